This design comes from an exercise in tuning for small area on the open sky130 flow, not from production work. Where RTL was checked, it was by simulation tests only, not by an equivalence proof against the original. Order is by start time. A run may have started before the one above it ended, and the first run may already hold edits. Not every run is shown, and edits may drop behaviour that the tests do not exercise. Function not checked in runs 3 to 6: the RTL went through the layout flow alone. Power and IR drop assume default switching activity.

==> design.v <==
module alu(
    input logic [31:0] operand_a,
    input logic [31:0] operand_b,
    input logic [11:0] immediate,  
    input logic [4:0] op_code,     
    output logic [31:0] result,
    output logic zero
);
    localparam ADD  = 5'b00000;  
    localparam SUB  = 5'b00001;  
    localparam SLL  = 5'b00010;  
    localparam SLT  = 5'b00011;  
    localparam SLTU = 5'b00100;  
    localparam XOR  = 5'b00101;  
    localparam SRL  = 5'b00110;  
    localparam SRA  = 5'b00111;  
    localparam OR   = 5'b01000;  
    localparam AND  = 5'b01001;  
    localparam ADDI  = 5'b01010;  
    localparam SLLI  = 5'b01011;  
    localparam SLTI  = 5'b01100;  
    localparam SLTUI = 5'b01101;  
    localparam XORI  = 5'b01110;  
    localparam SRLI  = 5'b01111;  
    localparam SRAI  = 5'b10000;  
    localparam ORI   = 5'b10001;  
    localparam ANDI  = 5'b10010;  
    logic [31:0] immediate_extended;
    assign immediate_extended = {{20{immediate[11]}}, immediate};   
     always_comb begin
        case (op_code)
            ADD:  result = operand_a + operand_b;
            SUB:  result = operand_a - operand_b;
            SLL:  result = operand_a << operand_b[4:0];
            SLT:  result = ($signed(operand_a) < $signed(operand_b)) ? 32'd1 : 32'd0;
            SLTU: result = (operand_a < operand_b) ? 32'd1 : 32'd0;  
            XOR:  result = operand_a ^ operand_b;
            SRL:  result = operand_a >> operand_b[4:0];
            SRA:  result = $signed(operand_a) >>> operand_b[4:0];  
            OR:   result = operand_a | operand_b;
            AND:  result = operand_a & operand_b;
            ADDI: result = operand_a + immediate_extended;
            SLLI: result = operand_a << immediate_extended[4:0];
            SLTI: result = ($signed(operand_a) < $signed(immediate_extended)) ? 32'd1 : 32'd0;
            SLTUI:result = (operand_a < immediate_extended) ? 32'd1 : 32'd0;
            XORI: result = operand_a ^ immediate_extended;
            SRLI: result = operand_a >> immediate_extended[4:0];
            SRAI: result = $signed(operand_a) >>> immediate_extended[4:0];  
            ORI:  result = operand_a | immediate_extended;
            ANDI: result = operand_a & immediate_extended;
            default: result = 32'd0;
        endcase
    end
    assign zero = (result == 32'd0);
endmodule
module control_unit(
    input logic [31:0] instruction,
    output logic [4:0] alu_op,
    output logic mem_read_enable,
    output logic mem_write_enable,
    output logic reg_read_enable,
    output logic reg_write_enable,
    output logic [4:0] reg_write_addr,
    output logic [4:0] reg_read_addr1,
    output logic [4:0] reg_read_addr2,
    output logic [11:0] immediate,
    output logic [2:0] load_operation,
    output logic [2:0] store_operation,
    output logic jump
);
    localparam R_TYPE = 7'b0110011;
    localparam I_TYPE = 7'b0010011;
    localparam LOAD   = 7'b0000011;
    localparam STORE  = 7'b0100011;
    localparam ADD_SUB  = 3'b000;  
    localparam SLL  = 3'b001;  
    localparam SLT  = 3'b010;  
    localparam SLTU = 3'b011;  
    localparam XOR  = 3'b100;  
    localparam SR   = 3'b101;  
    localparam OR   = 3'b110;  
    localparam AND  = 3'b111;  
    localparam ADDI  = 3'b000;  
    localparam SLLI  = 3'b001;  
    localparam SLTI  = 3'b010;  
    localparam SLTUI = 3'b011;  
    localparam XORI  = 3'b100;  
    localparam SRI  = 3'b101;  
    localparam ORI   = 3'b110;  
    localparam ANDI  = 3'b111;  
    always_comb begin
        immediate = 12'b000000000000;
        alu_op = 5'b11111;
        load_operation = 3'b011;
        store_operation = 3'b011;
        mem_read_enable = 0;
        mem_write_enable = 0;
        reg_read_enable = 0;
        reg_write_enable = 0;
        jump = 0;
        reg_write_addr = instruction[11:7];  
        reg_read_addr1 = instruction[19:15];  
        reg_read_addr2 = 5'b00000;  
        if (instruction != 32'b0) begin
            case (instruction[6:0])
                R_TYPE: begin
                    reg_read_addr2 = instruction[24:20];  
                    reg_read_enable = 1;
                    reg_write_enable = 1;
                    case (instruction[14:12]) 
                        ADD_SUB: alu_op = (instruction[30] ? 5'b00001 : 5'b00000);  
                        SLL  : alu_op = 5'b00010;
                        SLT  : alu_op = 5'b00011;
                        SLTU : alu_op = 5'b00100;
                        XOR  : alu_op = 5'b00101;
                        SR   : alu_op = (instruction[30] ? 5'b00111 : 5'b00110);  
                        OR   : alu_op = 5'b01000;
                        AND  : alu_op = 5'b01001;
                    endcase
                end
                I_TYPE: begin 
                    immediate = instruction[31:20];
                    reg_read_enable = 1;
                    reg_write_enable = 1;
                    case (instruction[14:12])
                        ADDI : alu_op = 5'b01010;
                        SLLI : alu_op = 5'b01011;
                        SLTI : alu_op = 5'b01100;
                        SLTUI: alu_op = 5'b01101;
                        XORI : alu_op = 5'b01110;
                        SRI : begin
                            immediate = instruction[24:20];  
                            alu_op = (instruction[30] ? 5'b10000 : 5'b01111);  
                        end
                        ORI  : alu_op = 5'b10001;
                        ANDI : alu_op = 5'b10010;
                    endcase
                end
                LOAD: begin  
                    mem_read_enable = 1;
                    immediate = instruction[31:20];
                    load_operation = instruction[14:12];
                    alu_op = 5'b01010;  
                    reg_write_enable = 1;
                end
                STORE: begin  
                    immediate = {instruction[31:25], instruction[11:7]};
                    store_operation = instruction[14:12];
                    reg_read_addr2 = instruction[24:20];  
                    reg_read_enable = 1;
                    mem_write_enable = 1;
                    alu_op = 5'b01010;  
                end
                7'b1101111: begin  
                    jump = 1;
                    reg_write_enable = 1;
                end
            endcase
        end
    end
endmodule
module register_file(
    input logic clk,
    input logic reset,
    input logic [4:0] reg_read_addr1,  
    input logic [4:0] reg_read_addr2,  
    input logic [4:0] reg_write_addr,  
    input logic [31:0] reg_write_data,  
    input logic [2:0] load_operation,  
    input logic reg_write_enable,  
    input logic reg_read_enable,  
    input logic read_from_mem,  
    input logic [31:0] data_from_mem,  
    output logic [31:0] reg_read_data1,
    output logic [31:0] reg_read_data2
);
    logic [31:0] registers [0:31];
    localparam LB  = 3'b000;  
    localparam LH  = 3'b001;  
    localparam LW  = 3'b010;  
    localparam LBU = 3'b100;  
    localparam LHU = 3'b101;  
    assign reg_read_data1 = reg_read_addr1 ? registers[reg_read_addr1] : 32'b0;
    assign reg_read_data2 = reg_read_addr2 ? registers[reg_read_addr2] : 32'b0;
    always @(posedge clk or posedge reset) begin
        if (reset) begin
            integer i;
            for (i = 0; i < 32; i = i + 1) begin
                registers[i] = 32'h00000000;
            end
            registers[1] = 32'h00000002;   
            registers[2] = 32'h00000007;   
            registers[4] = 32'h00000010;   
            registers[5] = 32'hFFFFFFF0;   
            registers[7] = 32'h00000014;   
        end else if (reg_write_enable && (reg_write_addr != 0)) begin
            if (read_from_mem) begin
                case(load_operation)
                    LB  : registers[reg_write_addr] = {{24{data_from_mem[7]}}, data_from_mem[7:0]};
                    LH  : registers[reg_write_addr] = {{16{data_from_mem[15]}}, data_from_mem[15:0]};
                    LW  : registers[reg_write_addr] = data_from_mem;
                    LBU : registers[reg_write_addr] = {24'b0, data_from_mem[7:0]};
                    LHU : registers[reg_write_addr] = {16'b0, data_from_mem[15:0]};
                endcase
            end else begin
                registers[reg_write_addr] = reg_write_data;
            end
        end
    end
endmodule
`timescale 1ns / 1ps
module program_counter(
    input wire clk,
    input wire reset,
    input wire [31:0] jump_addr,
    input wire jump,
    output reg [31:0] pc
);
    always @(posedge clk or posedge reset)
    begin
        if (reset) begin
            pc <= 4'h0;
        end else if (jump) begin
            pc <= jump_addr; 
        end else begin
            pc <= pc + 4; 
        end
    end
endmodule
module riscv_core(
    input  logic        clk,
    input  logic        reset,           
    output logic [31:0] imem_addr,
    input  logic [31:0] imem_rdata,
    output logic [31:0] dmem_addr,
    output logic        dmem_re,
    input  logic [31:0] dmem_rdata,
    output logic        dmem_we,
    output logic [31:0] dmem_wdata,
    output logic        wb_en,
    output logic [4:0]  wb_addr,
    output logic [31:0] wb_data
);
logic [31:0] alu_result;
logic [31:0] reg_read_data1;
logic [31:0] reg_read_data2;
logic [31:0] program_counter;
logic [4:0] alu_op;
logic [11:0] immediate;
logic [2:0] load_operation;
logic [2:0] store_operation;
logic jump;
logic mem_read_enable, mem_write_enable;
logic reg_write_enable;
logic reg_read_enable;
logic [4:0] reg_read_addr1, reg_read_addr2, reg_write_addr;
logic [31:0] instruction;
logic [31:0] jump_target;
logic [31:0] link_addr;
logic [31:0] reg_write_data;
assign instruction = imem_rdata;
assign imem_addr   = program_counter;
control_unit control_unit_inst (
    .instruction(instruction),
    .alu_op(alu_op),
    .mem_read_enable(mem_read_enable),
    .mem_write_enable(mem_write_enable),
    .reg_read_enable(reg_read_enable),
    .reg_write_enable(reg_write_enable),
    .reg_write_addr(reg_write_addr),
    .reg_read_addr1(reg_read_addr1),
    .reg_read_addr2(reg_read_addr2),
    .immediate(immediate),
    .load_operation(load_operation),
    .store_operation(store_operation),
    .jump(jump)
);
alu alu_inst (
    .operand_a(reg_read_data1),
    .operand_b(reg_read_data2),
    .immediate(immediate),
    .op_code(alu_op),
    .result(alu_result),
    .zero()
);
assign jump_target = program_counter + {{12{instruction[31]}}, instruction[19:12],
                                        instruction[20], instruction[30:21], 1'b0};
assign link_addr = program_counter + 32'd4;
assign reg_write_data = jump ? link_addr : alu_result;
register_file register_file_inst (
    .clk(clk),
    .reset(reset),
    .reg_read_addr1(reg_read_addr1),
    .reg_read_addr2(reg_read_addr2),
    .reg_write_addr(reg_write_addr),
    .reg_write_data(reg_write_data),
    .load_operation(load_operation),
    .reg_write_enable(reg_write_enable),
    .reg_read_enable(reg_read_enable),
    .read_from_mem(mem_read_enable),
    .data_from_mem(dmem_rdata),
    .reg_read_data1(reg_read_data1),
    .reg_read_data2(reg_read_data2)
);
program_counter pc_inst (
    .clk(clk),
    .reset(reset),
    .jump_addr(jump_target),
    .jump(jump),
    .pc(program_counter)
);
assign dmem_addr = alu_result;
assign dmem_re   = mem_read_enable;
assign dmem_we   = mem_write_enable && reg_read_enable && (alu_result != 32'd0) &&
                   (store_operation == 3'b000 || store_operation == 3'b001 ||
                    store_operation == 3'b010);
always_comb begin
    case (store_operation)
        3'b000:  dmem_wdata = {24'b0, reg_read_data2[7:0]};    
        3'b001:  dmem_wdata = {16'b0, reg_read_data2[15:0]};   
        default: dmem_wdata = reg_read_data2;                  
    endcase
end
assign wb_addr = reg_write_addr;
assign wb_en   = reg_write_enable && (reg_write_addr != 5'd0) &&
                 (!mem_read_enable || load_operation == 3'b000 || load_operation == 3'b001 ||
                  load_operation == 3'b010 || load_operation == 3'b100 ||
                  load_operation == 3'b101);
always_comb begin
    if (mem_read_enable) begin
        case (load_operation)
            3'b000:  wb_data = {{24{dmem_rdata[7]}}, dmem_rdata[7:0]};     
            3'b001:  wb_data = {{16{dmem_rdata[15]}}, dmem_rdata[15:0]};   
            3'b100:  wb_data = {24'b0, dmem_rdata[7:0]};                   
            3'b101:  wb_data = {16'b0, dmem_rdata[15:0]};                  
            default: wb_data = dmem_rdata;                                 
        endcase
    end else begin
        wb_data = reg_write_data;
    end
end
endmodule
==> run.sh <==
#!/bin/bash
# synth_recipe.tcl (not shown) runs the flow's synth.tcl, then flattens the netlist and writes it again
# the make line also repeats each setting of config.mk as NAME=value (left out here)
make -C /OpenROAD-flow-scripts/flow DESIGN_CONFIG=/design/flow/config.mk WORK_HOME=/design/flow/orfs CLKGATE_MAP_FILE= SYNTH_SCRIPT=/design/flow/synth_recipe.tcl finish
==> config.mk <==
export PLATFORM = sky130hd
export DESIGN_NAME = riscv_core
export DESIGN_NICKNAME = riscv_core
export VERILOG_FILES = /design/flow/design.v
export SDC_FILE = /design/flow/constraint.sdc
export NUM_CORES = 8
export LEC_CHECK = 0
export CAP_MARGIN = 20
export CORE_MARGIN = 2
export CORE_UTILIZATION = 28
export PLACE_DENSITY = 0.4
export SETUP_SLACK_MARGIN = 2.0
export SLEW_MARGIN = 20
==> constraint.sdc <==
create_clock -name core_clock -period 16.0 [get_ports {clk}]
set_input_delay 3.2000 -clock core_clock [delete_from_list [all_inputs] [get_ports {clk}]]
set_output_delay 3.2000 -clock core_clock [all_outputs]
set_load 0.01 [all_outputs]
==> summary.txt, run 1 <==
Route
  – TritonRoute pass-1 iters: 30
  – Vias per cell: around 6.5
  – Wire length per cell: approximately 43 µm
  – 1st-iter DRT viols: 10.99k
  – Routed vias: around 76k
  – Detailed Route WL: just over 500,000 µm
  – Final ANT Viol Nets: 0
  – DR DRC count: 0

GRT
  – Overflow after GRT: 0
  – Largest net degree at the start of global routing: 142
  – Vias in the first global route: 71.09k
  – First-pass GRT wire length: 668,300 µm
  – GRT Total Usage: 0.4023
  – Initial antenna violation count: 39

Timing
  – RSZ-0062 raised after global routing: true
  – Worst-Margin Slew: ~1.2 ns
  – Final setup vio count: 0
  – Ratio of final minimum period to clock period: 0.8812
  – Layout Skew: 0.05530 ns
  – Slew Limit Fails: 0
  – Hold slack final: 0.4972 ns
  – Setup_tns: 0 ns
  – Rel. slew slack: 0.1875
  – Hold Fails Final Rpt: 0
  – Fmax: slightly above 0.07 GHz
  – Setup ws final: roughly 1.9 ns
  – Minimum clock period: 14.10 ns

Clock tree
  – H-tree depth: 4
  – Worst-Skew Late Latency: 0.86 ns
  – CTS Buf Count: 130
  – CTS tree: built
  – Clk slew on worst S/H paths: around 0.06 ns
  – Root buf cell: clkbuf_16
  – Clock Sinks: 1,023
  – Clock buffer depth: 3

Logic synthesis
  – Most used DFF post-synth: dfrtp_1
  – Seq/Total Area, Yosys: 0.3830
  – Ys Warns: 6
  – Top cells by area, synth: dfrtp_1 37%, o21ai_0 8.2%, nand2_1 7.4%
  – Post-synthesis cell count: between 8k and 9k
  – Synthesized area: 0.06695 mm²
  – Async set-or-reset flop fraction in the synthesized netlist: 1.000
  – Synth top area share: 0.3693
  – Cell variety after synth: around 120
  – EDFF count, synth: 0
  – Average cell area after synthesis: 8.245 µm²
  – #FFs+latches synth: slightly above 1k
  – Post-synth top cells: 1,321 x nand2_1, 1,097 x o21ai_0, 988 x dfrtp_1
  – Most frequent cell after synthesis: nand2_1
  – Cell taking the most area after synthesis: dfrtp_1

Power and ir drop
  – VDD IR max: 0.09281 mV
  – Cell Pwr Density: 80.38 mW/mm²
  – Lkg Pwr: 34.77 nW

Floorplanning
  – Site Rows: 179
  – IO Pins: just over 200
  – Initial Utilization: 0.2815
  – Die area: 0.2430 mm²
  – Chip Height: 493.0 µm
  – Core area: 0.2379 mm²
  – Horiz. Die Dim: 493.0 µm

Run
  – Max-cap check violation count: 0

Placement
  – Final Wtd Congestion: 1.051
  – Post-DP HPWL: approximately 360,000 µm
  – Pre-CTS setup slack: -0.1624 ns
  – PortBufs: 200
  – Placed instance count: approximately 11k

Final layout
  – Layout cell share with drive strength beyond 1: 0.1581
  – Synth-to-layout area growth: 21.64%
  – Multi-input gate area: 0.03955 mm²
  – Sequential Area: approximately 0.026 mm²
  – Count of nets after finishing: roughly 8.5k
  – Non-filler cells, final: between 10k and 15k
  – Core utilization of the finished layout: 0.3424
  – Fill count: about 25k

Setup path
  – CP peak stage delay: 0.72 ns
  – Req. time, crit path: approximately 13 ns
  – Critical Path Start Type: primary input
  – Slowest CP cell: or4_1
  – Category of the worst setup path capture point: primary output
  – Arrival @ worst endpoint: 10.90 ns
  – Path type of the worst setup path: primary input to primary output
  – Crit-path max FO: 22

Worst hold path
  – HP Class: flop to flop

Status
  – Outcome: timing/DRC/antenna clean
==> critical path: cells and delay by family <==
| family | cells | cell delay (ns) |
|---|---|---|
| fa+ha+maj | 1 | 0.22 |
| mux | 1 | 0.22 |
| buf+inv | 5 | 1.22 |
| compound gates | 9 | 2.77 |
| simple gates | 12 | 3.18 |
==> final timing paths <==
check | startpoint | end | slack, ns | cells after the start
hold reg to reg | register_file_inst.registers[5][6] | register_file_inst.registers[5][6] | 0.50 | 2
setup / recovery | imem_rdata[16] | dmem_we | 1.90 | 28
setup reg to reg | register_file_inst.registers[10][7] | register_file_inst.registers[18][28] | 8.10 | 30
min in group asynchronous | reset | register_file_inst.registers[31][12] | 2.76 | 2
hold / removal | register_file_inst.registers[5][6] | register_file_inst.registers[5][6] | 0.50 | 2
max in group asynchronous | reset | register_file_inst.registers[10][13] | 10.12 | 5
==> stage by stage <==
stage	instance area (µm²)	power (mW)
6_report	81440	6.546
4_1_cts	80820	6.557
3_3_place_gp	75080	3.403
2_1_floorplan	66950	3.064
5_1_grt	81360	6.725
3_5_place_dp	75130	3.405
==> per-layer routing <==
metal | share of wire | GRT usage
met5 | 0.00047 | 0
met4 | 0.086 | 0.2762
met3 | 0.11 | 0.1273
met2 | 0.42 | 0.5959
met1 | 0.39 | 0.4968
==> sequential cells by signal, summed over array words and instances (netlist names) <==
register and cells:
register_file_inst.registers 992, pc_inst.pc 31
==> cell families after synthesis <==
group / count (synthesis) / share of synthesized area
AND/OR/NAND/NOR: 2929 / 0.2103
AO/OA/AOI/OAI: 2710 / 0.2599
multiplexers: 353 / 0.05573
other: 1 / 0.00005601
buffers and inverters: 863 / 0.05203
flip-flops: 1023 / 0.3830
adder cells (fa/ha/maj): 127 / 0.02403
XOR/XNOR: 114 / 0.01491
==> report_power, final <==
part           total, mW  switching, mW  internal (mW)
Combinational      0.719          0.487          0.232
Sequential          2.68         0.0619           2.62
Clock               3.15           1.31           1.83
==> repair_timing <==
action,4_1_cts,5_1_grt
endpoints found under the setup margin,38,7
pin swaps,29,30
gates resized for setup,203,68
setup buffers,53,19
cloned,4,0
hold buffers,0,0
==> cell type report <==
type,count,area share
clock inverters,44,0.008005
well taps,3167,0.04866
repair buffers,834,0.08979
diodes,33,0.001014
multi-input cells,6237,0.4857
inverters,96,0.004517
flip-flops and latches,1023,0.3149
clock buffers,195,0.04741
==> cells in the final DEF, fill, tap and decap left out, types with 44 or more instances in the layout <==
cell	instances
ha_1	119
nand3_1	226
a22oi_1	490
inv_1	85
a221oi_1	101
a2111oi_0	48
mux2_2	97
nand2_1	1283
clkbuf_16	134
dfrtp_1	988
a21oi_1	347
a21o_1	44
nor2_1	368
clkdlybuf4s50_1	182
and2_1	59
xnor2_1	68
xor2_1	45
buf_4	575
and3_1	225
nand4_1	187
nor3_1	82
nand2b_1	45
o21ai_0	1085
a22o_1	104
mux2i_1	244
==> run 2, diff against run 1 <==
==> design.v (replaced) <==
module riscv_core(
    input  logic        clk,
    input  logic        reset,           
    output logic [31:0] imem_addr,
    input  logic [31:0] imem_rdata,
    output logic [31:0] dmem_addr,
    output logic        dmem_re,
    input  logic [31:0] dmem_rdata,
    output logic        dmem_we,
    output logic [31:0] dmem_wdata,
    output logic        wb_en,
    output logic [4:0]  wb_addr,
    output logic [31:0] wb_data
);
logic [31:0] ins;
assign ins = imem_rdata;
logic [2:0] f3;
logic [4:0] rs1, rs2, rd;
assign f3  = ins[14:12];
assign rs1 = ins[19:15];
assign rs2 = ins[24:20];
assign rd  = ins[11:7];
logic is_r, is_i, is_ld, is_st, is_jal;
assign is_r   = ins[6:0] == 7'b0110011;
assign is_i   = ins[6:0] == 7'b0010011;
assign is_ld  = ins[6:0] == 7'b0000011;
assign is_st  = ins[6:0] == 7'b0100011;
assign is_jal = ins[6:0] == 7'b1101111;
logic [31:0] pc;
logic [31:0] pc_plus4, jump_target;
assign pc_plus4    = pc + 32'd4;
assign jump_target = pc + {{12{ins[31]}}, ins[19:12], ins[20], ins[30:21], 1'b0};
always_ff @(posedge clk or posedge reset) begin
    if (reset) pc <= 32'd0;
    else       pc <= is_jal ? jump_target : pc_plus4;
end
assign imem_addr = pc;
logic [31:0] rf [1:31];
logic [31:1] vld;
logic [31:1] wsel;
always_comb begin
    for (int i = 1; i < 32; i++) wsel[i] = wb_en && (rd == i);
end
always_ff @(posedge clk) begin
    for (int i = 1; i < 32; i++)
        if (wsel[i]) rf[i] <= wb_data;
end
always_ff @(posedge clk or posedge reset) begin
    if (reset) vld <= '0;
    else       vld <= vld | wsel;
end
logic [31:0] ra, rb;
logic [31:1] ua, ub;
always_comb begin
    ra = '0;
    rb = '0;
    for (int i = 1; i < 32; i++) begin
        ra = ra | (rf[i] & {32{rs1 == i && vld[i]}});
        rb = rb | (rf[i] & {32{rs2 == i && vld[i]}});
        ua[i] = rs1 == i && !vld[i];
        ub[i] = rs2 == i && !vld[i];
    end
    ra = ra | {{27{ua[5]}}, ua[4] | ua[5] | ua[7], 1'b0, ua[2] | ua[7], ua[1] | ua[2], ua[2]};
    rb = rb | {{27{ub[5]}}, ub[4] | ub[5] | ub[7], 1'b0, ub[2] | ub[7], ub[1] | ub[2], ub[2]};
end
logic [31:0] opb;
assign opb = is_r  ? rb :
             is_st ? {{20{ins[31]}}, ins[31:25], ins[11:7]} :
                     {{20{ins[31]}}, ins[31:20]};
logic sub;
assign sub = ins[4] && ((f3 == 3'b000 && ins[30] && ins[5]) || f3[2:1] == 2'b01);
logic [32:0] sum;
assign sum = {1'b0, ra} + {1'b0, opb ^ {32{sub}}} + {32'd0, sub};
logic slt, sltu;
assign sltu = !sum[32];
assign slt  = (ra[31] ^ opb[31]) ? ra[31] : sum[31];
logic        left;
logic [31:0] sh_in, sh_out, sh_rev;
logic        fill;
assign left = !f3[2];
always_comb begin
    for (int k = 0; k < 32; k++) sh_in[k] = left ? ra[31 - k] : ra[k];
end
assign fill   = ins[30] && !left && ra[31];
assign sh_out = 32'($signed({fill, sh_in}) >>> opb[4:0]);
always_comb begin
    for (int k = 0; k < 32; k++) sh_rev[k] = sh_out[31 - k];
end
logic [31:0] alu;
always_comb begin
    case (f3)
        3'b000:  alu = sum[31:0];
        3'b001:  alu = sh_rev;
        3'b010:  alu = {31'd0, slt};
        3'b011:  alu = {31'd0, sltu};
        3'b100:  alu = ra ^ opb;
        3'b101:  alu = sh_out;
        3'b110:  alu = ra | opb;
        default: alu = ra & opb;
    endcase
end
assign dmem_addr = sum[31:0];
assign dmem_re   = is_ld;
assign dmem_we   = is_st && (sum[31:0] != 32'd0) && !f3[2] && !(f3[1] && f3[0]);
assign dmem_wdata = {rb[31:16] & {16{f3[1]}}, rb[15:8] & {8{f3[1] | f3[0]}}, rb[7:0]};
logic [31:0] ld;
logic        ld_sign;
assign ld_sign = !f3[2] && (f3[0] ? dmem_rdata[15] : dmem_rdata[7]);
assign ld = f3[1]  ? dmem_rdata :
            f3[0]  ? {{16{ld_sign}}, dmem_rdata[15:0]} :
                     {{24{ld_sign}}, dmem_rdata[7:0]};
assign wb_addr = rd;
assign wb_en   = (rd != 5'd0) &&
                 (is_r || is_i || is_jal ||
                  (is_ld && !(f3[1] && f3[0]) && !(f3[2] && f3[1])));
assign wb_data = is_ld  ? ld :
                 is_jal ? pc_plus4 :
                          alu;
endmodule
==> summary.txt, run 2 <==
Status
  – Outcome: timing/DRC/antenna clean

Worst hold path
  – Critical hold path startpoint: vld[16]
  – Hold endpoint: vld[16]
  – Hold path cells: 1 (-1)
  – HP Class: flop to flop

Logic synthesis
  – Seq/Total Area, Yosys: 0.5608 (+0.1778)
  – Average cell area after synthesis: 11.39 µm² (+38%)
  – Ys Warns: 2 (-4)
  – Most used DFF post-synth: edfxtp_1
  – Async set-or-reset flop fraction in the synthesized netlist: 0.05882 (-0.9412)
  – Cell taking the most area after synthesis: edfxtp_1
  – Post-synthesis cell count: 4,906 (-40%)
  – Synth top area share: 0.5331 (+0.1638)
  – #FFs+latches synth: 1,054 (+3.0%)
  – Cell variety after synth: 91 (-21%)
  – Most frequent cell after synthesis: edfxtp_1
  – EDFF count, synth: 992 (+992)
  – Top cells by area, synth: edfxtp_1 53%, a22oi_1 5.1%, nand3_1 4.8%
  – Synthesized area: 0.05588 mm² (-17%)
  – Post-synth top cells: 992 x edfxtp_1, 538 x nand3_1, 377 x a22oi_1

Placement
  – Final Wtd Congestion: 0.9869 (-6.1%)
  – Placed instance count: 7,689 (-32%)
  – PortBufs: 200 (unchanged)
  – Post-DP HPWL: 253,500 µm (-29%)

Setup path
  – Worst flop-to-flop path endpoint: rf[6][26]
  – Req. time, crit path: 12.80 ns (about the same)
  – Critical Path Start Type: primary input
  – Category of the worst setup path capture point: primary output
  – Crit-path max FO: 11 (-50%)
  – Arrival @ worst endpoint: 10.91 ns (about the same)
  – Reg-to-reg setup timing slack: 8.34 ns (+0.24 ns)
  – Path type of the worst setup path: primary input to primary output
  – Crit Reg-Reg Startpoint: vld[14]
  – Worst R2R Path Depth: 19 (-37%)

Floorplanning
  – IO Pins: 202 (unchanged)
  – Initial Utilization: 0.2825 (+0.001015)
  – Die area: 0.2032 mm² (-16%)
  – Chip Height: 450.7 µm (-8.6%)
  – Core area: 0.1978 mm² (-17%)
  – Horiz. Die Dim: 450.7 µm (-8.6%)
  – Site Rows: 163 (-8.9%)

GRT
  – GRT Total Usage: 0.3632 (-0.03910)
  – Overflow after GRT: 0 (unchanged)
  – Vias in the first global route: 50.67k (-29%)
  – Largest net degree at the start of global routing: 63 (-56%)
  – Initial antenna violation count: 33 (-15%)
  – First-pass GRT wire length: 493,800 µm (-26%)

Clock tree
  – Root buf cell: clkbuf_16
  – CTS Buf Count: 130 (unchanged)
  – Hold buffers post-CTS: 0 (unchanged)
  – Clock Sinks: 1,054 (+3.0%)
  – H-tree depth: 4 (unchanged)
  – Clock buffer depth: 3 (unchanged)
  – CTS tree: built
  – Clk slew on worst S/H paths: 0.05 ns (about the same)
  – Worst-Skew Late Latency: 0.82 ns (-0.04 ns)

Route
  – DR DRC count: 0 (unchanged)
  – Final ANT Viol Nets: 0 (unchanged)
  – Wire length per cell: 48.04 µm (+11%)
  – 1st-iter DRT viols: 10.62k (-3.4%)
  – Vias per cell: 6.848 (+4.9%)
  – TritonRoute pass-1 iters: 10 (-67%)
  – Detailed Route WL: 383,400 µm (-24%)
  – Routed vias: 54.65k (-28%)

Final layout
  – Layout cell share with drive strength beyond 1: 0.1597 (+0.001524)
  – Largest register FFs: 992 (unchanged)
  – Most frequent cells in the layout: 992 x edfxtp_1, 535 x nand3_1, 377 x a22oi_1, 337 x buf_4, 246 x nand4_1
  – Synth-to-layout area growth: 21.87%
  – Count of nets after finishing: 5,402 (-37%)
  – Commonest non-fill, non-tap cell in the layout: edfxtp_1
  – Non-filler cells, final: 7,981 (-31%)
  – Fill count: 19.76k (-21%)

Timing
  – Rel. slew slack: 0.1756 (-0.01193)
  – Worst-Margin Slew: 1.237 ns (+0.01789 ns)
  – Fmax: 0.07089 GHz (about the same)
  – Hold Fails Final Rpt: 0 (unchanged)
  – Setup_tns: 0 ns (unchanged)
  – Ratio of final minimum period to clock period: 0.8817 (about the same)
  – Final setup vio count: 0 (unchanged)
  – Layout Skew: 0.04037 ns (-0.01493 ns)
  – Minimum clock period: 14.11 ns (+0.006920 ns)
  – Slew Limit Fails: 0 (unchanged)
  – RSZ-0062 raised after global routing: true

Power and ir drop
  – Lkg Pwr: 23.49 nW (-32%)
  – Total power: 7.426 mW (+13%)
  – Cell Pwr Density: 109.0 mW/mm² (+36%)
  – VDD IR max: 0.08990 mV (-3.1%)

Run
  – Max-cap check violation count: 0 (unchanged)
[run 2: changes by cell type after synthesis, moves of 136 or more]
cell      change
dfrtp_1     -926
nand3_1     +310
o21ai_0     -977
clkbuf_1    -320
nor2_1      -227
mux2i_1     -152
edfxtp_1    +992
a21oi_1     -136
nand2_1    -1109
[run 2: worst max-delay path by stage]
stage / startpoint / end / slack, ns / depth (start not counted)
4_1_cts: imem_rdata[15] / dmem_we / 1.95 / 25
2_1_floorplan: imem_rdata[22] / dmem_we / 2.57 / 27
6_report: imem_rdata[21] / dmem_we / 1.89 / 26
5_1_grt: imem_rdata[21] / dmem_we / 1.80 / 26
3_5_place_dp: imem_rdata[22] / dmem_we / 0.83 / 25
3_3_place_gp: imem_rdata[22] / dmem_we / 0.66 / 26
[run 2: power breakdown]
part           internal, mW  leakage, nW  total [mW]  switching, mW
logic                 0.409         11.7        1.20          0.787
registers              3.11         9.76        3.19         0.0778
clock network          1.79         2.06        3.04           1.25
total                  5.31         23.5        7.43           2.12
[run 2: cell type report]
class                      instances  area (µm²)  share of cell area
clock inverter                    71       714.4             0.01049
multi-input combinational       3355       23680              0.3477
inverter                          96       364.1            0.005346
clock buffer                     164        3530             0.05183
sequential                      1054       31340              0.4602
antenna                           30       75.07            0.001102
tap                             2640        3303             0.04850
timing repair buffer             571        5097             0.07484
[run 2: critical path: stages]
cell,delay [ns]
buf_2,0.26
buf_4,0.24
and3b_2,0.32
nand2_1,0.15
nor2_4,0.12
buf_4,0.27
a221o_1,0.26
a221oi_1,0.32
nand4_1,0.12
nor3_1,0.27
nand3_1,0.48
and2_1,0.44
xnor2_1,0.55
ha_1,0.31
inv_1,0.11
nand2_1,0.14
nand4b_1,0.13
nor3_1,0.15
or3b_1,0.41
or4_1,0.40
or4_1,0.39
or4_1,0.40
or4_1,0.47
nor4_1,0.24
a21oi_1,0.16
clkdlybuf4s50_1,0.52
[run 2: timing repair]
item | 4_1_cts | 5_1_grt
pin swaps | 13 | 11
setup buffers | 15 | 12
resized for setup | 123 | 62
setup endpoints to repair | 15 | 8
[run 2: per-stage QoR]
step / hold slack (ns) / utilization / worst slack, ns / instance area [µm²]
after CTS: 0.5943 / 0.3422 / 1.948 / 67700
final: 0.6069 / 0.3443 / 1.893 / 68110
after detailed placement: 0.5754 / 0.3181 / 0.8309 / 62920
after floorplan: 0.4689 / - / 2.570 / 55880
after global placement: 0.5732 / 0.3181 / 0.6649 / 62920
after global routing: 0.6254 / 0.3440 / 1.796 / 68050
[run 2: kinds of logic (layout without fill, tap and decap cells)]
family                   Yosys count  count (layout)  share of synthesized area
other                              1              31                 0.00006711
AO/OA/AOI/OAI                   1303            1303                     0.1699
AND/OR/NAND/NOR                 1693            1693                     0.1640
adder cells (fa/ha/maj)          128             128                    0.02893
multiplexers                     122             122                    0.02443
XOR/XNOR                         108             108                    0.01693
buffers and inverters            497             902                    0.03495
flip-flops                      1054            1054                     0.5608
[run 2: routing by layer]
metal | track usage | vias up | share of wire
li1 | - | 20396 | -
met1 | 0.4587 | 27679 | 0.38
met2 | 0.5237 | 5130 | 0.41
met3 | 0.1279 | 1420 | 0.13
met4 | 0.2351 | 26 | 0.079
met5 | 0 | - | 0.00053
==> run 3, diff against run 2 <==
--- a/design.v
+++ b/design.v
@@ -1,3 +1,10 @@
+module rf_read_bit(
+    input  logic [31:1] d,
+    input  logic [31:1] s,
+    output logic        y
+);
+assign y = |(d & s);
+endmodule
 module riscv_core(
     input  logic        clk,
     input  logic        reset,           
@@ -49,20 +56,26 @@
     if (reset) vld <= '0;
     else       vld <= vld | wsel;
 end
-logic [31:0] ra, rb;
-logic [31:1] ua, ub;
+logic [31:0] ra, rb, xa, xb;
+logic [31:1] sa, sb, ua, ub;
 always_comb begin
-    ra = '0;
-    rb = '0;
     for (int i = 1; i < 32; i++) begin
-        ra = ra | (rf[i] & {32{rs1 == i && vld[i]}});
-        rb = rb | (rf[i] & {32{rs2 == i && vld[i]}});
+        sa[i] = rs1 == i && vld[i];
+        sb[i] = rs2 == i && vld[i];
         ua[i] = rs1 == i && !vld[i];
         ub[i] = rs2 == i && !vld[i];
     end
-    ra = ra | {{27{ua[5]}}, ua[4] | ua[5] | ua[7], 1'b0, ua[2] | ua[7], ua[1] | ua[2], ua[2]};
-    rb = rb | {{27{ub[5]}}, ub[4] | ub[5] | ub[7], 1'b0, ub[2] | ub[7], ub[1] | ub[2], ub[2]};
 end
+for (genvar k = 0; k < 32; k++) begin : g_rd
+    logic [31:1] col;
+    for (genvar j = 1; j < 32; j++) begin : g_col
+        assign col[j] = rf[j][k];
+    end
+    rf_read_bit rda (.d(col), .s(sa), .y(xa[k]));
+    rf_read_bit rdb (.d(col), .s(sb), .y(xb[k]));
+end
+assign ra = xa | {{27{ua[5]}}, ua[4] | ua[5] | ua[7], 1'b0, ua[2] | ua[7], ua[1] | ua[2], ua[2]};
+assign rb = xb | {{27{ub[5]}}, ub[4] | ub[5] | ub[7], 1'b0, ub[2] | ub[7], ub[1] | ub[2], ub[2]};
 logic [31:0] opb;
 assign opb = is_r  ? rb :
              is_st ? {{20{ins[31]}}, ins[31:25], ins[11:7]} :
--- a/config.mk
+++ b/config.mk
@@ -9,5 +9,6 @@
 export CORE_MARGIN = 2
 export CORE_UTILIZATION = 28
 export PLACE_DENSITY = 0.4
-export SETUP_SLACK_MARGIN = 2.0
+export SETUP_SLACK_MARGIN = 0
 export SLEW_MARGIN = 20
+export SYNTH_HIERARCHICAL = 1
==> summary.txt, run 3 <==
Status
  – Outcome: timing/DRC/antenna clean

Clock tree
  – Worst-Skew Late Latency: 0.81 ns (about the same)
  – CTS tree: built
  – CTS resizes: 0 (-100%)
  – H-tree depth: 3 (-1)
  – Hold buffers post-CTS: 0 (unchanged)
  – Clock buffer depth: 3 (unchanged)
  – Root buf cell: clkbuf_16
  – Clock Sinks: 1,054 (unchanged)
  – Clk slew on worst S/H paths: 0.06 ns (about the same)
  – Post-CTS Setup Repair Bufs: 0 (-15)
  – CTS Buf Count: 119 (-8.5%)

Logic synthesis
  – Most used DFF post-synth: edfxtp_1
  – Top cells by area, synth: edfxtp_1 56%, a22oi_1 11%, ha_1 3.0%
  – Synth top area share: 0.5625 (+0.02946)
  – Cell variety after synth: 87 (-4.4%)
  – Seq/Total Area, Yosys: 0.5918 (+0.03099)
  – Synthesized area: 0.05296 mm² (-5.2%)
  – Post-synth top cells: 992 x edfxtp_1, 774 x a22oi_1, 221 x nor2_1
  – EDFF count, synth: 992 (unchanged)
  – Cell taking the most area after synthesis: edfxtp_1
  – Most frequent cell after synthesis: edfxtp_1
  – Async set-or-reset flop fraction in the synthesized netlist: 0.05882 (unchanged)
  – Average cell area after synthesis: 12.62 µm² (+11%)
  – Post-synthesis cell count: 4,196 (-14%)
  – #FFs+latches synth: 1,054 (unchanged)
  – Ys Warns: 8 (+6)

Setup path
  – Path type of the worst setup path: primary input to primary output
  – Crit-path max FO: 14 (+3)
  – Req. time, crit path: 12.80 ns (about the same)
  – Arrival @ worst endpoint: 12.09 ns (+1.18 ns)
  – Critical Path Start Type: primary input
  – Reg-to-reg setup timing slack: 8.03 ns (-0.31 ns)
  – Category of the worst setup path capture point: primary output
  – Worst flop-to-flop path endpoint: rf[22][28]
  – Crit Reg-Reg Startpoint: vld[5]
  – Worst R2R Path Depth: 20 (+1)

Placement
  – PortBufs: 200 (unchanged)
  – Final Wtd Congestion: 0.9768 (-1.0%)
  – Post-DP HPWL: 191,800 µm (-24%)

Final layout
  – Layout cell share with drive strength beyond 1: 0.1384 (-0.02128)
  – Commonest non-fill, non-tap cell in the layout: edfxtp_1
  – Synth-to-layout area growth: 20.56%
  – Largest register FFs: 992 (unchanged)
  – Count of nets after finishing: 4,794 (-11%)
  – Core utilization of the finished layout: 0.3399 (-0.004324)
  – Most frequent cells in the layout: 992 x edfxtp_1, 774 x a22oi_1, 202 x buf_4, 198 x a21oi_1, 197 x clkdlybuf4s50_1

Route
  – Wire length per cell: 37.75 µm (-21%)
  – Vias per cell: 6.120 (-11%)
  – TritonRoute pass-1 iters: 29 (+19)
  – Routed vias: 44.11k (-19%)
  – Detailed Route WL: 272,100 µm (-29%)
  – DR DRC count: 0 (unchanged)
  – 1st-iter DRT viols: 5,546 (-48%)
  – Final ANT Viol Nets: 0 (unchanged)

Timing
  – Hold Fails Final Rpt: 0 (unchanged)
  – Worst-Margin Slew: 1.141 ns (-0.09608 ns)
  – Fmax: 0.06542 GHz (-7.7%)
  – Layout Skew: 0.06475 ns (+0.02437 ns)
  – Rel. slew slack: 0.2341 (+0.05859)
  – Minimum clock period: 15.29 ns (+1.180 ns)
  – Slew Limit Fails: 0 (unchanged)
  – Ratio of final minimum period to clock period: 0.9554 (+0.07375)
  – RSZ-0062 raised after global routing: false
  – Setup_tns: 0 ns (unchanged)
  – Final setup vio count: 0 (unchanged)
  – Hold slack final: 0.5142 ns (-0.09278 ns)

GRT
  – GRT Total Usage: 0.2743 (-0.08893)
  – Vias in the first global route: 42.39k (-16%)
  – Met2 GRT Util: 0.4262 (-0.09746)
  – GR peak layer: met2
  – First-pass GRT wire length: 365,500 µm (-26%)
  – Met3 Use GR: 0.05879 (-0.06915)
  – Overflow after GRT: 0 (unchanged)
  – Largest net degree at the start of global routing: 63 (unchanged)
  – Routing usage on met1: 0.3694 (-0.08929)
  – Initial antenna violation count: 32 (-3.0%)

Floorplanning
  – IO Pins: 202 (unchanged)
  – Chip Height: 438.9 µm (-2.6%)
  – Site Rows: 159 (-2.5%)
  – Die area: 0.1926 mm² (-5.2%)
  – Initial Utilization: 0.2820 (-0.0005010)
  – Horiz. Die Dim: 438.9 µm (-2.6%)
  – Core area: 0.1878 mm² (-5.1%)

Worst hold path
  – Critical hold path startpoint: vld[14]
  – HP Class: flop to flop
  – Hold path cells: 1 (unchanged)
  – Hold endpoint: vld[14]

Run
  – Max-cap check violation count: 0 (unchanged)

Power and ir drop
  – Sw Share: 0.2785 (-0.006587)
  – Sequential group share of total power: 0.446 (+0.016)
  – Lkg Pwr: 21.93 nW (-6.6%)
  – NetSw: 1.978 mW (-6.5%)
  – Clock Power Share: 0.402 (-0.007)
  – Internal power: 5.126 mW (-3.5%)
  – Cell Pwr Density: 111.3 mW/mm² (+2.1%)
  – VDD IR max: 0.08952 mV (-0.42%)
  – Comb power frac: 0.152 (-0.009)
-- run 3: cell types whose count changed after synthesis, sizes merged, moves of 36 or more --
| cell | change |
|---|---|
| nand2 | -61 |
| or4 | +47 |
| clkbuf | -210 |
| nand3 | -357 |
| nor3 | -41 |
| a22oi | +397 |
| buf | -69 |
| nor2 | +40 |
| a221oi | -36 |
| nand4 | -109 |
-- run 3: how the worst max path moves through the flow --
stage | end | startpoint | slack, ns | depth (start not counted)
2_1_floorplan | wb_data[18] | imem_rdata[24] | 2.37 | 24
3_3_place_gp | dmem_we | imem_rdata[19] | 0.70 | 23
3_5_place_dp | dmem_we | imem_rdata[19] | 0.85 | 23
4_1_cts | dmem_we | imem_rdata[19] | 0.81 | 23
5_1_grt | dmem_we | imem_rdata[19] | 0.42 | 23
6_report | dmem_we | imem_rdata[16] | 0.71 | 23
-- run 3: metal layers --
| layer | share of wire | vias up |
|---|---|---|
| met5 | 0.00020 | - |
| met4 | 0.046 | 8 |
| met3 | 0.087 | 439 |
| met2 | 0.45 | 2436 |
| met1 | 0.42 | 22841 |
| li1 | - | 18390 |
-- run 3: power groups by stage --
| stage | sequential [mW] | clock [mW] | combinational [mW] |
|---|---|---|---|
| after CTS | 3.17 | 2.90 | 1.07 |
| after floorplan | 3.22 | 0 | 0.531 |
| after detailed placement | 3.23 | 0 | 1.07 |
| final | 3.17 | 2.86 | 1.08 |
| after global placement | 3.23 | 0 | 1.07 |
| after global routing | 3.17 | 3.01 | 1.15 |
-- run 3: Yosys stat by module, one instance, submodules excluded --
module | flops+latches | times used | area, µm² | cells inside
rf_read_bit | 0 | 64 | 153.9 | 20
riscv_core | 1054 | 1 | 43110 | 2916
-- run 3: cells by family (layout without fill, tap and decap cells) --
logic type / count (synthesis) / in the layout / share of synthesized area
AO/OA/AOI/OAI: 1550 / 1550 / 0.2208
flip-flops: 1054 / 1054 / 0.5918
AND/OR/NAND/NOR: 1043 / 1043 / 0.1037
buffers and inverters: 217 / 725 / 0.01597
adder cells (fa/ha/maj): 128 / 128 / 0.03053
XOR/XNOR: 108 / 108 / 0.01786
multiplexers: 95 / 95 / 0.01930
other: 1 / 10 / 0.00007081
-- run 3: per-stage QoR --
stage / total power, mW / setup slack, ns / instance area, µm² / cells
after floorplan: 3.755 / 2.374 / 52960 / 4196
after global placement: 4.302 / 0.7035 / 59790 / 6974
after detailed placement: 4.294 / 0.8518 / 59800 / 6974
after CTS: 7.147 / 0.8067 / 63820 / 7199
after global routing: 7.331 / 0.4212 / 63820 / 7199
final: 7.104 / 0.7133 / 63840 / 7208
-- run 3: area by class of cell --
type	instances	area (µm²)
Clock buffer	143	3089
Tap cell	2495	3122
Antenna cell	9	22.52
Sequential cell	1054	31340
Fill cell	18734	124000
Timing Repair Buffer	405	3563
Clock inverter	82	932.1
Inverter	95	356.6
Multi-Input combinational cell	2925	21420
-- run 3: critical path: stages --
cell	delay, ns
clkdlybuf4s50_1	0.81
and3b_1	0.50
and3_2	0.53
a221oi_2	0.36
nand3_1	0.22
or4_1	0.66
nand2b_1	0.23
inv_2	0.15
o21a_1	0.27
a22oi_1	0.18
fa_1	0.49
a211oi_1	0.36
o21ai_1	0.21
a31oi_1	0.54
o21ai_0	0.26
xor2_1	0.22
or4_1	0.54
or4b_1	0.55
or4_1	0.45
or4_1	0.53
nor4_1	0.18
a21oi_1	0.12
clkdlybuf4s50_1	0.50
==> run 4, diff against run 3 <==
==> config.mk (replaced) <==
export PLATFORM = sky130hd
export DESIGN_NAME = riscv_core
export DESIGN_NICKNAME = riscv_core
export VERILOG_FILES = /design/flow/design.v
export SDC_FILE = /design/flow/constraint.sdc
export NUM_CORES = 8
export LEC_CHECK = 0
export CAP_MARGIN = 0
export CORE_MARGIN = 2
export CORE_UTILIZATION = 60
export CTS_BUF_LIST = sky130_fd_sc_hd__clkbuf_4
export PLACE_DENSITY = 0.7
export SETUP_SLACK_MARGIN = 0
export SLEW_MARGIN = 0
export SYNTH_HIERARCHICAL = 1
==> summary.txt, run 4 <==
Logic synthesis
  – Seq/Total Area, Yosys: 0.5918 (unchanged)
  – Cell variety after synth: 87 (unchanged)
  – Async set-or-reset flop fraction in the synthesized netlist: 0.05882 (unchanged)
  – EDFF count, synth: 992 (unchanged)
  – Average cell area after synthesis: 12.62 µm² (unchanged)
  – Most frequent cell after synthesis: edfxtp_1
  – Cell taking the most area after synthesis: edfxtp_1
  – Synthesized area: 0.05296 mm² (unchanged)
  – Synth top area share: 0.5625 (unchanged)
  – Top cells by area, synth: edfxtp_1 56%, a22oi_1 11%, ha_1 3.0%
  – Post-synth top cells: 992 x edfxtp_1, 774 x a22oi_1, 221 x nor2_1
  – Most used DFF post-synth: edfxtp_1
  – Post-synthesis cell count: 4,196 (unchanged)
  – Ys Warns: 8 (unchanged)
  – #FFs+latches synth: 1,054 (unchanged)

Timing
  – Final setup vio count: 0 (unchanged)
  – Minimum clock period: 15.46 ns (+0.1695 ns)
  – Layout Skew: 0.1360 ns (+0.07122 ns)
  – Ratio of final minimum period to clock period: 0.9660 (+0.01059)
  – Worst-Margin Slew: 1.199 ns (+0.05829 ns)
  – Fmax: 0.06470 GHz (-1.1%)
  – Rel. slew slack: 0.1980 (-0.03611)
  – RSZ-0062 raised after global routing: false
  – Hold Fails Final Rpt: 0 (unchanged)
  – Setup_tns: 0 ns (unchanged)
  – Slew Limit Fails: 0 (unchanged)

Power and ir drop
  – Lkg Pwr: 21.86 nW (-0.31%)
  – VDD IR max: 0.08948 mV (about the same)
  – Cell Pwr Density: 106.1 mW/mm² (-4.6%)

Setup path
  – Req. time, crit path: 12.80 ns (about the same)
  – Worst flop-to-flop path endpoint: rf[11][0]
  – Crit-path max FO: 20 (+6)
  – Slowest CP cell: a221oi_1
  – Crit Reg-Reg Startpoint: vld[5]
  – Category of the worst setup path capture point: primary output
  – Arrival @ worst endpoint: 12.26 ns (+0.17 ns)
  – Worst R2R Path Depth: 21 (+5.0%)
  – Critical-path cell list: clkdlybuf4s50_1, and2_0, and3_1, buf_4, a222oi_1, nand3_1, or4_1, nor4_1, inv_1, ha_1, nand2_1, nor2_1, nand2_1, a221oi_1, nor3_1, o311ai_0, nand3_1, a31oi_1, xor2_1, nand4b_1, a31oi_4, clkdlybuf4s50_1
  – Critical Path Start Type: primary input
  – Reg-to-reg setup timing slack: 7.60 ns (-0.43 ns)
  – Path type of the worst setup path: primary input to primary output
  – CP peak stage delay: 0.77 ns (-0.04 ns)

GRT
  – GRT Total Usage: 0.4968 (+0.2225)
  – Overflow after GRT: 0 (unchanged)
  – First-pass GRT wire length: 315,900 µm (-14%)
  – Vias in the first global route: 44.24k (+4.4%)
  – Initial antenna violation count: 21 (-34%)
  – Largest net degree at the start of global routing: 63 (unchanged)

Status
  – Outcome: timing/DRC/antenna clean

Placement
  – DP Area: 0.05777 mm² (-3.4%)
  – Post-DP HPWL: 151,500 µm (-21%)
  – PortBufs: 200 (unchanged)
  – Final Wtd Congestion: 1.127 (+15%)
  – Placed instance count: 5,614 (-20%)

Floorplanning
  – Horiz. Die Dim: 301.1 µm (-31%)
  – Core area: 0.08716 mm² (-54%)
  – IO Pins: 202 (unchanged)
  – Site Rows: 108 (-32%)
  – Initial Utilization: 0.6076 (+0.3256)
  – Chip Height: 301.1 µm (-31%)
  – Die area: 0.09065 mm² (-53%)

Route
  – DR DRC count: 0 (unchanged)
  – 1st-iter DRT viols: 9,195 (+66%)
  – Metal3 WL: 40,880 µm (+72%)
  – M1 WL: 73,710 µm (-36%)
  – Wire length per cell: 37.44 µm (-0.81%)
  – Metal2 WL: 92,320 µm (-24%)
  – Detailed Route WL: 227,400 µm (-16%)
  – DR top layer: met5
  – Vias per cell: 7.754 (+27%)
  – TritonRoute pass-1 iters: 11 (-62%)
  – Final ANT Viol Nets: 0 (unchanged)
  – Routed vias: 47.10k (+6.8%)

Clock tree
  – Clock buffer depth: 4 (+1)
  – Post-CTS Setup Repair Bufs: 0 (unchanged)
  – H-tree depth: 5 (+2)
  – Clk slew on worst S/H paths: 0.06 ns (about the same)
  – CTS resizes: 0 (unchanged)
  – CTS tree: built
  – Hold buffers post-CTS: 0 (unchanged)
  – Clock Sinks: 1,054 (unchanged)
  – Root buf cell: clkbuf_4
  – CTS Buf Count: 286 (+140%)
  – Worst-Skew Late Latency: 1.24 ns (+0.43 ns)

Final layout
  – Synth-to-layout area growth: 15.26%
  – Non-filler cells, final: 6,074 (-16%)
  – Post-route cell area: 0.06104 mm² (-4.4%)
  – Most frequent cells in the layout: 992 x edfxtp_1, 774 x a22oi_1, 386 x clkbuf_4, 198 x a21oi_1, 198 x clkdlybuf4s50_1
  – Core utilization of the finished layout: 0.7003 (+0.3603)
  – Multi-input gate area: 0.02124 mm² (-0.81%)
  – Fill count: 6,362 (-66%)
  – Largest register FFs: 992 (unchanged)
  – Count of nets after finishing: 4,941 (+3.1%)
  – Layout cell share with drive strength beyond 1: 0.1654 (+0.02698)
  – Commonest non-fill, non-tap cell in the layout: edfxtp_1
  – Sequential Area: 0.03134 mm² (unchanged)

Run
  – Max-cap check violation count: 0 (unchanged)

Worst hold path
  – Critical hold path startpoint: vld[18]
  – HP Class: flop to flop
  – Hold path cells: 1 (unchanged)
  – Hold endpoint: vld[18]
==> run 4: worst max path at each step <==
| stage | start | slack [ns] | to | depth (start not counted) |
|---|---|---|---|---|
| after floorplan | imem_rdata[24] | 2.37 | wb_data[18] | 24 |
| after global placement | imem_rdata[24] | 1.25 | dmem_we | 25 |
| after detailed placement | imem_rdata[24] | 1.17 | dmem_we | 25 |
| after CTS | imem_rdata[24] | 1.13 | dmem_we | 25 |
| after global routing | imem_rdata[18] | 0.47 | wb_data[0] | 22 |
| final | imem_rdata[18] | 0.54 | wb_data[0] | 22 |
==> run 4: metrics by stage <==
stage               hold WS [ns]  power, mW  setup slack [ns]
finish                    0.5155      6.477            0.5439
CTS                       0.4923      6.433             1.133
global route              0.5276      6.674            0.4694
floorplan                 0.4455      3.755             2.374
detailed placement        0.4799      4.230             1.168
global placement          0.4817      4.220             1.247
==> run 4: cells by family (layout without fill, tap and decap cells) <==
group | Yosys count | in the layout | share of synthesized area
AND/OR/NAND/NOR | 1043 | 1043 | 0.1037
buffers and inverters | 217 | 919 | 0.01597
XOR/XNOR | 108 | 108 | 0.01786
AO/OA/AOI/OAI | 1550 | 1550 | 0.2208
multiplexers | 95 | 95 | 0.01930
other | 1 | 22 | 0.00007081
adder cells (fa/ha/maj) | 128 | 128 | 0.03053
flip-flops | 1054 | 1054 | 0.5918
==> run 4: cell type report <==
| class | instances | share of cell area |
|---|---|---|
| inverters | 95 | 0.005842 |
| diodes | 21 | 0.0008610 |
| multi-input cells | 2925 | 0.3480 |
| repair buffers | 385 | 0.05539 |
| flip-flops and latches | 1054 | 0.5135 |
| clock inverters | 53 | 0.005248 |
| well taps | 1155 | 0.02368 |
| clock buffers | 386 | 0.04748 |
==> run 4: worst max-delay path, delay by kind of cell <==
family                     cells  cell delay (ns)
xor gates and xnor gates       1             0.58
buffers and inverters          4             1.88
adders and majority gates      1             0.37
AOI/OAI and AO/OA              5             2.60
and+or+nand+nor               11             3.60
==> run 4: report_power, final <==
| group | internal, mW | switching, mW |
|---|---|---|
| logic | 0.368 | 0.688 |
| registers | 3.11 | 0.0585 |
| clock network | 1.17 | 1.09 |
==> run 4: Yosys stat by module, one instance, submodules excluded <==
module	flops+latches	area (µm²)	cells inside
riscv_core	1054	43110	2916
rf_read_bit	0	153.9	20
==> run 4: metal layers <==
layer  GRT usage  vias up
li1            -    18794
met1      0.6044    22231
met2      0.6836     4907
met3      0.2446     1150
met4      0.3603       18
met5    0.002646        -
==> run 5, diff against run 4 <==
==> design.v (replaced) <==
module mux2n(input logic a0, input logic a1, input logic s, output logic y);
assign y = ~(s ? a1 : a0);
endmodule
module alu(
    input  logic [31:0] a,
    input  logic [31:0] b,
    input  logic        sub,
    input  logic [2:0]  f3,
    input  logic        arith,
    output logic [31:0] sum,
    output logic [31:0] res
);
logic [31:0] bx, p, g;
logic [32:0] c;
logic [7:0]  G, P;
assign bx = b ^ {32{sub}};
assign p = a ^ bx;
assign g = a & bx;
assign c[0] = sub;
for (genvar j = 0; j < 8; j++) begin : grp
    localparam int B = 4 * j;
    assign G[j] = g[B+3] | p[B+3] & (g[B+2] | p[B+2] & (g[B+1] | p[B+1] & g[B]));
    assign P[j] = p[B+3] & p[B+2] & p[B+1] & p[B];
    assign c[B+1] = g[B] | p[B] & c[B];
    assign c[B+2] = g[B+1] | p[B+1] & c[B+1];
    assign c[B+3] = g[B+2] | p[B+2] & c[B+2];
    assign c[B+4] = G[j] | P[j] & c[B];
end
assign sum = p ^ c[31:0];
logic slt, sltu;
assign sltu = !c[32];
assign slt  = (a[31] ^ b[31]) ? a[31] : sum[31];
logic left, fill;
assign left = !f3[2];
assign fill = arith && !left && a[31];
logic [31:0] d [0:5];
for (genvar k = 0; k < 32; k++) begin : rev
    mux2n m (.a0(a[k]), .a1(a[31 - k]), .s(left), .y(d[0][k]));
end
for (genvar j = 0; j < 5; j++) begin : st
    logic fp;
    assign fp = (j % 2 == 0) ? !fill : fill;    
    for (genvar k = 0; k < 32; k++) begin : b_
        if (k + (1 << j) < 32) begin : in_
            mux2n m (.a0(d[j][k]), .a1(d[j][k + (1 << j)]), .s(b[j]), .y(d[j+1][k]));
        end else begin : fl
            mux2n m (.a0(d[j][k]), .a1(fp), .s(b[j]), .y(d[j+1][k]));
        end
    end
end
logic [31:0] shr, shl;
assign shr = d[5];
always_comb for (int k = 0; k < 32; k++) shl[k] = shr[31 - k];
logic c_sum, c_shl, c_shr, c_p, c_g;
assign c_sum = f3 == 3'b000;
assign c_shl = f3 == 3'b001;
assign c_shr = f3 == 3'b101;
assign c_p   = f3 == 3'b100 || f3 == 3'b110;
assign c_g   = f3 == 3'b110 || f3 == 3'b111;
assign res = ({32{c_sum}} & sum) | ({32{c_shl}} & shl) | ({32{c_shr}} & shr) |
             ({32{c_p}} & p) | ({32{c_g}} & g) |
             {31'd0, (f3 == 3'b010 && slt) || (f3 == 3'b011 && sltu)};
endmodule
module ao222n(
    input  logic a0, b0, a1, b1, a2, b2,
    output logic y
);
assign y = ~((a0 & b0) | (a1 & b1) | (a2 & b2));
endmodule
module ao22n(
    input  logic a0, b0, a1, b1,
    output logic y
);
assign y = ~((a0 & b0) | (a1 & b1));
endmodule
module nand4m(
    input  logic a, b, c, d,
    output logic y
);
assign y = ~(a & b & c & d);
endmodule
module nand3m(
    input  logic a, b, c,
    output logic y
);
assign y = ~(a & b & c);
endmodule
module nand2m(
    input  logic a, b,
    output logic y
);
assign y = ~(a & b);
endmodule
module or4m(
    input  logic a, b, c, d,
    output logic y
);
assign y = a | b | c | d;
endmodule
module rf_read_tree(
    input  logic [10:0] n,
    input  logic        e,
    output logic        y
);
logic t0, t1, t2;
nand4m m0 (.a(n[0]), .b(n[1]), .c(n[2]), .d(n[3]), .y(t0));
nand4m m1 (.a(n[4]), .b(n[5]), .c(n[6]), .d(n[7]), .y(t1));
nand3m m2 (.a(n[8]), .b(n[9]), .c(n[10]), .y(t2));
or4m   m3 (.a(t0), .b(t1), .c(t2), .d(e), .y(y));
endmodule
module rf_read_bit_a(
    input  logic [31:0] d,
    input  logic [31:0] s,
    input  logic        e,
    output logic        y
);
logic [10:0] n;
for (genvar i = 0; i < 10; i++) begin : g
    ao222n m (.a0(d[3*i]), .b0(s[3*i]), .a1(d[3*i+1]), .b1(s[3*i+1]),
              .a2(d[3*i+2]), .b2(s[3*i+2]), .y(n[i]));
end
ao22n m10 (.a0(d[30]), .b0(s[30]), .a1(d[31]), .b1(s[31]), .y(n[10]));
rf_read_tree t (.n(n), .e(e), .y(y));
endmodule
module rf_read_bit_b(
    input  logic [31:1] d,
    input  logic [31:1] s,
    input  logic        e,
    output logic        y
);
logic [10:0] n;
for (genvar i = 0; i < 10; i++) begin : g
    ao222n m (.a0(d[3*i+1]), .b0(s[3*i+1]), .a1(d[3*i+2]), .b1(s[3*i+2]),
              .a2(d[3*i+3]), .b2(s[3*i+3]), .y(n[i]));
end
nand2m m10 (.a(d[31]), .b(s[31]), .y(n[10]));
rf_read_tree t (.n(n), .e(e), .y(y));
endmodule
module pc_inc(
    input  logic [31:1] pc,
    output logic [31:1] pc4
);
logic [31:2] c;
assign c[2] = 1'b1;
for (genvar i = 2; i < 32; i++) begin : g
    assign pc4[i] = pc[i] ^ c[i];
    if (i < 31) begin : g_c
        assign c[i + 1] = pc[i] & c[i];
    end
end
assign pc4[1] = pc[1];
endmodule
module riscv_core(
    input  logic        clk,
    input  logic        reset,           
    output logic [31:0] imem_addr,
    input  logic [31:0] imem_rdata,
    output logic [31:0] dmem_addr,
    output logic        dmem_re,
    input  logic [31:0] dmem_rdata,
    output logic        dmem_we,
    output logic [31:0] dmem_wdata,
    output logic        wb_en,
    output logic [4:0]  wb_addr,
    output logic [31:0] wb_data
);
logic [31:0] ins;
assign ins = imem_rdata;
logic [2:0] f3;
logic [4:0] rs1, rs2, rd;
assign f3  = ins[14:12];
assign rs1 = ins[19:15];
assign rs2 = ins[24:20];
assign rd  = ins[11:7];
logic is_r, is_i, is_ld, is_st, is_jal;
assign is_r   = ins[6:0] == 7'b0110011;
assign is_i   = ins[6:0] == 7'b0010011;
assign is_ld  = ins[6:0] == 7'b0000011;
assign is_st  = ins[6:0] == 7'b0100011;
assign is_jal = ins[6:0] == 7'b1101111;
logic [31:1] pc, pc4;
logic [31:0] sum;
pc_inc inc (.pc(pc), .pc4(pc4));
always_ff @(posedge clk or posedge reset) begin
    if (reset) pc <= '0;
    else       pc <= is_jal ? sum[31:1] : pc4;
end
assign imem_addr = {pc, 1'b0};
logic [31:0] rf [1:31];
logic [31:1] vld;
logic [31:1] wsel;
always_comb begin
    for (int i = 1; i < 32; i++) wsel[i] = wb_en && (rd == i);
end
always_ff @(posedge clk) begin
    for (int i = 1; i < 32; i++)
        if (wsel[i]) rf[i] <= wb_data;
end
always_ff @(posedge clk or posedge reset) begin
    if (reset) vld <= '0;
    else       vld <= vld | wsel;
end
logic [31:0] sa;
logic [31:1] sb, ua, ub;
always_comb begin
    sa[0] = is_jal;
    for (int i = 1; i < 32; i++) begin
        sa[i] = !is_jal && rs1 == i && vld[i];
        ua[i] = !is_jal && rs1 == i && !vld[i];
        sb[i] = rs2 == i && vld[i];
        ub[i] = rs2 == i && !vld[i];
    end
end
logic [31:0] ea, eb;
assign ea = {{27{ua[5]}}, ua[4] | ua[5] | ua[7], 1'b0, ua[2] | ua[7], ua[1] | ua[2], ua[2]};
assign eb = {{27{ub[5]}}, ub[4] | ub[5] | ub[7], 1'b0, ub[2] | ub[7], ub[1] | ub[2], ub[2]};
logic [31:0] ra, rb;
for (genvar k = 0; k < 32; k++) begin : g_rd
    logic [31:1] col;
    for (genvar j = 1; j < 32; j++) begin : g_col
        assign col[j] = rf[j][k];
    end
    rf_read_bit_a rda (.d({col, imem_addr[k]}), .s(sa), .e(ea[k]), .y(ra[k]));
    rf_read_bit_b rdb (.d(col), .s(sb), .e(eb[k]), .y(rb[k]));
end
logic [31:0] opb;
assign opb = is_r   ? rb :
             is_st  ? {{20{ins[31]}}, ins[31:25], ins[11:7]} :
             is_jal ? {{12{ins[31]}}, ins[19:12], ins[20], ins[30:21], 1'b0} :
                      {{20{ins[31]}}, ins[31:20]};
logic sub;
assign sub = ins[4] && ((f3 == 3'b000 && ins[30] && ins[5]) || f3[2:1] == 2'b01);
logic [31:0] alu_res;
alu alu_i (.a(ra), .b(opb), .sub(sub), .f3(f3), .arith(ins[30]), .sum(sum), .res(alu_res));
assign dmem_addr  = sum;
assign dmem_re    = is_ld;
assign dmem_we    = is_st && (sum != 32'd0) && !f3[2] && !(f3[1] && f3[0]);
assign dmem_wdata = {rb[31:16] & {16{f3[1]}}, rb[15:8] & {8{f3[1] | f3[0]}}, rb[7:0]};
logic [31:0] ld;
logic        ld_sign;
assign ld_sign = !f3[2] && (f3[0] ? dmem_rdata[15] : dmem_rdata[7]);
assign ld = f3[1] ? dmem_rdata :
            f3[0] ? {{16{ld_sign}}, dmem_rdata[15:0]} :
                    {{24{ld_sign}}, dmem_rdata[7:0]};
assign wb_addr = rd;
assign wb_en   = (rd != 5'd0) &&
                 (is_r || is_i || is_jal ||
                  (is_ld && !(f3[1] && f3[0]) && !(f3[2] && f3[1])));
assign wb_data = is_ld  ? ld :
                 is_jal ? {pc4, 1'b0} :
                          alu_res;
endmodule
--- a/config.mk
+++ b/config.mk
@@ -7,9 +7,11 @@
 export LEC_CHECK = 0
 export CAP_MARGIN = 0
 export CORE_MARGIN = 2
-export CORE_UTILIZATION = 60
-export CTS_BUF_LIST = sky130_fd_sc_hd__clkbuf_4
-export PLACE_DENSITY = 0.7
+export CORE_UTILIZATION = 50
+export CTS_BUF_LIST = sky130_fd_sc_hd__clkbuf_16
+export CTS_CLUSTER_DIAMETER = 80
+export CTS_CLUSTER_SIZE = 30
+export PLACE_DENSITY = 0.6
 export SETUP_SLACK_MARGIN = 0
 export SLEW_MARGIN = 0
 export SYNTH_HIERARCHICAL = 1
==> summary.txt, run 5 <==
Logic synthesis
  – Ys Warns: 10 (+2)
  – Average cell area after synthesis: 15.12 µm² (+20%)
  – Post-synth top cells: 992 x edfxtp_1, 643 x a222oi_1, 265 x nand2_1
  – EDFF count, synth: 992 (unchanged)
  – Post-synthesis cell count: 3,198 (-24%)
  – #FFs+latches synth: 1,054 (unchanged)
  – Seq/Total Area, Yosys: 0.6483 (+0.05649)
  – Synth top area share: 0.6162 (+0.05370)
  – Cell variety after synth: 69 (-21%)
  – Most used DFF post-synth: edfxtp_1
  – Top cells by area, synth: edfxtp_1 62%, a222oi_1 13%, mux2i_1 4.3%
  – Most frequent cell after synthesis: edfxtp_1
  – Async set-or-reset flop fraction in the synthesized netlist: 0.05882 (unchanged)
  – Cell taking the most area after synthesis: edfxtp_1
  – Synthesized area: 0.04834 mm² (-8.7%)

Floorplanning
  – IO Pins: 202 (unchanged)
  – Initial Utilization: 0.5021 (-0.1055)
  – Horiz. Die Dim: 314.9 µm (+4.6%)
  – Chip Height: 314.9 µm (+4.6%)
  – Core area: 0.09628 mm² (+10%)
  – Site Rows: 114 (+5.6%)
  – Die area: 0.09919 mm² (+9.4%)

Clock tree
  – Worst-Skew Late Latency: 0.72 ns (-0.52 ns)
  – Clock buffer depth: 3 (-1)
  – Clk slew on worst S/H paths: 0.11 ns (+0.05 ns)
  – Hold buffers post-CTS: 0 (unchanged)
  – Clock Sinks: 1,054 (unchanged)
  – H-tree depth: 2 (-3)
  – CTS tree: built
  – Root buf cell: clkbuf_16
  – CTS Buf Count: 49 (-83%)
  – Post-CTS Setup Repair Bufs: 0 (unchanged)
  – CTS resizes: 0 (unchanged)

GRT
  – Overflow after GRT: 0 (unchanged)
  – Vias in the first global route: 36.40k (-18%)
  – First-pass GRT wire length: 284,400 µm (-10%)
  – Initial antenna violation count: 22 (+4.8%)
  – GRT Total Usage: 0.4060 (-0.09075)
  – Largest net degree at the start of global routing: 66 (+4.8%)

Final layout
  – Largest register FFs: 992 (unchanged)
  – Synth-to-layout area growth: 14.28%
  – Count of nets after finishing: 3,719 (-25%)
  – Sequential Area: 0.03134 mm² (unchanged)
  – Fill count: 7,611 (+20%)
  – Most frequent cells in the layout: 992 x edfxtp_1, 643 x a222oi_1, 265 x nand2_1, 211 x buf_4, 208 x mux2i_1
  – Multi-input gate area: 0.01684 mm² (-21%)
  – Commonest non-fill, non-tap cell in the layout: edfxtp_1
  – Layout cell share with drive strength beyond 1: 0.1245 (-0.04083)

Power and ir drop
  – Sw Share: 0.2659 (-0.01682)
  – Sequential group share of total power: 0.581 (+0.092)
  – Comb power frac: 0.126 (-0.037)
  – VDD IR max: 0.1050 mV (+17%)
  – Clock Power Share: 0.293 (-0.055)
  – Internal power: 3.966 mW (-15%)
  – Cell Pwr Density: 97.80 mW/mm² (-7.8%)
  – Lkg Pwr: 19.40 nW (-11%)
  – NetSw: 1.437 mW (-22%)

Setup path
  – Critical Path Start Type: primary input
  – Path type of the worst setup path: primary input to primary output
  – Category of the worst setup path capture point: primary output
  – Crit-path max FO: 32 (+60%)
  – Req. time, crit path: 12.80 ns (about the same)
  – Arrival @ worst endpoint: 12.61 ns (+0.35 ns)

Route
  – DR DRC count: 0 (unchanged)
  – Vias per cell: 8.045 (+3.7%)
  – Routed vias: 39.26k (-17%)
  – Final ANT Viol Nets: 0 (unchanged)
  – Wire length per cell: 42.26 µm (+13%)
  – Detailed Route WL: 206,300 µm (-9.3%)
  – TritonRoute pass-1 iters: 17 (+6)
  – 1st-iter DRT viols: 10.11k (+10%)

Status
  – Outcome: timing/DRC/antenna clean

Run
  – Max-cap check violation count: 0 (unchanged)

Timing
  – Fmax: 0.06324 GHz (-2.3%)
  – Rel. slew slack: 0.08687 (-0.1112)
  – Hold Fails Final Rpt: 0 (unchanged)
  – Layout Skew: 0.05146 ns (-0.08451 ns)
  – Ratio of final minimum period to clock period: 0.9883 (+0.02232)
  – Worst-Margin Slew: 1.370 ns (+0.1708 ns)
  – RSZ-0062 raised after global routing: false
  – Setup_tns: 0 ns (unchanged)
  – Hold slack final: 0.5070 ns (-0.008454 ns)
  – Slew Limit Fails: 0 (unchanged)
  – Final setup vio count: 0 (unchanged)
  – Minimum clock period: 15.81 ns (+0.3572 ns)

Worst hold path
  – HP Class: flop to flop

Placement
  – Post-DP HPWL: 149,100 µm (-1.6%)
  – PortBufs: 200 (unchanged)
  – Final Wtd Congestion: 1.049 (-6.9%)
[run 5: worst paths after layout]
check                                from          to  slack, ns  depth (start not counted)
min reg2reg                       vld[19]     vld[19]       0.51                          1
min in group asynchronous           reset       pc[3]       3.16                          3
max reg2reg                       vld[22]   rf[10][0]       7.34                         25
max in group asynchronous           reset      pc[13]      12.09                          3
max                        imem_rdata[20]  wb_data[0]       0.19                         27
min                               vld[19]     vld[19]       0.51                          1
[run 5: through the flow]
| step | total power, mW | setup WS [ns] | instance area (µm²) | utilization | cells |
|---|---|---|---|---|---|
| 2_1_floorplan | 3.487 | 0.6398 | 48350 | - | 3201 |
| 3_3_place_gp | 3.840 | 0.5800 | 53580 | 0.5565 | 4795 |
| 3_5_place_dp | 3.853 | 0.5879 | 53580 | 0.5565 | 4795 |
| 4_1_cts | 5.387 | 0.5776 | 55230 | 0.5736 | 4873 |
| 5_1_grt | 5.534 | 0.0008438 | 55230 | 0.5736 | 4873 |
| 6_report | 5.403 | 0.1867 | 55250 | 0.5738 | 4880 |
[run 5: worst max-delay path, cell delays in order]
cell and delay [ns]:
clkdlybuf4s50_1 0.70, nor3b_1 0.81, and3_1 1.18, a222oi_1 0.34, nand4_1 0.26, or4_1 0.37, nand2_1 0.08, o21ai_0 0.13
xor2_1 0.36, ha_1 0.34, a211oi_1 0.28, o21bai_1 0.15, or4_1 0.55, o22ai_2 0.29, nor2_1 0.10, fa_1 0.40
fa_1 0.40, fa_1 0.39, xor2_1 0.19, maj3_1 0.37, o2bb2ai_1 0.13, o21ai_1 0.21, nand2_1 0.10, a2bb2oi_2 0.14
nand3_1 0.20, nand2_1 0.32, clkdlybuf4s50_1 0.59
[run 5: power groups by stage]
stage | logic, mW | clock network [mW] | registers, mW
6_report | 0.679 | 1.58 | 3.14
3_5_place_dp | 0.653 | 0 | 3.20
5_1_grt | 0.706 | 1.69 | 3.14
2_1_floorplan | 0.301 | 0 | 3.19
3_3_place_gp | 0.641 | 0 | 3.20
4_1_cts | 0.655 | 1.59 | 3.14
[run 5: modules after synthesis (local to each module, per instance), excerpt]
module      area [µm²]  times used  cells
riscv_core       34820           1   1680
pc_inc           370.4           1     31
ao222n           10.01         640      1
mux2n            10.01         192      1
or4m             7.507          64      1
nand4m           6.256         128      1
nand3m           5.005          64      1
[run 5: cells by family (layout without fill, tap and decap cells)]
family                   after synthesis  in the layout  share of synthesized area
buffers and inverters                121            517                    0.01183
XOR/XNOR                              42             42                   0.007609
multiplexers                         215            215                    0.04470
AND/OR/NAND/NOR                      769            769                    0.08347
flip-flops                          1054           1054                     0.6483
other                                  1             11                 0.00007757
adder cells (fa/ha/maj)               84             84                    0.02526
AO/OA/AOI/OAI                        912            912                     0.1787
[run 5: cell type report]
| class | instances | area share |
|---|---|---|
| diodes | 7 | 0.0003171 |
| clock buffers | 50 | 0.02265 |
| clock inverters | 28 | 0.007157 |
| inverters | 21 | 0.001472 |
| multi-input cells | 2026 | 0.3049 |
| flip-flops and latches | 1054 | 0.5673 |
| well taps | 1276 | 0.02890 |
| repair buffers | 418 | 0.06736 |
[run 5: metal layers]
layer,up-vias,track usage,share of wire
met5,-,0.001451,0.00052
met4,16,0.1450,0.045
met3,554,0.1578,0.17
met2,3800,0.5743,0.41
met1,19598,0.5688,0.37
li1,15291,-,-
==> run 6, diff against run 5 <==
==> flow/run.sh (new file) <==
#!/bin/bash
# The standard layout (standard.sh), with two changes: the port buffers are
# the smallest buffer cell, and clock tree synthesis adds no dummy loads.
set -euo pipefail
export BUFFER_PORTS_ARGS="-buffer_cell sky130_fd_sc_hd__buf_1"
export CTS_ARGS="-sink_clustering_enable -repair_clock_nets -dont_use_dummy_load -buf_list sky130_fd_sc_hd__clkbuf_16 -sink_clustering_size 30 -sink_clustering_max_diameter 80"
bash standard.sh > standard.log 2>&1
==> standard.sh (new file) <==
#!/bin/bash
# synth_recipe.tcl (not shown) runs the flow's synth.tcl, then flattens the netlist and writes it again
# the make line also repeats each setting of config.mk as NAME=value (left out here)
make -C /OpenROAD-flow-scripts/flow DESIGN_CONFIG=/design/flow/config.mk WORK_HOME=/design/flow/orfs CLKGATE_MAP_FILE= SYNTH_SCRIPT=/design/flow/synth_recipe.tcl "${@:-finish}"
removed: run.sh
==> summary.txt, run 6 <==
Timing
  – Setup ws final: 0.5013 ns (+0.3146 ns)
  – Minimum clock period: 15.50 ns (-0.3146 ns)
  – Final setup vio count: 0 (unchanged)
  – Hold Fails Final Rpt: 0 (unchanged)
  – Ratio of final minimum period to clock period: 0.9687 (-0.01966)
  – Fmax: 0.06452 GHz (+2.0%)
  – RSZ-0062 raised after global routing: false
  – Worst-Margin Slew: 1.402 ns (+0.03228 ns)
  – Rel. slew slack: 0.06239 (-0.02448)
  – Layout Skew: 0.1137 ns (+0.06226 ns)
  – Slew Limit Fails: 0 (unchanged)
  – Setup_tns: 0 ns (unchanged)

Clock tree
  – CTS Buf Count: 49 (unchanged)
  – Post-CTS Setup Repair Bufs: 0 (unchanged)
  – Clock Sinks: 1,054 (unchanged)
  – Worst-Skew Late Latency: 0.72 ns (about the same)
  – Root buf cell: clkbuf_16
  – Clock buffer depth: 3 (unchanged)
  – Hold buffers post-CTS: 0 (unchanged)
  – CTS resizes: 0 (unchanged)
  – Clk slew on worst S/H paths: 0.08 ns (-0.03 ns)
  – CTS tree: built
  – H-tree depth: 2 (unchanged)

Logic synthesis
  – Cell taking the most area after synthesis: edfxtp_1
  – #FFs+latches synth: 1,054 (unchanged)
  – Average cell area after synthesis: 15.12 µm² (unchanged)
  – Synth top area share: 0.6162 (unchanged)
  – Ys Warns: 10 (unchanged)
  – Post-synthesis cell count: 3,198 (unchanged)
  – Post-synth top cells: 992 x edfxtp_1, 643 x a222oi_1, 265 x nand2_1
  – Most used DFF post-synth: edfxtp_1
  – Synthesized area: 0.04834 mm² (unchanged)
  – Cell variety after synth: 69 (unchanged)
  – Async set-or-reset flop fraction in the synthesized netlist: 0.05882 (unchanged)
  – Top cells by area, synth: edfxtp_1 62%, a222oi_1 13%, mux2i_1 4.3%
  – Seq/Total Area, Yosys: 0.6483 (unchanged)
  – EDFF count, synth: 992 (unchanged)
  – Most frequent cell after synthesis: edfxtp_1

Setup path
  – Crit path from: imem_rdata[20]
  – CP peak stage delay: 0.74 ns (-0.44 ns)
  – Arrival @ worst endpoint: 12.30 ns (-0.31 ns)
  – Category of the worst setup path capture point: primary output
  – Critical path depth: 28 (+3.7%)
  – Slowest CP cell: or4_1
  – Req. time, crit path: 12.80 ns (about the same)
  – Crit Reg-Reg Startpoint: vld[10]
  – Worst R2R Path Depth: 26 (+4.0%)
  – CP Buf/Inv Count: 3 (+1)
  – CP top delay family: simple AND/OR/NAND/NOR gates
  – Reg-to-reg setup timing slack: 6.82 ns (-0.52 ns)
  – Crit-path max FO: 19 (-41%)
  – Path type of the worst setup path: primary input to primary output
  – Critical Path Start Type: primary input
  – Setup crit end: wb_data[0]
  – Worst flop-to-flop path endpoint: rf[11][0]

Route
  – Metal2 WL: 86,740 µm (+1.4%)
  – M1 WL: 77,180 µm (+0.63%)
  – Detailed Route WL: 204,900 µm (-0.66%)
  – Final ANT Viol Nets: 0 (unchanged)
  – DR DRC count: 0 (unchanged)
  – Wire length per cell: 42.49 µm (+0.54%)
  – Metal3 WL: 31,730 µm (-8.5%)
  – 1st-iter DRT viols: 9,668 (-4.4%)
  – Routed vias: 38.70k (-1.4%)
  – Vias per cell: 8.025 (-0.24%)
  – TritonRoute pass-1 iters: 15 (-2)
  – DR top layer: met5

Final layout
  – Count of nets after finishing: 3,690 (-0.78%)
  – Commonest non-fill, non-tap cell in the layout: edfxtp_1
  – Core utilization of the finished layout: 0.5536 (-0.02016)
  – Largest register FFs: 992 (unchanged)
  – Layout cell share with drive strength beyond 1: 0.1136 (-0.01096)
  – Most frequent cells in the layout: 992 x edfxtp_1, 643 x a222oi_1, 265 x nand2_1, 208 x mux2i_1, 198 x buf_1
  – Synth-to-layout area growth: 10.27%

Status
  – Outcome: timing/DRC/antenna clean

Worst hold path
  – Critical hold path startpoint: vld[25]
  – HP Class: flop to flop

GRT
  – Vias in the first global route: 36.20k (-0.53%)
  – First-pass GRT wire length: 283,200 µm (-0.41%)
  – Overflow after GRT: 0 (unchanged)
  – Initial antenna violation count: 19 (-14%)
  – Largest net degree at the start of global routing: 63 (-4.5%)
  – GRT Total Usage: 0.4053 (-0.0007946)

Power and ir drop
  – Lkg Pwr: 18.51 nW (-4.5%)
  – VDD IR max: 0.1117 mV (+6.4%)
  – Cell Pwr Density: 96.23 mW/mm² (-1.6%)

Run
  – Max-cap check violation count: 0 (unchanged)

Floorplanning
  – Die area: 0.09919 mm² (unchanged)
  – Chip Height: 314.9 µm (unchanged)
  – Horiz. Die Dim: 314.9 µm (unchanged)
  – Site Rows: 114 (unchanged)
  – IO Pins: 202 (unchanged)
  – Initial Utilization: 0.5021 (unchanged)
  – Core area: 0.09628 mm² (unchanged)

Placement
  – Final Wtd Congestion: 1.009 (-3.8%)
  – PortBufs: 200 (unchanged)
  – Post-DP HPWL: 148,300 µm (-0.58%)
  – Pre-CTS setup slack: 0.9795 ns (+0.3916 ns)
run 6: cell count changes in the layout (fill, tap and decap cells not counted), sizes merged:
cell / delta
clkdlybuf4s50: -199
buf: +168
inv: -14
clkinv: -10
bufinv: -2
clkinvlp: -2
clkbuf: +1
run 6: how the worst min path moves through the flow:
| stage | slack [ns] | depth (start not counted) | endpoint |
|---|---|---|---|
| floorplan | 0.43 | 1 | vld[3] |
| global placement | 0.47 | 1 | vld[3] |
| detailed placement | 0.49 | 1 | vld[25] |
| CTS | 0.50 | 1 | vld[25] |
| global route | 0.52 | 1 | vld[29] |
| finish | 0.50 | 1 | vld[25] |
run 6: metal layers:
layer  global-route usage  vias to the layer above
met3               0.1362                      453
met1               0.5695                    19537
met2               0.5868                     3502
met5                    0                        -
met4               0.1465                       10
li1                     -                    15196
run 6: logic make-up (layout without fill, tap and decap cells):
logic type,after synthesis,after routing,synth area share
XOR/XNOR,42,42,0.007609
flip-flops,1054,1054,0.6483
adder cells (fa/ha/maj),84,84,0.02526
AND/OR/NAND/NOR,769,769,0.08347
AO/OA/AOI/OAI,912,912,0.1787
multiplexers,215,215,0.04470
buffers and inverters,121,459,0.01183
other,1,11,0.00007757
run 6: through the flow:
stage	area, µm²	power (mW)	instances	hold WS (ns)
floorplan	48350	3.487	3201	0.4332
global placement	52050	3.770	4765	0.4713
detailed placement	52050	3.785	4765	0.4852
CTS	53270	5.117	4814	0.5019
global route	53290	5.251	4815	0.5177
finish	53300	5.130	4822	0.5009
run 6: layout make-up:
cell class                 count  area [µm²]
antenna                        7       17.52
clock buffer                  49        1226
fill                        7873       42980
inverter                      21       81.33
multi-input combinational   2026       16850
sequential                  1054       31340
tap                         1276        1597
timing repair buffer         389        2192
run 6: where the power goes:
| part | switching (mW) | leakage (nW) | internal [mW] | total [mW] |
|---|---|---|---|---|
| registers | 0.0562 | 9.93 | 3.09 | 3.15 |
| clock network | 0.835 | 0.604 | 0.547 | 1.38 |
| logic | 0.438 | 7.98 | 0.161 | 0.599 |
| total | 1.33 | 18.5 | 3.80 | 5.13 |
run 6: Yosys stat by module, one instance, submodules excluded, a selection:
| module | copies in the design | cells inside | flip-flops and latches | area (µm²) |
|---|---|---|---|---|
| alu | 1 | 335 | 0 | 2696 |
| ao222n | 640 | 1 | 0 | 10.01 |
| ao22n | 32 | 1 | 0 | 12.51 |
| mux2n | 192 | 1 | 0 | 10.01 |
| nand2m | 32 | 1 | 0 | 3.754 |
| nand3m | 64 | 1 | 0 | 5.005 |
| nand4m | 128 | 1 | 0 | 6.256 |
| or4m | 64 | 1 | 0 | 7.507 |
| pc_inc | 1 | 31 | 0 | 370.4 |
| riscv_core | 1 | 1680 | 1054 | 34820 |
run 6: worst reg2reg max path, cell delays in order, from the launching register on:
cell and delay, ns:
dfrtp_1 0.46, and3_1 0.53, buf_4 0.38, a222oi_1 0.60, nand4_1 0.50, or4_1 0.75, nand2_1 0.12, o21ai_0 0.15
xor2_1 0.33, ha_1 0.33, o21ai_1 0.19, o21ai_0 0.17, or4_1 0.52, o22ai_2 0.22, nor2_1 0.09, fa_1 0.38
fa_1 0.40, fa_1 0.39, xor2_1 0.19, maj3_1 0.36, o2bb2ai_1 0.13, o21ai_1 0.23, nand2_1 0.09, a2bb2oi_2 0.15
nand3_1 0.18, nand2_1 0.62, buf_4 0.44
==> run 7, diff against run 6 <==
--- a/design.v
+++ b/design.v
@@ -6,7 +6,10 @@
     input  logic [31:0] b,
     input  logic        sub,
     input  logic [2:0]  f3,
-    input  logic        arith,
+    input  logic        arith,     
+    input  logic        c_sum, c_shl, c_shr, c_p, c_g, c_slt, c_sltu, c_ld, c_pc,
+    input  logic [31:0] ld,        
+    input  logic [31:0] pc4,       
     output logic [31:0] sum,
     output logic [31:0] res
 );
@@ -51,15 +54,9 @@
 logic [31:0] shr, shl;
 assign shr = d[5];
 always_comb for (int k = 0; k < 32; k++) shl[k] = shr[31 - k];
-logic c_sum, c_shl, c_shr, c_p, c_g;
-assign c_sum = f3 == 3'b000;
-assign c_shl = f3 == 3'b001;
-assign c_shr = f3 == 3'b101;
-assign c_p   = f3 == 3'b100 || f3 == 3'b110;
-assign c_g   = f3 == 3'b110 || f3 == 3'b111;
 assign res = ({32{c_sum}} & sum) | ({32{c_shl}} & shl) | ({32{c_shr}} & shr) |
-             ({32{c_p}} & p) | ({32{c_g}} & g) |
-             {31'd0, (f3 == 3'b010 && slt) || (f3 == 3'b011 && sltu)};
+             ({32{c_p}} & p) | ({32{c_g}} & g) | ({32{c_ld}} & ld) | ({32{c_pc}} & pc4) |
+             {31'd0, (c_slt && slt) || (c_sltu && sltu)};
 endmodule
 module ao222n(
     input  logic a0, b0, a1, b1, a2, b2,
@@ -96,6 +93,12 @@
     output logic y
 );
 assign y = a | b | c | d;
+endmodule
+module or3m(
+    input  logic a, b, c,
+    output logic y
+);
+assign y = a | b | c;
 endmodule
 module rf_read_tree(
     input  logic [10:0] n,
@@ -108,6 +111,16 @@
 nand3m m2 (.a(n[8]), .b(n[9]), .c(n[10]), .y(t2));
 or4m   m3 (.a(t0), .b(t1), .c(t2), .d(e), .y(y));
 endmodule
+module rf_read_tree3(
+    input  logic [10:0] n,
+    output logic        y
+);
+logic t0, t1, t2;
+nand4m m0 (.a(n[0]), .b(n[1]), .c(n[2]), .d(n[3]), .y(t0));
+nand4m m1 (.a(n[4]), .b(n[5]), .c(n[6]), .d(n[7]), .y(t1));
+nand3m m2 (.a(n[8]), .b(n[9]), .c(n[10]), .y(t2));
+or3m   m3 (.a(t0), .b(t1), .c(t2), .y(y));
+endmodule
 module rf_read_bit_a(
     input  logic [31:0] d,
     input  logic [31:0] s,
@@ -119,8 +132,8 @@
     ao222n m (.a0(d[3*i]), .b0(s[3*i]), .a1(d[3*i+1]), .b1(s[3*i+1]),
               .a2(d[3*i+2]), .b2(s[3*i+2]), .y(n[i]));
 end
-ao22n m10 (.a0(d[30]), .b0(s[30]), .a1(d[31]), .b1(s[31]), .y(n[10]));
-rf_read_tree t (.n(n), .e(e), .y(y));
+ao222n m10 (.a0(d[30]), .b0(s[30]), .a1(d[31]), .b1(s[31]), .a2(e), .b2(e), .y(n[10]));
+rf_read_tree3 t (.n(n), .y(y));
 endmodule
 module rf_read_bit_b(
     input  logic [31:1] d,
@@ -203,10 +216,10 @@
 logic [31:0] sa;
 logic [31:1] sb, ua, ub;
 always_comb begin
-    sa[0] = is_jal;
+    sa[0] = ins[2];
     for (int i = 1; i < 32; i++) begin
-        sa[i] = !is_jal && rs1 == i && vld[i];
-        ua[i] = !is_jal && rs1 == i && !vld[i];
+        sa[i] = !ins[2] && rs1 == i && vld[i];
+        ua[i] = !ins[2] && rs1 == i && !vld[i];
         sb[i] = rs2 == i && vld[i];
         ub[i] = rs2 == i && !vld[i];
     end
@@ -224,19 +237,31 @@
     rf_read_bit_b rdb (.d(col), .s(sb), .e(eb[k]), .y(rb[k]));
 end
 logic [31:0] opb;
-assign opb = is_r   ? rb :
-             is_st  ? {{20{ins[31]}}, ins[31:25], ins[11:7]} :
-             is_jal ? {{12{ins[31]}}, ins[19:12], ins[20], ins[30:21], 1'b0} :
-                      {{20{ins[31]}}, ins[31:20]};
+assign opb = ins[2]            ? {{12{ins[31]}}, ins[19:12], ins[20], ins[30:21], 1'b0} :
+             !ins[5]           ? {{20{ins[31]}}, ins[31:20]} :
+             ins[4]            ? rb :
+                                 {{20{ins[31]}}, ins[31:25], ins[11:7]};
 logic sub;
 assign sub = ins[4] && ((f3 == 3'b000 && ins[30] && ins[5]) || f3[2:1] == 2'b01);
-logic [31:0] alu_res;
-alu alu_i (.a(ra), .b(opb), .sub(sub), .f3(f3), .arith(ins[30]), .sum(sum), .res(alu_res));
+logic c_sum, c_shl, c_shr, c_p, c_g, c_slt, c_sltu, c_ld, c_pc;
+assign c_sum  = ins[4] && f3 == 3'b000;
+assign c_shl  = ins[4] && f3 == 3'b001;
+assign c_slt  = ins[4] && f3 == 3'b010;
+assign c_sltu = ins[4] && f3 == 3'b011;
+assign c_shr  = ins[4] && f3 == 3'b101;
+assign c_p    = ins[4] && (f3 == 3'b100 || f3 == 3'b110);
+assign c_g    = ins[4] && (f3 == 3'b110 || f3 == 3'b111);
+assign c_ld   = !ins[4] && !ins[2];
+assign c_pc   = !ins[4] && ins[2];
+logic [31:0] ld;
+alu alu_i (.a(ra), .b(opb), .sub(sub), .f3(f3), .arith(ins[30]),
+           .c_sum(c_sum), .c_shl(c_shl), .c_shr(c_shr), .c_p(c_p), .c_g(c_g),
+           .c_slt(c_slt), .c_sltu(c_sltu), .c_ld(c_ld), .c_pc(c_pc),
+           .ld(ld), .pc4({pc4, 1'b0}), .sum(sum), .res(wb_data));
 assign dmem_addr  = sum;
 assign dmem_re    = is_ld;
 assign dmem_we    = is_st && (sum != 32'd0) && !f3[2] && !(f3[1] && f3[0]);
 assign dmem_wdata = {rb[31:16] & {16{f3[1]}}, rb[15:8] & {8{f3[1] | f3[0]}}, rb[7:0]};
-logic [31:0] ld;
 logic        ld_sign;
 assign ld_sign = !f3[2] && (f3[0] ? dmem_rdata[15] : dmem_rdata[7]);
 assign ld = f3[1] ? dmem_rdata :
@@ -246,7 +271,4 @@
 assign wb_en   = (rd != 5'd0) &&
                  (is_r || is_i || is_jal ||
                   (is_ld && !(f3[1] && f3[0]) && !(f3[2] && f3[1])));
-assign wb_data = is_ld  ? ld :
-                 is_jal ? {pc4, 1'b0} :
-                          alu_res;
-endmodule
+endmodule
==> run.sh (new file) <==
#!/bin/bash
# synth_recipe.tcl (not shown) runs the flow's synth.tcl, then flattens the netlist and writes it again
# the make line also repeats each setting of config.mk as NAME=value (left out here)
make -C /OpenROAD-flow-scripts/flow DESIGN_CONFIG=/design/flow/config.mk WORK_HOME=/design/flow/orfs CLKGATE_MAP_FILE= SYNTH_SCRIPT=/design/flow/synth_recipe.tcl finish
--- a/config.mk
+++ b/config.mk
@@ -12,6 +12,6 @@
 export CTS_CLUSTER_DIAMETER = 80
 export CTS_CLUSTER_SIZE = 30
 export PLACE_DENSITY = 0.6
-export SETUP_SLACK_MARGIN = 0
+export SETUP_SLACK_MARGIN = 0.2
 export SLEW_MARGIN = 0
 export SYNTH_HIERARCHICAL = 1
removed: flow/run.sh
removed: standard.sh
==> summary.txt, run 7 <==
Clock tree
  – CTS Buf Count: 50 (+2.0%)
  – Root buf cell: clkbuf_16
  – Clk slew on worst S/H paths: 0.10 ns (+0.02 ns)
  – Clock buffer depth: 3 (unchanged)
  – Clock Sinks: 1,054 (unchanged)
  – Worst-Skew Late Latency: 0.68 ns (-0.04 ns)
  – H-tree depth: 2 (unchanged)
  – Post-CTS Setup Repair Bufs: 0 (unchanged)
  – CTS tree: built

Route
  – Wire length per cell: 43.94 µm (+3.4%)
  – 1st-iter DRT viols: 10.88k (+13%)
  – Detailed Route WL: 204,800 µm (about the same)
  – Routed vias: 38.46k (-0.60%)
  – Final ANT Viol Nets: 0 (unchanged)
  – Metal2 WL: 86,570 µm (-0.19%)
  – M1 WL: 72,890 µm (-5.6%)
  – DR DRC count: 0 (unchanged)
  – Metal3 WL: 37,130 µm (+17%)
  – Vias per cell: 8.254 (+2.9%)
  – TritonRoute pass-1 iters: 17 (+2)
  – DR top layer: met5

Power and ir drop
  – Cell Pwr Density: 109.2 mW/mm² (+14%)
  – VDD IR max: 0.1250 mV (+12%)
  – Lkg Pwr: 18.69 nW (+0.97%)

Final layout
  – Largest register FFs: 992 (unchanged)
  – Most frequent cells in the layout: 992 x edfxtp_1, 695 x a222oi_1, 198 x mux2i_1, 198 x clkdlybuf4s50_1, 152 x buf_4
  – Commonest non-fill, non-tap cell in the layout: edfxtp_1
  – Fill count: 7,440 (-5.5%)
  – Layout cell share with drive strength beyond 1: 0.1133 (-0.0003171)
  – Sequential Area: 0.03134 mm² (unchanged)
  – Non-filler cells, final: 4,660 (-3.4%)
  – Multi-input gate area: 0.01622 mm² (-3.8%)
  – Synth-to-layout area growth: 13.54%
  – Count of nets after finishing: 3,509 (-4.9%)

Worst hold path
  – HP Class: flop to flop

Floorplanning
  – Site Rows: 113 (-0.88%)
  – Die area: 0.09790 mm² (-1.3%)
  – Core area: 0.09473 mm² (-1.6%)
  – IO Pins: 202 (unchanged)
  – Horiz. Die Dim: 312.9 µm (-0.65%)
  – Initial Utilization: 0.5036 (+0.001514)
  – Chip Height: 312.9 µm (-0.65%)

Logic synthesis
  – Ys Warns: 10 (unchanged)
  – Most used DFF post-synth: edfxtp_1
  – EDFF count, synth: 992 (unchanged)
  – Most frequent cell after synthesis: edfxtp_1
  – Seq/Total Area, Yosys: 0.6569 (+0.008638)
  – Synthesized area: 0.04771 mm² (-1.3%)
  – Average cell area after synthesis: 15.74 µm² (+4.1%)
  – Top cells by area, synth: edfxtp_1 62%, a222oi_1 15%, mux2i_1 4.2%
  – Async set-or-reset flop fraction in the synthesized netlist: 0.05882 (unchanged)
  – #FFs+latches synth: 1,054 (unchanged)
  – Cell taking the most area after synthesis: edfxtp_1
  – Post-synth top cells: 992 x edfxtp_1, 695 x a222oi_1, 198 x mux2i_1
  – Synth top area share: 0.6244 (+0.008210)
  – Post-synthesis cell count: 3,031 (-5.2%)
  – Cell variety after synth: 64 (-7.2%)

Setup path
  – CP most frequent cell: fa_1
  – Category of the worst setup path capture point: primary output
  – CP peak stage delay: 0.95 ns (+0.21 ns)
  – CP top delay family: compound AO/OA/AOI/OAI gates
  – Req. time, crit path: 12.80 ns (about the same)
  – Crit-path max FO: 26 (+7)
  – Path type of the worst setup path: primary input to primary output
  – CP Buf/Inv Count: 2 (-1)
  – Critical Path Start Type: primary input
  – Reg-to-reg setup timing slack: 7.59 ns (+0.77 ns)
  – Arrival @ worst endpoint: 12.57 ns (+0.27 ns)
  – Slowest CP cell: clkdlybuf4s50_1

Timing
  – Final setup vio count: 0 (unchanged)
  – Hold Fails Final Rpt: 0 (unchanged)
  – Slew Limit Fails: 0 (unchanged)
  – Fmax: 0.06342 GHz (-1.7%)
  – Ratio of final minimum period to clock period: 0.9855 (+0.01681)
  – Layout Skew: 0.04494 ns (-0.06878 ns)
  – Rel. slew slack: 0.05879 (-0.003599)
  – Minimum clock period: 15.77 ns (+0.2689 ns)
  – Setup_tns: 0 ns (unchanged)
  – Worst-Margin Slew: 1.406 ns (+0.003895 ns)
  – RSZ-0062 raised after global routing: false

GRT
  – Overflow after GRT: 0 (unchanged)
  – GRT Total Usage: 0.4051 (about the same)
  – First-pass GRT wire length: 282,500 µm (-0.24%)
  – Vias in the first global route: 35.37k (-2.3%)
  – Initial antenna violation count: 20 (+1)
  – Largest net degree at the start of global routing: 63 (unchanged)

Placement
  – PortBufs: 200 (unchanged)
  – Post-DP HPWL: 143,100 µm (-3.5%)
  – Placed instance count: 4,573 (-4.0%)
  – Final Wtd Congestion: 1.030 (+2.0%)

Status
  – Outcome: timing/DRC/antenna clean

Run
  – Max-cap check violation count: 0 (unchanged)
-- run 7: changes by cell type in the layout (fill, tap and decap cells not counted), moves of 29 or more --
cell / change
a222oi_1: +52
mux2_2: +31
buf_1: -198
or3_1: +33
a22oi_2: -32
or4_1: -33
buf_4: -35
clkdlybuf4s50_1: +198
a22oi_1: +29
nand2_1: -159
-- run 7: path summary, 6_finish.rpt --
check,from,endpoint,depth (start not counted)
max in group asynchronous,reset,pc[24],3
hold / removal,vld[27],vld[27],1
min in group asynchronous,reset,vld[17],3
hold reg to reg,vld[27],vld[27],1
setup / recovery,imem_rdata[20],wb_data[0],25
setup reg to reg,vld[4],rf[10][0],23
-- run 7: cell families (layout without fill, tap and decap cells) --
kind of cell / after synthesis / in the layout / synth area share
muxes: 236 / 236 / 0.05051
other: 1 / 11 / 0.00007861
xor gates and xnor gates: 42 / 42 / 0.007711
buffers and inverters: 101 / 455 / 0.01002
DFF: 1054 / 1054 / 0.6569
and+or+nand+nor: 622 / 622 / 0.07394
AOI/OAI and AO/OA: 892 / 892 / 0.1754
adders and majority gates: 83 / 83 / 0.02539
-- run 7: where the power goes --
group,switching [mW],total (mW),internal [mW]
Combinational,0.734,1.10,0.370
Clock,0.942,1.59,0.643
Sequential,0.0600,3.23,3.17
-- run 7: per-stage QoR --
stage                     setup WS, ns  hold slack [ns]  total power, mW  area, µm²  utilization
final                           0.2324           0.5050            5.917      54160       0.5718
after global placement          0.4243           0.4812            4.331      52440       0.5536
after CTS                       0.4251           0.5037            5.874      54140       0.5715
after global routing            0.2593           0.5216            6.043      54150       0.5716
after floorplan                 0.4190           0.4473            3.749      47740            -
after detailed placement        0.4523           0.4766            4.344      52440       0.5536
-- run 7: metal layers --
layer / global-route usage / vias to the layer above
met2: 0.5827 / 4029
met4: 0.1148 / 18
met1: 0.5581 / 19127
met3: 0.1791 / 484
li1: - / 14806
met5: 0 / -
-- run 7: cell type report --
class,instances,area share
Sequential cell,1054,0.5786
Multi-Input combinational cell,1881,0.2994
Timing Repair Buffer,358,0.06006
Tap cell,1265,0.02922
Clock buffer,53,0.02449
Clock inverter,29,0.006907
Inverter,15,0.001040
Antenna cell,5,0.0002310
-- run 7: Yosys stat by module, one instance, submodules excluded, a selection --
module / times used / flops+latches / cell area [µm²]
riscv_core: 1 / 1054 / 34310
alu: 1 / 0 / 2694
pc_inc: 1 / 0 / 370.4
ao222n: 672 / 0 / 10.01
mux2n: 192 / 0 / 10.01
or4m: 32 / 0 / 7.507
nand4m: 128 / 0 / 6.256
or3m: 32 / 0 / 6.256
nand3m: 64 / 0 / 5.005
nand2m: 32 / 0 / 3.754
-- run 7: what timing repair did --
item / CTS / global route
resized for setup: 0 / 2
setup endpoints to repair: 0 / 1
endpoints found under the hold margin: 0 / 0
hold buffers: 0 / 0
==> run 8, diff against run 7 <==
==> flow/run.sh (new file) <==
#!/bin/bash
# The standard layout (standard.sh), with these changes: the port buffers are
# the smallest buffer cell, clock tree synthesis uses large sink clusters and
# adds no dummy loads, and after global routing the resizer downsizes gates
# off the critical paths (RECOVER_POWER).
set -euo pipefail
export BUFFER_PORTS_ARGS="-buffer_cell sky130_fd_sc_hd__buf_1"
export CTS_ARGS="-sink_clustering_enable -repair_clock_nets -dont_use_dummy_load -buf_list sky130_fd_sc_hd__clkbuf_16 -sink_clustering_size 30 -sink_clustering_max_diameter 80"
export RECOVER_POWER=100
bash standard.sh > standard.log 2>&1
==> standard.sh (new file) <==
#!/bin/bash
# synth_recipe.tcl (not shown) runs the flow's synth.tcl, then flattens the netlist and writes it again
# the make line also repeats each setting of config.mk as NAME=value (left out here)
make -C /OpenROAD-flow-scripts/flow DESIGN_CONFIG=/design/flow/config.mk WORK_HOME=/design/flow/orfs CLKGATE_MAP_FILE= SYNTH_SCRIPT=/design/flow/synth_recipe.tcl "${@:-finish}"
--- a/config.mk
+++ b/config.mk
@@ -8,9 +8,6 @@
 export CAP_MARGIN = 0
 export CORE_MARGIN = 2
 export CORE_UTILIZATION = 50
-export CTS_BUF_LIST = sky130_fd_sc_hd__clkbuf_16
-export CTS_CLUSTER_DIAMETER = 80
-export CTS_CLUSTER_SIZE = 30
 export PLACE_DENSITY = 0.6
 export SETUP_SLACK_MARGIN = 0.2
 export SLEW_MARGIN = 0
removed: run.sh
==> summary.txt, run 8 <==
Status
  – Outcome: complete, but fails checks
  – Violated checks: capacitance limit, slew limit

Final layout
  – Largest register FFs: 992 (unchanged)
  – Fill count: 7,728 (+3.9%)
  – Post-route cell area: 0.05187 mm² (-4.2%)
  – Synth-to-layout area growth: 8.739%
  – Commonest non-fill, non-tap cell in the layout: edfxtp_1
  – Count of nets after finishing: 3,488 (-0.60%)
  – Most frequent cells in the layout: 992 x edfxtp_1, 695 x a222oi_1, 198 x mux2i_1, 189 x buf_1, 142 x nand4_1
  – Non-filler cells, final: 4,608 (-1.1%)
  – Layout cell share with drive strength beyond 1: 0.07672 (-0.03656)

Clock tree
  – H-tree depth: 2 (unchanged)
  – Hold buffers post-CTS: 0 (unchanged)
  – Clock Sinks: 1,054 (unchanged)
  – CTS resizes: 0 (unchanged)
  – Clk slew on worst S/H paths: 0.07 ns (-0.03 ns)
  – CTS tree: built
  – Post-CTS Setup Repair Bufs: 0 (unchanged)
  – CTS Buf Count: 50 (unchanged)
  – Worst-Skew Late Latency: 0.71 ns (+0.03 ns)
  – Clock buffer depth: 3 (unchanged)
  – Root buf cell: clkbuf_16

Floorplanning
  – Core area: 0.09473 mm² (unchanged)
  – IO Pins: 202 (unchanged)
  – Site Rows: 113 (unchanged)
  – Chip Height: 312.9 µm (unchanged)
  – Horiz. Die Dim: 312.9 µm (unchanged)
  – Die area: 0.09790 mm² (unchanged)
  – Initial Utilization: 0.5036 (unchanged)

Placement
  – Pre-CTS setup slack: 1.649 ns (+1.196 ns)
  – PortBufs: 200 (unchanged)
  – Final Wtd Congestion: 1.058 (+2.8%)
  – DP Area: 0.05101 mm² (-2.7%)
  – Placed instance count: 4,552 (-0.46%)
  – Post-DP HPWL: 139,300 µm (-2.7%)

Timing
  – Hold Fails Final Rpt: 0 (unchanged)
  – Setup_tns: 0 ns (unchanged)
  – Layout Skew: 0.09409 ns (+0.04914 ns)
  – Worst-Margin Slew: 4.675 ns (+3.269 ns)
  – Setup ws final: 0.5418 ns (+0.3094 ns)
  – Ratio of final minimum period to clock period: 0.9661 (-0.01934)
  – Minimum clock period: 15.46 ns (-0.3094 ns)
  – RSZ-0062 raised after global routing: false
  – Final setup vio count: 0 (unchanged)
  – Slew Limit Fails: 1,676 (+1,676)
  – Fmax: 0.06469 GHz (+2.0%)
  – Rel. slew slack: -2.116 (-2.175)

Logic synthesis
  – Cell variety after synth: 64 (unchanged)
  – Synthesized area: 0.04771 mm² (unchanged)
  – Seq/Total Area, Yosys: 0.6569 (unchanged)
  – EDFF count, synth: 992 (unchanged)
  – Async set-or-reset flop fraction in the synthesized netlist: 0.05882 (unchanged)
  – Synth top area share: 0.6244 (unchanged)
  – Average cell area after synthesis: 15.74 µm² (unchanged)
  – Post-synthesis cell count: 3,031 (unchanged)
  – Most used DFF post-synth: edfxtp_1
  – #FFs+latches synth: 1,054 (unchanged)
  – Cell taking the most area after synthesis: edfxtp_1
  – Post-synth top cells: 992 x edfxtp_1, 695 x a222oi_1, 198 x mux2i_1
  – Ys Warns: 10 (unchanged)
  – Top cells by area, synth: edfxtp_1 62%, a222oi_1 15%, mux2i_1 4.2%
  – Most frequent cell after synthesis: edfxtp_1

GRT
  – GRT Total Usage: 0.4083 (+0.003218)
  – Largest net degree at the start of global routing: 63 (unchanged)
  – First-pass GRT wire length: 282,500 µm (about the same)
  – Overflow after GRT: 0 (unchanged)
  – Vias in the first global route: 35.70k (+0.94%)
  – Initial antenna violation count: 25 (+25%)

Route
  – Routed vias: 38.23k (-0.60%)
  – Final ANT Viol Nets: 0 (unchanged)
  – Detailed Route WL: 206,300 µm (+0.77%)
  – TritonRoute pass-1 iters: 14 (-3)
  – 1st-iter DRT viols: 10.74k (-1.3%)
  – Vias per cell: 8.297 (+0.52%)
  – Wire length per cell: 44.77 µm (+1.9%)
  – DR DRC count: 0 (unchanged)

Power and ir drop
  – VDD IR max: 0.1233 mV (-1.4%)
  – Cell Pwr Density: 108.4 mW/mm² (-0.74%)
  – Lkg Pwr: 17.56 nW (-6.0%)

Setup path
  – Crit path from: imem_rdata[23]
  – Path type of the worst setup path: primary input to primary output
  – Crit Reg-Reg Startpoint: vld[21]
  – Crit-path max FO: 33 (+27%)
  – Arrival @ worst endpoint: 12.26 ns (-0.31 ns)
  – Critical Path Start Type: primary input
  – Req. time, crit path: 12.80 ns (about the same)
  – Category of the worst setup path capture point: primary output

Worst hold path
  – HP Class: flop to flop
  – Critical hold path startpoint: vld[26]

Run
  – Max-cap check violation count: 51 (+51)
## run 8: cell types whose count changed in the layout (fill, tap and decap cells not counted), sizes merged
cell / before / now
clkinv: 14 / 1
inv: 27 / 14
clkbuf: 53 / 122
buf: 160 / 265
diode: 5 / 6
clkinvlp: 3 / 0
clkdlybuf4s50: 198 / 0
## run 8: cells by family (layout without fill, tap and decap cells)
| group | count (synthesis) | count (layout) | share of synthesized area |
|---|---|---|---|
| xor gates and xnor gates | 42 | 42 | 0.007711 |
| buffers and inverters | 101 | 402 | 0.01002 |
| adders and majority gates | 83 | 83 | 0.02539 |
| DFF | 1054 | 1054 | 0.6569 |
| and+or+nand+nor | 622 | 622 | 0.07394 |
| muxes | 236 | 236 | 0.05051 |
| AOI/OAI and AO/OA | 892 | 892 | 0.1754 |
| other | 1 | 12 | 0.00007861 |
## run 8: power by group
part           internal, mW  total [mW]  leakage [nW]  switching, mW
Combinational         0.250       0.986          7.07          0.736
Sequential             3.18        3.23          9.88         0.0526
Clock                 0.558        1.41         0.616          0.852
## run 8: path summary, 6_finish.rpt
kind	slack [ns]	end	cells after the start
setup / recovery	0.54	wb_data[1]	18
hold / removal	0.48	vld[26]	1
setup reg to reg	6.90	rf[10][0]	22
hold reg to reg	0.48	vld[26]	1
max in group asynchronous	8.99	pc[25]	3
min in group asynchronous	4.34	vld[27]	3
## run 8: area by class of cell
class	count	area, µm²	area share
repair buffers	337	1579	0.03044
flip-flops and latches	1054	31340	0.6041
inverters	15	56.30	0.001085
multi-input cells	1881	16050	0.3094
clock buffers	50	1251	0.02412
diodes	6	15.01	0.0002894
well taps	1265	1583	0.03051
## run 8: worst max-delay path, stage by stage
cell,delay (ns)
clkbuf_1,0.25
nor2b_1,0.96
and3_2,0.95
a222oi_1,0.29
nand3_1,0.41
or4_1,0.19
mux2i_1,0.07
a211oi_1,0.54
clkbuf_1,1.84
mux2i_1,0.46
mux2i_1,0.17
mux2i_1,0.44
mux2i_1,0.21
mux2i_1,0.38
a222oi_1,0.20
nand3_1,0.16
clkbuf_1,1.23
buf_1,0.23
## run 8: modules after synthesis, one instance, submodules excluded, a selection
| module | copies in the design | flops+latches | cells inside |
|---|---|---|---|
| nand3m | 64 | 0 | 1 |
| alu | 1 | 0 | 327 |
| riscv_core | 1 | 1054 | 1521 |
| mux2n | 192 | 0 | 1 |
| nand4m | 128 | 0 | 1 |
| pc_inc | 1 | 0 | 31 |
| or4m | 32 | 0 | 1 |
| or3m | 32 | 0 | 1 |
| ao222n | 672 | 0 | 1 |
| nand2m | 32 | 0 | 1 |
## run 8: through the flow
step	utilization	power (mW)	hold slack, ns
finish	0.5476	5.625	0.4791
global route	0.5475	5.738	0.5074
CTS	0.5517	5.584	0.4811
detailed placement	0.5385	4.233	0.4638
global placement	0.5385	4.215	0.4583
floorplan	-	3.749	0.4473
## run 8: per-layer routing
metal	wire, µm	global-route usage	vias up
met5	156	0.01983	-
met4	7615	0.1182	12
met3	36900	0.1589	478
met2	85210	0.5769	3918
met1	76440	0.5835	19084
li1	-	-	14740
==> run 9, diff against run 8 <==
==> flow/run.sh (replaced) <==
#!/bin/bash
# The standard layout (standard.sh), with these changes: the port buffers are
# the smallest buffer cell; before global placement, the drivers of nets with
# many loads get a stronger cell of the same function (flow/upsize.tcl), so
# fewer buffers are needed; clock tree synthesis uses large sink clusters and
# adds no dummy loads.
set -euo pipefail
export BUFFER_PORTS_ARGS="-buffer_cell sky130_fd_sc_hd__buf_1"
export PRE_GLOBAL_PLACE_TCL="$PWD/flow/upsize.tcl"
export CTS_ARGS="-sink_clustering_enable -repair_clock_nets -dont_use_dummy_load -buf_list sky130_fd_sc_hd__clkbuf_16 -sink_clustering_size 30 -sink_clustering_max_diameter 80"
bash standard.sh > standard.log 2>&1
==> flow/upsize.tcl (new file) <==
# Give the drivers of high-fanout nets a stronger cell of the same function,
# so that repair_design need not buffer those nets.
proc my_upsize_fanout_drivers {} {
  set db [ord::get_db]
  set block [ord::get_db_block]
  set n 0
  foreach net [$block getNets] {
    if {[$net getSigType] ne "SIGNAL"} continue
    set drv ""
    set loads 0
    foreach it [$net getITerms] {
      if {[$it isOutputSignal]} { set drv $it } elseif {[$it isInputSignal]} { incr loads }
    }
    if {$drv eq "" || $loads < 12} continue
    set inst [$drv getInst]
    set m [[$inst getMaster] getName]
    if {![regexp {^(sky130_fd_sc_hd__[a-z0-9]+)_([0-9]+)$} $m -> base size]} continue
    if {[string match "*df*" $base] || [string match "*clk*" $base] || [string match "*buf*" $base]} continue
    set want [expr {$loads <= 20 ? 2 : 4}]
    if {$size >= $want} continue
    set nm [$db findMaster "${base}_$want"]
    if {$nm eq "NULL"} continue
    if {[$inst swapMaster $nm]} { incr n }
  }
  puts "my_upsize_fanout_drivers: resized $n drivers"
}
my_upsize_fanout_drivers
==> summary.txt, run 9 <==
Route
  – Final ANT Viol Nets: 0 (unchanged)
  – Vias per cell: 8.502 (+2.5%)
  – Routed vias: 38.63k (+1.0%)
  – TritonRoute pass-1 iters: 14 (unchanged)
  – DR DRC count: 0 (unchanged)
  – Wire length per cell: 46.41 µm (+3.7%)
  – 1st-iter DRT viols: 10.87k (+1.2%)
  – Detailed Route WL: 210,800 µm (+2.2%)

Setup path
  – Path type of the worst setup path: primary input to primary output
  – Worst flop-to-flop path endpoint: rf[16][0]
  – Critical Path Start Type: primary input
  – Category of the worst setup path capture point: primary output
  – Req. time, crit path: 12.80 ns (about the same)
  – Crit Reg-Reg Startpoint: vld[7]
  – Arrival @ worst endpoint: 11.57 ns (-0.69 ns)
  – Crit-path max FO: 32 (-3.0%)
  – Reg-to-reg setup timing slack: 7.96 ns (+1.06 ns)
  – Worst R2R Path Depth: 21 (-4.5%)

Logic synthesis
  – Seq/Total Area, Yosys: 0.6569 (unchanged)
  – Cell variety after synth: 64 (unchanged)
  – #FFs+latches synth: 1,054 (unchanged)
  – Post-synthesis cell count: 3,031 (unchanged)
  – Ys Warns: 10 (unchanged)
  – Top cells by area, synth: edfxtp_1 62%, a222oi_1 15%, mux2i_1 4.2%
  – Most used DFF post-synth: edfxtp_1
  – Synthesized area: 0.04771 mm² (unchanged)
  – Async set-or-reset flop fraction in the synthesized netlist: 0.05882 (unchanged)
  – Synth top area share: 0.6244 (unchanged)
  – EDFF count, synth: 992 (unchanged)
  – Most frequent cell after synthesis: edfxtp_1
  – Post-synth top cells: 992 x edfxtp_1, 695 x a222oi_1, 198 x mux2i_1
  – Average cell area after synthesis: 15.74 µm² (unchanged)
  – Cell taking the most area after synthesis: edfxtp_1

Clock tree
  – CTS resizes: 0 (unchanged)
  – H-tree depth: 2 (unchanged)
  – Post-CTS Setup Repair Bufs: 0 (unchanged)
  – CTS Buf Count: 50 (unchanged)
  – CTS tree: built
  – Root buf cell: clkbuf_16
  – Clk slew on worst S/H paths: 0.09 ns (+0.02 ns)
  – Worst-Skew Late Latency: 0.73 ns (+0.02 ns)
  – Clock buffer depth: 3 (unchanged)
  – Clock Sinks: 1,054 (unchanged)
  – Hold buffers post-CTS: 0 (unchanged)

Final layout
  – Synth-to-layout area growth: 10.38%
  – Post-route cell area: 0.05266 mm² (+1.5%)
  – Count of nets after finishing: 3,420 (-1.9%)
  – Largest register FFs: 992 (unchanged)
  – Layout cell share with drive strength beyond 1: 0.1055 (+0.02882)
  – Commonest non-fill, non-tap cell in the layout: edfxtp_1
  – Most frequent cells in the layout: 992 x edfxtp_1, 695 x a222oi_1, 198 x mux2i_1, 197 x buf_1, 134 x nand4_1

Power and ir drop
  – Clock Power Share: 0.249 (-0.002)
  – Sw Share: 0.2933 (+0.001695)
  – Comb power frac: 0.179 (+0.004)
  – Internal power: 3.988 mW (about the same)
  – Cell Pwr Density: 107.2 mW/mm² (-1.2%)
  – Lkg Pwr: 17.91 nW (+2.0%)
  – Total power: 5.643 mW (+0.32%)
  – NetSw: 1.655 mW (+0.90%)
  – Sequential group share of total power: 0.572 (-0.002)
  – VDD IR max: 0.1152 mV (-6.5%)

Timing
  – Setup ws final: 1.226 ns (+0.6841 ns)
  – Rel. slew slack: 0.07993 (+2.196)
  – Hold Fails Final Rpt: 0 (unchanged)
  – Setup_tns: 0 ns (unchanged)
  – Layout Skew: 0.1367 ns (+0.04257 ns)
  – Final setup vio count: 0 (unchanged)
  – Slew Limit Fails: 0 (-100%)
  – Hold slack final: 0.5133 ns (+0.03423 ns)
  – Minimum clock period: 14.77 ns (-0.6841 ns)
  – Ratio of final minimum period to clock period: 0.9234 (-0.04275)
  – RSZ-0062 raised after global routing: false
  – Fmax: 0.06769 GHz (+4.6%)
  – Worst-Margin Slew: 1.362 ns (-3.313 ns)

Worst hold path
  – Hold path cells: 1 (unchanged)
  – Hold endpoint: vld[30]
  – Critical hold path startpoint: vld[30]
  – HP Class: flop to flop

Placement
  – PortBufs: 200 (unchanged)
  – Post-DP HPWL: 134,800 µm (-3.2%)
  – DP Area: 0.05139 mm² (+0.74%)
  – Final Wtd Congestion: 1.033 (-2.4%)
  – Pre-CTS setup slack: 1.705 ns (+0.05619 ns)

Floorplanning
  – IO Pins: 202 (unchanged)
  – Die area: 0.09790 mm² (unchanged)
  – Initial Utilization: 0.5036 (unchanged)
  – Horiz. Die Dim: 312.9 µm (unchanged)
  – Chip Height: 312.9 µm (unchanged)
  – Site Rows: 113 (unchanged)
  – Core area: 0.09473 mm² (unchanged)

GRT
  – Initial antenna violation count: 34 (+36%)
  – GRT Total Usage: 0.4182 (+0.009942)
  – Vias in the first global route: 35.50k (-0.56%)
  – Overflow after GRT: 0 (unchanged)
  – First-pass GRT wire length: 287,600 µm (+1.8%)
  – Largest net degree at the start of global routing: 63 (unchanged)

Run
  – Max-cap check violation count: 0 (-100%)

Status
  – Outcome: timing/DRC/antenna clean
-- run 9: cell counts after synthesis --
No cell type changed its count.
-- run 9: power by group through the flow --
stage | sequential (mW) | combinational [mW] | clock [mW]
2_1_floorplan | 3.27 | 0.483 | 0
3_3_place_gp | 3.29 | 0.952 | 0
3_5_place_dp | 3.29 | 0.966 | 0
4_1_cts | 3.22 | 0.968 | 1.41
5_1_grt | 3.23 | 1.04 | 1.49
6_report | 3.23 | 1.01 | 1.41
-- run 9: Yosys stat by module (local to each module, per instance), excerpt --
module / copies in the design / cells
nand4m: 128 / 1
nand2m: 32 / 1
pc_inc: 1 / 31
nand3m: 64 / 1
mux2n: 192 / 1
alu: 1 / 327
or4m: 32 / 1
or3m: 32 / 1
riscv_core: 1 / 1521
ao222n: 672 / 1
-- run 9: cell families (layout without fill, tap and decap cells) --
group | after synthesis | in the layout | synth area share
AOI/OAI and AO/OA | 892 | 892 | 0.1754
xor gates and xnor gates | 42 | 42 | 0.007711
adders and majority gates | 83 | 83 | 0.02539
buffers and inverters | 101 | 334 | 0.01002
DFF | 1054 | 1054 | 0.6569
muxes | 236 | 236 | 0.05051
other | 1 | 15 | 0.00007861
and+or+nand+nor | 622 | 622 | 0.07394
-- run 9: metal layers --
metal | vias to the layer above | wire [µm] | global-route usage
li1 | 14614 | - | -
met4 | 32 | 7510 | 0.1146
met5 | - | 334 | 0.01015
met3 | 602 | 37520 | 0.1775
met1 | 19384 | 76130 | 0.5778
met2 | 3993 | 89340 | 0.6063
-- run 9: layout make-up --
| type | instances | area (µm²) |
|---|---|---|
| Multi-Input combinational cell | 1881 | 17120 |
| Antenna cell | 9 | 22.52 |
| Tap cell | 1265 | 1583 |
| Fill cell | 7617 | 42070 |
| Inverter | 15 | 61.31 |
| Timing Repair Buffer | 269 | 1285 |
| Sequential cell | 1054 | 31340 |
| Clock buffer | 50 | 1251 |
-- run 9: worst max-delay path by stage --
stage,slack (ns),end,start
finish,1.23,dmem_we,imem_rdata[20]
global route,1.16,wb_data[0],imem_rdata[20]
CTS,1.67,dmem_we,imem_rdata[20]
detailed placement,1.70,dmem_we,imem_rdata[20]
global placement,1.68,dmem_we,imem_rdata[20]
floorplan,0.42,wb_data[0],imem_rdata[23]
-- run 9: metrics by stage --
stage | utilization | instances
floorplan | - | 3036
global placement | 0.5425 | 4484
CTS | 0.5557 | 4534
detailed placement | 0.5425 | 4484
finish | 0.5559 | 4543
global route | 0.5557 | 4535
-- run 9: critical path, cell delays in order --
cell      delay, ns
buf_1          0.57
nor3b_1        0.25
and3_4         0.43
a222oi_1       0.43
nand4_1        0.59
or4_1          0.90
a311oi_1       0.39
a21oi_1        0.10
xor2_1         0.20
ha_1           0.23
a211oi_1       0.29
nor2_1         0.11
or3_1          0.41
o21bai_1       0.46
inv_1          0.13
fa_1           0.40
fa_1           0.40
fa_1           0.52
nor4_1         0.64
nand4_1        0.23
nor2_1         0.40
nor4b_1        0.10
buf_1          0.17
==> run 10, diff against run 9 <==
==> flow/run.sh (replaced) <==
#!/bin/bash
# The standard layout (standard.sh) with two changes, made through the
# ORFS variables it reads: the port buffers are the smallest buffer cell
# (buf_1), and clock tree synthesis uses clusters of up to 30 sinks and adds
# no dummy loads. The full make output goes to standard.log; ORFS writes each
# step's log under orfs/logs/.
set -euo pipefail
export BUFFER_PORTS_ARGS="-buffer_cell sky130_fd_sc_hd__buf_1"
export CTS_ARGS="-sink_clustering_enable -repair_clock_nets -dont_use_dummy_load -buf_list sky130_fd_sc_hd__clkbuf_16 -sink_clustering_size 30 -sink_clustering_max_diameter 80"
bash standard.sh > standard.log 2>&1
removed: flow/upsize.tcl
==> summary.txt, run 10 <==
Status
  – Outcome: timing/DRC/antenna clean

Final layout
  – Post-route cell area: 0.05228 mm² (-0.72%)
  – Core utilization of the finished layout: 0.5519 (-0.003989)
  – Commonest non-fill, non-tap cell in the layout: edfxtp_1
  – Synth-to-layout area growth: 9.591%
  – Layout cell share with drive strength beyond 1: 0.1049 (-0.0006522)
  – Largest register FFs: 992 (unchanged)
  – Most frequent cells in the layout: 992 x edfxtp_1, 695 x a222oi_1, 198 x mux2i_1, 197 x buf_1, 142 x nand4_1
  – Count of nets after finishing: 3,488 (+2.0%)

Clock tree
  – CTS Buf Count: 50 (unchanged)
  – Root buf cell: clkbuf_16
  – Post-CTS Setup Repair Bufs: 0 (unchanged)
  – Clock Sinks: 1,054 (unchanged)
  – CTS tree: built
  – Hold buffers post-CTS: 0 (unchanged)
  – Worst-Skew Late Latency: 0.72 ns (about the same)
  – Clk slew on worst S/H paths: 0.07 ns (-0.02 ns)
  – Clock buffer depth: 3 (unchanged)
  – CTS resizes: 0 (unchanged)
  – H-tree depth: 2 (unchanged)

Power and ir drop
  – VDD IR max: 0.1261 mV (+9.4%)
  – NetSw: 1.647 mW (-0.54%)
  – Internal power: 3.986 mW (about the same)
  – Comb power frac: 0.177 (-0.002)
  – Clock Power Share: 0.251 (+0.002)
  – Sequential group share of total power: 0.572 (about the same)
  – Lkg Pwr: 17.86 nW (-0.31%)
  – Sw Share: 0.2923 (-0.001027)
  – Cell Pwr Density: 107.7 mW/mm² (+0.54%)

Setup path
  – CP top delay family: simple AND/OR/NAND/NOR gates
  – Setup crit end: wb_data[27]
  – Reg-to-reg setup timing slack: 7.73 ns (-0.23 ns)
  – Crit path from: imem_rdata[20]
  – Critical Path Start Type: primary input
  – Category of the worst setup path capture point: primary output
  – Slowest CP cell: nand4_1
  – Worst R2R Path Depth: 21 (unchanged)
  – Crit Reg-Reg Startpoint: vld[22]
  – Worst flop-to-flop path endpoint: rf[1][27]
  – Crit-path max FO: 24 (-25%)
  – Req. time, crit path: 12.80 ns (about the same)
  – CP Buf/Inv Count: 3 (unchanged)
  – CP most frequent cell: fa_1
  – CP peak stage delay: 0.94 ns (+0.04 ns)
  – Arrival @ worst endpoint: 11.72 ns (+0.15 ns)
  – Path type of the worst setup path: primary input to primary output
  – Critical path depth: 23 (unchanged)
  – Critical-path cell list: buf_1, nor3b_1, and3_1, buf_4, a222oi_1, nand4_1, or4_1, a31oi_1, o21ai_0, xor2_1, ha_1, nand2_1, o21ai_0, or3_1, o21bai_1, o21bai_1, fa_1, fa_1, fa_1, xor2_1, nand2_1, nand4_1, buf_1

Route
  – Vias per cell: 8.315 (-2.2%)
  – 1st-iter DRT viols: 10.84k (-0.30%)
  – TritonRoute pass-1 iters: 14 (unchanged)
  – Routed vias: 38.34k (-0.73%)
  – Final ANT Viol Nets: 0 (unchanged)
  – Wire length per cell: 44.82 µm (-3.4%)
  – DR DRC count: 0 (unchanged)
  – Detailed Route WL: 206,700 µm (-2.0%)

GRT
  – First-pass GRT wire length: 282,500 µm (-1.8%)
  – Largest net degree at the start of global routing: 63 (unchanged)
  – GRT Total Usage: 0.4083 (-0.009942)
  – Initial antenna violation count: 26 (-24%)
  – Vias in the first global route: 35.70k (+0.56%)
  – Overflow after GRT: 0 (unchanged)

Placement
  – DP Area: 0.05101 mm² (-0.74%)
  – PortBufs: 200 (unchanged)
  – Final Wtd Congestion: 1.058 (+2.5%)
  – Post-DP HPWL: 139,300 µm (+3.3%)

Logic synthesis
  – Cell variety after synth: 64 (unchanged)
  – Synthesized area: 0.04771 mm² (unchanged)
  – Main combinational cell family by area after synthesis: compound AO/OA/AOI/OAI gates
  – Cell taking the most area after synthesis: edfxtp_1
  – Simple-Gate Fraction of Synth Area: 0.07394 (unchanged)
  – Most frequent cell after synthesis: edfxtp_1
  – Top cells by area, synth: edfxtp_1 62%, a222oi_1 15%, mux2i_1 4.2%
  – Post-synthesis cell count: 3,031 (unchanged)
  – Mux cell area share after synthesis: 0.05051 (unchanged)
  – Average cell area after synthesis: 15.74 µm² (unchanged)
  – Post-synthesis adder-cell area fraction: 0.02539 (unchanged)
  – Post-synth top cells: 992 x edfxtp_1, 695 x a222oi_1, 198 x mux2i_1
  – XOR/XNOR share of the synthesized area: 0.007711 (unchanged)
  – Synth Area in Compound Gates: 0.1754 (unchanged)
  – Async set-or-reset flop fraction in the synthesized netlist: 0.05882 (unchanged)
  – Most used DFF post-synth: edfxtp_1
  – #FFs+latches synth: 1,054 (unchanged)
  – EDFF count, synth: 992 (unchanged)
  – Synth top area share: 0.6244 (unchanged)
  – Seq/Total Area, Yosys: 0.6569 (unchanged)
  – Ys Warns: 10 (unchanged)

Timing
  – Rel. slew slack: 0.1063 (+0.02642)
  – Slew Limit Fails: 0 (unchanged)
  – Setup_tns: 0 ns (unchanged)
  – RSZ-0062 raised after global routing: false
  – Layout Skew: 0.09565 ns (-0.04100 ns)
  – Hold Fails Final Rpt: 0 (unchanged)
  – Ratio of final minimum period to clock period: 0.9323 (+0.008904)
  – Minimum clock period: 14.92 ns (+0.1425 ns)
  – Worst-Margin Slew: 1.338 ns (-0.02381 ns)
  – Final setup vio count: 0 (unchanged)
  – Fmax: 0.06704 GHz (-0.96%)

Floorplanning
  – Die area: 0.09790 mm² (unchanged)
  – Horiz. Die Dim: 312.9 µm (unchanged)
  – Chip Height: 312.9 µm (unchanged)
  – Site Rows: 113 (unchanged)
  – IO Pins: 202 (unchanged)
  – Initial Utilization: 0.5036 (unchanged)
  – Core area: 0.09473 mm² (unchanged)

Run
  – Max-cap check violation count: 0 (unchanged)

Worst hold path
  – HP Class: flop to flop
## run 10: layer usage
| metal | wire length (µm) | vias up | GRT usage |
|---|---|---|---|
| met4 | 7547 | 12 | 0.1182 |
| met5 | 280 | - | 0.01983 |
| met3 | 37420 | 467 | 0.1589 |
| met2 | 85450 | 3981 | 0.5769 |
| met1 | 75960 | 19152 | 0.5835 |
| li1 | - | 14730 | - |
## run 10: per-stage QoR
| stage | setup WS, ns | instances | hold WS [ns] | power, mW |
|---|---|---|---|---|
| 4_1_cts | 1.627 | 4602 | 0.4811 | 5.584 |
| 3_3_place_gp | 1.745 | 4552 | 0.4583 | 4.215 |
| 2_1_floorplan | 0.4190 | 3036 | 0.4473 | 3.749 |
| 5_1_grt | 1.087 | 4604 | 0.5074 | 5.740 |
| 3_5_place_dp | 1.649 | 4552 | 0.4638 | 4.233 |
| 6_report | 1.083 | 4611 | 0.4800 | 5.633 |
## run 10: power groups by stage
stage	sequential, mW	clock (mW)	combinational, mW
3_5_place_dp	3.28	0	0.954
2_1_floorplan	3.27	0	0.483
3_3_place_gp	3.28	0	0.936
6_report	3.22	1.41	1.00
4_1_cts	3.22	1.41	0.956
5_1_grt	3.22	1.49	1.03
## run 10: worst min path at each step
stage	startpoint	endpoint	slack, ns	depth (start not counted)
2_1_floorplan	vld[10]	vld[10]	0.45	1
3_3_place_gp	vld[21]	vld[21]	0.46	1
3_5_place_dp	vld[27]	vld[27]	0.46	1
4_1_cts	vld[25]	vld[25]	0.48	1
5_1_grt	vld[26]	vld[26]	0.51	1
6_report	vld[25]	vld[25]	0.48	1
## run 10: area by class of cell
class                      count  area, µm²
clock buffer                  50       1251
antenna                        9      22.52
timing repair buffer         337       1808
sequential                  1054      31340
multi-input combinational   1881      16220
tap                         1265       1583
fill                        7647      42450
inverter                      15      56.30
## run 10: Yosys stat by module, one instance, submodules excluded, a selection
| module | flip-flops and latches | copies in the design | cells inside | area, µm² |
|---|---|---|---|---|
| or4m | 0 | 32 | 1 | 7.507 |
| nand4m | 0 | 128 | 1 | 6.256 |
| pc_inc | 0 | 1 | 31 | 370.4 |
| ao222n | 0 | 672 | 1 | 10.01 |
| or3m | 0 | 32 | 1 | 6.256 |
| nand3m | 0 | 64 | 1 | 5.005 |
| nand2m | 0 | 32 | 1 | 3.754 |
## run 10: kinds of logic after synthesis
logic type,count (synthesis)
mux,236
simple gates,622
other cells,1
xor+xnor,42
buf+inv,101
compound gates,892
fa+ha+maj,83
flops,1054
## run 10: worst register-to-register path, delay by kind of cell (launching register included)
family,cells,cell delay [ns]
buf+inv,1,0.56
compound gates,6,1.81
mux,1,0.28
flops,1,0.39
xor+xnor,2,0.51
simple gates,7,2.93
fa+ha+maj,4,1.54
==> run 11, diff against run 10 <==
--- a/design.v
+++ b/design.v
@@ -57,6 +57,12 @@
 assign res = ({32{c_sum}} & sum) | ({32{c_shl}} & shl) | ({32{c_shr}} & shr) |
              ({32{c_p}} & p) | ({32{c_g}} & g) | ({32{c_ld}} & ld) | ({32{c_pc}} & pc4) |
              {31'd0, (c_slt && slt) || (c_sltu && sltu)};
+endmodule
+module rf_hold(
+    input  logic q, w, wn, d,
+    output logic y
+);
+assign y = (w & d) | (wn & q);
 endmodule
 module ao222n(
     input  logic a0, b0, a1, b1, a2, b2,
@@ -202,12 +208,25 @@
 logic [31:0] rf [1:31];
 logic [31:1] vld;
 logic [31:1] wsel;
+logic [3:0] wlo;
+logic [7:0] whi;
+logic [31:1] wseln;
 always_comb begin
-    for (int i = 1; i < 32; i++) wsel[i] = wb_en && (rd == i);
+    for (int i = 0; i < 4; i++) wlo[i] = rd[1:0] == i;
+    for (int i = 0; i < 8; i++) whi[i] = wb_en && rd[4:2] == i;
+    for (int i = 1; i < 32; i++) begin
+        wsel[i]  = wlo[i % 4] && whi[i / 4];
+        wseln[i] = !(wlo[i % 4] && whi[i / 4]);
+    end
+end
+logic [31:0] rf_d [1:31];
+for (genvar i = 1; i < 32; i++) begin : g_rf
+    for (genvar k = 0; k < 32; k++) begin : g_bit
+        rf_hold h (.q(rf[i][k]), .w(wsel[i]), .wn(wseln[i]), .d(wb_data[k]), .y(rf_d[i][k]));
+    end
 end
 always_ff @(posedge clk) begin
-    for (int i = 1; i < 32; i++)
-        if (wsel[i]) rf[i] <= wb_data;
+    for (int i = 1; i < 32; i++) rf[i] <= rf_d[i];
 end
 always_ff @(posedge clk or posedge reset) begin
     if (reset) vld <= '0;
==> flow/run.sh (replaced) <==
#!/bin/bash
# The standard layout (standard.sh) with these changes, made through the
# ORFS variables it reads: the port buffers are the smallest buffer cell
# (buf_1); before global placement the drivers of nets with many loads get
# a stronger cell of the same function, and in global placement and the
# resize step the resizer buffers nets with buf_1 and buf_2 only
# (flow/place.tcl, flow/smallbuf.tcl); clock tree synthesis uses clusters of
# up to 30 sinks and adds no dummy loads. The full make output goes to
# standard.log; ORFS writes each step's log under orfs/logs/.
set -euo pipefail
export BUFFER_PORTS_ARGS="-buffer_cell sky130_fd_sc_hd__buf_1"
export PRE_GLOBAL_PLACE_TCL="$PWD/flow/place.tcl"
export PRE_RESIZE_TCL="$PWD/flow/smallbuf.tcl"
export CTS_ARGS="-sink_clustering_enable -repair_clock_nets -dont_use_dummy_load -buf_list sky130_fd_sc_hd__clkbuf_16 -sink_clustering_size 30 -sink_clustering_max_diameter 80"
bash standard.sh > standard.log 2>&1
==> flow/cells.tcl (new file) <==
# sky130_fd_sc_hd combinational cells: name {area_um2 max_capacitance_pF}
set ::my_cells [dict create \
  a2111o_1 {11.2608 0.1758} \
  a2111o_2 {12.5120 0.3241} \
  a2111o_4 {21.2704 0.5356} \
  a2111oi_0 {8.7584 0.0211} \
  a2111oi_1 {10.0096 0.0311} \
  a2111oi_2 {15.0144 0.0568} \
  a2111oi_4 {27.5264 0.1053} \
  a211o_1 {8.7584 0.1767} \
  a211o_2 {10.0096 0.3250} \
  a211o_4 {17.5168 0.5594} \
  a211oi_1 {7.5072 0.0476} \
  a211oi_2 {12.5120 0.0888} \
  a211oi_4 {20.0192 0.1419} \
  a21bo_1 {10.0096 0.1831} \
  a21bo_2 {10.0096 0.2884} \
  a21bo_4 {16.2656 0.4752} \
  a21boi_0 {7.5072 0.0485} \
  a21boi_1 {7.5072 0.0760} \
  a21boi_2 {11.2608 0.1291} \
  a21boi_4 {18.7680 0.2152} \
  a21o_1 {7.5072 0.1776} \
  a21o_2 {8.7584 0.3095} \
  a21o_4 {15.0144 0.5686} \
  a21oi_1 {5.0048 0.0742} \
  a21oi_2 {8.7584 0.1282} \
  a21oi_4 {16.2656 0.2216} \
  a221o_1 {10.0096 0.1584} \
  a221o_2 {11.2608 0.2994} \
  a221o_4 {21.2704 0.5374} \
  a221oi_1 {8.7584 0.0549} \
  a221oi_2 {15.0144 0.0961} \
  a221oi_4 {26.2752 0.1666} \
  a222oi_1 {10.0096 0.0659} \
  a22o_1 {8.7584 0.1593} \
  a22o_2 {10.0096 0.3012} \
  a22o_4 {17.5168 0.5566} \
  a22oi_1 {7.5072 0.0888} \
  a22oi_2 {12.5120 0.1703} \
  a22oi_4 {21.2704 0.2939} \
  a2bb2o_1 {10.0096 0.1584} \
  a2bb2o_2 {11.2608 0.3003} \
  a2bb2o_4 {20.0192 0.5026} \
  a2bb2oi_1 {8.7584 0.0696} \
  a2bb2oi_2 {15.0144 0.1300} \
  a2bb2oi_4 {26.2752 0.2261} \
  a311o_1 {10.0096 0.1428} \
  a311o_2 {11.2608 0.2985} \
  a311o_4 {20.0192 0.4532} \
  a311oi_1 {8.7584 0.0440} \
  a311oi_2 {15.0144 0.0842} \
  a311oi_4 {26.2752 0.1337} \
  a31o_1 {8.7584 0.1602} \
  a31o_2 {8.7584 0.2719} \
  a31o_4 {17.5168 0.4990} \
  a31oi_1 {6.2560 0.0659} \
  a31oi_2 {12.5120 0.1181} \
  a31oi_4 {21.2704 0.2115} \
  a32o_1 {10.0096 0.1511} \
  a32o_2 {11.2608 0.2646} \
  a32o_4 {21.2704 0.5365} \
  a32oi_1 {8.7584 0.0852} \
  a32oi_2 {16.2656 0.1557} \
  a32oi_4 {27.5264 0.2518} \
  a41o_1 {10.0096 0.1657} \
  a41o_2 {11.2608 0.3250} \
  a41o_4 {21.2704 0.5603} \
  a41oi_1 {8.7584 0.0659} \
  a41oi_2 {16.2656 0.1245} \
  a41oi_4 {27.5264 0.1941} \
  and2_0 {6.2560 0.1090} \
  and2_1 {6.2560 0.1584} \
  and2_2 {7.5072 0.3030} \
  and2_4 {8.7584 0.5393} \
  and2b_1 {7.5072 0.1694} \
  and2b_2 {8.7584 0.3104} \
  and2b_4 {10.0096 0.4688} \
  and3_1 {6.2560 0.1575} \
  and3_2 {7.5072 0.3095} \
  and3_4 {11.2608 0.5328} \
  and3b_1 {8.7584 0.1575} \
  and3b_2 {10.0096 0.3095} \
  and3b_4 {12.5120 0.4605} \
  and4_1 {8.7584 0.1611} \
  and4_2 {10.0096 0.3003} \
  and4_4 {11.2608 0.5319} \
  and4b_1 {10.0096 0.1557} \
  and4b_2 {11.2608 0.2976} \
  and4b_4 {13.7632 0.4633} \
  and4bb_1 {12.5120 0.1566} \
  and4bb_2 {12.5120 0.2701} \
  and4bb_4 {16.2656 0.4614} \
  buf_1 {3.7536 0.1300} \
  buf_12 {20.0192 5.0000} \
  buf_16 {27.5264 5.0000} \
  buf_2 {5.0048 0.3159} \
  buf_4 {7.5072 0.5612} \
  buf_6 {11.2608 0.7855} \
  buf_8 {15.0144 5.0000} \
  bufbuf_16 {32.5312 1.4942} \
  bufbuf_8 {18.7680 0.9412} \
  bufinv_16 {30.0288 1.5097} \
  bufinv_8 {17.5168 0.9421} \
  fa_1 {20.0192 0.1566} \
  fa_2 {22.5216 0.2930} \
  fa_4 {27.5264 0.5328} \
  fah_1 {33.7824 0.1630} \
  fahcin_1 {33.7824 0.0714} \
  fahcon_1 {33.7824 0.0687} \
  ha_1 {12.5120 0.1575} \
  ha_2 {15.0144 0.2957} \
  ha_4 {25.0240 0.5237} \
  inv_1 {3.7536 0.1813} \
  inv_12 {16.2656 1.4172} \
  inv_16 {20.0192 1.6818} \
  inv_2 {3.7536 0.3314} \
  inv_4 {6.2560 0.5631} \
  inv_6 {8.7584 0.7828} \
  inv_8 {11.2608 1.0355} \
  maj3_1 {10.0096 0.1557} \
  maj3_2 {11.2608 0.3049} \
  maj3_4 {13.7632 0.5347} \
  mux2_1 {11.2608 0.1730} \
  mux2_2 {11.2608 0.2976} \
  mux2_4 {15.0144 0.5365} \
  mux2_8 {26.2752 0.9311} \
  mux2i_1 {10.0096 0.0687} \
  mux2i_2 {13.7632 0.1080} \
  mux2i_4 {22.5216 0.1904} \
  mux4_1 {26.2752 0.1611} \
  mux4_2 {22.5216 0.3012} \
  mux4_4 {25.0240 0.5484} \
  nand2_1 {3.7536 0.1666} \
  nand2_2 {6.2560 0.2957} \
  nand2_4 {11.2608 0.5301} \
  nand2_8 {20.0192 0.9338} \
  nand2b_1 {6.2560 0.1502} \
  nand2b_2 {8.7584 0.2857} \
  nand2b_4 {13.7632 0.5219} \
  nand3_1 {5.0048 0.1465} \
  nand3_2 {10.0096 0.2600} \
  nand3_4 {17.5168 0.4697} \
  nand3b_1 {7.5072 0.1437} \
  nand3b_2 {11.2608 0.2637} \
  nand3b_4 {20.0192 0.4797} \
  nand4_1 {6.2560 0.1245} \
  nand4_2 {12.5120 0.2005} \
  nand4_4 {21.2704 0.3580} \
  nand4b_1 {8.7584 0.1245} \
  nand4b_2 {15.0144 0.2005} \
  nand4b_4 {23.7728 0.3644} \
  nand4bb_1 {11.2608 0.1236} \
  nand4bb_2 {16.2656 0.2005} \
  nand4bb_4 {27.5264 0.3562} \
  nor2_1 {3.7536 0.0861} \
  nor2_2 {6.2560 0.1419} \
  nor2_4 {11.2608 0.2518} \
  nor2_8 {20.0192 0.4331} \
  nor2b_1 {6.2560 0.0824} \
  nor2b_2 {8.7584 0.1428} \
  nor2b_4 {13.7632 0.2545} \
  nor3_1 {5.0048 0.0522} \
  nor3_2 {10.0096 0.0925} \
  nor3_4 {16.2656 0.1538} \
  nor3b_1 {7.5072 0.0494} \
  nor3b_2 {12.5120 0.0934} \
  nor3b_4 {18.7680 0.1465} \
  nor4_1 {6.2560 0.0366} \
  nor4_2 {12.5120 0.0641} \
  nor4_4 {21.2704 0.1126} \
  nor4b_1 {8.7584 0.0339} \
  nor4b_2 {15.0144 0.0650} \
  nor4b_4 {23.7728 0.1135} \
  nor4bb_1 {10.0096 0.0366} \
  nor4bb_2 {16.2656 0.0604} \
  nor4bb_4 {25.0240 0.1117} \
  o2111a_1 {11.2608 0.1611} \
  o2111a_2 {12.5120 0.2994} \
  o2111a_4 {20.0192 0.5512} \
  o2111ai_1 {8.7584 0.0714} \
  o2111ai_2 {15.0144 0.1291} \
  o2111ai_4 {26.2752 0.2152} \
  o211a_1 {10.0096 0.1831} \
  o211a_2 {10.0096 0.2683} \
  o211a_4 {17.5168 0.5090} \
  o211ai_1 {7.5072 0.0742} \
  o211ai_2 {12.5120 0.1337} \
  o211ai_4 {21.2704 0.2152} \
  o21a_1 {7.5072 0.1630} \
  o21a_2 {8.7584 0.2948} \
  o21a_4 {15.0144 0.5100} \
  o21ai_0 {5.0048 0.0504} \
  o21ai_1 {5.0048 0.0806} \
  o21ai_2 {8.7584 0.1392} \
  o21ai_4 {16.2656 0.2243} \
  o21ba_1 {10.0096 0.1566} \
  o21ba_2 {10.0096 0.2646} \
  o21ba_4 {16.2656 0.4523} \
  o21bai_1 {7.5072 0.0778} \
  o21bai_2 {11.2608 0.1401} \
  o21bai_4 {18.7680 0.2454} \
  o221a_1 {11.2608 0.1529} \
  o221a_2 {11.2608 0.2811} \
  o221a_4 {20.0192 0.4880} \
  o221ai_1 {8.7584 0.0705} \
  o221ai_2 {15.0144 0.1282} \
  o221ai_4 {26.2752 0.2161} \
  o22a_1 {8.7584 0.1621} \
  o22a_2 {10.0096 0.3049} \
  o22a_4 {17.5168 0.5301} \
  o22ai_1 {6.2560 0.0733} \
  o22ai_2 {12.5120 0.1373} \
  o22ai_4 {20.0192 0.2170} \
  o2bb2a_1 {10.0096 0.1566} \
  o2bb2a_2 {11.2608 0.2948} \
  o2bb2a_4 {20.0192 0.4971} \
  o2bb2ai_1 {8.7584 0.0760} \
  o2bb2ai_2 {15.0144 0.1346} \
  o2bb2ai_4 {27.5264 0.2463} \
  o311a_1 {10.0096 0.1557} \
  o311a_2 {11.2608 0.2939} \
  o311a_4 {21.2704 0.5393} \
  o311ai_0 {8.7584 0.0293} \
  o311ai_1 {8.7584 0.0458} \
  o311ai_2 {16.2656 0.0824} \
  o311ai_4 {26.2752 0.1428} \
  o31a_1 {8.7584 0.1492} \
  o31a_2 {10.0096 0.2857} \
  o31a_4 {17.5168 0.5447} \
  o31ai_1 {7.5072 0.0476} \
  o31ai_2 {12.5120 0.0806} \
  o31ai_4 {21.2704 0.1447} \
  o32a_1 {10.0096 0.1502} \
  o32a_2 {11.2608 0.3003} \
  o32a_4 {22.5216 0.5566} \
  o32ai_1 {8.7584 0.0467} \
  o32ai_2 {16.2656 0.0888} \
  o32ai_4 {27.5264 0.1538} \
  o41a_1 {11.2608 0.1474} \
  o41a_2 {12.5120 0.3058} \
  o41a_4 {21.2704 0.5447} \
  o41ai_1 {8.7584 0.0339} \
  o41ai_2 {16.2656 0.0623} \
  o41ai_4 {27.5264 0.1090} \
  or2_0 {6.2560 0.1007} \
  or2_1 {6.2560 0.1648} \
  or2_2 {6.2560 0.2994} \
  or2_4 {8.7584 0.5145} \
  or2b_1 {7.5072 0.1694} \
  or2b_2 {8.7584 0.3122} \
  or2b_4 {11.2608 0.5155} \
  or3_1 {6.2560 0.1676} \
  or3_2 {7.5072 0.3104} \
  or3_4 {11.2608 0.5319} \
  or3b_1 {8.7584 0.1676} \
  or3b_2 {8.7584 0.2692} \
  or3b_4 {11.2608 0.4697} \
  or4_1 {7.5072 0.1676} \
  or4_2 {8.7584 0.3104} \
  or4_4 {11.2608 0.5347} \
  or4b_1 {10.0096 0.1676} \
  or4b_2 {10.0096 0.2655} \
  or4b_4 {13.7632 0.5338} \
  or4bb_1 {11.2608 0.1676} \
  or4bb_2 {12.5120 0.3122} \
  or4bb_4 {15.0144 0.5328} \
  xnor2_1 {8.7584 0.0696} \
  xnor2_2 {16.2656 0.1218} \
  xnor2_4 {27.5264 0.2115} \
  xnor3_1 {22.5216 0.1547} \
  xnor3_2 {23.7728 0.3012} \
  xnor3_4 {26.2752 0.5548} \
  xor2_1 {8.7584 0.0769} \
  xor2_2 {16.2656 0.1300} \
  xor2_4 {27.5264 0.2197} \
  xor3_1 {23.7728 0.1511} \
  xor3_2 {25.0240 0.2857} \
  xor3_4 {27.5264 0.5063} \
]
==> flow/place.tcl (new file) <==
source [file join [file dirname [info script]] smallbuf.tcl]
source [file join [file dirname [info script]] cells.tcl]
proc my_upsize_drivers {} {
  set wire_per_load 2.0
  set headroom 1.3
  set buf_area 7.5072
  set db [ord::get_db]
  set n 0
  set gain 0.0
  foreach net [[ord::get_db_block] getNets] {
    if {[$net getSigType] ne "SIGNAL"} continue
    set drv ""
    set loads 0
    set cap 0.0
    foreach it [$net getITerms] {
      if {[$it isOutputSignal]} { set drv $it; continue }
      if {![$it isInputSignal]} continue
      incr loads
      set lp [get_lib_pins -quiet */[[[$it getInst] getMaster] getName]/[[$it getMTerm] getName]]
      if {$lp ne ""} { set cap [expr {$cap + [get_property $lp capacitance]}] }
    }
    if {$drv eq "" || $loads < 8} continue
    set inst [$drv getInst]
    if {![regexp {^sky130_fd_sc_hd__([a-z0-9]+)_([0-9]+)$} [[$inst getMaster] getName] -> base size]} continue
    set cur "${base}_$size"
    if {![dict exists $::my_cells $cur]} continue
    lassign [dict get $::my_cells $cur] a0 m0
    set need [expr {$headroom * ($cap + $loads * $wire_per_load * 1e-3)}]
    if {$m0 >= $need} continue
    set best ""
    foreach s {1 2 3 4 6 8 12 16} {
      set c "${base}_$s"
      if {![dict exists $::my_cells $c]} continue
      lassign [dict get $::my_cells $c] a m
      if {$m < $need || $a - $a0 >= $buf_area} continue
      if {$best eq "" || $a < $ba} { set best $c; set ba $a }
    }
    if {$best eq ""} continue
    set nm [$db findMaster "sky130_fd_sc_hd__$best"]
    if {$nm ne "NULL" && [$inst swapMaster $nm]} { incr n; set gain [expr {$gain + $ba - $a0}] }
  }
  puts "my_upsize_drivers: resized $n drivers, +[format %.1f $gain] um2"
}
my_upsize_drivers
==> flow/smallbuf.tcl (new file) <==
# Sourced before global placement and before the resize step: the resizer may
# buffer nets only with the small buffers (buf_1, buf_2).
set_dont_use {sky130_fd_sc_hd__buf_4 sky130_fd_sc_hd__buf_6 sky130_fd_sc_hd__buf_8 sky130_fd_sc_hd__buf_12 sky130_fd_sc_hd__buf_16 sky130_fd_sc_hd__clkbuf_4 sky130_fd_sc_hd__clkbuf_8 sky130_fd_sc_hd__clkbuf_16 sky130_fd_sc_hd__bufbuf_8 sky130_fd_sc_hd__bufbuf_16}
--- a/config.mk
+++ b/config.mk
@@ -7,8 +7,8 @@
 export LEC_CHECK = 0
 export CAP_MARGIN = 0
 export CORE_MARGIN = 2
-export CORE_UTILIZATION = 50
-export PLACE_DENSITY = 0.6
+export CORE_UTILIZATION = 55
+export PLACE_DENSITY = 0.7
 export SETUP_SLACK_MARGIN = 0.2
 export SLEW_MARGIN = 0
 export SYNTH_HIERARCHICAL = 1
==> summary.txt, run 11 <==
Status
  – Outcome: timing/DRC/antenna clean

Clock tree
  – Hold buffers post-CTS: 0 (unchanged)
  – Post-CTS Setup Repair Bufs: 0 (unchanged)
  – CTS Buf Count: 49 (-2.0%)
  – Clock buffer depth: 3 (unchanged)
  – Clk slew on worst S/H paths: 0.05 ns (-0.02 ns)
  – Worst-Skew Late Latency: 0.67 ns (-0.05 ns)
  – H-tree depth: 2 (unchanged)
  – Clock Sinks: 1,054 (unchanged)
  – Root buf cell: clkbuf_16
  – CTS resizes: 0 (unchanged)
  – CTS tree: built

Logic synthesis
  – Cell variety after synth: 57 (-11%)
  – Post-synthesis cell count: 4,055 (+34%)
  – Synth top area share: 0.4256 (-0.1988)
  – Seq/Total Area, Yosys: 0.4589 (-0.1981)
  – Most used DFF post-synth: dfxtp_1
  – Cell taking the most area after synthesis: dfxtp_1
  – Ys Warns: 12 (+2)
  – Top cells by area, synth: dfxtp_1 43%, a22o_1 19%, a222oi_1 15%
  – Async set-or-reset flop fraction in the synthesized netlist: 0.05882 (unchanged)
  – Average cell area after synthesis: 11.51 µm² (-27%)
  – EDFF count, synth: 0 (-100%)
  – Synthesized area: 0.04666 mm² (-2.2%)
  – Post-synth top cells: 992 x a22o_1, 992 x dfxtp_1, 695 x a222oi_1
  – #FFs+latches synth: 1,054 (unchanged)

Power and ir drop
  – Cell Pwr Density: 102.9 mW/mm² (-4.5%)
  – Lkg Pwr: 19.19 nW (+7.5%)
  – VDD IR max: 0.09359 mV (-26%)

Final layout
  – Most frequent cells in the layout: 992 x a22o_1, 992 x dfxtp_1, 695 x a222oi_1, 287 x buf_1, 199 x mux2i_1
  – Core utilization of the finished layout: 0.6048 (+0.05288)
  – Synth-to-layout area growth: 8.645%
  – Fill count: 7,132 (-6.7%)
  – Count of nets after finishing: 4,482 (+28%)
  – Multi-input gate area: 0.02528 mm² (+56%)
  – Largest register FFs: 992 (unchanged)
  – Sequential Area: 0.02141 mm² (-32%)
  – Layout cell share with drive strength beyond 1: 0.07920 (-0.02569)

Route
  – Final ANT Viol Nets: 0 (unchanged)
  – Routed vias: 48.03k (+25%)
  – Vias per cell: 8.767 (+5.4%)
  – Detailed Route WL: 231,000 µm (+12%)
  – Wire length per cell: 42.17 µm (-5.9%)
  – DR DRC count: 0 (unchanged)
  – 1st-iter DRT viols: 12.32k (+14%)
  – TritonRoute pass-1 iters: 28 (+14)

GRT
  – Vias in the first global route: 42.89k (+20%)
  – Overflow after GRT: 0 (unchanged)
  – GRT Total Usage: 0.5044 (+0.09613)
  – Largest net degree at the start of global routing: 50 (-21%)
  – Initial antenna violation count: 24 (-7.7%)
  – First-pass GRT wire length: 322,800 µm (+14%)

Floorplanning
  – Core area: 0.08382 mm² (-12%)
  – Site Rows: 106 (-6.2%)
  – Horiz. Die Dim: 295.3 µm (-5.6%)
  – Die area: 0.08718 mm² (-11%)
  – Initial Utilization: 0.5567 (+0.05306)
  – IO Pins: 202 (unchanged)
  – Chip Height: 295.3 µm (-5.6%)

Setup path
  – Category of the worst setup path capture point: primary output
  – CP peak stage delay: 0.92 ns (-0.02 ns)
  – Critical-path cell list: buf_1, nor2b_1, and3_2, a222oi_1, nand4_1, or4_1, mux2i_1, a211oi_4, xor2_1, ha_1, a211oi_2, o21a_1, inv_1, a211oi_2, a211oi_2, a21bo_2, fa_1, fa_1, fa_1, nor4_1, nand4_1, nor2_1, nor4b_1, buf_1
  – Req. time, crit path: 12.80 ns (about the same)
  – Path type of the worst setup path: primary input to primary output
  – Critical Path Start Type: primary input
  – Crit-path max FO: 26 (+8.3%)
  – Arrival @ worst endpoint: 11.66 ns (-0.06 ns)
  – Slowest CP cell: and3_2

Timing
  – Setup_tns: 0 ns (unchanged)
  – Hold slack final: 0.5049 ns (+0.02493 ns)
  – Worst-Margin Slew: 1.375 ns (+0.03770 ns)
  – Layout Skew: 0.08549 ns (-0.01017 ns)
  – Final setup vio count: 0 (unchanged)
  – Rel. slew slack: 0.08304 (-0.02330)
  – Hold Fails Final Rpt: 0 (unchanged)
  – Setup ws final: 1.144 ns (+0.06062 ns)
  – Slew Limit Fails: 0 (unchanged)
  – RSZ-0062 raised after global routing: false
  – Fmax: 0.06731 GHz (+0.41%)
  – Ratio of final minimum period to clock period: 0.9285 (-0.003789)
  – Minimum clock period: 14.86 ns (-0.06062 ns)

Placement
  – Final Wtd Congestion: 1.097 (+3.6%)
  – Post-DP HPWL: 159,800 µm (+15%)
  – PortBufs: 200 (unchanged)
  – Pre-CTS setup slack: 1.642 ns (-0.006390 ns)

Worst hold path
  – HP Class: flop to flop

Run
  – Max-cap check violation count: 0 (unchanged)
==> run 11: cell count changes after synthesis, moves of 19 or more <==
cell | previous run | this run
nand3_1 | 95 | 122
clkbuf_1 | 50 | 69
dfxtp_1 | 0 | 992
and3_1 | 63 | 97
edfxtp_1 | 992 | 0
nor3_1 | 37 | 8
a22o_1 | 0 | 992
==> run 11: power breakdown <==
| group | internal, mW | switching (mW) |
|---|---|---|
| Sequential | 2.69 | 0.0921 |
| Combinational | 0.270 | 0.750 |
| Clock | 0.549 | 0.858 |
==> run 11: worst max-delay path: cells and delay by family <==
family,cells,cell delay (ns)
buffers and inverters,3,0.67
and+or+nand+nor,8,3.91
xor gates and xnor gates,1,0.12
adders and majority gates,4,1.66
AOI/OAI and AO/OA,7,1.95
muxes,1,0.14
==> run 11: kinds of logic after synthesis <==
family / after synthesis / share of synthesized area
buf+inv: 118 / 0.01196
compound gates: 1885 / 0.3663
other cells: 1 / 0.00008037
xor+xnor: 42 / 0.007884
simple gates: 634 / 0.07688
fa+ha+maj: 84 / 0.02620
flops: 1054 / 0.4589
mux: 237 / 0.05186
==> run 11: layer usage <==
layer	global-route usage	part of all wire	up-vias
met5	0.005543	0.00081	-
met1	0.6532	0.35	23137
met4	0.3699	0.099	20
li1	-	-	18824
met3	0.1734	0.16	1182
met2	0.6921	0.39	4863
==> run 11: worst paths after layout <==
path                                startpoint         to  slack [ns]  cells past startpoint
worst min register to register       rf[8][21]  rf[8][21]        0.50                      1
min in group asynchronous                reset      pc[1]        2.52                      2
worst max-delay path            imem_rdata[20]    dmem_we        1.14                     24
worst min-delay path                 rf[8][21]  rf[8][21]        0.50                      1
max in group asynchronous                reset     pc[21]       12.32                      3
worst max register to register          vld[2]  rf[26][0]        7.00                     23
==> run 11: Yosys stat by module (local to each module, per instance), excerpt <==
| module | area [µm²] | flip-flops and latches |
|---|---|---|
| alu | 2711 | 0 |
| ao222n | 10.01 | 0 |
| nand2m | 3.754 | 0 |
| nand4m | 6.256 | 0 |
| or3m | 6.256 | 0 |
| or4m | 7.507 | 0 |
| rf_hold | 8.758 | 0 |
==> run 11: cell type report <==
class | instances | share of cell area
diodes | 13 | 0.0006417
clock buffers | 49 | 0.02419
inverters | 16 | 0.001234
multi-input cells | 2888 | 0.4987
flip-flops and latches | 1054 | 0.4224
well taps | 1134 | 0.02799
repair buffers | 324 | 0.02490
==> run 11: through the flow <==
| step | area, µm² | cells | power [mW] |
|---|---|---|---|
| 2_1_floorplan | 46690 | 4060 | 3.318 |
| 3_3_place_gp | 49430 | 5416 | 3.789 |
| 3_5_place_dp | 49430 | 5416 | 3.788 |
| 4_1_cts | 50660 | 5465 | 5.123 |
| 5_1_grt | 50680 | 5471 | 5.300 |
| 6_report | 50690 | 5478 | 5.215 |
==> run 12, diff against run 11 <==
--- a/design.v
+++ b/design.v
@@ -1,5 +1,5 @@
-module mux2n(input logic a0, input logic a1, input logic s, output logic y);
-assign y = ~(s ? a1 : a0);
+module mux2n(input logic a0, input logic a1, input logic s, input logic sn, output logic y);
+assign y = ~((s | a0) & (sn | a1));
 endmodule
 module alu(
     input  logic [31:0] a,
@@ -38,16 +38,16 @@
 assign fill = arith && !left && a[31];
 logic [31:0] d [0:5];
 for (genvar k = 0; k < 32; k++) begin : rev
-    mux2n m (.a0(a[k]), .a1(a[31 - k]), .s(left), .y(d[0][k]));
+    mux2n m (.a0(a[k]), .a1(a[31 - k]), .s(left), .sn(!left), .y(d[0][k]));
 end
 for (genvar j = 0; j < 5; j++) begin : st
     logic fp;
     assign fp = (j % 2 == 0) ? !fill : fill;    
     for (genvar k = 0; k < 32; k++) begin : b_
         if (k + (1 << j) < 32) begin : in_
-            mux2n m (.a0(d[j][k]), .a1(d[j][k + (1 << j)]), .s(b[j]), .y(d[j+1][k]));
+            mux2n m (.a0(d[j][k]), .a1(d[j][k + (1 << j)]), .s(b[j]), .sn(!b[j]), .y(d[j+1][k]));
         end else begin : fl
-            mux2n m (.a0(d[j][k]), .a1(fp), .s(b[j]), .y(d[j+1][k]));
+            mux2n m (.a0(d[j][k]), .a1(fp), .s(b[j]), .sn(!b[j]), .y(d[j+1][k]));
         end
     end
 end
@@ -63,6 +63,12 @@
     output logic y
 );
 assign y = (w & d) | (wn & q);
+endmodule
+module mux2a(
+    input  logic a0, a1, s, sn,
+    output logic y
+);
+assign y = (s & a1) | (sn & a0);
 endmodule
 module ao222n(
     input  logic a0, b0, a1, b1, a2, b2,
@@ -200,9 +206,13 @@
 logic [31:1] pc, pc4;
 logic [31:0] sum;
 pc_inc inc (.pc(pc), .pc4(pc4));
+logic [31:1] pc_next;
+for (genvar i = 1; i < 32; i++) begin : g_pc
+    mux2a m (.a0(pc4[i]), .a1(sum[i]), .s(is_jal), .sn(!is_jal), .y(pc_next[i]));
+end
 always_ff @(posedge clk or posedge reset) begin
     if (reset) pc <= '0;
-    else       pc <= is_jal ? sum[31:1] : pc4;
+    else       pc <= pc_next;
 end
 assign imem_addr = {pc, 1'b0};
 logic [31:0] rf [1:31];
==> config.mk (replaced) <==
export PLATFORM = sky130hd
export DESIGN_NAME = riscv_core
export DESIGN_NICKNAME = riscv_core
export VERILOG_FILES = /design/flow/design.v
export SDC_FILE = /design/flow/constraint.sdc
export NUM_CORES = 8
export LEC_CHECK = 0
export CAP_MARGIN = 20
export CORE_MARGIN = 2
export CORE_UTILIZATION = 55
export PLACE_DENSITY = 0.7
export SETUP_SLACK_MARGIN = 0.5
export SLEW_MARGIN = 20
export SYNTH_HIERARCHICAL = 1
==> summary.txt, run 12 <==
Setup path
  – Path type of the worst setup path: primary input to primary output
  – Critical Path Start Type: primary input
  – Crit-path max FO: 32 (+23%)
  – Req. time, crit path: 12.80 ns (about the same)
  – Arrival @ worst endpoint: 12.23 ns (+0.57 ns)
  – Category of the worst setup path capture point: primary output

Route
  – Wire length per cell: 44.85 µm (+6.4%)
  – DR DRC count: 0 (unchanged)
  – Detailed Route WL: 242,800 µm (+5.1%)
  – Vias per cell: 9.158 (+4.5%)
  – Final ANT Viol Nets: 0 (unchanged)
  – TritonRoute pass-1 iters: 22 (-21%)
  – Routed vias: 49.58k (+3.2%)
  – 1st-iter DRT viols: 14.49k (+18%)

Clock tree
  – CTS tree: built
  – CTS resizes: 0 (unchanged)
  – Hold buffers post-CTS: 0 (unchanged)
  – Clock Sinks: 1,054 (unchanged)
  – Clk slew on worst S/H paths: 0.07 ns (+0.02 ns)
  – CTS Buf Count: 45 (-8.2%)
  – H-tree depth: 2 (unchanged)
  – Root buf cell: clkbuf_16
  – Clock buffer depth: 3 (unchanged)
  – Worst-Skew Late Latency: 0.67 ns (about the same)
  – Post-CTS Setup Repair Bufs: 0 (unchanged)

GRT
  – Largest net degree at the start of global routing: 46 (-8.0%)
  – Vias in the first global route: 44.27k (+3.2%)
  – Overflow after GRT: 0 (unchanged)
  – GRT Total Usage: 0.5393 (+0.03486)
  – Initial antenna violation count: 35 (+46%)
  – First-pass GRT wire length: 338,800 µm (+5.0%)

Power and ir drop
  – VDD IR max: 0.1217 mV (+30%)
  – Lkg Pwr: 18.48 nW (-3.7%)
  – Cell Pwr Density: 104.5 mW/mm² (+1.6%)

Logic synthesis
  – Most frequent cell after synthesis: a22o_1
  – Async set-or-reset flop fraction in the synthesized netlist: 0.05882 (unchanged)
  – Average cell area after synthesis: 11.31 µm² (-1.7%)
  – Cell variety after synth: 58 (+1.8%)
  – Ys Warns: 12 (unchanged)
  – #FFs+latches synth: 1,054 (unchanged)
  – Seq/Total Area, Yosys: 0.4668 (+0.007936)
  – Post-synth top cells: 1,023 x a22o_1, 992 x dfxtp_1, 695 x a222oi_1
  – Most used DFF post-synth: dfxtp_1
  – Synth top area share: 0.4330 (+0.007361)
  – Synthesized area: 0.04587 mm² (-1.7%)
  – Post-synthesis cell count: 4,057 (+0.049%)
  – EDFF count, synth: 0 (unchanged)
  – Top cells by area, synth: dfxtp_1 43%, a22o_1 20%, a222oi_1 15%
  – Cell taking the most area after synthesis: dfxtp_1

Final layout
  – Largest register FFs: 992 (unchanged)
  – Count of nets after finishing: 4,474 (-0.18%)
  – Most frequent cells in the layout: 1,023 x a22o_1, 992 x dfxtp_1, 695 x a222oi_1, 276 x buf_1, 196 x o22ai_1
  – Core utilization of the finished layout: 0.6039 (-0.0009000)
  – Commonest non-fill, non-tap cell in the layout: a22o_1
  – Synth-to-layout area growth: 8.454%
  – Layout cell share with drive strength beyond 1: 0.07333 (-0.005868)

Floorplanning
  – Core area: 0.08237 mm² (-1.7%)
  – Die area: 0.08572 mm² (-1.7%)
  – Chip Height: 292.8 µm (-0.84%)
  – Site Rows: 105 (-0.94%)
  – IO Pins: 202 (unchanged)
  – Horiz. Die Dim: 292.8 µm (-0.84%)
  – Initial Utilization: 0.5568 (about the same)

Timing
  – RSZ-0062 raised after global routing: false
  – Minimum clock period: 15.43 ns (+0.5775 ns)
  – Layout Skew: 0.08735 ns (+0.001865 ns)
  – Setup_tns: 0 ns (unchanged)
  – Ratio of final minimum period to clock period: 0.9646 (+0.03610)
  – Final setup vio count: 0 (unchanged)
  – Worst-Margin Slew: 1.194 ns (-0.1819 ns)
  – Fmax: 0.06479 GHz (-3.7%)
  – Slew Limit Fails: 0 (unchanged)
  – Hold Fails Final Rpt: 0 (unchanged)
  – Rel. slew slack: 0.1931 (+0.1101)

Placement
  – Final Wtd Congestion: 1.114 (+1.6%)
  – PortBufs: 200 (unchanged)
  – Post-DP HPWL: 163,000 µm (+2.0%)

Status
  – Outcome: timing/DRC/antenna clean

Run
  – Max-cap check violation count: 0 (unchanged)

Worst hold path
  – HP Class: flop to flop
==> run 12: changes by cell type in the layout (fill, tap and decap cells not counted), sizes merged, moves of 2 or more <==
cell	change
nand2	-2
mux2	-31
inv	+5
a22o	+31
clkbuf	-2
diode	+8
mux2i	-192
o22ai	+192
buf	-11
==> run 12: critical path: stages <==
cell and delay [ns]:
buf_1 0.50, nor2b_1 0.39, and3_2 0.66, a222oi_1 0.49, nand4_1 0.46, or4_1 0.85, a311oi_1 0.46, a21oi_1 0.10
xor2_1 0.30, ha_1 0.33, a21oi_1 0.19, o21ai_0 0.19, a211oi_2 0.31, a211oi_2 0.20, a21bo_2 0.26, fa_1 0.38
fa_1 0.40, fa_1 0.40, xor2_1 0.38, maj3_2 0.30, a221o_1 0.17, nor3_1 0.09, a211oi_4 0.94, buf_1 0.23
==> run 12: where the power goes <==
| group | total (mW) | internal [mW] | switching [mW] | leakage (nW) |
|---|---|---|---|---|
| Sequential | 2.82 | 2.70 | 0.122 | 8.83 |
| Clock | 1.35 | 0.507 | 0.846 | 0.555 |
| Combinational | 1.03 | 0.258 | 0.771 | 9.09 |
| Total | 5.20 | 3.46 | 1.74 | 18.5 |
==> run 12: kinds of logic after synthesis <==
kind of cell / Yosys count / synth area share
muxes: 14 / 0.003246
adders and majority gates: 84 / 0.02665
buffers and inverters: 120 / 0.01211
and+or+nand+nor: 634 / 0.07843
DFF: 1054 / 0.4668
xor gates and xnor gates: 42 / 0.008020
other: 1 / 0.00008176
AOI/OAI and AO/OA: 2108 / 0.4047
==> run 12: area by class of cell <==
type / instances / area [µm²]
Antenna cell: 21 / 52.55
Clock buffer: 45 / 1126
Fill cell: 6995 / 32630
Inverter: 21 / 81.33
Multi-Input combinational cell: 2888 / 24470
Sequential cell: 1054 / 21410
Tap cell: 1070 / 1339
Timing Repair Buffer: 315 / 1264
==> run 12: per-stage QoR <==
step	hold WS, ns	total power [mW]	worst slack, ns	cells	cell area (µm²)
after detailed placement	0.4755	3.804	1.145	5346	48520
after global routing	0.5145	5.252	0.6369	5399	49710
after global placement	0.4764	3.808	1.221	5344	48500
final	0.4897	5.198	0.5664	5414	49740
after floorplan	0.4473	3.301	1.182	4062	45900
after CTS	0.4923	5.082	1.120	5391	49650
==> run 12: per-module statistics from Yosys (local to each module, per instance), a selection <==
| module | cells | times used |
|---|---|---|
| mux2a | 1 | 31 |
| rf_hold | 1 | 992 |
| or4m | 1 | 32 |
| pc_inc | 31 | 1 |
| mux2n | 1 | 192 |
| alu | 328 | 1 |
| or3m | 1 | 32 |
| nand4m | 1 | 128 |
| riscv_core | 1523 | 1 |
| ao222n | 1 | 672 |
| nand2m | 1 | 32 |
| nand3m | 1 | 64 |
==> run 12: final timing paths <==
kind,slack (ns),startpoint,end,depth (start not counted)
worst max-delay path,0.57,imem_rdata[20],wb_data[0],24
worst min-delay path,0.49,vld[8],vld[8],1
worst max register to register,6.80,vld[4],rf[16][0],24
worst min register to register,0.49,vld[8],vld[8],1
max in group asynchronous,12.28,reset,vld[15],3
min in group asynchronous,2.60,reset,pc[18],2
==> run 12: metal layers <==
metal,up-vias,part of all wire,track usage
li1,19023,-,-
met4,35,0.11,0.4248
met1,23642,0.34,0.6830
met5,-,0.0016,0.01475
met3,1323,0.18,0.2178
met2,5556,0.38,0.7195

## static timing again, ports no longer ideal
The flow's constraints put no driver on any port. The routed layouts listed below were extracted and timed again, unchanged, in two steps.
Step 1 sets driving cells, clkbuf_16 on the clock port and buf_2 on the other inputs (assumed; they add their load-dependent delay and slew).
Step 2 also shifts input and output timing later by t, the mid clock arrival at the registers, as if the neighbouring blocks saw the same clock.
a / b / c = ideal ports / drivers / drivers and shift; a / b = the first two.
run	shift t [ns]	setup WS [ns]	worst setup path after step 2	latest minus earliest clock arrival (ns)	pins driven straight from the clock port
run 1	0.929	1.900 / 1.870 / 1.870	input to output	0.055 / 0.056	1
run 2	0.900	1.893 / 1.834 / 1.834	input to output	0.040 / 0.040	1
run 3	0.861	0.713 / 0.683 / 0.683	input to output	0.065 / 0.065	1
run 4	1.244	0.544 / 0.516 / 0.516	input to output	0.136 / 0.136	1
run 5	0.763	0.187 / 0.163 / 0.163	input to output	0.052 / 0.052	1
run 6	0.731	0.501 / 0.474 / 0.474	input to output	0.113 / 0.114	1
run 7	0.732	0.232 / 0.197 / 0.197	input to output	0.045 / 0.045	1
run 8	0.741	0.542 / 0.519 / 0.519	input to output	0.094 / 0.094	1
run 9	0.744	1.226 / 1.173 / 1.173	input to output	0.136 / 0.137	1
run 10	0.743	1.083 / 1.049 / 1.049	input to output	0.095 / 0.096	1
run 11	0.706	1.144 / 1.120 / 1.120	input to output	0.085 / 0.085	1
run 12	0.705	0.566 / 0.449 / 0.449	input to output	0.087 / 0.087	1
The setup slack of run 12, which loses most, moves by -0.117 ns with the drivers and by -0.117 ns with both steps.
